From an optimization exercise on the open Yosys and OpenROAD flow, aimed at small area; shortcuts taken in it are not production practice.
RTL that was checked went through simulation tests only; none was proved equivalent to the original.
The runs stand in the order in which they began. Some may have run side by side, so a run need not build on the results above it, and the first need not be the original design.
Some runs may be left out. An edit can pass the tests and still lose a function that they never use.
Function not checked in runs 6, 7 and 15: the RTL went through the layout flow alone.
The clock cells of runs 24 to 34 come from the design's own scripts or RTL, not from TritonCTS.
No driver is modelled on the clock port, so clock power and skew are understated where the tree is cut down; a real chip needs a root buffer or a tree.

==> config.mk <==
export PLATFORM = sky130hd
export DESIGN_NAME = mvm_uart_system
export DESIGN_NICKNAME = mvm_uart_system
export VERILOG_FILES = /design/flow/design.v
export SDC_FILE = /design/flow/constraint.sdc
export NUM_CORES = 4
export LEC_CHECK = 0
export CAP_MARGIN = 20
export CORE_MARGIN = 2
export CORE_UTILIZATION = 40
export SLEW_MARGIN = 20
==> run.sh <==
#!/bin/bash
# synth_recipe.tcl (not shown) runs the flow's synth.tcl, then flattens the netlist and writes it again
# the make line also repeats each setting of config.mk as NAME=value (left out here)
make -C /OpenROAD-flow-scripts/flow DESIGN_CONFIG=/design/flow/config.mk WORK_HOME=/design/flow/orfs CLKGATE_MAP_FILE= SYNTH_SCRIPT=/design/flow/synth_recipe.tcl finish
==> constraint.sdc <==
create_clock -name core_clock -period 10.0 [get_ports {clk}]
set_input_delay 2.0000 -clock core_clock [delete_from_list [all_inputs] [get_ports {clk}]]
set_output_delay 2.0000 -clock core_clock [all_outputs]
set_load 0.01 [all_outputs]
==> design.v <==
module uart_tx #(
    parameter CLOCKS_PER_PULSE = 4,
             BITS_PER_WORD    = 8,
             W_OUT            = 256,
             STOP_BITS        = 1,
    localparam NUM_WORDS   = (W_OUT + BITS_PER_WORD - 1) / BITS_PER_WORD,
    localparam TOTAL_BITS  = BITS_PER_WORD + 1 + STOP_BITS
)(
    input  logic clk,    
    input  logic rstn,   
    input  logic s_valid,
    input  logic [W_OUT-1:0] s_data,
    output logic s_ready,
    output logic tx
);
    typedef enum logic [2:0] {
        IDLE,
        LOAD,
        START,
        DATA,
        STOP,
        WAIT
    } state_t;
    state_t state;
    logic [$clog2(CLOCKS_PER_PULSE)-1:0] clock_counter;
    logic [$clog2(BITS_PER_WORD)-1:0] bit_counter;
    logic [$clog2(NUM_WORDS)-1:0] word_counter;
    logic [W_OUT-1:0] tx_data;
    logic [BITS_PER_WORD-1:0] current_byte;
    logic [31:0] total_bytes_sent;
    always_ff @(posedge clk or negedge rstn) begin
        if (!rstn) begin
            state <= IDLE;
            clock_counter <= '0;
            bit_counter <= '0;
            word_counter <= '0;
            tx_data <= '0;
            current_byte <= '0;
            tx <= 1'b1;
            s_ready <= 1'b1;
            total_bytes_sent <= '0;
        end else begin
            case (state)
                IDLE: begin
                    tx <= 1'b1;
                    s_ready <= 1'b1;
                    if (s_valid) begin
                        state <= LOAD;
                        tx_data <= s_data;
                        word_counter <= '0;
                        s_ready <= 1'b0;
                    end
                end
                LOAD: begin
                    current_byte <= tx_data[word_counter*BITS_PER_WORD +: BITS_PER_WORD];
                    state <= START;
                    clock_counter <= '0;
                end
                START: begin
                    tx <= 1'b0;
                    if (clock_counter == CLOCKS_PER_PULSE - 1) begin
                        state <= DATA;
                        clock_counter <= '0;
                        bit_counter <= '0;
                    end else begin
                        clock_counter <= clock_counter + 1;
                    end
                end
                DATA: begin
                    tx <= current_byte[bit_counter];
                    if (clock_counter == CLOCKS_PER_PULSE - 1) begin
                        clock_counter <= '0;
                        if (bit_counter == BITS_PER_WORD - 1) begin
                            state <= STOP;
                        end else begin
                            bit_counter <= bit_counter + 1;
                        end
                    end else begin
                        clock_counter <= clock_counter + 1;
                    end
                end
                STOP: begin
                    tx <= 1'b1;
                    if (clock_counter == CLOCKS_PER_PULSE - 1) begin
                        clock_counter <= '0;
                        total_bytes_sent <= total_bytes_sent + 1;
                        if (word_counter == NUM_WORDS - 1) begin
                            state <= WAIT;
                        end else begin
                            word_counter <= word_counter + 1;
                            state <= LOAD;
                        end
                    end else begin
                        clock_counter <= clock_counter + 1;
                    end
                end
                WAIT: begin
                    tx <= 1'b1;
                    if (clock_counter == CLOCKS_PER_PULSE - 1) begin
                        state <= IDLE;
                        s_ready <= 1'b1;
                    end else begin
                        clock_counter <= clock_counter + 1;
                    end
                end
            endcase
        end
    end
endmodule
module uart_rx #(
    parameter CLOCKS_PER_PULSE = 4,
             BITS_PER_WORD    = 8,
             W_OUT            = 24,
    localparam NUM_WORDS      = (W_OUT + BITS_PER_WORD - 1) / BITS_PER_WORD,
    localparam SAMPLE_POINT   = CLOCKS_PER_PULSE/2
)(
    input  logic clk,
    input  logic rstn,
    input  logic rx,
    output logic m_valid,
    output logic [W_OUT-1:0] m_data
);
    typedef enum logic [2:0] {
        IDLE,
        START,
        DATA,
        STOP,
        ACCUMULATE
    } state_t;
    state_t state;
    logic [$clog2(CLOCKS_PER_PULSE)-1:0] clock_counter;
    logic [$clog2(BITS_PER_WORD)-1:0] bit_counter;
    logic [$clog2(NUM_WORDS)-1:0] word_counter;
    logic [BITS_PER_WORD-1:0] shift_reg;
    logic [W_OUT-1:0] data_accumulator;
    logic rx_meta, rx_sync;
    always_ff @(posedge clk) begin
        {rx_sync, rx_meta} <= {rx_meta, rx};
    end
    always_ff @(posedge clk or negedge rstn) begin
        if (!rstn) begin
            state <= IDLE;
            clock_counter <= '0;
            bit_counter <= '0;
            word_counter <= '0;
            shift_reg <= '0;
            data_accumulator <= '0;
            m_valid <= 1'b0;
            m_data <= '0;
        end else begin
            m_valid <= 1'b0;
            case (state)
                IDLE: begin
                    if (!rx_sync) begin
                        state <= START;
                        clock_counter <= '0;
                        if (word_counter == '0)
                            data_accumulator <= '0;
                    end
                end
                START: begin
                    if (clock_counter == SAMPLE_POINT) begin
                        if (!rx_sync) begin
                            state <= DATA;
                            clock_counter <= '0;
                            bit_counter <= '0;
                        end else
                            state <= IDLE;
                    end else
                        clock_counter <= clock_counter + 1;
                end
                DATA: begin
                    if (clock_counter == SAMPLE_POINT) begin
                        shift_reg <= {rx_sync, shift_reg[BITS_PER_WORD-1:1]};
                        bit_counter <= bit_counter + 1;
                        if (bit_counter == BITS_PER_WORD-1)
                            state <= STOP;
                    end
                    if (clock_counter == CLOCKS_PER_PULSE-1)
                        clock_counter <= '0;
                    else
                        clock_counter <= clock_counter + 1;
                end
                STOP: begin
                    if (clock_counter == SAMPLE_POINT) begin
                        if (rx_sync) begin
                            state <= ACCUMULATE;
                            clock_counter <= '0;
                        end else
                            state <= IDLE;   
                    end else
                        clock_counter <= clock_counter + 1;
                end
                ACCUMULATE: begin
                    data_accumulator[(word_counter*BITS_PER_WORD) +: BITS_PER_WORD] <= shift_reg;
                    word_counter <= word_counter + 1;
                    if (word_counter == NUM_WORDS-1) begin
                        state <= IDLE;
                        word_counter <= '0;
                        m_valid <= 1'b1;
                        m_data <= {shift_reg, data_accumulator[W_OUT-BITS_PER_WORD-1:0]};
                    end else
                        state <= IDLE;
                end
            endcase
        end
    end
endmodule
module skid_buffer #(
    parameter int WIDTH = 8
) (
    input  logic              clk,
    input  logic              rst_n,
    input  logic              s_valid,
    output logic              s_ready,
    input  logic [WIDTH-1:0]  s_data,
    output logic              m_valid,
    input  logic              m_ready,
    output logic [WIDTH-1:0]  m_data
);
    logic [WIDTH-1:0] pipe_data;
    logic             pipe_valid;
    logic [WIDTH-1:0] skid_data;
    logic             skid_valid;
    wire pipe_stall = m_valid && !m_ready;
    wire pipe_transfer = m_valid && m_ready;
    wire input_transfer = s_valid && s_ready;
    assign s_ready = !skid_valid;
    always_ff @(posedge clk or negedge rst_n) begin
        if (!rst_n) begin
            pipe_data <= '0;
            skid_data <= '0;
        end else begin
            if (input_transfer) begin
                pipe_data <= s_data;
            end
            if (input_transfer && pipe_stall) begin
                skid_data <= s_data;
            end
        end
    end
    always_ff @(posedge clk or negedge rst_n) begin
        if (!rst_n) begin
            pipe_valid <= 1'b0;
            skid_valid <= 1'b0;
        end else begin
            if (pipe_transfer) begin
                pipe_valid <= skid_valid ? 1'b1 : input_transfer;
            end else if (!pipe_stall) begin
                pipe_valid <= input_transfer;
            end
            if (pipe_transfer) begin
                skid_valid <= 1'b0;
            end else if (input_transfer && pipe_stall) begin
                skid_valid <= 1'b1;
            end
        end
    end
    assign m_valid = pipe_valid;
    assign m_data = pipe_data;
endmodule
module matvec_mul #(
    parameter R=8, C=8, W_X=8, W_K=8,
    localparam DEPTH = $clog2(C),
               W_M = W_X + W_K,
               W_Y = W_M + DEPTH
  )(  
    input  logic clk, cen,
    input  logic signed [R-1:0][C-1:0][W_K-1:0] k,
    input  logic signed        [C-1:0][W_X-1:0] x, 
    output logic signed        [R-1:0][W_Y-1:0] y
  );
  localparam C_PAD = 2**$clog2(C);
  logic signed [W_Y-1:0] tree [R][DEPTH+1][C_PAD];  
  logic signed [C_PAD-1:0][W_X-1:0] x_pad;
  logic signed [R-1:0][C_PAD-1:0][W_K-1:0] k_pad;      
  always_comb begin
    x_pad = '0;
    k_pad = '0;
    for (int i = 0; i < C; i++) begin
      x_pad[i] = x[i];
    end
    for (int i = 0; i < R; i++) begin
      for (int j = 0; j < C; j++) begin
        k_pad[i][j] = k[i][j];
      end
    end
  end
  genvar r, c, d, a;
  for (r=0; r<R; r=r+1) begin
    for (c=0; c<C_PAD; c=c+1)
      always_ff @(posedge clk)   
        if (cen) tree[r][0][c] <= $signed(k_pad[r][c]) * $signed(x_pad[c]);
    for (d=0; d<DEPTH; d=d+1)
      for (a=0; a<C_PAD/2**(d+1); a=a+1)
        always_ff @(posedge clk)   
          if (cen) tree[r][d+1][a] <= tree[r][d][2*a] + tree[r][d][2*a+1];
    assign y[r] = tree[r][DEPTH][0];
  end
endmodule
module axis_matvec_mul #(
    parameter R=8, C=8, W_X=8, W_K=8,
    localparam W_Y = W_X + W_K + $clog2(C)
)(
    input  logic clk, rstn,
    output logic s_axis_kx_tready,
    input  logic s_axis_kx_tvalid,
    input  logic [R*C*W_K + C*W_X -1:0] s_axis_kx_tdata,
    input  logic m_axis_y_tready,
    output logic m_axis_y_tvalid,
    output logic [R*W_Y-1:0] m_axis_y_tdata
);
    typedef enum logic [2:0] {
        IDLE,
        LOAD_DATA,
        COMPUTING,
        RESULT_READY
    } state_t;
    state_t state, next_state;
    logic [R-1:0][C-1:0][W_K-1:0] k_reg;
    logic [C-1:0][W_X-1:0] x_reg;
    logic [R*W_Y-1:0] y_reg;
    logic computing;
    logic [$clog2(C+2)-1:0] compute_counter;
    always_ff @(posedge clk or negedge rstn) begin
        if (!rstn) begin
            state <= IDLE;
        end else begin
            state <= next_state;
        end
    end
    matvec_mul #(
        .R(R), .C(C), .W_X(W_X), .W_K(W_K)
    ) MATVEC (
        .clk(clk),
        .cen(computing),
        .k(k_reg),
        .x(x_reg),
        .y(y_reg)
    );
    always_comb begin
        next_state = state;
        case (state)
            IDLE: 
                if (s_axis_kx_tvalid && s_axis_kx_tready)
                    next_state = LOAD_DATA;
            LOAD_DATA:
                next_state = COMPUTING;
            COMPUTING: 
                if (compute_counter == C+1)
                    next_state = RESULT_READY;
            RESULT_READY:
                if (m_axis_y_tready)
                    next_state = IDLE;
        endcase
    end
    always_ff @(posedge clk or negedge rstn) begin
        if (!rstn) begin
            k_reg <= '0;
            x_reg <= '0;
            computing <= 1'b0;
            compute_counter <= '0;
            m_axis_y_tvalid <= 1'b0;
            m_axis_y_tdata <= '0;
        end else begin
            case (state)
                IDLE: begin
                    compute_counter <= '0;
                    computing <= 1'b0;
                    if (s_axis_kx_tvalid && s_axis_kx_tready) begin
                        for (int r = 0; r < R; r++) begin
                            for (int c = 0; c < C; c++) begin
                                k_reg[r][c] <= s_axis_kx_tdata[(r*C + c)*W_K +: W_K];
                            end
                        end
                        for (int c = 0; c < C; c++) begin
                            x_reg[c] <= s_axis_kx_tdata[R*C*W_K + c*W_X +: W_X];
                        end
                    end
                end
                LOAD_DATA: begin
                    computing <= 1'b1;
                end
                COMPUTING: begin
                    compute_counter <= compute_counter + 1;
                    if (compute_counter == C+1) begin
                        m_axis_y_tdata <= y_reg;
                        m_axis_y_tvalid <= 1'b1;
                        computing <= 1'b0;
                    end
                end
                RESULT_READY: begin
                    if (m_axis_y_tready) begin
                        m_axis_y_tvalid <= 1'b0;
                    end
                end
            endcase
        end
    end
    assign s_axis_kx_tready = (state == IDLE);
endmodule
module mvm_uart_system #(
    parameter int CLOCKS_PER_PULSE = 16,
    parameter int BITS_PER_WORD    = 8,
    parameter int R       = 8,
    parameter int C       = 8,
    parameter int W_X     = 4,
    parameter int W_K     = 3,
    parameter int W_Y_OUT = 32,
    localparam int W_Y      = W_X + W_K + $clog2(C),
    localparam int W_BUS_KX = R*C*W_K + C*W_X,
    localparam int W_BUS_Y  = R*W_Y_OUT
)(
    input  logic clk,
    input  logic rstn,
    input  logic rx,
    output logic tx
);
    logic                  rx_valid, rx_ready;
    logic [W_BUS_KX-1:0]  rx_data;
    logic                  skid_valid, skid_ready;
    logic [W_BUS_KX-1:0]  skid_data;
    logic                  mvm_valid, mvm_ready;
    logic [R*W_Y-1:0]     mvm_data;
    logic                  tx_valid;
    logic                  tx_ready;
    logic [R*W_Y_OUT-1:0] tx_data;
    enum logic [2:0] {
        IDLE,
        RECEIVING,
        PROCESSING,
        TRANSMITTING,
        COMPLETE
    } state;
    always_ff @(posedge clk or negedge rstn) begin
        if (!rstn) begin
            state <= IDLE;
        end else begin
            case (state)
                IDLE: if (rx_valid) state <= RECEIVING;
                RECEIVING: if (skid_valid) state <= PROCESSING;
                PROCESSING: if (mvm_valid) state <= TRANSMITTING;
                TRANSMITTING: if (tx_ready && !tx_valid) state <= COMPLETE;
                COMPLETE: state <= IDLE;
            endcase
        end
    end
    uart_rx #(
        .CLOCKS_PER_PULSE (CLOCKS_PER_PULSE),
        .BITS_PER_WORD    (BITS_PER_WORD),
        .W_OUT            (W_BUS_KX)
    ) UART_RX (
        .clk     (clk),
        .rstn    (rstn),
        .rx      (rx),
        .m_valid (rx_valid),
        .m_data  (rx_data)
    );
    skid_buffer #(
        .WIDTH (W_BUS_KX)
    ) UART_TO_MVM_SKID (
        .clk     (clk),
        .rst_n    (rstn),
        .s_valid (rx_valid),
        .s_ready (rx_ready),
        .s_data  (rx_data),
        .m_valid (skid_valid),
        .m_ready (skid_ready),
        .m_data  (skid_data)
    );
    axis_matvec_mul #(
        .R   (R),
        .C   (C),
        .W_X (W_X),
        .W_K (W_K)
    ) AXIS_MVM (
        .clk                (clk),
        .rstn               (rstn),
        .s_axis_kx_tready   (skid_ready),
        .s_axis_kx_tvalid   (skid_valid),
        .s_axis_kx_tdata    (skid_data),
        .m_axis_y_tready    (tx_ready),
        .m_axis_y_tvalid    (mvm_valid),
        .m_axis_y_tdata     (mvm_data)
    );
    genvar r;
    generate
        for (r = 0; r < R; r++) begin : g_output_conversion
            logic [W_Y-1:0] y_up;
            assign y_up = mvm_data[W_Y*(r+1)-1 : W_Y*r];
            assign tx_data[W_Y_OUT*(r+1)-1 : W_Y_OUT*r] = $signed(y_up);
        end
    endgenerate
    uart_tx #(
        .CLOCKS_PER_PULSE (CLOCKS_PER_PULSE),
        .BITS_PER_WORD    (BITS_PER_WORD),
        .W_OUT            (W_BUS_Y)
    ) UART_TX (
        .clk     (clk),
        .rstn    (rstn),
        .s_ready (tx_ready),
        .s_valid (mvm_valid),
        .s_data  (tx_data),
        .tx      (tx)
    );
endmodule
==> results.txt, run 1 <==
status: complete, no violations
CP max stage delay: 540 ps
share of layout cells above drive strength 1: 12.0%
fin util: 44.4%
final period utilization: 43.6%
worst hold path stage count: 0
Die Y: 539 um
HP Class: flop to flop
ys flop type: dfrtp_1
initial antenna violation count: 20
mapped cell area: 114,000 sq um
die width: 539 um
gr ovfl total: 0
min Tclk post-route: 4360 ps
Root Buffer: clkbuf_16
most used cell, CP: ha_1
Inserted Clock Buffers: 231
Vias: 69,700
Total GRT Usage: 18.4%
vias in the first global route: 69,900
CP max-delay cell: buf_4
CTS tree: done
global placement routability congestion: 0.863
clock sinks: 2,117
Max H-tree Level: 4
Critical Path RT: 10,750 ps
Worst-path clk slew: 60 ps
Mapped Cells: 9,560
final setup violation count: 0
Max Cap Violations: 0
Syn-to-layout area delta: 10.6%
Worst setup EP type: flop
final hold violations: 0
hold buffer count at CTS: 0
Ports: 4
critical path arrival: 5110 ps
max reg flops: 1,008
Routed Wire Length: 269,000 um
Post-CTS Setup Inserts: 0
Final Non-Filler Cells: 13,600
Biggest register: AXIS_MVM.MATVEC.tree
Die ar.: 290,000 sq um
RSZ-0062 raised after global routing: false
worst r2r path cells: 10
largest net degree at the start of global routing: 198
top fanout value on the critical path: 62
normalized max-slew margin: 21.6%
dpl hpwl: 196,000 um
Reg-to-Reg Start: UART_RX.word_counter[0]
commonest non-fill, non-tap cells in the layout: 1,309 x nand2_1, 1,096 x dfrtp_1, 1,008 x edfxtp_1
Filler cells: 25,700
critical path class: flop to flop
Placed Cells: 13,100
worst skew pair latency: 890 ps
Max clock buf depth: 4
detailed-router iteration count before antenna repair: 6
commonest non-fill, non-tap cell in the layout: nand2_1
fmax: 0.230 GHz
Resized cells post-CTS: 0
Netlist cell types: 87
syn_area_per_cell: 12.0 sq um
sequential area share after synthesis: 50.7%
critical hold path startpoint: UART_RX.rx_meta
critical path startpoint: UART_RX.word_counter[0]
Slew @ Worst Pin: 1180 ps
worst clock skew: 83.5 ps
core area: 285,000 sq um
first-pass GRT wire length: 415,000 um
EDFF count, synth: 1,008
post-route ant nets: 0
synthesis-stage register bit count: 2,117
Final TNS setup: 0 ps
port buffer count: 3
CP startpoint kind: flop
number of DRC markers in iteration 0: 5,121
syn nets: 10,900
Nets: 10,900
YS warnings: 7
DRC: 0
Initial Utilization: 40.2%
multi-input logic area: 52,300 sq um
Avg WL per Cell: 19.8 um
register area: 58,000 sq um
top flop regs: AXIS_MVM.MATVEC.tree: 1008 flops, UART_RX.m_data: 224 flops, UART_TO_MVM_SKID.pipe_data: 224 flops
Final Slew Violations: 0
via/cell ratio: 5.14
worst path cell trace: inv_1 > ha_1 > nor3b_1 > ha_1 > nor2b_1 > o21a_1 > nand2_4 > buf_4 > o31a_1 > a22o_1
async set or reset register ratio after synthesis: 52.3%
row count: 196
-- layout make-up --
| class | count | share of cell area [%] |
|---|---|---|
| Sequential cell | 2117 | 45.9 |
| Multi-Input combinational cell | 6354 | 41.3 |
| Clock buffer | 309 | 5.14 |
| Tap cell | 3762 | 3.72 |
| Inverter | 812 | 2.41 |
| Clock inverter | 112 | 0.931 |
| Timing Repair Buffer | 78 | 0.586 |
| Antenna cell | 14 | 0.0277 |
-- worst max-delay path, delay by kind of cell (launching register included) --
family                   cells  cell delay [ps]
adder cells (fa/ha/maj)      2              610
flip-flops                   1              490
buffers and inverters        2              820
AND/OR/NAND/NOR              3             1080
AO/OA/AOI/OAI                3             1160
-- layer usage --
metal / track usage, % / routed length [um]
met1: 26.6 / 127000
met2: 29.2 / 122000
met3: 1.98 / 11200
met4: 5.69 / 8020
met5: 0 / 13
-- cells in the mapped netlist, types with 102 or more instances --
master	instances	area share [%]
ha_1	972	11
nand2b_1	186	1.0
dfrtp_1	1105	24
o21ai_1	117	0.51
edfxtp_1	1008	26
a21oi_1	372	1.6
xor2_1	114	0.87
nor2b_1	117	0.64
and2_1	254	1.4
xnor2_1	410	3.1
inv_1	811	2.7
mux2_2	637	6.3
a21o_1	102	0.67
fa_1	376	6.6
a22o_1	107	0.82
nand2_1	1312	4.3
clkbuf_1	220	0.72
o21ai_0	315	1.4
nor2_1	246	0.81
-- per-stage QoR --
stage | hold slack, ps | setup slack (ps) | cell area [sq um]
2_1_floorplan | 310 | 2170 | 114000
4_1_cts | 346 | 5600 | 126000
5_1_grt | 356 | 5400 | 126000
6_report | 347 | 5640 | 126000
3_3_place_gp | 311 | 5770 | 119000
3_5_place_dp | 332 | 5650 | 119000
-- cell families (layout without fill, tap and decap cells) --
| family | after synthesis | count (layout) | share of synthesized area [%] |
|---|---|---|---|
| simple gates | 2417 | 2417 | 9.91 |
| flops | 2117 | 2117 | 50.7 |
| compound gates | 1406 | 1406 | 7.97 |
| fa+ha+maj | 1348 | 1348 | 17.2 |
| buf+inv | 1089 | 1311 | 3.64 |
| mux | 657 | 657 | 6.50 |
| xor+xnor | 526 | 526 | 4.04 |
| other cells | 0 | 14 | 0 |
-- path summary, 6_finish.rpt --
path	endpoint	slack, ps
worst max-delay path	UART_RX.data_accumulator[125]	5640
worst min-delay path	UART_RX.rx_sync	350
worst max register to register	UART_RX.data_accumulator[125]	5640
worst min register to register	UART_RX.rx_sync	350
max in group asynchronous	UART_RX.m_data[10]	6650
min in group asynchronous	UART_TX.bit_counter[0]	1040
Power of run 1 is not shown: the default activity estimate is doubtful for this run.
==> run 2, diff against run 1 <==
==> design.v (replaced) <==
module mvm_uart_system (
    input  logic clk,
    input  logic rstn,
    input  logic rx,
    output logic tx
);
    localparam logic [1:0] M_RX = 2'd0, M_CMP = 2'd1, M_TX = 2'd2;
    logic [1:0] mode;
    logic [3:0] ph;      
    logic [7:0] cnt;     
    logic [1:0] bj;      
    logic [2:0] c;       
    logic [2:0] r;       
    logic       xp;      
    wire rx_mode  = (mode == M_RX);
    wire cmp_mode = (mode == M_CMP);
    wire tx_mode  = (mode == M_TX);
    wire cnt_zero = (cnt == 8'd0);
    wire [3:0] bitn = cnt[7:4];
    wire go = rx_mode  ? ~rx :
              cmp_mode ? (ph == {r[0], 3'b000}) :
                         (ph == 4'd0);
    wire last = rx_mode  ? (cnt == 8'd143) :
                cmp_mode ? (cnt == 8'd39) :
                           (cnt == 8'd159);
    wire rx_data = rx_mode & (bitn != 4'd0);
    wire rx_adv  = rx_data & (cnt[3:0] == 4'd15);
    wire wbase   = rx_data & (ph[2:0] == c);
    always_ff @(posedge clk or negedge rstn) begin
        if (!rstn) begin
            ph <= '0;
        end else begin
            ph <= ph + 4'd1;
        end
    end
    always_ff @(posedge clk or negedge rstn) begin
        if (!rstn) begin
            mode <= M_RX;
            cnt  <= '0;
            bj   <= '0;
            c    <= '0;
            r    <= '0;
            xp   <= 1'b0;
        end else begin
            if ((cnt_zero & ~go) | last)
                cnt <= '0;
            else
                cnt <= cnt + 8'd1;
            if (rx_adv) begin
                if (!xp) begin
                    if (bj == 2'd2) begin
                        bj <= '0;
                        c  <= c + 3'd1;
                        if (c == 3'd7) begin
                            r <= r + 3'd1;
                            if (r == 3'd7) xp <= 1'b1;
                        end
                    end else begin
                        bj <= bj + 2'd1;
                    end
                end else begin
                    bj <= bj + 2'd1;
                    if (bj == 2'd3) begin
                        c <= c + 3'd1;
                        if (c == 3'd7) begin
                            xp   <= 1'b0;
                            mode <= M_CMP;
                        end
                    end
                end
            end
            if (cmp_mode & last)
                mode <= M_TX;
            if (tx_mode & last) begin
                bj <= bj + 2'd1;
                if (bj == 2'd3) begin
                    r    <= r + 3'd1;
                    mode <= (r == 3'd7) ? M_RX : M_CMP;
                end
            end
        end
    end
    logic [15:0] kl [12];
    logic [7:0]  xl [4];
    logic [11:0] ktail;
    logic [3:0]  xc;
    genvar g;
    for (g = 0; g < 12; g++) begin : g_kloop
        wire we = wbase & ~xp & (ph[3] == r[0]) &
                  (r[2:1] == 2'(g / 3)) & (bj == 2'(g % 3));
        always_ff @(posedge clk)
            kl[g] <= {kl[g][14:0], we ? rx : kl[g][15]};
        assign ktail[g] = kl[g][15];
    end
    for (g = 0; g < 4; g++) begin : g_xloop
        wire we = wbase & xp & (bj == 2'(g));
        always_ff @(posedge clk)
            xl[g] <= {xl[g][6:0], we ? rx : xl[g][7]};
        assign xc[g] = xl[g][7];
    end
    logic [9:0] R;
    wire k      = ktail[{r[2:1], 2'b00} - {2'b00, r[2:1]} + {2'b00, cnt[5:4]}];
    wire acc    = cmp_mode & ~cnt[3] & k;
    wire neg    = cnt[5];
    wire [3:0] op  = acc ? (xc ^ {4{neg}}) : 4'd0;
    wire       cin = acc & neg;
    wire [7:0] cin_v = cmp_mode & cnt_zero ? 8'd0 : R[9:2];
    wire [7:0] sum   = cin_v + {{4{op[3]}}, op} + {7'd0, cin};
    wire shift = (cmp_mode & ((cnt == 8'd8) | (cnt == 8'd24))) |
                 (tx_mode & (cnt[3:0] == 4'd15) & (bitn != 4'd0) & (bitn != 4'd9));
    always_ff @(posedge clk) begin
        if (shift)
            R <= {R[9], R[9:1]};
        else
            R <= {sum, R[1:0]};
    end
    always_comb begin
        if (!tx_mode)
            tx = 1'b1;
        else if (bitn == 4'd0)
            tx = cnt_zero & ~go;
        else if (bitn == 4'd9)
            tx = 1'b1;
        else
            tx = R[0];
    end
endmodule
==> run 2 against run 1 <==
Maximum frequency decreased by 11%. Non-clock buffer count decreased by 75. Die area decreased by 93%. Flip-flop and latch count decreased by 1860. Clock-buffer cell count decreased by 276. Largest cell class unchanged.
==> results.txt, run 2 <==
Worst-path clk slew: 60 ps (about the same)
die width: 138 um (-74%)
Final TNS setup: 0 ps (unchanged)
CP startpoint kind: flop
Ports: 4 (unchanged)
Post-CTS Setup Inserts: 0 (unchanged)
Compound-Gate Fraction of Synth Area: 3.57% (-4.4 points)
largest net degree at the start of global routing: 24 (-88%)
critical path class: flop to output pin
critical path arrival: 2880 ps (-2230 ps)
clock sinks: 257 (-88%)
Filler cells: 1,517 (-94%)
Post-Synth Adder-Cell Area: 4.51% (-13 points)
Synth area leaders: dfxtp_1 65%, dfrtp_1 8.0%, mux2_2 4.7%
setup slack, reg-to-reg: 5550 ps (-90 ps)
first-pass GRT wire length: 17,100 um (-96%)
worst skew pair latency: 500 ps (-390 ps)
final cell area excluding filler cells: 8230 sq um (-93%)
Avg WL per Cell: 13.3 um (-33%)
final setup violation count: 0 (unchanged)
Biggest register: kl
async set or reset register ratio after synthesis: 8.95% (-43 points)
Critical Path RT: 8000 ps (-2750 ps)
Root Buffer: clkbuf_16
dpl hpwl: 6590 um (-97%)
vias in the first global route: 3,530 (-95%)
HP Class: flop to flop
number of DRC markers in iteration 0: 227 (-96%)
leading area contributor after synthesis: dfxtp_1
Placed Area: 7410 sq um (-94%)
detailed-router iteration count before antenna repair: 4 (-2)
Max H-tree Level: 1 (-3)
sequential area share after synthesis: 73.9% (+23 points)
synthesis-stage register bit count: 257 (-88%)
Worst setup EP type: output pin
initial antenna violation count: 0 (-100%)
status: complete, no violations
Synth top area share: 64.6% (+38 points)
hold buffer count at CTS: 0 (unchanged)
multi-input logic area: 1750 sq um (-97%)
post-route ant nets: 0 (unchanged)
Hold WS: 317 ps (-30.9 ps)
Max clock buf depth: 3 (-1)
Die Y: 138 um (-74%)
gr ovfl total: 0 (unchanged)
core area: 17,400 sq um (-94%)
mapped cell area: 7160 sq um (-94%)
commonest non-fill, non-tap cells in the layout: 231 x dfxtp_1, 30 x mux2_2, 28 x nor2_1
Total GRT Usage: 11.6% (-6.9 points)
synth cell count leaders: 231 x dfxtp_1, 30 x mux2_2, 28 x nor2_1
Ant. Diodes: 0 (-14)
Inserted Clock Buffers: 25 (-89%)
Initial Utilization: 41.1% (+0.92 points)
Placed Cells: 717 (-95%)
top flop regs: kl: 192 flops, xl: 32 flops, R: 10 flops
Max Cap Violations: 0 (unchanged)
min Tclk post-route: 4880 ps (+521 ps)
Syn-to-layout area delta: 15.0%
Resized cells post-CTS: 0 (unchanged)
largest family of logic cells by synthesized area: simple AND/OR/NAND/NOR gates
syn_area_per_cell: 14.3 sq um (+20%)
worst clock skew: 9.33 ps (-74.1 ps)
XOR/XNOR share of the synthesized area: 3.29% (-0.75 points)
share of layout cells above drive strength 1: 15.4% (+3.4 points)
row count: 48 (-76%)
final period utilization: 48.8% (+5.2 points)
EDFF count, synth: 3 (-99.7%)
CTS tree: done
Slew @ Worst Pin: 625 ps (-550 ps)
RSZ-0062 raised after global routing: false
Vias: 3,406 (-95%)
final hold violations: 0 (unchanged)
Final Slew Violations: 0 (unchanged)
port buffer count: 3 (unchanged)
count leader, synth: dfxtp_1
Die ar.: 19,000 sq um (-93%)
commonest non-fill, non-tap cell in the layout: dfxtp_1
Netlist cell types: 51 (-41%)
normalized max-slew margin: 58.3% (+37 points)
top fanout value on the critical path: 14 (-77%)
max reg flops: 192 (-81%)
global placement routability congestion: 0.798 (-7.6%)
via/cell ratio: 4.46 (-13%)
YS warnings: 3 (-4)
Routed Wire Length: 10,100 um (-96%)
register area: 5290 sq um (-91%)
syn nets: 527 (-95%)
fmax: 0.205 GHz (-11%)
simple-gate portion of the synthesized area: 7.13% (-2.8 points)
mux share of post-synthesis cell area: 5.94% (-0.56 points)
Final Non-Filler Cells: 763 (-94%)
DRC: 0 (unchanged)
Nets: 546 (-95%)
Mapped Cells: 500 (-95%)
ys flop type: dfxtp_1
run 2: final cells by class:
cell class	instances	share of cell area, %
Clock inverter	13	1.60
Clock buffer	33	8.45
Multi-Input combinational cell	216	21.2
Timing Repair Buffer	3	0.304
Sequential cell	257	64.3
Tap cell	225	3.42
Inverter	16	0.729
run 2: through the flow:
| step | setup WS, ps | util, % |
|---|---|---|
| floorplan | 5830 | - |
| global placement | 5690 | 42.6 |
| detailed placement | 5570 | 42.6 |
| CTS | 5100 | 47.3 |
| global route | 4960 | 47.3 |
| finish | 5120 | 47.3 |
run 2: cells by family (layout without fill, tap and decap cells):
logic type                 after synthesis  after routing
DFF                                    257            257
and+or+nand+nor                         95             95
xor gates and xnor gates                26             26
AOI/OAI and AO/OA                       36             36
buffers and inverters                   27             65
muxes                                   35             35
adders and majority gates               24             24
run 2: routing by layer:
| metal | part of all wire (%) | GRT usage [%] |
|---|---|---|
| met5 | 0 | 0 |
| met4 | 2.7 | 3.97 |
| met3 | 3.5 | 2.72 |
| met2 | 42 | 18.1 |
| met1 | 52 | 15.8 |
run 2: critical path, cell delays in order (launching register included):
cell,delay [ps]
dfrtp_1,580
or4_4,640
or3_1,390
o211ai_1,200
clkdlybuf4s50_1,560
run 2: final timing paths:
path | from | to | cells after the start
worst max-delay path | cnt[5] | tx | 4
worst min-delay path | kl[8][13] | kl[8][14] | 0
worst max register to register | r[2] | R[8] | 14
worst min register to register | kl[8][13] | kl[8][14] | 0
max in group asynchronous | rstn | r[2] | 1
min in group asynchronous | rstn | cnt[1] | 1
Power of run 2 is not shown: the default activity estimate is doubtful for this run.
==> run 3, diff against run 2 <==
--- a/config.mk
+++ b/config.mk
@@ -9,3 +9,6 @@
 export CORE_MARGIN = 2
 export CORE_UTILIZATION = 40
+export CTS_BUF_LIST = sky130_fd_sc_hd__clkbuf_8
+export CTS_CLUSTER_DIAMETER = 60
+export CTS_CLUSTER_SIZE = 20
 export SLEW_MARGIN = 20
==> run 3 against run 2 <==
Clock-buffer cell count is 16 lower. Still clean. Critical path depth stayed put. Synthesized cell count did not move. First-iteration DRC count fell by 3.1%. Sequential share of layout area up 4.6 points. Routed wire length fell by 2.7%. Maximum frequency is 0.58% lower. Clock skew increased by 14 ps. Critical path type unchanged. Via count fell by 2.4%. Register-to-register slack worse by 20 ps. Non-clock buffer count is the same. Highest routed layer unchanged. Global-route usage is 0.30 points lower.
==> results.txt, run 3 <==
Buf/Inv on CP: 1 (unchanged)
fmax: 0.204 GHz (-0.58%)
Biggest register: kl
largest net degree at the start of global routing: 24 (unchanged)
first-pass GRT wire length: 16,600 um (-2.7%)
Resized cells post-CTS: 0 (unchanged)
DRC: 0 (unchanged)
Final Slew Violations: 0 (unchanged)
mux share of post-synthesis cell area: 5.94% (unchanged)
syn nets: 527 (unchanged)
Max clock buf depth: 3 (unchanged)
hold buffer count at CTS: 0 (unchanged)
clock sinks: 257 (unchanged)
min Tclk post-route: 4910 ps (+28.7 ps)
Final TNS setup: 0 ps (unchanged)
mapped cell area: 7160 sq um (unchanged)
status: complete, no violations
Post-CTS Setup Inserts: 0 (unchanged)
share of layout cells above drive strength 1: 12.0% (-3.4 points)
commonest non-fill, non-tap cell in the layout: dfxtp_1
Worst-path clk slew: 120 ps (+60 ps)
count leader, synth: dfxtp_1
worst skew pair latency: 510 ps (about the same)
Netlist cell types: 51 (unchanged)
Compound-Gate Fraction of Synth Area: 3.57% (unchanged)
post-route ant nets: 0 (unchanged)
max reg flops: 192 (unchanged)
vias in the first global route: 3,417 (-3.2%)
XOR/XNOR share of the synthesized area: 3.29% (unchanged)
initial antenna violation count: 0 (unchanged)
detailed-router iteration count before antenna repair: 4 (unchanged)
critical path arrival: 2910 ps (+30 ps)
final cell area excluding filler cells: 7680 sq um (-6.7%)
final period utilization: 49.1% (+0.29 points)
Placed Cells: 717 (unchanged)
via/cell ratio: 4.49 (+0.52%)
largest family of logic cells by synthesized area: simple AND/OR/NAND/NOR gates
Final Non-Filler Cells: 741 (-2.9%)
Inserted Clock Buffers: 17 (-32%)
number of DRC markers in iteration 0: 220 (-3.1%)
Avg WL per Cell: 13.3 um (+0.15%)
Initial Utilization: 41.1% (unchanged)
Max Cap Violations: 0 (unchanged)
Placed Area: 7410 sq um (unchanged)
Ports: 4 (unchanged)
critical path class: flop to output pin
final hold violations: 0 (unchanged)
ys flop type: dfxtp_1
worst clock skew: 23.6 ps (+14.3 ps)
row count: 48 (unchanged)
Nets: 538 (-1.5%)
Die Y: 138 um (unchanged)
Max H-tree Level: 1 (unchanged)
EDFF count, synth: 3 (unchanged)
synth cell count leaders: 231 x dfxtp_1, 30 x mux2_2, 28 x nor2_1
Syn-to-layout area delta: 7.38%
CP startpoint kind: flop
Mapped Cells: 500 (unchanged)
final setup violation count: 0 (unchanged)
Routed Wire Length: 9850 um (-2.7%)
async set or reset register ratio after synthesis: 8.95% (unchanged)
CTS tree: done
worst path cell trace: or4_4 > or3_1 > o211ai_1 > clkdlybuf4s50_1
global placement routability congestion: 0.798 (unchanged)
commonest non-fill, non-tap cells in the layout: 231 x dfxtp_1, 30 x mux2_2, 28 x nor2_1
YS warnings: 3 (unchanged)
dpl hpwl: 6590 um (unchanged)
Synth top area share: 64.6% (unchanged)
Critical Path RT: 8000 ps (about the same)
fin util: 44.1% (-3.1 points)
CP max stage delay: 640 ps (about the same)
Post-Synth Adder-Cell Area: 4.51% (unchanged)
Die ar.: 19,000 sq um (unchanged)
RSZ-0062 raised after global routing: false
Filler cells: 1,564 (+3.1%)
Worst setup EP type: output pin
die width: 138 um (unchanged)
Vias: 3,325 (-2.4%)
Ant. Diodes: 0 (unchanged)
CP delay by family, top: simple AND/OR/NAND/NOR gates
synthesis-stage register bit count: 257 (unchanged)
Synth area leaders: dfxtp_1 65%, dfrtp_1 8.0%, mux2_2 4.7%
HP Class: flop to flop
simple-gate portion of the synthesized area: 7.13% (unchanged)
sequential area share after synthesis: 73.9% (unchanged)
top fanout value on the critical path: 14 (unchanged)
normalized max-slew margin: 58.9% (+0.57 points)
Total GRT Usage: 11.3% (-0.30 points)
Slew @ Worst Pin: 617 ps (-8.61 ps)
port buffer count: 3 (unchanged)
leading area contributor after synthesis: dfxtp_1
syn_area_per_cell: 14.3 sq um (unchanged)
top flop regs: kl: 192 flops, xl: 32 flops, R: 10 flops
Root Buffer: clkbuf_8
gr ovfl total: 0 (unchanged)
CP max-delay cell: or4_4
core area: 17,400 sq um (unchanged)
-- run 3: cell counts after synthesis --
No cell type changed its count.
-- run 3: through the flow --
stage	hold slack [ps]	worst slack, ps
CTS	311	5050
detailed placement	312	5570
global placement	310	5690
floorplan	310	5830
finish	312	5090
global route	313	4920
-- run 3: area by class of cell --
class,instances,area [sq um],area share (%)
clock inverter,7,45.0,0.586
tap,225,282,3.66
timing repair buffer,3,25.0,0.326
inverter,16,60.1,0.782
multi-input combinational,216,1750,22.8
sequential,257,5290,68.8
clock buffer,17,234,3.04
-- run 3: worst register-to-register path: cells and delay by family (launching register included) --
family                   cells  cell delay (ps)
adder cells (fa/ha/maj)      3             1560
multiplexers                 3              960
AO/OA/AOI/OAI                4              640
flip-flops                   1              630
AND/OR/NAND/NOR              3              420
buffers and inverters        1              150
-- run 3: metal layers --
metal  track usage, %  vias up  share of wire, %
met5                0        -                 0
met4             3.68        0               2.4
met3             2.35       18               3.2
met1             15.9     1601                52
met2             17.4       35                42
li1                 -     1671                 -
-- run 3: kinds of logic (layout without fill, tap and decap cells) --
kind of cell / count (synthesis) / in the layout
XOR/XNOR: 26 / 26
flip-flops: 257 / 257
adder cells (fa/ha/maj): 24 / 24
AND/OR/NAND/NOR: 95 / 95
AO/OA/AOI/OAI: 36 / 36
multiplexers: 35 / 35
buffers and inverters: 27 / 43
-- run 3: path summary, 6_finish.rpt --
kind / start / endpoint / slack (ps) / cells past startpoint
max in group asynchronous: rstn / bj[0] / 8190 / 1
min in group asynchronous: rstn / cnt[5] / 1450 / 1
worst min register to register: xl[1][2] / xl[1][3] / 310 / 0
worst max register to register: r[2] / R[8] / 5530 / 14
worst max-delay path: cnt[5] / tx / 5090 / 4
worst min-delay path: xl[1][2] / xl[1][3] / 310 / 0
Power of run 3 is not shown: the default activity estimate is doubtful for this run.
==> run 4, diff against run 3 <==
--- a/config.mk
+++ b/config.mk
@@ -9,6 +9,6 @@
 export CORE_MARGIN = 2
 export CORE_UTILIZATION = 40
-export CTS_BUF_LIST = sky130_fd_sc_hd__clkbuf_8
-export CTS_CLUSTER_DIAMETER = 60
-export CTS_CLUSTER_SIZE = 20
+export CTS_BUF_LIST = sky130_fd_sc_hd__clkbuf_16
+export CTS_CLUSTER_DIAMETER = 80
+export CTS_CLUSTER_SIZE = 30
 export SLEW_MARGIN = 20
==> run 4 against run 3 <==
Critical path depth did not move. Routed wire length decreased by 1.9%. Still clean on timing, DRC and antenna. Synthesized cell count unchanged. Critical path type unchanged.
==> results.txt, run 4 <==
critical path arrival: 2840 ps (-70 ps)
simple-gate portion of the synthesized area: 7.13% (unchanged)
fmax: 0.207 GHz (+1.4%)
DRC: 0 (unchanged)
sequential area share after synthesis: 73.9% (unchanged)
YS warnings: 3 (unchanged)
Post-CTS Setup Inserts: 0 (unchanged)
largest net degree at the start of global routing: 31 (+29%)
Reg-to-Reg Start: r[2]
Max clock buf depth: 3 (unchanged)
Placed Cells: 717 (unchanged)
post-route ant nets: 0 (unchanged)
syn nets: 527 (unchanged)
via/cell ratio: 4.50 (+0.24%)
vias in the first global route: 3,351 (-1.9%)
Die Y: 138 um (unchanged)
share of layout cells above drive strength 1: 11.2% (-0.84 points)
port buffer count: 3 (unchanged)
status: complete, no violations
Syn-to-layout area delta: 8.85%
normalized max-slew margin: 58.8% (about the same)
hold buffer count at CTS: 0 (unchanged)
Netlist cell types: 51 (unchanged)
Initial Utilization: 41.1% (unchanged)
gr ovfl total: 0 (unchanged)
async set or reset register ratio after synthesis: 8.95% (unchanged)
final setup violation count: 0 (unchanged)
Total GRT Usage: 11.1% (-0.21 points)
worst path cell trace: or4_4 > or3_1 > o211ai_1 > clkdlybuf4s50_1
Die ar.: 19,000 sq um (unchanged)
final period utilization: 48.4% (-0.68 points)
worst skew pair latency: 470 ps (-40 ps)
Worst setup EP type: output pin
RSZ-0062 raised after global routing: false
critical hold path startpoint: kl[10][11]
HP Class: flop to flop
Max H-tree Level: 1 (unchanged)
synth cell count leaders: 231 x dfxtp_1, 30 x mux2_2, 28 x nor2_1
top flop regs: kl: 192 flops, xl: 32 flops, R: 10 flops
syn_area_per_cell: 14.3 sq um (unchanged)
critical path class: flop to output pin
largest family of logic cells by synthesized area: simple AND/OR/NAND/NOR gates
Final TNS setup: 0 ps (unchanged)
Ports: 4 (unchanged)
Nets: 534 (-0.74%)
Vias: 3,306 (-0.57%)
Biggest register: kl
min Tclk post-route: 4840 ps (-67.7 ps)
XOR/XNOR share of the synthesized area: 3.29% (unchanged)
global placement routability congestion: 0.798 (unchanged)
CP max-delay cell: or4_4
count leader, synth: dfxtp_1
CP startpoint kind: flop
first-pass GRT wire length: 16,300 um (-1.7%)
initial antenna violation count: 0 (unchanged)
Synth area leaders: dfxtp_1 65%, dfrtp_1 8.0%, mux2_2 4.7%
final hold violations: 0 (unchanged)
Synth top area share: 64.6% (unchanged)
detailed-router iteration count before antenna repair: 6 (+2)
EDFF count, synth: 3 (unchanged)
Mapped Cells: 500 (unchanged)
commonest non-fill, non-tap cell in the layout: dfxtp_1
worst clock skew: 13.2 ps (-10.4 ps)
Inserted Clock Buffers: 13 (-4)
CTS tree: done
Ant. Diodes: 0 (unchanged)
Final Non-Filler Cells: 735 (-0.81%)
Resized cells post-CTS: 0 (unchanged)
clock sinks: 257 (unchanged)
Worst-path clk slew: 100 ps (-20 ps)
Final Slew Violations: 0 (unchanged)
number of DRC markers in iteration 0: 338 (+54%)
ys flop type: dfxtp_1
top fanout value on the critical path: 14 (unchanged)
dpl hpwl: 6590 um (unchanged)
core area: 17,400 sq um (unchanged)
max reg flops: 192 (unchanged)
CP max stage delay: 640 ps (about the same)
Root Buffer: clkbuf_16
synthesis-stage register bit count: 257 (unchanged)
row count: 48 (unchanged)
mapped cell area: 7160 sq um (unchanged)
critical path startpoint: cnt[5]
mux share of post-synthesis cell area: 5.94% (unchanged)
Max Cap Violations: 0 (unchanged)
Slew @ Worst Pin: 617 ps (+0.692 ps)
Routed Wire Length: 9660 um (-1.9%)
Critical Path RT: 8000 ps (about the same)
Compound-Gate Fraction of Synth Area: 3.57% (unchanged)
die width: 138 um (unchanged)
commonest non-fill, non-tap cells in the layout: 231 x dfxtp_1, 30 x mux2_2, 28 x nor2_1
Post-Synth Adder-Cell Area: 4.51% (unchanged)
Avg WL per Cell: 13.1 um (-1.1%)
leading area contributor after synthesis: dfxtp_1
==> run 4: cell families after synthesis <==
group,after synthesis
AOI/OAI and AO/OA,36
xor gates and xnor gates,26
adders and majority gates,24
buffers and inverters,27
DFF,257
muxes,35
and+or+nand+nor,95
==> run 4: worst max-delay path: cells and delay by family, from the launching register on <==
kind                   cells  cell delay [ps]
and+or+nand+nor            2             1030
DFF                        1              590
buffers and inverters      1              560
AOI/OAI and AO/OA          1              200
==> run 4: layer usage <==
metal,vias up,share of wire [%],global-route usage (%)
li1,1663,-,-
met1,1593,51,15.5
met2,33,43,17.5
met3,17,3.1,2.24
met4,0,2.4,3.06
met5,-,0,0
==> run 4: worst paths after layout <==
check / to / slack [ps] / depth (start not counted)
max: tx / 5160 / 4
min: kl[10][12] / 330 / 0
max reg2reg: R[8] / 5550 / 14
min reg2reg: kl[10][12] / 330 / 0
max in group asynchronous: mode[0] / 8120 / 1
min in group asynchronous: cnt[0] / 1510 / 1
==> run 4: through the flow <==
| stage | util (%) | instance area (sq um) | setup slack [ps] | hold WS, ps |
|---|---|---|---|---|
| CTS | 44.8 | 7790 | 5140 | 330 |
| floorplan | - | 7160 | 5830 | 310 |
| global placement | 42.6 | 7410 | 5690 | 310 |
| finish | 44.7 | 7790 | 5160 | 326 |
| detailed placement | 42.6 | 7410 | 5570 | 312 |
| global route | 44.7 | 7790 | 5000 | 335 |
==> run 4: layout make-up <==
cell class,instances,area (sq um)
Clock buffer,13,325
Clock inverter,5,58.8
Fill cell,1549,9630
Inverter,16,60.1
Multi-Input combinational cell,216,1750
Sequential cell,257,5290
Tap cell,225,282
Timing Repair Buffer,3,25.0
Power of run 4 is not shown: the default activity estimate is doubtful for this run.
==> run 5, diff against run 4 <==
--- a/config.mk
+++ b/config.mk
@@ -8,7 +8,7 @@
 export CAP_MARGIN = 20
 export CORE_MARGIN = 2
-export CORE_UTILIZATION = 40
-export CTS_BUF_LIST = sky130_fd_sc_hd__clkbuf_16
-export CTS_CLUSTER_DIAMETER = 80
-export CTS_CLUSTER_SIZE = 30
+export CORE_UTILIZATION = 65
+export CTS_BUF_LIST = sky130_fd_sc_hd__clkbuf_4
+export CTS_CLUSTER_DIAMETER = 40
+export CTS_CLUSTER_SIZE = 10
 export SLEW_MARGIN = 20
==> run 5 against run 4 <==
First-iteration DRC count fell by 66%. Critical path depth did not move. Via count rose by 3.4%. Register-to-register slack improved by 30 ps. Die area fell by 37%. Utilization rose by 26 points. Final area fell by 1.7%. Clock skew rose by 4.1 ps. Clock-buffer cell count rose by 26. Flip-flop and latch count did not move. Critical path type unchanged.
==> results.txt, run 5 <==
YS warnings: 3 (unchanged)
synth cell count leaders: 231 x dfxtp_1, 30 x mux2_2, 28 x nor2_1
critical path arrival: 2980 ps (+140 ps)
Max clock buf depth: 3 (unchanged)
Worst-path clk slew: 90 ps (about the same)
core area: 10,800 sq um (-38%)
Total GRT Usage: 18.3% (+7.2 points)
via/cell ratio: 5.04 (+12%)
Nets: 555 (+3.9%)
async set or reset register ratio after synthesis: 8.95% (unchanged)
Max H-tree Level: 2 (+1)
Synth top area share: 64.6% (unchanged)
ys flop type: dfxtp_1
number of DRC markers in iteration 0: 115 (-66%)
normalized max-slew margin: 60.3% (+1.5 points)
clock sinks: 257 (unchanged)
initial antenna violation count: 0 (unchanged)
worst path cell trace: or4_4 > or3_1 > o211ai_1 > clkdlybuf4s50_1
max reg flops: 192 (unchanged)
syn nets: 527 (unchanged)
CP max stage delay: 640 ps (about the same)
fmax: 0.201 GHz (-2.8%)
dpl hpwl: 6540 um (-0.80%)
Netlist cell types: 51 (unchanged)
Resized cells post-CTS: 0 (unchanged)
largest net degree at the start of global routing: 24 (-23%)
vias in the first global route: 3,551 (+6.0%)
Critical Path RT: 8000 ps (about the same)
gr ovfl total: 0 (unchanged)
RSZ-0062 raised after global routing: false
Routed Wire Length: 10,100 um (+4.4%)
CTS tree: done
mapped cell area: 7160 sq um (unchanged)
EDFF count, synth: 3 (unchanged)
row count: 38 (-21%)
synthesis-stage register bit count: 257 (unchanged)
die width: 109 um (-21%)
Placed Cells: 632 (-12%)
Biggest register: kl
global placement routability congestion: 0.752 (-5.7%)
top sig layer: met4
Slew @ Worst Pin: 593 ps (-24.3 ps)
sequential area share after synthesis: 73.9% (unchanged)
worst clock skew: 17.3 ps (+4.08 ps)
critical path class: flop to output pin
count leader, synth: dfxtp_1
routed wl met2: 4600 um (+11%)
setup slack, reg-to-reg: 5580 ps (+30 ps)
min Tclk post-route: 4980 ps (+142 ps)
top flop regs: kl: 192 flops, xl: 32 flops, R: 10 flops
first-pass GRT wire length: 16,700 um (+2.3%)
port buffer count: 3 (unchanged)
M1 WL: 4940 um (-0.64%)
Syn-to-layout area delta: 6.96%
Post-CTS Setup Inserts: 0 (unchanged)
Worst setup EP type: output pin
commonest non-fill, non-tap cell in the layout: dfxtp_1
final hold violations: 0 (unchanged)
hold buffer count at CTS: 0 (unchanged)
Mapped Cells: 500 (unchanged)
final setup violation count: 0 (unchanged)
Inserted Clock Buffers: 34 (+21)
Avg WL per Cell: 14.8 um (+13%)
HP Class: flop to flop
CP startpoint kind: flop
Die Y: 109 um (-21%)
CP delay by family, top: simple AND/OR/NAND/NOR gates
Max Cap Violations: 0 (unchanged)
Initial Utilization: 66.3% (+25 points)
final period utilization: 49.8% (+1.4 points)
Ports: 4 (unchanged)
status: complete, no violations
Final TNS setup: 0 ps (unchanged)
top fanout value on the critical path: 14 (unchanged)
share of layout cells above drive strength 1: 15.8% (+4.6 points)
Final Non-Filler Cells: 679 (-7.6%)
CP max-delay cell: or4_4
leading area contributor after synthesis: dfxtp_1
Ant. Diodes: 0 (unchanged)
met3 wire length: 362 um (+20%)
Root Buffer: clkbuf_4
post-route ant nets: 0 (unchanged)
Synth area leaders: dfxtp_1 65%, dfrtp_1 8.0%, mux2_2 4.7%
detailed-router iteration count before antenna repair: 4 (-2)
commonest non-fill, non-tap cells in the layout: 231 x dfxtp_1, 39 x clkbuf_4, 30 x mux2_2
worst skew pair latency: 570 ps (+100 ps)
DRC: 0 (unchanged)
Final Slew Violations: 0 (unchanged)
Die ar.: 11,900 sq um (-37%)
Buf/Inv on CP: 1 (unchanged)
syn_area_per_cell: 14.3 sq um (unchanged)
Vias: 3,420 (+3.4%)
[run 5: worst paths after layout]
| path | to | from | depth (start not counted) |
|---|---|---|---|
| setup / recovery | tx | cnt[5] | 4 |
| hold / removal | kl[10][15] | kl[10][14] | 0 |
| setup reg to reg | R[8] | r[2] | 14 |
| hold reg to reg | kl[10][15] | kl[10][14] | 0 |
| max in group asynchronous | ph[1] | rstn | 1 |
| min in group asynchronous | cnt[2] | rstn | 1 |
[run 5: worst register-to-register path, stage by stage (launching register included)]
cell and delay [ps]:
dfrtp_1 590, inv_1 150, fa_1 660, mux4_2 520, mux2i_1 150, o32ai_1 130
nand2_1 140, nor2_1 80, fa_1 480, fa_1 440, a21o_1 180, a21oi_1 260
or4b_2 180, o2111ai_1 100, mux2_2 270
[run 5: cell families after synthesis]
kind of cell	after synthesis	synth area share [%]
AO/OA/AOI/OAI	36	3.57
XOR/XNOR	26	3.29
adder cells (fa/ha/maj)	24	4.51
buffers and inverters	27	1.64
flip-flops	257	73.9
multiplexers	35	5.94
AND/OR/NAND/NOR	95	7.13
[run 5: area by class of cell]
type / instances / area (sq um)
flip-flops and latches: 257 / 5290
fillers: 734 / 3140
multi-input cells: 216 / 1750
clock buffers: 39 / 293
well taps: 140 / 175
clock inverters: 8 / 62.6
inverters: 16 / 60.1
repair buffers: 3 / 25.0
[run 5: through the flow]
| stage | area, sq um | util (%) | worst slack [ps] | hold WS, ps |
|---|---|---|---|---|
| floorplan | 7160 | - | 5830 | 310 |
| global placement | 7300 | 67.7 | 5660 | 310 |
| detailed placement | 7300 | 67.7 | 5580 | 312 |
| CTS | 7660 | 71.0 | 4990 | 318 |
| global route | 7650 | 70.9 | 4900 | 325 |
| finish | 7650 | 70.9 | 5020 | 326 |
[run 5: routing by layer]
| layer | GRT usage [%] | up-vias |
|---|---|---|
| li1 | - | 1724 |
| met1 | 24.7 | 1640 |
| met2 | 28.2 | 43 |
| met3 | 4.54 | 13 |
| met4 | 7.88 | 0 |
| met5 | 0 | - |
Power of run 5 is not shown: the default activity estimate is doubtful for this run.
==> run 6, diff against run 5 <==
--- a/design.v
+++ b/design.v
@@ -19,9 +19,8 @@
     wire [3:0] bitn = cnt[7:4];
     wire go = rx_mode  ? ~rx :
-              cmp_mode ? (ph == {r[0], 3'b000}) :
-                         (ph == 4'd0);
-    wire last = rx_mode  ? (cnt == 8'd143) :
-                cmp_mode ? (cnt == 8'd39) :
-                           (cnt == 8'd159);
+              cmp_mode ? ((ph[2:0] == 3'd0) & (ph[3] == r[0])) :
+                         1'b1;
+    wire last = (cnt[3:0] == 4'd15) &
+                (bitn == (rx_mode ? 4'd8 : cmp_mode ? 4'd2 : 4'd9));
     wire rx_data = rx_mode & (bitn != 4'd0);
     wire rx_adv  = rx_data & (cnt[3:0] == 4'd15);
@@ -100,5 +99,13 @@
     end
     logic [9:0] R;
-    wire k      = ktail[{r[2:1], 2'b00} - {2'b00, r[2:1]} + {2'b00, cnt[5:4]}];
+    logic [2:0] krow;
+    always_comb
+        case (r[2:1])
+            2'd0: krow = ktail[2:0];
+            2'd1: krow = ktail[5:3];
+            2'd2: krow = ktail[8:6];
+            default: krow = ktail[11:9];
+        endcase
+    wire k      = cnt[5] ? krow[2] : cnt[4] ? krow[1] : krow[0];
     wire acc    = cmp_mode & ~cnt[3] & k;
     wire neg    = cnt[5];
@@ -107,5 +114,5 @@
     wire [7:0] cin_v = cmp_mode & cnt_zero ? 8'd0 : R[9:2];
     wire [7:0] sum   = cin_v + {{4{op[3]}}, op} + {7'd0, cin};
-    wire shift = (cmp_mode & ((cnt == 8'd8) | (cnt == 8'd24))) |
+    wire shift = (cmp_mode & (cnt[3:0] == 4'd8) & ~cnt[5]) |
                  (tx_mode & (cnt[3:0] == 4'd15) & (bitn != 4'd0) & (bitn != 4'd9));
     always_ff @(posedge clk) begin
@@ -115,13 +122,4 @@
             R <= {sum, R[1:0]};
     end
-    always_comb begin
-        if (!tx_mode)
-            tx = 1'b1;
-        else if (bitn == 4'd0)
-            tx = cnt_zero & ~go;
-        else if (bitn == 4'd9)
-            tx = 1'b1;
-        else
-            tx = R[0];
-    end
+    assign tx = ~tx_mode | (bitn == 4'd9) | ((bitn != 4'd0) & R[0]);
 endmodule
--- a/config.mk
+++ b/config.mk
@@ -8,7 +8,7 @@
 export CAP_MARGIN = 20
 export CORE_MARGIN = 2
-export CORE_UTILIZATION = 65
-export CTS_BUF_LIST = sky130_fd_sc_hd__clkbuf_4
-export CTS_CLUSTER_DIAMETER = 40
-export CTS_CLUSTER_SIZE = 10
+export CORE_UTILIZATION = 40
+export CTS_BUF_LIST = sky130_fd_sc_hd__clkbuf_8
+export CTS_CLUSTER_DIAMETER = 60
+export CTS_CLUSTER_SIZE = 20
 export SLEW_MARGIN = 20
==> run 6 against run 5 <==
First-iteration DRC count is 60% higher. Largest cell class unchanged. Final area is 0.77% higher. Highest routed layer unchanged. Clock-buffer cell count is 20 lower.
==> results.txt, run 6 <==
status: complete, no violations
critical path class: flop to output pin
post-route ant nets: 0 (unchanged)
YS warnings: 3 (unchanged)
commonest non-fill, non-tap cells in the layout: 231 x dfxtp_1, 23 x dfrtp_1, 22 x nor2_1
ys flop type: dfxtp_1
clock sinks: 257 (unchanged)
Mapped Cells: 504 (+0.80%)
count leader, synth: dfxtp_1
HP Class: flop to flop
Post-CTS Setup Inserts: 0 (unchanged)
Final Slew Violations: 0 (unchanged)
critical path startpoint: cnt[5]
Max Cap Violations: 0 (unchanged)
Synth area leaders: dfxtp_1 65%, dfrtp_1 8.1%, ha_1 3.3%
syn_area_per_cell: 14.2 sq um (-1.0%)
Synth top area share: 64.8% (+0.16 points)
setup slack, reg-to-reg: 6420 ps (+840 ps)
row count: 48 (+26%)
RSZ-0062 raised after global routing: false
synthesis-stage register bit count: 257 (unchanged)
worst clock skew: 18.2 ps (+0.908 ps)
Final TNS setup: 0 ps (unchanged)
Total GRT Usage: 11.2% (-7.1 points)
Reg-to-Reg Start: cnt[5]
dpl hpwl: 6520 um (-0.23%)
R2R Path End: R[8]
Resized cells post-CTS: 0 (unchanged)
final period utilization: 43.1% (-6.7 points)
min Tclk post-route: 4310 ps (-669 ps)
worst path cell trace: or3_1 > a21oi_1 > o21bai_1 > clkdlybuf4s50_1
syn nets: 528 (+0.19%)
Initial Utilization: 41.1% (-25 points)
max reg flops: 192 (unchanged)
final setup violation count: 0 (unchanged)
number of DRC markers in iteration 0: 184 (+60%)
EDFF count, synth: 3 (unchanged)
Worst setup EP type: output pin
DRC: 0 (unchanged)
fmax: 0.232 GHz (+16%)
CTS tree: done
global placement routability congestion: 0.819 (+8.8%)
critical path arrival: 2310 ps (-670 ps)
Vias: 3,407 (-0.38%)
vias in the first global route: 3,372 (-5.0%)
Critical Path RT: 8000 ps (about the same)
Die ar.: 18,900 sq um (+60%)
top flop regs: kl: 192 flops, xl: 32 flops, R: 10 flops
top fanout value on the critical path: 17 (+3)
Routed Wire Length: 9880 um (-2.0%)
CP max stage delay: 620 ps (-20 ps)
gr ovfl total: 0 (unchanged)
mapped cell area: 7140 sq um (-0.24%)
CP startpoint kind: flop
Worst-path clk slew: 110 ps (+20 ps)
WHS Endpoint: kl[7][15]
normalized max-slew margin: 58.9% (-1.4 points)
sequential area share after synthesis: 74.1% (+0.18 points)
commonest non-fill, non-tap cell in the layout: dfxtp_1
async set or reset register ratio after synthesis: 8.95% (unchanged)
leading area contributor after synthesis: dfxtp_1
Slew @ Worst Pin: 617 ps (+23.5 ps)
Nets: 538 (-3.1%)
Syn-to-layout area delta: 8.04%
core area: 17,400 sq um (+61%)
Avg WL per Cell: 13.3 um (-11%)
final hold violations: 0 (unchanged)
worst hold path stage count: 0 (unchanged)
critical hold path startpoint: kl[7][14]
Ports: 4 (unchanged)
Ant. Diodes: 0 (unchanged)
hold buffer count at CTS: 0 (unchanged)
Biggest register: kl
Die Y: 138 um (+26%)
via/cell ratio: 4.57 (-9.2%)
Root Buffer: clkbuf_8
initial antenna violation count: 0 (unchanged)
share of layout cells above drive strength 1: 11.2% (-4.6 points)
largest net degree at the start of global routing: 24 (unchanged)
die width: 138 um (+26%)
Max clock buf depth: 3 (unchanged)
Netlist cell types: 58 (+14%)
Max H-tree Level: 1 (-1)
port buffer count: 3 (unchanged)
CP max-delay cell: dfrtp_1
Inserted Clock Buffers: 18 (-47%)
first-pass GRT wire length: 16,500 um (-1.5%)
worst skew pair latency: 510 ps (-60 ps)
worst r2r path cells: 12 (-2)
detailed-router iteration count before antenna repair: 4 (unchanged)
synth cell count leaders: 231 x dfxtp_1, 23 x dfrtp_1, 22 x nor2_1
## run 6: cell count changes in the layout (fill, tap and decap cells not counted), moves of 5 or more
cell / change
clkbuf_4: -39
clkbuf_8: +19
mux2_2: -10
o21ai_0: +7
and3_1: -6
nand4_1: +6
nor2_1: -6
nor2b_1: +6
nand3_1: +5
## run 6: critical path, delay by kind of cell (launching register included)
family,cells,cell delay [ps]
compound gates,2,260
simple gates,1,450
buf+inv,1,480
flops,1,620
## run 6: cell families (layout without fill, tap and decap cells)
logic type | after synthesis | after routing | synth area share [%]
compound gates | 47 | 47 | 4.36
xor+xnor | 26 | 26 | 3.29
fa+ha+maj | 21 | 21 | 3.89
buf+inv | 24 | 40 | 1.73
flops | 257 | 257 | 74.1
mux | 26 | 26 | 4.15
simple gates | 103 | 103 | 8.46
## run 6: layout make-up
class	instances	area (sq um)
Sequential cell	257	5290
Multi-Input combinational cell	223	1730
Timing Repair Buffer	3	25.0
Fill cell	1554	9640
Tap cell	225	282
Clock buffer	19	262
Clock inverter	7	88.8
Inverter	11	41.3
## run 6: stage by stage
step	area (sq um)	setup slack [ps]	util (%)	hold WS (ps)	std cells
after global routing	7710	5580	44.4	317	745
final	7710	5690	44.4	319	745
after CTS	7720	5660	44.5	320	745
after detailed placement	7370	6170	42.5	312	719
after floorplan	7140	6680	-	310	504
after global placement	7370	6250	42.5	309	719
## run 6: routing by layer
| layer | GRT usage [%] | vias up | wire length (um) |
|---|---|---|---|
| met5 | 0 | - | 0 |
| met4 | 4.81 | 0 | 259 |
| met2 | 16.8 | 74 | 4210 |
| met3 | 2.98 | 26 | 488 |
| met1 | 15.2 | 1612 | 4920 |
| li1 | - | 1695 | - |
## run 6: worst max path at each step
stage,to,cells after the start
2_1_floorplan,tx,5
3_3_place_gp,cnt[5],5
3_5_place_dp,cnt[7],5
4_1_cts,tx,4
5_1_grt,tx,4
6_report,tx,4
Power of run 6 is not shown: the default activity estimate is doubtful for this run.
==> run 7, diff against run 6 <==
==> flow/run.sh (new file) <==
#!/bin/bash
# Own layout flow: the standard ORFS flow (standard.sh) with two changes:
#  - Yosys's technology mapping uses an area-oriented ABC script (flow/abc_area.script)
#    in place of ORFS's speed script; registers and names are untouched.
#  - clock tree synthesis uses mid-size clock buffers and no dummy loads.
# Each tool's full output goes to logs in this folder (standard.log, and ORFS's own
# per-step logs under orfs/logs/).
set -euo pipefail
W=$PWD
S=$W/scripts_area
rm -rf "$S"
cp -r "$FLOW_HOME/scripts" "$S"
cp "$W/flow/abc_area.script" "$S/abc_speed.script"
CTS="-sink_clustering_enable -repair_clock_nets -dont_use_dummy_load -buf_list sky130_fd_sc_hd__clkbuf_8 -sink_clustering_size 20 -sink_clustering_max_diameter 60"
bash "$W/standard.sh" "SCRIPTS_DIR=$S" "CTS_ARGS=$CTS" finish > "$W/standard.log" 2>&1
==> flow/abc_area.script (new file) <==
&get -n
&st
&dch
&nf -R 1000
&put
topo
dnsize -c
==> standard.sh (new file) <==
#!/bin/bash
# synth_recipe.tcl (not shown) runs the flow's synth.tcl, then flattens the netlist and writes it again
# the make line also repeats each setting of config.mk as NAME=value (left out here)
make -C /OpenROAD-flow-scripts/flow DESIGN_CONFIG=/design/flow/config.mk WORK_HOME=/design/flow/orfs CLKGATE_MAP_FILE= SYNTH_SCRIPT=/design/flow/synth_recipe.tcl "${@:-finish}"
--- a/config.mk
+++ b/config.mk
@@ -9,6 +9,3 @@
 export CORE_MARGIN = 2
 export CORE_UTILIZATION = 40
-export CTS_BUF_LIST = sky130_fd_sc_hd__clkbuf_8
-export CTS_CLUSTER_DIAMETER = 60
-export CTS_CLUSTER_SIZE = 20
 export SLEW_MARGIN = 20
removed: run.sh
==> run 7 against run 6 <==
Via count is 7.3% lower. Routed wire length fell by 9.7%. Largest cell class unchanged. Setup slack got worse by 75 ps.
==> results.txt, run 7 <==
Max H-tree Level: 1 (unchanged)
Buf/Inv on CP: 1 (unchanged)
Ports: 4 (unchanged)
final setup violation count: 0 (unchanged)
Final Non-Filler Cells: 705 (-5.4%)
final period utilization: 43.9% (+0.75 points)
Synth area leaders: dfxtp_1 68%, dfrtp_1 8.5%, mux2_1 4.0%
Max clock buf depth: 3 (unchanged)
CP startpoint kind: flop
EDFF count, synth: 3 (unchanged)
Slew @ Worst Pin: 1020 ps (+403 ps)
leading area contributor after synthesis: dfxtp_1
Syn-to-layout area delta: 8.20%
YS warnings: 3 (unchanged)
normalized max-slew margin: 32.0% (-27 points)
mapped cell area: 6770 sq um (-5.2%)
Worst setup EP type: output pin
worst skew pair latency: 510 ps (about the same)
CP max-delay cell: or4_1
Critical Path RT: 8000 ps (about the same)
Reg-to-Reg Start: cnt[5]
core area: 16,600 sq um (-4.5%)
Vias: 3,157 (-7.3%)
worst clock skew: 36.1 ps (+17.8 ps)
global placement routability congestion: 0.762 (-6.9%)
RSZ-0062 raised after global routing: false
hold buffer count at CTS: 0 (unchanged)
Netlist cell types: 39 (-33%)
Initial Utilization: 40.8% (-0.30 points)
clock sinks: 257 (unchanged)
Worst-path clk slew: 100 ps (about the same)
Die Y: 134 um (-2.5%)
die width: 134 um (-2.5%)
top fanout value on the critical path: 14 (-3)
Total GRT Usage: 10.5% (-0.68 points)
critical path startpoint: cnt[5]
share of layout cells above drive strength 1: 4.12% (-7.0 points)
gr ovfl total: 0 (unchanged)
count leader, synth: dfxtp_1
worst r2r path cells: 11 (-1)
commonest non-fill, non-tap cells in the layout: 231 x dfxtp_1, 24 x mux2_1, 23 x nor2_1, 23 x dfrtp_1, 22 x nand2_1
number of DRC markers in iteration 0: 93 (-49%)
critical path arrival: 2390 ps (+80 ps)
sequential area share after synthesis: 78.1% (+4.0 points)
Avg WL per Cell: 12.7 um (-4.6%)
Final TNS setup: 0 ps (unchanged)
top flop regs: kl: 192 flops, xl: 32 flops, R: 10 flops
initial antenna violation count: 0 (unchanged)
synthesis-stage register bit count: 257 (unchanged)
Synth top area share: 68.3% (+3.5 points)
Mapped Cells: 464 (-7.9%)
synth cell count leaders: 231 x dfxtp_1, 24 x mux2_1, 23 x dfrtp_1, 23 x nor2_1, 22 x nand2_1
min Tclk post-route: 4390 ps (+74.5 ps)
setup slack, reg-to-reg: 6090 ps (-330 ps)
syn nets: 488 (-7.6%)
worst path cell trace: or4_1 > a21o_1 > clkdlybuf4s50_1
Placed Cells: 687 (-4.5%)
async set or reset register ratio after synthesis: 8.95% (unchanged)
critical path class: flop to output pin
post-route ant nets: 0 (unchanged)
via/cell ratio: 4.48 (-2.1%)
status: complete, no violations
row count: 47 (-2.1%)
CP delay by family, top: simple AND/OR/NAND/NOR gates
CTS tree: done
final hold violations: 0 (unchanged)
number of cells on the critical path: 3 (-1)
Root Buffer: clkbuf_8
CP max stage delay: 670 ps (+50 ps)
DRC: 0 (unchanged)
HP Class: flop to flop
largest net degree at the start of global routing: 24 (unchanged)
syn_area_per_cell: 14.6 sq um (+3.0%)
port buffer count: 3 (unchanged)
Routed Wire Length: 8920 um (-9.7%)
Post-CTS Setup Inserts: 0 (unchanged)
Ant. Diodes: 0 (unchanged)
dpl hpwl: 5890 um (-9.7%)
Max Cap Violations: 0 (unchanged)
detailed-router iteration count before antenna repair: 4 (unchanged)
R2R Path End: R[8]
ys flop type: dfxtp_1
Die ar.: 18,000 sq um (-5.0%)
max reg flops: 192 (unchanged)
Nets: 511 (-5.0%)
first-pass GRT wire length: 15,000 um (-8.9%)
Inserted Clock Buffers: 18 (unchanged)
Final Slew Violations: 0 (unchanged)
vias in the first global route: 3,094 (-8.2%)
crit path capture: tx
commonest non-fill, non-tap cell in the layout: dfxtp_1
Resized cells post-CTS: 0 (unchanged)
Biggest register: kl
fmax: 0.228 GHz (-1.7%)
==> run 7: worst min-delay path by stage <==
stage               startpoint          to  slack, ps  cells after the start
finish                xl[3][2]    xl[3][3]        330                      0
global route         kl[8][10]   kl[8][11]        340                      0
CTS                   xl[3][2]    xl[3][3]        330                      0
detailed placement    kl[2][5]    kl[2][6]        310                      0
global placement    kl[10][12]  kl[10][13]        310                      0
floorplan             kl[0][9]   kl[0][10]        310                      0
==> run 7: worst register-to-register path: stages (launching register included) <==
cell and delay [ps]:
dfrtp_1 550, or4_1 670, or4_1 660, and2_0 250, fa_1 430, fa_1 420, nand3_1 90, nand2_1 80
a21o_1 190, a21oi_1 170, xor2_1 160, a21oi_1 80
==> run 7: routing by layer <==
layer	GRT usage, %	vias up	wire length, um
li1	-	1577	-
met1	14.5	1519	4430
met2	16.0	41	3830
met3	2.72	20	400
met4	4.09	0	249
met5	0	-	0
==> run 7: cell type report <==
class	count	area (sq um)
fill	1529	9260
sequential	257	5290
multi-input combinational	196	1450
tap	220	275
clock buffer	18	248
inverter	11	41.3
timing repair buffer	3	25.0
==> run 7: cell families after synthesis <==
family          Yosys count  synth area share (%)
flops                   257                  78.1
simple gates             90                  6.41
compound gates           38                  3.79
mux                      24                  3.99
xor+xnor                 23                  2.97
fa+ha+maj                21                  4.10
buf+inv                  11                 0.610
==> run 7: metrics by stage <==
stage	setup slack [ps]	hold slack (ps)	cell area (sq um)	util, %
global placement	5900	310	7080	42.7
CTS	5610	325	7320	44.2
detailed placement	5780	312	7080	42.7
finish	5610	328	7330	44.2
global route	5500	337	7330	44.2
floorplan	6460	310	6770	-
Power of run 7 is not shown: the default activity estimate is doubtful for this run.
==> run 8, diff against run 7 <==
--- a/design.v
+++ b/design.v
@@ -5,5 +5,5 @@
     output logic tx
 );
-    localparam logic [1:0] M_RX = 2'd0, M_CMP = 2'd1, M_TX = 2'd2;
+    localparam logic [1:0] M_RXK = 2'd0, M_RXX = 2'd1, M_CMP = 2'd2, M_TX = 2'd3;
     logic [1:0] mode;
     logic [3:0] ph;      
@@ -12,6 +12,6 @@
     logic [2:0] c;       
     logic [2:0] r;       
-    logic       xp;      
-    wire rx_mode  = (mode == M_RX);
+    wire rx_mode  = ~mode[1];
+    wire xp       = (mode == M_RXX);
     wire cmp_mode = (mode == M_CMP);
     wire tx_mode  = (mode == M_TX);
@@ -35,10 +35,9 @@
     always_ff @(posedge clk or negedge rstn) begin
         if (!rstn) begin
-            mode <= M_RX;
+            mode <= M_RXK;
             cnt  <= '0;
             bj   <= '0;
             c    <= '0;
             r    <= '0;
-            xp   <= 1'b0;
         end else begin
             if ((cnt_zero & ~go) | last)
@@ -53,5 +52,5 @@
                         if (c == 3'd7) begin
                             r <= r + 3'd1;
-                            if (r == 3'd7) xp <= 1'b1;
+                            if (r == 3'd7) mode <= M_RXX;
                         end
                     end else begin
@@ -62,8 +61,5 @@
                     if (bj == 2'd3) begin
                         c <= c + 3'd1;
-                        if (c == 3'd7) begin
-                            xp   <= 1'b0;
-                            mode <= M_CMP;
-                        end
+                        if (c == 3'd7) mode <= M_CMP;
                     end
                 end
@@ -75,5 +71,5 @@
                 if (bj == 2'd3) begin
                     r    <= r + 3'd1;
-                    mode <= (r == 3'd7) ? M_RX : M_CMP;
+                    mode <= (r == 3'd7) ? M_RXK : M_CMP;
                 end
             end
@@ -113,5 +109,12 @@
     wire       cin = acc & neg;
     wire [7:0] cin_v = cmp_mode & cnt_zero ? 8'd0 : R[9:2];
-    wire [7:0] sum   = cin_v + {{4{op[3]}}, op} + {7'd0, cin};
+    wire [7:0] opx = {{4{op[3]}}, op};
+    logic [8:0] cy;
+    logic [7:0] sum;
+    assign cy[0] = cin;
+    for (genvar i = 0; i < 8; i++) begin : g_fa
+        assign sum[i]  = cin_v[i] ^ opx[i] ^ cy[i];
+        assign cy[i+1] = (cin_v[i] & opx[i]) | (cin_v[i] & cy[i]) | (opx[i] & cy[i]);
+    end
     wire shift = (cmp_mode & (cnt[3:0] == 4'd8) & ~cnt[5]) |
                  (tx_mode & (cnt[3:0] == 4'd15) & (bitn != 4'd0) & (bitn != 4'd9));
--- a/flow/run.sh
+++ b/flow/run.sh
@@ -12,4 +12,4 @@
 cp -r "$FLOW_HOME/scripts" "$S"
 cp "$W/flow/abc_area.script" "$S/abc_speed.script"
-CTS="-sink_clustering_enable -repair_clock_nets -dont_use_dummy_load -buf_list sky130_fd_sc_hd__clkbuf_8 -sink_clustering_size 20 -sink_clustering_max_diameter 60"
+CTS=$(cat "$W/flow/cts_args")
 bash "$W/standard.sh" "SCRIPTS_DIR=$S" "CTS_ARGS=$CTS" finish > "$W/standard.log" 2>&1
==> flow/cts_args (new file) <==
-sink_clustering_enable -repair_clock_nets -dont_use_dummy_load -buf_list sky130_fd_sc_hd__clkbuf_4 sky130_fd_sc_hd__clkbuf_8 -sink_clustering_size 22 -sink_clustering_max_diameter 50
==> run 8 against run 7 <==
The run now fails in 4_1_cts. Synthesized cell count shrank 3.2%. Area after synthesis shrank 1.4%.
==> results.txt, run 8 <==
synthesis-stage register bit count: 256 (-0.39%)
syn_area_per_cell: 14.9 sq um (+1.9%)
mapped cell area: 6680 sq um (-1.4%)
Ports: 4 (unchanged)
async set or reset register ratio after synthesis: 8.59% (-0.36 points)
error msg: [ERROR STA-0564] clock_tree_synthesis positional arguments not supported.
dpl hpwl: 5720 um (-2.8%)
count leader, synth: dfxtp_1
ys flop type: dfxtp_1
Die Y: 133 um (-0.69%)
row count: 47 (unchanged)
port buffer count: 3 (unchanged)
YS warnings: 3 (unchanged)
sequential area share after synthesis: 78.9% (+0.75 points)
Mapped Cells: 449 (-3.2%)
syn nets: 472 (-3.3%)
Initial Utilization: 40.5% (-0.29 points)
synth cell count leaders: 231 x dfxtp_1, 30 x nand2_1, 26 x mux2_1
global placement routability congestion: 0.822 (+7.8%)
status: did not finish
Synth top area share: 69.3% (+0.99 points)
die width: 133 um (-0.69%)
stopping stage: 4_1_cts
leading area contributor after synthesis: dfxtp_1
Placed Area: 6980 sq um (-1.4%)
Synth area leaders: dfxtp_1 69%, dfrtp_1 8.2%, mux2_1 4.4%
EDFF count, synth: 3 (unchanged)
Netlist cell types: 38 (-2.6%)
-- run 8: cell types whose count changed after synthesis, moves of 3 or more --
cell | previous run | this run
a21o_1 | 5 | 1
ha_1 | 19 | 13
nand2_1 | 22 | 30
and2_0 | 9 | 6
a21oi_1 | 13 | 9
nand3_1 | 17 | 7
o21ai_0 | 3 | 8
xor2_1 | 9 | 6
fa_1 | 2 | 7
-- run 8: cells by family after synthesis --
logic type,share of synthesized area [%]
adder cells (fa/ha/maj),4.54
AND/OR/NAND/NOR,6.02
AO/OA/AOI/OAI,3.00
XOR/XNOR,2.36
multiplexers,4.54
flip-flops,78.9
buffers and inverters,0.675
-- run 8: through the flow --
step / utilization [%] / setup WS [ps] / instances
floorplan: - / 5370 / 449
global placement: 42.4 / 5110 / 672
detailed placement: 42.4 / 4950 / 672
-- run 8: worst min-delay path by stage --
stage	startpoint	cells after the start	to
after detailed placement	kl[0][11]	0	kl[0][12]
after global placement	kl[9][14]	0	kl[9][15]
after floorplan	kl[0][9]	0	kl[0][10]
==> run 9, diff against run 8 <==
==> flow/cts_args (replaced) <==
-sink_clustering_enable -repair_clock_nets -dont_use_dummy_load -buf_list sky130_fd_sc_hd__clkbuf_8 -sink_clustering_size 20 -sink_clustering_max_diameter 60
==> run 9 against run 8 <==
The run now finishes clean. Synthesized cell count stayed put. Area after synthesis stayed put.
==> results.txt, run 9 <==
status: complete, no violations
Worst setup EP type: flop
fmax: 0.199 GHz
top fanout value on the critical path: 10
share of layout cells above drive strength 1: 4.04%
CP max stage delay: 510 ps
via/cell ratio: 4.38
CTS tree: done
most used cell, CP: fa_1
RSZ-0062 raised after global routing: false
Filler cells: 1,488
Biggest register: kl
R2R Path End: R[9]
async set or reset register ratio after synthesis: 8.59% (unchanged)
largest net degree at the start of global routing: 23
Die Y: 133 um (unchanged)
number of DRC markers in iteration 0: 145
vias in the first global route: 2,950
row count: 47 (unchanged)
dpl hpwl: 5720 um (unchanged)
mapped cell area: 6680 sq um (unchanged)
max reg flops: 192
initial antenna violation count: 0
Reg-to-Reg Start: r[2]
Inserted Clock Buffers: 18
min Tclk post-route: 5040 ps
Initial Utilization: 40.5% (unchanged)
Mapped Cells: 449 (unchanged)
Total GRT Usage: 10.1%
CP startpoint kind: flop
synth cell count leaders: 231 x dfxtp_1, 30 x nand2_1, 26 x mux2_1
Synth top area share: 69.3% (unchanged)
CP max-delay cell: dfrtp_1
Die ar.: 17,700 sq um
clock sinks: 256
final hold violations: 0
commonest non-fill, non-tap cells in the layout: 231 x dfxtp_1, 30 x nand2_1, 26 x mux2_1
setup slack, reg-to-reg: 4960 ps
first-pass GRT wire length: 14,300 um
Max H-tree Level: 1
normalized max-slew margin: 34.2%
Critical Path RT: 10,230 ps
Slew @ Worst Pin: 974 ps
worst path cell trace: nor2_1 > a222oi_1 > a21oi_1 > nor2_1 > a21oi_1 > o21ai_0 > clkinv_1 > nand2_1 > fa_1 > clkinv_1 > fa_1 > fa_1 > fa_1 > fa_1 > fa_1 > fa_1 > xor2_1 > xnor2_1
Post-CTS Setup Inserts: 0
critical path arrival: 5270 ps
hold buffer count at CTS: 0
Routed Wire Length: 8670 um
crit path capture: R[9]
post-route ant nets: 0
top flop regs: kl: 192 flops, xl: 32 flops, R: 10 flops
Resized cells post-CTS: 0
HP Class: flop to flop
Root Buffer: clkbuf_8
worst r2r path cells: 18
global placement routability congestion: 0.822 (unchanged)
port buffer count: 3 (unchanged)
Max clock buf depth: 3
worst skew pair latency: 500 ps
Max Cap Violations: 0
Synth area leaders: dfxtp_1 69%, dfrtp_1 8.2%, mux2_1 4.4%
synthesis-stage register bit count: 256 (unchanged)
Final TNS setup: 0 ps
Nets: 495
commonest non-fill, non-tap cell in the layout: dfxtp_1
Placed Cells: 672 (unchanged)
Avg WL per Cell: 12.6 um
sequential area share after synthesis: 78.9% (unchanged)
gr ovfl total: 0
Worst-path clk slew: 110 ps
Ant. Diodes: 0
syn_area_per_cell: 14.9 sq um (unchanged)
critical path startpoint: r[2]
final period utilization: 50.4%
syn nets: 472 (unchanged)
Syn-to-layout area delta: 8.21%
EDFF count, synth: 3 (unchanged)
Netlist cell types: 38 (unchanged)
YS warnings: 3 (unchanged)
core area: 16,500 sq um
Final Slew Violations: 0
Ports: 4 (unchanged)
DRC: 0
Final Non-Filler Cells: 690
final setup violation count: 0
detailed-router iteration count before antenna repair: 5
count leader, synth: dfxtp_1
ys flop type: dfxtp_1
worst clock skew: 52.7 ps
critical path class: flop to flop
Vias: 3,020
die width: 133 um (unchanged)
leading area contributor after synthesis: dfxtp_1
-- run 9: cells by family after synthesis --
family | count (synthesis) | synth area share, %
fa+ha+maj | 20 | 4.54
simple gates | 86 | 6.02
buf+inv | 12 | 0.675
mux | 27 | 4.54
flops | 256 | 78.9
compound gates | 30 | 3.00
xor+xnor | 18 | 2.36
-- run 9: through the flow --
stage	setup slack (ps)	area [sq um]	hold WS (ps)	utilization, %
floorplan	5370	6680	310	-
global placement	5110	6980	310	42.4
detailed placement	4950	6980	312	42.4
CTS	4920	7230	304	43.9
global route	4600	7220	309	43.9
finish	4960	7220	300	43.9
-- run 9: critical path: cells and delay by family (launching register included) --
family / cells / cell delay, ps
AOI/OAI and AO/OA: 4 / 930
xor gates and xnor gates: 2 / 300
adders and majority gates: 7 / 2460
buffers and inverters: 2 / 220
DFF: 1 / 510
and+or+nand+nor: 3 / 330
-- run 9: cell type report --
cell class | count | area, sq um | area share [%]
Clock buffer | 18 | 248 | 3.43
Inverter | 12 | 45.0 | 0.624
Multi-Input combinational cell | 181 | 1370 | 18.9
Sequential cell | 256 | 5270 | 72.9
Tap cell | 220 | 275 | 3.81
Timing Repair Buffer | 3 | 25.0 | 0.346
-- run 9: worst min path at each step --
stage,startpoint,depth (start not counted),endpoint,slack [ps]
5_1_grt,xl[0][3],0,xl[0][4],310
2_1_floorplan,kl[0][9],0,kl[0][10],310
6_report,kl[10][4],0,kl[10][5],300
3_3_place_gp,kl[9][14],0,kl[9][15],310
4_1_cts,xl[2][0],0,xl[2][1],300
3_5_place_dp,kl[0][11],0,kl[0][12],310
-- run 9: routing by layer --
layer | vias to the layer above | track usage [%] | wire length [um]
met2 | 46 | 14.6 | 3580
met4 | 0 | 4.02 | 234
met1 | 1449 | 14.4 | 4510
met5 | - | 0 | 0
li1 | 1506 | - | -
met3 | 19 | 2.63 | 346
Power of run 9 is not shown: the default activity estimate is doubtful for this run.
==> run 10, diff against run 9 <==
==> flow/cts_args (replaced) <==
-sink_clustering_enable -repair_clock_nets -dont_use_dummy_load -buf_list sky130_fd_sc_hd__clkbuf_8 -sink_clustering_size 23 -sink_clustering_max_diameter 50
==> run 10 against run 9 <==
Routed wire length down 0.83%. Worst hold slack lost 25 ps. First-iteration DRC count up 12%. Via count is 0.26% lower. Register-to-register slack better by 20 ps. Non-clock buffer count unchanged. Maximum frequency is 0.47% higher. Area after synthesis stayed put. Clock skew rose by 18 ps. Global-route usage about the same. Highest routed layer unchanged. Largest cell class unchanged. Utilization is 0.17 points higher.
==> results.txt, run 10 <==
synthesis-stage register bit count: 256 (unchanged)
sequential area share after synthesis: 78.9% (unchanged)
via/cell ratio: 4.35 (-0.55%)
Die Y: 133 um (unchanged)
Synth top area share: 69.3% (unchanged)
Reg-to-Reg Start: r[2]
Nets: 497 (+0.40%)
critical path startpoint: r[2]
dpl hpwl: 5720 um (unchanged)
Post-CTS Setup Inserts: 0 (unchanged)
hold buffer count at CTS: 0 (unchanged)
CP startpoint kind: flop
Total GRT Usage: 10.0% (-0.033 points)
clock sinks: 256 (unchanged)
ys flop type: dfxtp_1
commonest non-fill, non-tap cell in the layout: dfxtp_1
largest family of logic cells by synthesized area: simple AND/OR/NAND/NOR gates
number of DRC markers in iteration 0: 163 (+12%)
top flop regs: kl: 192 flops, xl: 32 flops, R: 10 flops
Avg WL per Cell: 12.4 um (-1.1%)
syn nets: 472 (unchanged)
Biggest register: kl
register area: 5270 sq um (unchanged)
Synth area leaders: dfxtp_1 69%, dfrtp_1 8.2%, mux2_1 4.4%
Final TNS setup: 0 ps (unchanged)
Vias: 3,012 (-0.26%)
Critical Path RT: 10,200 ps (-30 ps)
critical path class: flop to flop
CTS tree: done
detailed-router iteration count before antenna repair: 4 (-1)
row count: 47 (unchanged)
Hold WS: 275 ps (-24.8 ps)
die width: 133 um (unchanged)
DRC: 0 (unchanged)
first-pass GRT wire length: 14,300 um (-0.15%)
worst r2r path cells: 18 (unchanged)
RSZ-0062 raised after global routing: false
max reg flops: 192 (unchanged)
leading area contributor after synthesis: dfxtp_1
Resized cells post-CTS: 0 (unchanged)
share of layout cells above drive strength 1: 4.45% (+0.41 points)
fmax: 0.199 GHz (+0.47%)
Initial Utilization: 40.5% (unchanged)
EDFF count, synth: 3 (unchanged)
count leader, synth: dfxtp_1
largest net degree at the start of global routing: 24 (+4.3%)
status: complete, no violations
min Tclk post-route: 5010 ps (-23.5 ps)
YS warnings: 3 (unchanged)
async set or reset register ratio after synthesis: 8.59% (unchanged)
Ports: 4 (unchanged)
Die ar.: 17,700 sq um (unchanged)
final period utilization: 50.1% (-0.23 points)
simple-gate portion of the synthesized area: 6.02% (unchanged)
Root Buffer: clkbuf_8
commonest non-fill, non-tap cells in the layout: 231 x dfxtp_1, 30 x nand2_1, 26 x mux2_1
multi-input logic area: 1370 sq um (unchanged)
Slew @ Worst Pin: 978 ps (+3.99 ps)
Worst-path clk slew: 120 ps (about the same)
final cell area excluding filler cells: 7250 sq um (+0.38%)
fin util: 44.0% (+0.17 points)
Placed Area: 6980 sq um (unchanged)
port buffer count: 3 (unchanged)
Syn-to-layout area delta: 8.62%
XOR/XNOR share of the synthesized area: 2.36% (unchanged)
initial antenna violation count: 0 (unchanged)
Post-Synth Adder-Cell Area: 4.54% (unchanged)
setup slack, reg-to-reg: 4990 ps (+20 ps)
gr ovfl total: 0 (unchanged)
Filler cells: 1,482 (-0.40%)
normalized max-slew margin: 33.9% (-0.27 points)
Worst setup EP type: flop
mapped cell area: 6680 sq um (unchanged)
final hold violations: 0 (unchanged)
core area: 16,500 sq um (unchanged)
top fanout value on the critical path: 10 (unchanged)
critical path arrival: 5220 ps (-50 ps)
Compound-Gate Fraction of Synth Area: 3.00% (unchanged)
final setup violation count: 0 (unchanged)
vias in the first global route: 2,985 (+1.2%)
Max clock buf depth: 3 (unchanged)
crit path capture: R[9]
Max H-tree Level: 1 (unchanged)
HP Class: flop to flop
mux share of post-synthesis cell area: 4.54% (unchanged)
R2R Path End: R[9]
Ant. Diodes: 0 (unchanged)
synth cell count leaders: 231 x dfxtp_1, 30 x nand2_1, 26 x mux2_1
worst clock skew: 70.5 ps (+17.7 ps)
Netlist cell types: 38 (unchanged)
global placement routability congestion: 0.822 (unchanged)
Final Slew Violations: 0 (unchanged)
Max Cap Violations: 0 (unchanged)
post-route ant nets: 0 (unchanged)
Routed Wire Length: 8600 um (-0.83%)
Inserted Clock Buffers: 20 (+2)
Mapped Cells: 449 (unchanged)
syn_area_per_cell: 14.9 sq um (unchanged)
worst skew pair latency: 510 ps (about the same)
-- run 10: worst min path at each step --
stage | startpoint | to | slack (ps) | cells after the start
6_report | kl[8][4] | kl[8][5] | 280 | 0
3_3_place_gp | kl[9][14] | kl[9][15] | 310 | 0
2_1_floorplan | kl[0][9] | kl[0][10] | 310 | 0
3_5_place_dp | kl[0][11] | kl[0][12] | 310 | 0
4_1_cts | kl[8][4] | kl[8][5] | 280 | 0
5_1_grt | kl[8][4] | kl[8][5] | 280 | 0
-- run 10: through the flow --
step	instances	setup WS [ps]
5_1_grt	692	4630
3_5_place_dp	672	4950
2_1_floorplan	449	5370
3_3_place_gp	672	5110
6_report	692	4990
4_1_cts	692	4950
-- run 10: area by class of cell --
type                            instances  area share (%)
Sequential cell                       256            72.6
Multi-Input combinational cell        181            18.8
Clock buffer                           20            3.80
Tap cell                              220            3.80
Inverter                               12           0.621
Timing Repair Buffer                    3           0.345
-- run 10: cell families after synthesis --
kind of cell	after synthesis
and+or+nand+nor	86
buffers and inverters	12
DFF	256
muxes	27
adders and majority gates	20
AOI/OAI and AO/OA	30
xor gates and xnor gates	18
-- run 10: critical path, stage by stage, from the launching register on --
cell	delay [ps]
dfrtp_1	500
nor2_1	120
a222oi_1	390
a21oi_1	120
nor2_1	90
a21oi_1	50
o21ai_0	360
clkinv_1	150
nand2_1	110
fa_1	180
clkinv_1	70
fa_1	370
fa_1	390
fa_1	380
fa_1	390
fa_1	380
fa_1	380
xor2_1	180
xnor2_1	120
-- run 10: layer usage --
metal	wire, um	track usage [%]
met4	242	4.14
met3	291	2.55
met2	3610	14.7
met1	4450	14.2
met5	0	0
Power of run 10 is not shown: the default activity estimate is doubtful for this run.
==> run 11, diff against run 10 <==
--- a/config.mk
+++ b/config.mk
@@ -8,4 +8,4 @@
 export CAP_MARGIN = 20
 export CORE_MARGIN = 2
-export CORE_UTILIZATION = 40
+export CORE_UTILIZATION = 60
 export SLEW_MARGIN = 20
==> run 11 against run 10 <==
Still clean. Routed wire length rose by 0.97%. Worst hold slack better by 54 ps. Clock-buffer cell count decreased by 4. Utilization grew 21 points. Area after synthesis stayed put. Register-to-register slack got worse by 150 ps. Non-clock buffer count stayed put. Critical endpoint unchanged.
==> results.txt, run 11 <==
status: complete, no violations
post-route ant nets: 0 (unchanged)
Nets: 493 (-0.80%)
setup slack, reg-to-reg: 4840 ps (-150 ps)
Synth top area share: 69.3% (unchanged)
leading area contributor after synthesis: dfxtp_1
ys flop type: dfxtp_1
CP startpoint kind: flop
Resized cells post-CTS: 0 (unchanged)
Reg-to-Reg Start: r[2]
commonest non-fill, non-tap cell in the layout: dfxtp_1
port buffer count: 3 (unchanged)
DRC: 0 (unchanged)
Max Cap Violations: 0 (unchanged)
gr ovfl total: 0 (unchanged)
syn_area_per_cell: 14.9 sq um (unchanged)
first-pass GRT wire length: 14,400 um (+0.92%)
final setup violation count: 0 (unchanged)
sequential area share after synthesis: 78.9% (unchanged)
worst clock skew: 68.4 ps (-2.02 ps)
Ports: 4 (unchanged)
RSZ-0062 raised after global routing: false
Hold WS: 329 ps (+54.3 ps)
Max clock buf depth: 3 (unchanged)
core area: 10,800 sq um (-34%)
CP max stage delay: 530 ps (+30 ps)
Final TNS setup: 0 ps (unchanged)
syn nets: 472 (unchanged)
Critical Path RT: 10,170 ps (-30 ps)
largest net degree at the start of global routing: 24 (unchanged)
critical hold path startpoint: xl[3][6]
final period utilization: 51.6% (+1.5 points)
worst r2r path cells: 18 (unchanged)
dpl hpwl: 5810 um (+1.6%)
Max H-tree Level: 1 (unchanged)
detailed-router iteration count before antenna repair: 4 (unchanged)
HP Class: flop to flop
top flop regs: kl: 192 flops, xl: 32 flops, R: 10 flops
number of DRC markers in iteration 0: 186 (+14%)
Ant. Diodes: 0 (unchanged)
Total GRT Usage: 15.6% (+5.6 points)
YS warnings: 3 (unchanged)
critical path class: flop to flop
synthesis-stage register bit count: 256 (unchanged)
worst path cell trace: nor2_1 > a222oi_1 > nand2_1 > o21ai_0 > a21oi_1 > o21ai_0 > clkinv_1 > nand2_1 > fa_1 > clkinv_1 > fa_1 > fa_1 > fa_1 > fa_1 > fa_1 > fa_1 > xor2_1 > xnor2_1
Vias: 2,951 (-2.0%)
Die Y: 109 um (-18%)
normalized max-slew margin: 29.6% (-4.3 points)
Routed Wire Length: 8680 um (+0.97%)
global placement routability congestion: 0.880 (+7.0%)
async set or reset register ratio after synthesis: 8.59% (unchanged)
multi-input logic area: 1370 sq um (unchanged)
Initial Utilization: 61.6% (+21 points)
synth cell count leaders: 231 x dfxtp_1, 30 x nand2_1, 26 x mux2_1
CP max-delay cell: dfrtp_1
Worst setup EP type: flop
clock sinks: 256 (unchanged)
Die ar.: 12,000 sq um (-32%)
Placed Area: 6880 sq um (-1.4%)
Buf/Inv on CP: 2 (unchanged)
Netlist cell types: 38 (unchanged)
Worst-path clk slew: 120 ps (about the same)
Synth area leaders: dfxtp_1 69%, dfrtp_1 8.2%, mux2_1 4.4%
final hold violations: 0 (unchanged)
Post-CTS Setup Inserts: 0 (unchanged)
fmax: 0.194 GHz (-2.9%)
Final Slew Violations: 0 (unchanged)
register area: 5270 sq um (unchanged)
R2R Path End: R[9]
Biggest register: kl
worst hold path stage count: 0 (unchanged)
Inserted Clock Buffers: 16 (-20%)
commonest non-fill, non-tap cells in the layout: 231 x dfxtp_1, 30 x nand2_1, 26 x mux2_1
Syn-to-layout area delta: 6.30%
max reg flops: 192 (unchanged)
most used cell, CP: fa_1
CP delay by family, top: adder cells
number of cells on the critical path: 18 (unchanged)
EDFF count, synth: 3 (unchanged)
Filler cells: 804 (-46%)
top fanout value on the critical path: 10 (unchanged)
mapped cell area: 6680 sq um (unchanged)
Slew @ Worst Pin: 1040 ps (+64.0 ps)
Avg WL per Cell: 14.3 um (+15%)
row count: 38 (-19%)
fin util: 65.5% (+21 points)
Mapped Cells: 449 (unchanged)
initial antenna violation count: 0 (unchanged)
die width: 109 um (-18%)
critical path arrival: 5330 ps (+110 ps)
share of layout cells above drive strength 1: 3.63% (-0.82 points)
CTS tree: done
vias in the first global route: 2,950 (-1.2%)
worst skew pair latency: 500 ps (about the same)
hold buffer count at CTS: 0 (unchanged)
via/cell ratio: 4.85 (+12%)
final cell area excluding filler cells: 7100 sq um (-2.1%)
min Tclk post-route: 5160 ps (+149 ps)
count leader, synth: dfxtp_1
WHS Endpoint: xl[3][7]
Root Buffer: clkbuf_8
[run 11: cell counts after synthesis]
Identical to the previous run, type by type.
[run 11: logic make-up after synthesis]
logic type,after synthesis,share of synthesized area (%)
adder cells (fa/ha/maj),20,4.54
buffers and inverters,12,0.675
flip-flops,256,78.9
XOR/XNOR,18,2.36
multiplexers,27,4.54
AO/OA/AOI/OAI,30,3.00
AND/OR/NAND/NOR,86,6.02
[run 11: how the worst max path moves through the flow]
stage	start	slack, ps	endpoint
final	r[2]	4840	R[9]
after global routing	r[2]	4480	R[9]
after CTS	r[2]	4840	R[9]
after detailed placement	r[2]	4970	R[9]
after global placement	r[2]	5100	R[9]
after floorplan	r[2]	5370	R[9]
[run 11: final cells by class]
type | count | share of cell area [%]
inverter | 12 | 0.635
sequential | 256 | 74.2
multi-input combinational | 181 | 19.2
timing repair buffer | 3 | 0.353
clock buffer | 16 | 3.10
tap | 140 | 2.47
[run 11: worst register-to-register path: cells and delay by family (launching register included)]
| family | cells | cell delay, ps |
|---|---|---|
| compound gates | 4 | 900 |
| xor+xnor | 2 | 300 |
| fa+ha+maj | 7 | 2540 |
| buf+inv | 2 | 230 |
| flops | 1 | 530 |
| simple gates | 3 | 320 |
[run 11: per-layer routing]
metal  wire length [um]  GRT usage, %  up-vias
met5                  0             0        -
met4                154          4.52        0
met3                358          3.32       15
met2               3740          24.1       44
met1               4430          22.5     1385
li1                   -             -     1507
[run 11: per-stage QoR]
| step | setup slack (ps) | std cells |
|---|---|---|
| after detailed placement | 4970 | 592 |
| after global routing | 4480 | 608 |
| after global placement | 5100 | 592 |
| after floorplan | 5370 | 449 |
| final | 4840 | 608 |
| after CTS | 4840 | 608 |
Power of run 11 is not shown: the default activity estimate is doubtful for this run.
==> run 12, diff against run 11 <==
==> flow/abc_area.script (replaced) <==
&get -n
&st
&deepsyn -T 30
&dch
&nf -R 1000
&put
topo
dnsize -c
==> run 12 against run 11 <==
Synthesized cell count fell by 0.45%. Clock-buffer cell count unchanged. Cell count down 0.33%. Largest cell class unchanged. Flip-flop and latch count stayed put. Setup slack improved by 340 ps.
==> results.txt, run 12 <==
status: complete, no violations
EDFF count, synth: 3 (unchanged)
dpl hpwl: 5720 um (-1.7%)
final setup violation count: 0 (unchanged)
Slew @ Worst Pin: 673 ps (-369 ps)
Filler cells: 797 (-0.87%)
global placement routability congestion: 0.801 (-8.9%)
met3 usage: 3.53% (+0.21 points)
die width: 109 um (-0.64%)
Critical Path RT: 10,220 ps (+50 ps)
Worst setup EP type: flop
Biggest register: kl
DRC: 0 (unchanged)
commonest non-fill, non-tap cells in the layout: 231 x dfxtp_1, 27 x o21ai_0, 22 x nand2_1, 22 x dfrtp_1, 17 x nor2_1
critical path arrival: 5040 ps (-290 ps)
number of DRC markers in iteration 0: 160 (-14%)
synthesis-stage register bit count: 256 (unchanged)
Routed Wire Length: 8590 um (-0.99%)
final hold violations: 0 (unchanged)
Final TNS setup: 0 ps (unchanged)
min Tclk post-route: 4820 ps (-342 ps)
top fanout value on the critical path: 10 (unchanged)
Max Cap Violations: 0 (unchanged)
port buffer count: 3 (unchanged)
ys flop type: dfxtp_1
gr ovfl total: 0 (unchanged)
count leader, synth: dfxtp_1
worst clock skew: 71.3 ps (+2.90 ps)
YS warnings: 3 (unchanged)
Resized cells post-CTS: 0 (unchanged)
most used cell, CP: fa_1
Total GRT Usage: 15.5% (-0.11 points)
normalized max-slew margin: 54.8% (+25 points)
Syn-to-layout area delta: 6.38% (about the same)
gr busiest metal: met2
Inserted Clock Buffers: 16 (unchanged)
Final Slew Violations: 0 (unchanged)
final setup margin: 5180 ps (+342 ps)
Avg WL per Cell: 14.2 um (-0.66%)
syn_area_per_cell: 14.7 sq um (-0.89%)
CP max stage delay: 490 ps (-40 ps)
sequential area share after synthesis: 79.9% (+1.1 points)
share of layout cells above drive strength 1: 3.65% (+0.016 points)
Buf/Inv on CP: 1 (-1)
GR Layer Usage met1: 22.3% (-0.24 points)
mapped cell area: 6590 sq um (-1.3%)
CTS tree: done
synth cell count leaders: 231 x dfxtp_1, 28 x o21ai_0, 22 x dfrtp_1, 22 x nand2_1, 17 x nor2_1
first-pass GRT wire length: 14,400 um (-0.15%)
fin util: 64.9% (-0.53 points)
Placed Area: 6790 sq um (-1.3%)
initial antenna violation count: 0 (unchanged)
HP Class: flop to flop
Nets: 491 (-0.41%)
commonest non-fill, non-tap cell in the layout: dfxtp_1
Die Y: 109 um (-0.64%)
CP max-delay cell: dfrtp_1
Ant. Diodes: 0 (unchanged)
core area: 10,800 sq um (-0.44%)
worst skew pair latency: 500 ps (about the same)
post-route ant nets: 0 (unchanged)
CP delay by family, top: adder cells
worst path cell trace: and2_0 > a222oi_1 > nand3_1 > nand3b_1 > a21oi_1 > a21oi_1 > fa_1 > clkinv_1 > fa_1 > fa_1 > fa_1 > fa_1 > fa_1 > fa_1 > xor2_1 > xnor2_1
Mapped Cells: 447 (-0.45%)
Die ar.: 11,800 sq um (-1.3%)
Netlist cell types: 35 (-7.9%)
Worst-path clk slew: 120 ps (about the same)
vias in the first global route: 2,988 (+1.3%)
critical path class: flop to flop
detailed-router iteration count before antenna repair: 6 (+2)
final period utilization: 48.2% (-3.4 points)
Synth top area share: 70.2% (+0.93 points)
Post-CTS Setup Inserts: 0 (unchanged)
Max H-tree Level: 1 (unchanged)
pre-CTS WS: 5200 ps (+232 ps)
Root Buffer: clkbuf_8
leading area contributor after synthesis: dfxtp_1
top flop regs: kl: 192 flops, xl: 32 flops, R: 10 flops
CP startpoint kind: flop
hold buffer count at CTS: 0 (unchanged)
Synth area leaders: dfxtp_1 70%, dfrtp_1 8.4%, ha_1 2.5%
Initial Utilization: 61.0% (-0.55 points)
met2 Track Usage GR: 23.8% (-0.28 points)
final cell area excluding filler cells: 7010 sq um (-1.3%)
syn nets: 470 (-0.42%)
via/cell ratio: 4.92 (+1.3%)
Vias: 2,980 (+0.98%)
RSZ-0062 raised after global routing: false
async set or reset register ratio after synthesis: 8.59% (unchanged)
clock sinks: 256 (unchanged)
largest net degree at the start of global routing: 24 (unchanged)
fmax: 0.207 GHz (+7.1%)
Max clock buf depth: 3 (unchanged)
Ports: 4 (unchanged)
row count: 38 (unchanged)
max reg flops: 192 (unchanged)
-- run 12: kinds of logic after synthesis --
logic type	synth area share [%]
XOR/XNOR	1.86
multiplexers	2.39
AND/OR/NAND/NOR	6.14
flip-flops	79.9
AO/OA/AOI/OAI	4.45
adder cells (fa/ha/maj)	4.60
buffers and inverters	0.627
-- run 12: layout make-up --
class,count,area [sq um],area share (%)
well taps,140,175,2.50
clock buffers,16,220,3.14
repair buffers,3,25.0,0.357
inverters,11,41.3,0.589
flip-flops and latches,256,5270,75.1
multi-input cells,180,1280,18.3
-- run 12: worst paths after layout --
check	from	to	slack [ps]	cells after the start
setup / recovery	r[2]	R[9]	5180	16
hold / removal	kl[8][13]	kl[8][14]	310	0
setup reg to reg	r[2]	R[9]	5180	16
hold reg to reg	kl[8][13]	kl[8][14]	310	0
max in group asynchronous	rstn	cnt[3]	8120	1
min in group asynchronous	rstn	r[2]	1450	1
-- run 12: through the flow --
stage | hold WS [ps] | std cells
final | 314 | 606
after global routing | 329 | 606
after CTS | 323 | 606
after detailed placement | 312 | 590
after global placement | 310 | 590
after floorplan | 310 | 447
-- run 12: routing by layer --
metal / up-vias / part of all wire (%)
met5: - / 0
met4: 0 / 1.7
met3: 16 / 4.4
met2: 43 / 43
met1: 1411 / 51
li1: 1510 / -
-- run 12: worst register-to-register path, stage by stage (launching register included) --
cell,delay (ps)
dfrtp_1,490
and2_0,230
a222oi_1,350
nand3_1,130
nand3b_1,110
a21oi_1,80
a21oi_1,230
fa_1,210
clkinv_1,80
fa_1,390
fa_1,400
fa_1,390
fa_1,390
fa_1,390
fa_1,380
xor2_1,180
xnor2_1,120
Power of run 12 is not shown: the default activity estimate is doubtful for this run.
==> run 13, diff against run 12 <==
==> flow/cts_args (replaced) <==
-sink_clustering_enable -repair_clock_nets -dont_use_dummy_load -buf_list sky130_fd_sc_hd__clkbuf_8 -sink_clustering_size 22 -sink_clustering_max_diameter 80
==> run 13 against run 12 <==
Still clean. Worst hold slack got worse by 4.7 ps. Routed wire length is 0.80% higher. Clock skew shrank 37 ps. Die area did not move. Final area down 0.20%. Utilization down 0.13 points.
==> results.txt, run 13 <==
die width: 109 um (unchanged)
leading area contributor after synthesis: dfxtp_1
final period utilization: 48.3% (+0.12 points)
vias in the first global route: 3,013 (+0.84%)
post-route ant nets: 0 (unchanged)
critical path class: flop to flop
sequential area share after synthesis: 79.9% (unchanged)
Total GRT Usage: 15.8% (+0.30 points)
normalized max-slew margin: 55.2% (+0.40 points)
Synth top area share: 70.2% (unchanged)
worst path cell trace: and2_0 > a222oi_1 > nand3_1 > nand3b_1 > a21oi_1 > a21oi_1 > fa_1 > clkinv_1 > fa_1 > fa_1 > fa_1 > fa_1 > fa_1 > fa_1 > xor2_1 > xnor2_1
Root Buffer: clkbuf_8
Initial Utilization: 61.0% (unchanged)
most used cell, CP: fa_1
share of layout cells above drive strength 1: 3.44% (-0.21 points)
HP Class: flop to flop
simple-gate portion of the synthesized area: 6.14% (unchanged)
Critical Path RT: 10,230 ps (about the same)
Vias: 2,998 (+0.60%)
max reg flops: 192 (unchanged)
Slew @ Worst Pin: 667 ps (-5.96 ps)
Nets: 490 (-0.20%)
Max clock buf depth: 3 (unchanged)
EDFF count, synth: 3 (unchanged)
syn_area_per_cell: 14.7 sq um (unchanged)
worst clock skew: 34.6 ps (-36.8 ps)
fmax: 0.207 GHz (-0.25%)
XOR/XNOR share of the synthesized area: 1.86% (unchanged)
YS warnings: 3 (unchanged)
Resized cells post-CTS: 0 (unchanged)
Biggest register: kl
mapped cell area: 6590 sq um (unchanged)
Final Slew Violations: 0 (unchanged)
ys flop type: dfxtp_1
Worst-path clk slew: 120 ps (about the same)
synth cell count leaders: 231 x dfxtp_1, 28 x o21ai_0, 22 x dfrtp_1, 22 x nand2_1, 17 x nor2_1
commonest non-fill, non-tap cell in the layout: dfxtp_1
Ports: 4 (unchanged)
CP max-delay cell: dfrtp_1
global placement routability congestion: 0.801 (unchanged)
Worst setup EP type: flop
commonest non-fill, non-tap cells in the layout: 231 x dfxtp_1, 27 x o21ai_0, 22 x nand2_1, 22 x dfrtp_1, 17 x nor2_1
top fanout value on the critical path: 10 (unchanged)
Synth area leaders: dfxtp_1 70%, dfrtp_1 8.4%, ha_1 2.5%
async set or reset register ratio after synthesis: 8.59% (unchanged)
Final TNS setup: 0 ps (unchanged)
Filler cells: 791 (-0.75%)
Compound-Gate Fraction of Synth Area: 4.45% (unchanged)
CP max stage delay: 490 ps (about the same)
worst skew pair latency: 510 ps (about the same)
status: complete, no violations
Avg WL per Cell: 14.3 um (+0.97%)
Die ar.: 11,800 sq um (unchanged)
CTS tree: done
initial antenna violation count: 0 (unchanged)
Post-Synth Adder-Cell Area: 4.60% (unchanged)
top flop regs: kl: 192 flops, xl: 32 flops, R: 10 flops
final hold violations: 0 (unchanged)
count leader, synth: dfxtp_1
dpl hpwl: 5720 um (unchanged)
final setup violation count: 0 (unchanged)
Routed Wire Length: 8660 um (+0.80%)
hold buffer count at CTS: 0 (unchanged)
Netlist cell types: 35 (unchanged)
Syn-to-layout area delta: 6.17%
CP startpoint kind: flop
synthesis-stage register bit count: 256 (unchanged)
largest net degree at the start of global routing: 23 (-4.2%)
critical path arrival: 5060 ps (+20 ps)
port buffer count: 3 (unchanged)
Mapped Cells: 447 (unchanged)
mux share of post-synthesis cell area: 2.39% (unchanged)
detailed-router iteration count before antenna repair: 4 (-2)
Inserted Clock Buffers: 15 (-1)
DRC: 0 (unchanged)
syn nets: 470 (unchanged)
first-pass GRT wire length: 14,600 um (+1.3%)
min Tclk post-route: 4830 ps (+11.9 ps)
Die Y: 109 um (unchanged)
fin util: 64.8% (-0.13 points)
number of DRC markers in iteration 0: 164 (+2.5%)
gr ovfl total: 0 (unchanged)
Post-CTS Setup Inserts: 0 (unchanged)
Ant. Diodes: 0 (unchanged)
Max Cap Violations: 0 (unchanged)
clock sinks: 256 (unchanged)
RSZ-0062 raised after global routing: false
via/cell ratio: 4.96 (+0.77%)
largest family of logic cells by synthesized area: simple AND/OR/NAND/NOR gates
row count: 38 (unchanged)
Max H-tree Level: 1 (unchanged)
core area: 10,800 sq um (unchanged)
==> run 13: worst paths after layout <==
check | from | end | slack [ps] | cells after the start
max in group asynchronous | rstn | mode[1] | 8170 | 1
hold reg to reg | kl[7][13] | kl[7][14] | 310 | 0
min in group asynchronous | rstn | ph[1] | 1450 | 1
setup / recovery | r[2] | R[9] | 5170 | 16
hold / removal | kl[7][13] | kl[7][14] | 310 | 0
setup reg to reg | r[2] | R[9] | 5170 | 16
==> run 13: cell type report <==
class	instances	area [sq um]	area share, %
flip-flops and latches	256	5270	75.3
multi-input cells	180	1280	18.3
clock buffers	15	206	2.95
well taps	140	175	2.50
inverters	11	41.3	0.590
repair buffers	3	25.0	0.358
==> run 13: layer usage <==
metal  track usage (%)  share of wire (%)  vias up
met2              24.4                 43       38
li1                  -                  -     1505
met4              5.77                2.6        0
met1              22.4                 51     1437
met5                 0                  0        -
met3              3.11                3.6       18
==> run 13: cell families after synthesis <==
kind of cell | Yosys count
adder cells (fa/ha/maj) | 20
XOR/XNOR | 14
flip-flops | 256
multiplexers | 14
AND/OR/NAND/NOR | 83
buffers and inverters | 11
AO/OA/AOI/OAI | 49
==> run 13: critical path, delay by kind of cell (launching register included) <==
family / cells / cell delay, ps
simple gates: 3 / 460
compound gates: 3 / 670
fa+ha+maj: 7 / 2560
xor+xnor: 2 / 300
flops: 1 / 490
buf+inv: 1 / 80
==> run 13: metrics by stage <==
step | hold WS [ps] | cell area (sq um) | setup slack [ps] | instances
floorplan | 310 | 6590 | 5500 | 447
global placement | 310 | 6790 | 5350 | 590
detailed placement | 312 | 6790 | 5200 | 590
CTS | 308 | 7000 | 5160 | 605
global route | 316 | 6990 | 4840 | 605
finish | 309 | 6990 | 5170 | 605
Power of run 13 is not shown: the default activity estimate is doubtful for this run.
==> run 14, diff against run 13 <==
--- a/design.v
+++ b/design.v
@@ -22,5 +22,5 @@
                          1'b1;
     wire last = (cnt[3:0] == 4'd15) &
-                (bitn == (rx_mode ? 4'd8 : cmp_mode ? 4'd2 : 4'd9));
+                (bitn == (rx_mode ? 4'd8 : cmp_mode ? 4'd3 : 4'd9));
     wire rx_data = rx_mode & (bitn != 4'd0);
     wire rx_adv  = rx_data & (cnt[3:0] == 4'd15);
@@ -103,10 +103,11 @@
             default: krow = ktail[11:9];
         endcase
-    wire k      = cnt[5] ? krow[2] : cnt[4] ? krow[1] : krow[0];
+    wire zfill  = cmp_mode & (cnt[5:4] == 2'd0);
+    wire k      = cnt[5] ? (cnt[4] ? krow[2] : krow[1]) : krow[0];
     wire acc    = cmp_mode & ~cnt[3] & k;
-    wire neg    = cnt[5];
+    wire neg    = cnt[5] & cnt[4];
     wire [3:0] op  = acc ? (xc ^ {4{neg}}) : 4'd0;
     wire       cin = acc & neg;
-    wire [7:0] cin_v = cmp_mode & cnt_zero ? 8'd0 : R[9:2];
+    wire [7:0] cin_v = R[9:2];
     wire [7:0] opx = {{4{op[3]}}, op};
     logic [8:0] cy;
@@ -117,9 +118,11 @@
         assign cy[i+1] = (cin_v[i] & opx[i]) | (cin_v[i] & cy[i]) | (opx[i] & cy[i]);
     end
-    wire shift = (cmp_mode & (cnt[3:0] == 4'd8) & ~cnt[5]) |
-                 (tx_mode & (cnt[3:0] == 4'd15) & (bitn != 4'd0) & (bitn != 4'd9));
+    wire shift = zfill |
+                 ((cnt[3:0] == 4'd15) &
+                  ((cmp_mode & (cnt[5] ^ cnt[4])) |
+                   (tx_mode & (bitn != 4'd0) & (bitn != 4'd9))));
     always_ff @(posedge clk) begin
         if (shift)
-            R <= {R[9], R[9:1]};
+            R <= {R[9] & ~zfill, R[9:1]};
         else
             R <= {sum, R[1:0]};
==> run 14 against run 13 <==
Highest routed layer unchanged. Maximum frequency down 5.8%. Critical endpoint is now R[9]. Final area barely moved. Die area about the same. Routed wire length decreased by 1.1%. Critical path type unchanged.
==> results.txt, run 14 <==
status: complete, no violations
final hold violations: 0 (unchanged)
Die ar.: 11,800 sq um (about the same)
count leader, synth: dfxtp_1
share of layout cells above drive strength 1: 3.46% (+0.015 points)
Initial Utilization: 61.0% (about the same)
Worst-path clk slew: 120 ps (about the same)
Routed Wire Length: 8570 um (-1.1%)
top sig layer: met4
Total GRT Usage: 15.7% (-0.092 points)
Mapped Cells: 445 (-0.45%)
initial antenna violation count: 0 (unchanged)
multi-input logic area: 1280 sq um (+0.39%)
worst skew pair latency: 490 ps (-20 ps)
RSZ-0062 raised after global routing: false
Biggest register: kl
Nets: 491 (+0.20%)
top fanout value on the critical path: 12 (+2)
Max Cap Violations: 0 (unchanged)
first-pass GRT wire length: 14,300 um (-1.7%)
gr ovfl total: 0 (unchanged)
Slew @ Worst Pin: 700 ps (+32.2 ps)
syn nets: 471 (+0.21%)
Final TNS setup: 0 ps (unchanged)
Netlist cell types: 32 (-8.6%)
row count: 38 (unchanged)
Resized cells post-CTS: 0 (unchanged)
ys flop type: dfxtp_1
min Tclk post-route: 5130 ps (+295 ps)
Ports: 4 (unchanged)
detailed-router iteration count before antenna repair: 4 (unchanged)
Final Slew Violations: 0 (unchanged)
number of DRC markers in iteration 0: 118 (-28%)
final setup violation count: 0 (unchanged)
syn_area_per_cell: 14.8 sq um (+0.49%)
critical path arrival: 5560 ps (+500 ps)
CP startpoint kind: flop
Filler cells: 796 (+0.63%)
commonest non-fill, non-tap cells in the layout: 232 x dfxtp_1, 34 x a21oi_1, 22 x dfrtp_1
Worst setup EP type: flop
Post-CTS Setup Inserts: 0 (unchanged)
commonest non-fill, non-tap cell in the layout: dfxtp_1
HP Class: flop to flop
Synth top area share: 70.5% (+0.28 points)
die width: 109 um (about the same)
leading area contributor after synthesis: dfxtp_1
Hold WS: 321 ps (+11.6 ps)
CTS tree: done
Critical Path RT: 10,430 ps (+200 ps)
clock sinks: 256 (unchanged)
final period utilization: 51.3% (+3.0 points)
Max H-tree Level: 1 (unchanged)
worst hold path stage count: 0 (unchanged)
Root Buffer: clkbuf_8
largest net degree at the start of global routing: 23 (unchanged)
worst clock skew: 29.9 ps (-4.62 ps)
sequential area share after synthesis: 79.8% (-0.18 points)
vias in the first global route: 2,949 (-2.1%)
final setup margin: 4870 ps (-295 ps)
Max clock buf depth: 3 (unchanged)
via/cell ratio: 4.97 (+0.33%)
hold buffer count at CTS: 0 (unchanged)
YS warnings: 3 (unchanged)
register area: 5260 sq um (-0.19%)
Die Y: 109 um (about the same)
Syn-to-layout area delta: 6.17% (about the same)
met3 wire length: 306 um (-2.5%)
post-route ant nets: 0 (unchanged)
max reg flops: 192 (unchanged)
normalized max-slew margin: 53.4% (-1.8 points)
pre-CTS WS: 4920 ps (-277 ps)
Vias: 2,998 (unchanged)
global placement routability congestion: 0.850 (+6.2%)
Synth area leaders: dfxtp_1 70%, dfrtp_1 8.4%, ha_1 3.0%
EDFF count, synth: 2 (-1)
synth cell count leaders: 232 x dfxtp_1, 34 x a21oi_1, 22 x dfrtp_1
DRC: 0 (unchanged)
critical path class: flop to flop
async set or reset register ratio after synthesis: 8.59% (unchanged)
dpl hpwl: 5710 um (-0.16%)
M1 WL: 4360 um (-0.84%)
mapped cell area: 6590 sq um (about the same)
Avg WL per Cell: 14.2 um (-0.75%)
top flop regs: kl: 192 flops, xl: 32 flops, R: 10 flops
fmax: 0.195 GHz (-5.8%)
Inserted Clock Buffers: 15 (unchanged)
worst r2r path cells: 18 (+2)
port buffer count: 3 (unchanged)
core area: 10,800 sq um (unchanged)
routed wl met2: 3660 um (-1.7%)
synthesis-stage register bit count: 256 (unchanged)
Ant. Diodes: 0 (unchanged)
-- run 14: cell types whose count changed after synthesis, sizes merged, moves of 3 or more --
cell    previous run  this run
mux2              14        17
nand3             12         6
o21ai             28         3
a222oi             3         0
and2               8         2
ha                13        16
a21oi              8        34
nor3b              0         5
and3               2         5
a31oi              2         5
-- run 14: metal layers --
metal	up-vias	GRT usage (%)
met1	1428	22.8
met5	-	0
met3	23	3.11
met2	43	23.6
li1	1504	-
met4	0	5.95
-- run 14: cell families (layout without fill, tap and decap cells) --
group | after synthesis | in the layout | synth area share [%]
buffers and inverters | 13 | 31 | 0.741
and+or+nand+nor | 72 | 72 | 5.30
muxes | 17 | 17 | 2.91
adders and majority gates | 23 | 23 | 5.17
AOI/OAI and AO/OA | 53 | 53 | 4.67
DFF | 256 | 256 | 79.8
xor gates and xnor gates | 11 | 11 | 1.46
-- run 14: through the flow --
stage | instance area (sq um) | cells | util (%)
floorplan | 6590 | 445 | -
global placement | 6790 | 588 | 62.9
detailed placement | 6790 | 588 | 62.9
CTS | 7000 | 603 | 64.9
global route | 7000 | 603 | 64.8
finish | 7000 | 603 | 64.8
-- run 14: final cells by class --
class | instances | share of cell area (%)
multi-input cells | 176 | 18.4
flip-flops and latches | 256 | 75.1
inverters | 13 | 0.698
clock buffers | 15 | 2.95
well taps | 140 | 2.50
repair buffers | 3 | 0.358
-- run 14: critical path, cell delays in order (launching register included) --
cell and delay (ps):
dfrtp_1 510, nor2b_1 210, a22o_1 240, o21ai_0 170, a2111oi_0 140, and2_0 260, nor2_1 130, a21oi_1 70
fa_1 420, fa_1 400, fa_1 400, fa_1 400, fa_1 410, fa_1 400, fa_1 380, a21boi_0 150
o21ai_0 120, xor2_1 180, a21oi_1 110
-- run 14: worst paths after layout --
| path | start | to | slack (ps) |
|---|---|---|---|
| min reg2reg | kl[2][12] | kl[2][13] | 320 |
| max in group asynchronous | rstn | cnt[3] | 8140 |
| min | kl[2][12] | kl[2][13] | 320 |
| max reg2reg | r[1] | R[9] | 4870 |
| min in group asynchronous | rstn | cnt[7] | 1480 |
| max | r[1] | R[9] | 4870 |
Power of run 14 is not shown: the default activity estimate is doubtful for this run.
==> run 15, diff against run 14 <==
--- a/design.v
+++ b/design.v
@@ -25,4 +25,9 @@
     wire rx_data = rx_mode & (bitn != 4'd0);
     wire rx_adv  = rx_data & (cnt[3:0] == 4'd15);
+    wire tx_end  = tx_mode & last;
+    wire bj_step = rx_adv | tx_end;
+    wire bj_wrap = (bj == 2'd3) | (~xp & ~tx_mode & (bj == 2'd2));
+    wire c_step  = rx_adv & bj_wrap;
+    wire r_step  = (c_step & ~xp & (c == 3'd7)) | (tx_end & (bj == 2'd3));
     wire wbase   = rx_data & (ph[2:0] == c);
     always_ff @(posedge clk or negedge rstn) begin
@@ -41,37 +46,15 @@
             r    <= '0;
         end else begin
-            if ((cnt_zero & ~go) | last)
-                cnt <= '0;
-            else
-                cnt <= cnt + 8'd1;
-            if (rx_adv) begin
-                if (!xp) begin
-                    if (bj == 2'd2) begin
-                        bj <= '0;
-                        c  <= c + 3'd1;
-                        if (c == 3'd7) begin
-                            r <= r + 3'd1;
-                            if (r == 3'd7) mode <= M_RXX;
-                        end
-                    end else begin
-                        bj <= bj + 2'd1;
-                    end
-                end else begin
-                    bj <= bj + 2'd1;
-                    if (bj == 2'd3) begin
-                        c <= c + 3'd1;
-                        if (c == 3'd7) mode <= M_CMP;
-                    end
-                end
-            end
-            if (cmp_mode & last)
+            cnt[7:4] <= last ? 4'd0 : cnt[7:4] + {3'd0, cnt[3:0] == 4'd15};
+            cnt[3:0] <= {cnt[3:1] + {2'd0, cnt[0]}, ~cnt[0] & ~(cnt_zero & ~go)};
+            if (bj_step) bj <= bj_wrap ? 2'd0 : bj + 2'd1;
+            if (c_step)  c  <= c + 3'd1;
+            if (r_step)  r  <= r + 3'd1;
+            if (c_step & (c == 3'd7) & (xp | (r == 3'd7)))
+                mode <= xp ? M_CMP : M_RXX;
+            if (last & cmp_mode)
                 mode <= M_TX;
-            if (tx_mode & last) begin
-                bj <= bj + 2'd1;
-                if (bj == 2'd3) begin
-                    r    <= r + 3'd1;
-                    mode <= (r == 3'd7) ? M_RXK : M_CMP;
-                end
-            end
+            if (r_step & tx_mode)
+                mode <= (r == 3'd7) ? M_RXK : M_CMP;
         end
     end
==> flow/cts_args (replaced) <==
-sink_clustering_enable -repair_clock_nets -dont_use_dummy_load -buf_list sky130_fd_sc_hd__clkbuf_8 -sink_clustering_size 21 -sink_clustering_max_diameter 70
==> run 15 against run 14 <==
Utilization shrank 0.086 points. Maximum frequency shrank 0.82%. Synthesized cell count shrank 0.67%. Sequential share of layout area grew 0.43 points. Largest cell class unchanged.
==> results.txt, run 15 <==
count leader, synth: dfxtp_1
fin util: 64.7% (-0.086 points)
Initial Utilization: 60.7% (-0.30 points)
Post-CTS Setup Inserts: 0 (unchanged)
final setup violation count: 0 (unchanged)
Vias: 2,962 (-1.2%)
simple-gate portion of the synthesized area: 5.23% (-0.065 points)
synthesis-stage register bit count: 256 (unchanged)
YS warnings: 3 (unchanged)
XOR/XNOR share of the synthesized area: 1.61% (+0.15 points)
critical path class: flop to flop
Critical Path RT: 10,360 ps (-70 ps)
Syn-to-layout area delta: 6.56%
dpl hpwl: 5470 um (-4.1%)
Ports: 4 (unchanged)
worst skew pair latency: 480 ps (about the same)
mux share of post-synthesis cell area: 2.07% (-0.84 points)
Nets: 492 (+0.20%)
Max H-tree Level: 1 (unchanged)
leading area contributor after synthesis: dfxtp_1
fmax: 0.193 GHz (-0.82%)
hold buffer count at CTS: 0 (unchanged)
largest net degree at the start of global routing: 23 (unchanged)
ys flop type: dfxtp_1
Final TNS setup: 0 ps (unchanged)
port buffer count: 3 (unchanged)
max reg flops: 192 (unchanged)
Final Slew Violations: 0 (unchanged)
Worst setup EP type: flop
CP max-delay cell: dfrtp_1
Inserted Clock Buffers: 16 (+1)
Slew @ Worst Pin: 748 ps (+48.3 ps)
EDFF count, synth: 2 (unchanged)
Max clock buf depth: 3 (unchanged)
min Tclk post-route: 5170 ps (+42.6 ps)
RSZ-0062 raised after global routing: false
most used cell, CP: fa_1
Worst-path clk slew: 120 ps (about the same)
top flop regs: kl: 192 flops, xl: 32 flops, R: 10 flops
Max Cap Violations: 0 (unchanged)
clock sinks: 256 (unchanged)
final hold violations: 0 (unchanged)
Netlist cell types: 31 (-3.1%)
Routed Wire Length: 8380 um (-2.2%)
row count: 38 (unchanged)
detailed-router iteration count before antenna repair: 4 (unchanged)
CTS tree: done
Ant. Diodes: 0 (unchanged)
DRC: 0 (unchanged)
Resized cells post-CTS: 0 (unchanged)
CP delay by family, top: adder cells
core area: 10,700 sq um (-0.44%)
Die Y: 108 um (-0.45%)
Synth area leaders: dfxtp_1 71%, dfrtp_1 8.4%, ha_1 3.5%
largest family of logic cells by synthesized area: adder cells
initial antenna violation count: 0 (unchanged)
status: complete, no violations
gr ovfl total: 0 (unchanged)
Root Buffer: clkbuf_8
syn_area_per_cell: 14.8 sq um (-0.26%)
first-pass GRT wire length: 14,200 um (-1.1%)
via/cell ratio: 4.92 (-1.0%)
sequential area share after synthesis: 80.5% (+0.75 points)
mapped cell area: 6530 sq um (-0.93%)
async set or reset register ratio after synthesis: 8.59% (unchanged)
post-route ant nets: 0 (unchanged)
Buf/Inv on CP: 0 (unchanged)
vias in the first global route: 2,940 (-0.31%)
Avg WL per Cell: 13.9 um (-2.0%)
commonest non-fill, non-tap cell in the layout: dfxtp_1
Synth top area share: 71.2% (+0.66 points)
commonest non-fill, non-tap cells in the layout: 232 x dfxtp_1, 32 x nor2_1, 25 x a21oi_1
Filler cells: 799 (+0.38%)
Total GRT Usage: 15.5% (-0.21 points)
worst path cell trace: nand2b_1 > o21ai_0 > nor4_1 > o21ai_0 > a211oi_1 > and2_0 > nor2_1 > a21oi_1 > fa_1 > fa_1 > fa_1 > fa_1 > fa_1 > fa_1 > fa_1 > o21ai_0 > a21o_1 > xor2_1 > a21oi_1
normalized max-slew margin: 50.1% (-3.2 points)
die width: 108 um (-0.45%)
Compound-Gate Fraction of Synth Area: 4.29% (-0.38 points)
global placement routability congestion: 0.916 (+7.7%)
number of DRC markers in iteration 0: 123 (+4.2%)
syn nets: 470 (-0.21%)
Mapped Cells: 442 (-0.67%)
HP Class: flop to flop
worst clock skew: 23.5 ps (-6.44 ps)
share of layout cells above drive strength 1: 3.90% (+0.44 points)
CP startpoint kind: flop
synth cell count leaders: 232 x dfxtp_1, 32 x nor2_1, 25 x a21oi_1
Biggest register: kl
critical path arrival: 5530 ps (-30 ps)
CP max stage delay: 510 ps (about the same)
Post-Synth Adder-Cell Area: 5.60% (+0.43 points)
final period utilization: 51.7% (+0.43 points)
Die ar.: 11,700 sq um (-0.89%)
top fanout value on the critical path: 11 (-1)
[run 15: metrics by stage]
step / setup slack (ps) / cells / hold slack (ps) / area, sq um
2_1_floorplan: 5250 / 442 / 310 / 6530
3_3_place_gp: 5030 / 586 / 310 / 6740
3_5_place_dp: 4920 / 586 / 312 / 6740
4_1_cts: 4860 / 602 / 318 / 6960
5_1_grt: 4380 / 602 / 320 / 6960
6_report: 4830 / 602 / 311 / 6960
[run 15: path summary, 6_finish.rpt]
| check | startpoint | to | slack, ps | depth (start not counted) |
|---|---|---|---|---|
| max | r[2] | R[9] | 4830 | 19 |
| min | kl[11][8] | kl[11][9] | 310 | 0 |
| max reg2reg | r[2] | R[9] | 4830 | 19 |
| min reg2reg | kl[11][8] | kl[11][9] | 310 | 0 |
| max in group asynchronous | rstn | cnt[4] | 8170 | 1 |
| min in group asynchronous | rstn | c[2] | 1470 | 1 |
[run 15: area by class of cell]
type	instances	area, sq um	share of cell area [%]
Clock buffer	16	220	3.17
Inverter	12	45.0	0.648
Sequential cell	256	5260	75.6
Multi-Input combinational cell	174	1230	17.6
Tap cell	140	175	2.52
Timing Repair Buffer	4	32.5	0.468
[run 15: cells by family after synthesis]
kind of cell               after synthesis
DFF                                    256
and+or+nand+nor                         76
AOI/OAI and AO/OA                       49
adders and majority gates               25
xor gates and xnor gates                12
buffers and inverters                   12
muxes                                   12
[run 15: metal layers]
metal / GRT usage, % / wire [um] / vias to the layer above
li1: - / - / 1483
met1: 22.6 / 4260 / 1407
met2: 22.6 / 3480 / 48
met3: 3.25 / 324 / 24
met4: 6.59 / 327 / 0
met5: 0 / 0 / -
[run 15: worst register-to-register path, delay by kind of cell (launching register included)]
| kind | cells | cell delay, ps |
|---|---|---|
| and+or+nand+nor | 4 | 740 |
| xor gates and xnor gates | 1 | 140 |
| AOI/OAI and AO/OA | 7 | 880 |
| DFF | 1 | 510 |
| adders and majority gates | 7 | 2770 |
Power of run 15 is not shown: the default activity estimate is doubtful for this run.
==> run 16, diff against run 15 <==
--- a/design.v
+++ b/design.v
@@ -22,5 +22,5 @@
                          1'b1;
     wire last = (cnt[3:0] == 4'd15) &
-                (bitn == (rx_mode ? 4'd8 : cmp_mode ? 4'd3 : 4'd9));
+                (bitn == (rx_mode ? 4'd8 : cmp_mode ? 4'd4 : 4'd9));
     wire rx_data = rx_mode & (bitn != 4'd0);
     wire rx_adv  = rx_data & (cnt[3:0] == 4'd15);
@@ -78,5 +78,5 @@
     end
     logic [9:0] R;
-    logic [2:0] krow;
+    logic [2:0] krow;    
     always_comb
         case (r[2:1])
@@ -86,22 +86,22 @@
             default: krow = ktail[11:9];
         endcase
-    wire zfill  = cmp_mode & (cnt[5:4] == 2'd0);
-    wire k      = cnt[5] ? (cnt[4] ? krow[2] : krow[1]) : krow[0];
-    wire acc    = cmp_mode & ~cnt[3] & k;
-    wire neg    = cnt[5] & cnt[4];
-    wire [3:0] op  = acc ? (xc ^ {4{neg}}) : 4'd0;
+    wire zfill  = cmp_mode & (bitn == 4'd0);
+    wire [1:0] j = {bitn[2] | (bitn[1] & bitn[0]), ~bitn[0]};
+    wire x      = xc[j];
+    wire acc    = cmp_mode & ~cnt[3] & x;
+    wire neg    = bitn[2];
+    wire [2:0] op  = acc ? (krow ^ {3{neg}}) : 3'd0;
     wire       cin = acc & neg;
-    wire [7:0] cin_v = R[9:2];
-    wire [7:0] opx = {{4{op[3]}}, op};
-    logic [8:0] cy;
-    logic [7:0] sum;
+    wire [6:0] opx = {{4{op[2]}}, op};
+    logic [7:0] cy;
+    logic [6:0] sum;
     assign cy[0] = cin;
-    for (genvar i = 0; i < 8; i++) begin : g_fa
-        assign sum[i]  = cin_v[i] ^ opx[i] ^ cy[i];
-        assign cy[i+1] = (cin_v[i] & opx[i]) | (cin_v[i] & cy[i]) | (opx[i] & cy[i]);
+    for (genvar i = 0; i < 7; i++) begin : g_fa
+        assign sum[i]  = R[i+3] ^ opx[i] ^ cy[i];
+        assign cy[i+1] = (R[i+3] & opx[i]) | (R[i+3] & cy[i]) | (opx[i] & cy[i]);
     end
     wire shift = zfill |
                  ((cnt[3:0] == 4'd15) &
-                  ((cmp_mode & (cnt[5] ^ cnt[4])) |
+                  ((cmp_mode & ~bitn[2]) |
                    (tx_mode & (bitn != 4'd0) & (bitn != 4'd9))));
     always_ff @(posedge clk) begin
@@ -109,5 +109,5 @@
             R <= {R[9] & ~zfill, R[9:1]};
         else
-            R <= {sum, R[1:0]};
+            R <= {sum, R[2:0]};
     end
     assign tx = ~tx_mode | (bitn == 4'd9) | ((bitn != 4'd0) & R[0]);
==> run 16 against run 15 <==
Clock skew is 23 ps higher. First-iteration DRC count down 8.1%. Utilization hardly changed. Synthesized cell count is 2.0% lower. Worst hold slack worse by 23 ps. Still clean.
==> results.txt, run 16 <==
Slew @ Worst Pin: 712 ps (-36.3 ps)
share of layout cells above drive strength 1: 4.20% (+0.31 points)
CP max stage delay: 510 ps (about the same)
via/cell ratio: 4.76 (-3.3%)
final hold violations: 0 (unchanged)
Max Cap Violations: 0 (unchanged)
Netlist cell types: 32 (+3.2%)
Max H-tree Level: 1 (unchanged)
most used cell, CP: fa_1
Max clock buf depth: 3 (unchanged)
CP max-delay cell: dfrtp_1
core area: 10,700 sq um (-0.44%)
die width: 108 um (-0.16%)
status: complete, no violations
post-route ant nets: 0 (unchanged)
critical path class: flop to flop
Die ar.: 11,700 sq um (-0.31%)
synthesis-stage register bit count: 256 (unchanged)
Syn-to-layout area delta: 6.46% (about the same)
final setup margin: 5790 ps (+961 ps)
synth cell count leaders: 231 x dfxtp_1, 34 x nor2_1, 22 x dfrtp_1
first-pass GRT wire length: 13,800 um (-2.2%)
worst path cell trace: nor2_1 > a211oi_1 > or3_1 > clkinv_1 > nand2_1 > mux2i_1 > fa_1 > fa_1 > fa_1 > fa_1 > fa_1 > fa_1 > xnor2_1 > nor2_1 > xnor2_1 > nor2_1
critical hold path startpoint: kl[1][5]
met3 wire length: 342 um (+5.6%)
detailed-router iteration count before antenna repair: 6 (+2)
Filler cells: 789 (-1.3%)
commonest non-fill, non-tap cell in the layout: dfxtp_1
critical path startpoint: cnt[6]
ys flop type: dfxtp_1
leading area contributor after synthesis: dfxtp_1
Routed Wire Length: 8160 um (-2.7%)
Vias: 2,816 (-4.9%)
pre-CTS WS: 5800 ps (+880 ps)
HP Class: flop to flop
Final TNS setup: 0 ps (unchanged)
M1 WL: 4090 um (-3.9%)
Biggest register: kl
Synth area leaders: dfxtp_1 71%, dfrtp_1 8.5%, ha_1 2.9%
initial antenna violation count: 0 (unchanged)
Total GRT Usage: 15.2% (-0.29 points)
Initial Utilization: 60.8% (+0.071 points)
Final Slew Violations: 0 (unchanged)
count leader, synth: dfxtp_1
Root Buffer: clkbuf_8
syn_area_per_cell: 15.0 sq um (+1.7%)
port buffer count: 3 (unchanged)
Hold WS: 288 ps (-23.3 ps)
commonest non-fill, non-tap cells in the layout: 231 x dfxtp_1, 34 x nor2_1, 22 x dfrtp_1
Die Y: 108 um (-0.16%)
Nets: 478 (-2.8%)
gr ovfl total: 0 (unchanged)
mapped cell area: 6510 sq um (-0.33%)
top fanout value on the critical path: 9 (-2)
syn nets: 457 (-2.8%)
Mapped Cells: 433 (-2.0%)
hold buffer count at CTS: 0 (unchanged)
CP delay by family, top: adder cells
worst clock skew: 46.2 ps (+22.7 ps)
global placement routability congestion: 0.815 (-11%)
RSZ-0062 raised after global routing: false
sequential area share after synthesis: 80.9% (+0.42 points)
min Tclk post-route: 4210 ps (-961 ps)
Critical Path RT: 10,400 ps (+40 ps)
Ant. Diodes: 0 (unchanged)
number of DRC markers in iteration 0: 113 (-8.1%)
top sig layer: met4
clock sinks: 256 (unchanged)
largest net degree at the start of global routing: 23 (unchanged)
Avg WL per Cell: 13.8 um (-1.1%)
CTS tree: done
Post-CTS Setup Inserts: 0 (unchanged)
Ports: 4 (unchanged)
Buf/Inv on CP: 1 (+1)
Inserted Clock Buffers: 16 (unchanged)
row count: 38 (unchanged)
CP startpoint kind: flop
YS warnings: 3 (unchanged)
Worst setup EP type: flop
Synth top area share: 71.1% (-0.075 points)
normalized max-slew margin: 51.2% (+1.1 points)
top flop regs: kl: 192 flops, xl: 32 flops, R: 10 flops
vias in the first global route: 2,907 (-1.1%)
EDFF count, synth: 3 (+1)
max reg flops: 192 (unchanged)
routed wl met2: 3480 um (+0.20%)
dpl hpwl: 5340 um (-2.5%)
async set or reset register ratio after synthesis: 8.59% (unchanged)
worst skew pair latency: 500 ps (+20 ps)
fmax: 0.238 GHz (+23%)
Resized cells post-CTS: 0 (unchanged)
final period utilization: 42.1% (-9.6 points)
DRC: 0 (unchanged)
final setup violation count: 0 (unchanged)
Worst-path clk slew: 110 ps (about the same)
critical path arrival: 4610 ps (-920 ps)
Reg-to-Reg Start: cnt[6]
run 16: cell types whose count changed after synthesis, moves of 2 or more:
| cell | change |
|---|---|
| mux2i_1 | +3 |
| mux4_2 | +2 |
| nor2_1 | +2 |
| nand4_1 | -3 |
| nor3b_1 | +4 |
| o21ai_0 | -7 |
| a21oi_1 | -5 |
| nand2_1 | -2 |
| ha_1 | -3 |
| xnor2_1 | +3 |
run 16: worst reg2reg max path: stages, from the launching register on:
cell and delay, ps:
dfrtp_1 510, nor2_1 140, a211oi_1 200, or3_1 160
clkinv_1 60, nand2_1 120, mux2i_1 120, fa_1 420
fa_1 390, fa_1 390, fa_1 390, fa_1 380
fa_1 380, xnor2_1 140, nor2_1 130, xnor2_1 130
nor2_1 50
run 16: metal layers:
metal  vias up  track usage (%)
li1       1437                -
met1      1320             21.4
met2        39             23.0
met3        20             3.56
met4         0             6.32
met5         -                0
run 16: per-stage QoR:
| step | util [%] | cell area (sq um) | std cells |
|---|---|---|---|
| floorplan | - | 6510 | 433 |
| global placement | 62.7 | 6710 | 576 |
| detailed placement | 62.7 | 6710 | 576 |
| CTS | 64.8 | 6930 | 592 |
| global route | 64.7 | 6930 | 592 |
| finish | 64.7 | 6930 | 592 |
run 16: path summary, 6_finish.rpt:
check / depth (start not counted) / slack, ps / to
setup / recovery: 16 / 5790 / R[9]
hold / removal: 0 / 290 / kl[1][6]
setup reg to reg: 16 / 5790 / R[9]
hold reg to reg: 0 / 290 / kl[1][6]
max in group asynchronous: 1 / 8180 / bj[1]
min in group asynchronous: 1 / 1440 / cnt[0]
run 16: area by class of cell:
class                   instances  area (sq um)  share of cell area, %
multi-input cells             164          1190                   17.2
clock buffers                  16           220                   3.18
inverters                      13          48.8                  0.704
well taps                     140           175                   2.53
flip-flops and latches        256          5270                   76.0
repair buffers                  3          25.0                  0.361
run 16: logic make-up (layout without fill, tap and decap cells):
| family | count (synthesis) | in the layout | share of synthesized area (%) |
|---|---|---|---|
| buffers and inverters | 13 | 32 | 0.750 |
| multiplexers | 16 | 16 | 3.06 |
| AO/OA/AOI/OAI | 34 | 34 | 2.98 |
| flip-flops | 256 | 256 | 80.9 |
| adder cells (fa/ha/maj) | 21 | 21 | 4.73 |
| XOR/XNOR | 14 | 14 | 1.88 |
| AND/OR/NAND/NOR | 79 | 79 | 5.67 |
Power of run 16 is not shown: the default activity estimate is doubtful for this run.
==> run 17, diff against run 16 <==
==> flow/cts_args (replaced) <==
-sink_clustering_enable -repair_clock_nets -dont_use_dummy_load -buf_list sky130_fd_sc_hd__clkbuf_8 -sink_clustering_size 20 -sink_clustering_max_diameter 60
==> run 17 against run 16 <==
Clock skew is 13 ps lower. First-iteration DRC count grew 12%. Sequential share of layout area shrank 0.15 points. Cell count is 0.17% higher. Critical path depth fell by 4. Flip-flop and latch count is the same. Routed wire length shrank 1.8%. Die area is the same. Non-clock buffer count unchanged. Worst hold slack gained 24 ps. Via count up 0.64%. Critical endpoint unchanged.
==> results.txt, run 17 <==
status: complete, no violations
core area: 10,700 sq um (unchanged)
number of DRC markers in iteration 0: 126 (+12%)
Avg WL per Cell: 13.5 um (-1.9%)
number of cells on the critical path: 12 (-4)
XOR/XNOR share of the synthesized area: 1.88% (unchanged)
Critical Path RT: 10,380 ps (-20 ps)
async set or reset register ratio after synthesis: 8.59% (unchanged)
Compound-Gate Fraction of Synth Area: 2.98% (unchanged)
syn_area_per_cell: 15.0 sq um (unchanged)
Mapped Cells: 433 (unchanged)
initial antenna violation count: 0 (unchanged)
leading area contributor after synthesis: dfxtp_1
Placed Area: 6710 sq um (unchanged)
Total GRT Usage: 15.1% (-0.12 points)
final cell area excluding filler cells: 6940 sq um (+0.20%)
register area: 5270 sq um (unchanged)
Buf/Inv on CP: 0 (-1)
ys flop type: dfxtp_1
top flop regs: kl: 192 flops, xl: 32 flops, R: 10 flops
clock sinks: 256 (unchanged)
critical path class: flop to flop
via/cell ratio: 4.78 (+0.47%)
Synth top area share: 71.1% (unchanged)
Max clock buf depth: 3 (unchanged)
Syn-to-layout area delta: 6.67%
synthesis-stage register bit count: 256 (unchanged)
Die Y: 108 um (unchanged)
mux share of post-synthesis cell area: 3.06% (unchanged)
mapped cell area: 6510 sq um (unchanged)
dpl hpwl: 5340 um (unchanged)
worst skew pair latency: 490 ps (about the same)
Worst-path clk slew: 110 ps (about the same)
final hold violations: 0 (unchanged)
simple-gate portion of the synthesized area: 5.67% (unchanged)
die width: 108 um (unchanged)
Synth area leaders: dfxtp_1 71%, dfrtp_1 8.5%, ha_1 2.9%
YS warnings: 3 (unchanged)
DRC: 0 (unchanged)
setup slack, reg-to-reg: 5760 ps (-30 ps)
vias in the first global route: 2,939 (+1.1%)
Post-CTS Setup Inserts: 0 (unchanged)
sequential area share after synthesis: 80.9% (unchanged)
Ant. Diodes: 0 (unchanged)
EDFF count, synth: 3 (unchanged)
normalized max-slew margin: 51.3% (+0.052 points)
critical path arrival: 4620 ps (about the same)
first-pass GRT wire length: 13,800 um (-0.30%)
WHS Endpoint: kl[1][6]
CP startpoint kind: flop
Post-Synth Adder-Cell Area: 4.73% (unchanged)
synth cell count leaders: 231 x dfxtp_1, 34 x nor2_1, 22 x dfrtp_1
Final Slew Violations: 0 (unchanged)
largest family of logic cells by synthesized area: simple AND/OR/NAND/NOR gates
count leader, synth: dfxtp_1
Ports: 4 (unchanged)
max reg flops: 192 (unchanged)
multi-input logic area: 1190 sq um (unchanged)
worst hold path stage count: 0 (unchanged)
global placement routability congestion: 0.815 (unchanged)
Max H-tree Level: 1 (unchanged)
post-route ant nets: 0 (unchanged)
Filler cells: 781 (-1.0%)
HP Class: flop to flop
Biggest register: kl
CTS tree: done
Die ar.: 11,700 sq um (unchanged)
fmax: 0.236 GHz (-0.71%)
RSZ-0062 raised after global routing: false
Resized cells post-CTS: 0 (unchanged)
top fanout value on the critical path: 11 (+2)
share of layout cells above drive strength 1: 4.42% (+0.21 points)
Vias: 2,834 (+0.64%)
Reg-to-Reg Start: r[1]
Netlist cell types: 32 (unchanged)
row count: 38 (unchanged)
gr ovfl total: 0 (unchanged)
port buffer count: 3 (unchanged)
detailed-router iteration count before antenna repair: 4 (-2)
Nets: 479 (+0.21%)
Max Cap Violations: 0 (unchanged)
worst path cell trace: mux4_2 > mux2i_1 > fa_1 > fa_1 > fa_1 > fa_1 > fa_1 > fa_1 > xnor2_1 > nor2_1 > xnor2_1 > nor2_1
final period utilization: 42.4% (+0.30 points)
Final TNS setup: 0 ps (unchanged)
final setup violation count: 0 (unchanged)
syn nets: 457 (unchanged)
worst r2r path cells: 12 (-4)
Initial Utilization: 60.8% (unchanged)
commonest non-fill, non-tap cells in the layout: 231 x dfxtp_1, 34 x nor2_1, 22 x dfrtp_1
Root Buffer: clkbuf_8
CP max-delay cell: dfrtp_1
Worst setup EP type: flop
critical hold path startpoint: kl[1][5]
worst clock skew: 33.4 ps (-12.8 ps)
Slew @ Worst Pin: 711 ps (-0.764 ps)
Inserted Clock Buffers: 17 (+1)
hold buffer count at CTS: 0 (unchanged)
Routed Wire Length: 8010 um (-1.8%)
R2R Path End: R[9]
commonest non-fill, non-tap cell in the layout: dfxtp_1
CP max stage delay: 580 ps (+70 ps)
largest net degree at the start of global routing: 23 (unchanged)
most used cell, CP: fa_1
CP delay by family, top: adder cells
min Tclk post-route: 4240 ps (+30.1 ps)
[run 17: cell counts after synthesis]
Identical to the previous run, type by type.
[run 17: area by class of cell]
cell class / count / share of cell area [%]
Clock buffer: 17 / 3.37
Sequential cell: 256 / 75.9
Timing Repair Buffer: 3 / 0.361
Multi-Input combinational cell: 164 / 17.2
Inverter: 13 / 0.703
Tap cell: 140 / 2.52
[run 17: logic make-up after synthesis]
group | Yosys count
AO/OA/AOI/OAI | 34
XOR/XNOR | 14
adder cells (fa/ha/maj) | 21
buffers and inverters | 13
flip-flops | 256
multiplexers | 16
AND/OR/NAND/NOR | 79
[run 17: stage by stage]
| stage | cells | hold WS [ps] | worst slack [ps] | utilization, % |
|---|---|---|---|---|
| 3_5_place_dp | 576 | 312 | 5800 | 62.7 |
| 5_1_grt | 593 | 313 | 5460 | 64.9 |
| 3_3_place_gp | 576 | 311 | 5870 | 62.7 |
| 4_1_cts | 593 | 313 | 5780 | 64.9 |
| 6_report | 593 | 311 | 5760 | 64.9 |
| 2_1_floorplan | 433 | 310 | 5980 | - |
[run 17: worst max-delay path by stage]
stage          slack (ps)   start  endpoint
3_3_place_gp         5870    r[1]      R[9]
6_report             5760    r[1]      R[9]
2_1_floorplan        5980    r[1]      R[9]
4_1_cts              5780    r[1]      R[9]
5_1_grt              5460  cnt[6]      R[9]
3_5_place_dp         5800    r[1]      R[9]
[run 17: layer usage]
| metal | track usage [%] | vias to the layer above | part of all wire [%] |
|---|---|---|---|
| met3 | 3.74 | 22 | 4.5 |
| met1 | 21.0 | 1330 | 50 |
| li1 | - | 1436 | - |
| met2 | 23.0 | 46 | 43 |
| met4 | 6.14 | 0 | 3.0 |
| met5 | 0 | - | 0 |
Power of run 17 is not shown: the default activity estimate is doubtful for this run.
==> run 18, diff against run 17 <==
==> flow/abc_area.script (replaced) <==
&get -n
&st
&dch
&nf -R 1000
&put
topo
dnsize -c
==> flow/cts_args (replaced) <==
-sink_clustering_enable -repair_clock_nets -dont_use_dummy_load -buf_list sky130_fd_sc_hd__clkbuf_8 -sink_clustering_size 21 -sink_clustering_max_diameter 70
==> run 18 against run 17 <==
Non-clock buffer count is 2 higher. Sequential share of layout area is 0.14 points higher. Via count is 0.11% higher. Maximum frequency is 3.2% lower. Utilization is 1.6 points higher. Critical path type unchanged. Highest routed layer unchanged.
==> results.txt, run 18 <==
status: complete, no violations
Filler cells: 738 (-5.5%)
Final Slew Violations: 0 (unchanged)
Mapped Cells: 433 (unchanged)
global placement routability congestion: 0.765 (-6.2%)
Worst setup EP type: flop
ys flop type: dfxtp_1
syn nets: 457 (unchanged)
Worst-path clk slew: 110 ps (about the same)
port buffer count: 3 (unchanged)
Die ar.: 11,700 sq um (-0.22%)
dpl hpwl: 5280 um (-1.1%)
row count: 37 (-2.6%)
sequential area share after synthesis: 81.1% (+0.19 points)
final hold violations: 0 (unchanged)
setup slack, reg-to-reg: 5620 ps (-140 ps)
Critical Path RT: 10,290 ps (-90 ps)
Ports: 4 (unchanged)
synth cell count leaders: 231 x dfxtp_1, 29 x nand2_1, 22 x dfrtp_1
largest net degree at the start of global routing: 23 (unchanged)
commonest non-fill, non-tap cell in the layout: dfxtp_1
Avg WL per Cell: 13.9 um (+2.7%)
Synth top area share: 71.2% (+0.16 points)
R2R Path End: R[9]
Max Cap Violations: 0 (unchanged)
post-route ant nets: 0 (unchanged)
gr ovfl total: 0 (unchanged)
worst skew pair latency: 500 ps (about the same)
Die Y: 108 um (-0.11%)
die width: 108 um (-0.11%)
EDFF count, synth: 3 (unchanged)
count leader, synth: dfxtp_1
Final TNS setup: 0 ps (unchanged)
Syn-to-layout area delta: 6.73% (about the same)
final period utilization: 43.8% (+1.4 points)
RSZ-0062 raised after global routing: false
Total GRT Usage: 15.5% (+0.34 points)
crit path capture: R[9]
via/cell ratio: 4.81 (+0.61%)
initial antenna violation count: 0 (unchanged)
max reg flops: 192 (unchanged)
synthesis-stage register bit count: 256 (unchanged)
clock sinks: 256 (unchanged)
critical path class: flop to flop
Biggest register: kl
Root Buffer: clkbuf_8
Inserted Clock Buffers: 16 (-1)
detailed-router iteration count before antenna repair: 4 (unchanged)
critical path arrival: 4670 ps (+50 ps)
Reg-to-Reg Start: r[1]
min Tclk post-route: 4380 ps (+141 ps)
Nets: 480 (+0.21%)
Slew @ Worst Pin: 980 ps (+270 ps)
vias in the first global route: 2,824 (-3.9%)
worst clock skew: 58.4 ps (+25.1 ps)
core area: 10,400 sq um (-2.6%)
critical path startpoint: r[1]
Netlist cell types: 32 (unchanged)
DRC: 0 (unchanged)
Vias: 2,837 (+0.11%)
Post-CTS Setup Inserts: 0 (unchanged)
number of DRC markers in iteration 0: 152 (+21%)
worst r2r path cells: 13 (+1)
async set or reset register ratio after synthesis: 8.59% (unchanged)
Max H-tree Level: 1 (unchanged)
first-pass GRT wire length: 14,000 um (+1.4%)
final setup violation count: 0 (unchanged)
normalized max-slew margin: 34.6% (-17 points)
Synth area leaders: dfxtp_1 71%, dfrtp_1 8.5%, ha_1 2.9%
Resized cells post-CTS: 0 (unchanged)
commonest non-fill, non-tap cells in the layout: 231 x dfxtp_1, 29 x nand2_1, 22 x dfrtp_1
Initial Utilization: 62.3% (+1.5 points)
fmax: 0.228 GHz (-3.2%)
CTS tree: done
YS warnings: 3 (unchanged)
HP Class: flop to flop
register area: 5270 sq um (unchanged)
mapped cell area: 6490 sq um (-0.23%)
top flop regs: kl: 192 flops, xl: 32 flops, R: 10 flops
CP startpoint kind: flop
leading area contributor after synthesis: dfxtp_1
Max clock buf depth: 3 (unchanged)
hold buffer count at CTS: 0 (unchanged)
Ant. Diodes: 0 (unchanged)
syn_area_per_cell: 15.0 sq um (-0.23%)
Routed Wire Length: 8190 um (+2.2%)
share of layout cells above drive strength 1: 4.63% (+0.21 points)
top fanout value on the critical path: 6 (-5)
multi-input logic area: 1190 sq um (-0.10%)
run 18: layout make-up:
| cell class | instances | share of cell area [%] |
|---|---|---|
| sequential | 256 | 76.0 |
| multi-input combinational | 166 | 17.2 |
| clock buffer | 16 | 3.18 |
| tap | 136 | 2.46 |
| inverter | 11 | 0.596 |
| timing repair buffer | 5 | 0.578 |
run 18: through the flow:
stage          cells  utilization (%)  setup slack [ps]  hold slack, ps  cell area [sq um]
6_report         590             66.5              5620             286               6930
2_1_floorplan    433                -              6150             310               6490
4_1_cts          590             66.6              5610             287               6930
3_5_place_dp     574             64.4              5690             312               6710
5_1_grt          590             66.5              5400             291               6930
3_3_place_gp     574             64.4              5870             310               6710
run 18: metal layers:
layer	up-vias	routed length [um]	GRT usage (%)
met5	-	0	0
met2	34	3250	22.0
li1	1469	-	-
met4	0	243	5.31
met3	20	296	2.95
met1	1314	4400	23.9
run 18: logic make-up (layout without fill, tap and decap cells):
logic type,after synthesis,in the layout,share of synthesized area (%)
flip-flops,256,256,81.1
XOR/XNOR,14,14,1.89
AND/OR/NAND/NOR,76,76,5.34
AO/OA/AOI/OAI,43,43,4.05
buffers and inverters,11,32,0.636
adder cells (fa/ha/maj),21,21,4.74
multiplexers,12,12,2.24
run 18: worst min path at each step:
stage / from / endpoint / slack [ps] / cells after the start
finish: kl[8][8] / kl[8][9] / 290 / 0
detailed placement: kl[2][9] / kl[2][10] / 310 / 0
global placement: xl[3][3] / xl[3][4] / 310 / 0
CTS: kl[8][6] / kl[8][7] / 290 / 0
floorplan: kl[0][9] / kl[0][10] / 310 / 0
global route: kl[8][8] / kl[8][9] / 290 / 0
run 18: critical path, cell delays in order (launching register included):
cell	delay, ps
dfrtp_1	440
nor2b_1	210
a222oi_1	450
nand2_1	170
nor2_1	130
a211oi_1	80
fa_1	440
fa_1	410
fa_1	390
fa_1	400
fa_1	400
fa_1	390
xnor2_1	170
o22ai_1	90
Power of run 18 is not shown: the default activity estimate is doubtful for this run.
==> run 19, diff against run 18 <==
==> flow/abc_area.script (replaced) <==
&get -n
&st
&syn2
&dch
&nf -R 1000
&put
topo
dnsize -c
==> run 19 against run 18 <==
Die area is essentially flat. Non-clock buffer count is the same. First-iteration DRC count grew 4.6%. Worst hold slack lost 22 ps. Clock skew shrank 4.2 ps. Critical path type is now flop to output pin. Clock-buffer cell count is the same. Highest routed layer unchanged. Setup slack lost 180 ps. Final area shrank 0.22%. Synthesized cell count grew 1.2%.
==> results.txt, run 19 <==
status: complete, no violations
Max Cap Violations: 0 (unchanged)
critical path class: flop to output pin
critical path arrival: 2560 ps (-2110 ps)
share of layout cells above drive strength 1: 4.36% (-0.27 points)
core area: 10,400 sq um (unchanged)
first-pass GRT wire length: 14,000 um (-0.10%)
critical path startpoint: cnt[6]
Critical Path RT: 8000 ps (-2290 ps)
number of cells on the critical path: 3 (-10)
leading area contributor after synthesis: dfxtp_1
number of DRC markers in iteration 0: 159 (+4.6%)
setup slack, reg-to-reg: 5810 ps (+190 ps)
Buf/Inv on CP: 1 (+1)
syn nets: 462 (+1.1%)
Routed Wire Length: 8100 um (-1.1%)
Worst-path clk slew: 110 ps (about the same)
normalized max-slew margin: 34.3% (-0.37 points)
Nets: 485 (+1.0%)
mapped cell area: 6490 sq um (about the same)
critical hold path startpoint: kl[3][5]
hold buffer count at CTS: 0 (unchanged)
commonest non-fill, non-tap cells in the layout: 231 x dfxtp_1, 42 x nor2_1, 22 x a21oi_1, 22 x dfrtp_1, 16 x clkbuf_8
Vias: 2,874 (+1.3%)
Ports: 4 (unchanged)
final period utilization: 45.6% (+1.8 points)
Initial Utilization: 62.3% (about the same)
top flop regs: kl: 192 flops, xl: 32 flops, R: 10 flops
Total GRT Usage: 15.4% (-0.10 points)
detailed-router iteration count before antenna repair: 4 (unchanged)
Syn-to-layout area delta: 6.56%
Die Y: 108 um (about the same)
clock sinks: 256 (unchanged)
Die ar.: 11,700 sq um (about the same)
synthesis-stage register bit count: 256 (unchanged)
global placement routability congestion: 0.823 (+7.7%)
worst skew pair latency: 490 ps (about the same)
R2R Path End: R[9]
worst clock skew: 54.2 ps (-4.23 ps)
worst path cell trace: nor4_1 > o21bai_1 > clkdlybuf4s50_1
gr ovfl total: 0 (unchanged)
final hold violations: 0 (unchanged)
RSZ-0062 raised after global routing: false
post-route ant nets: 0 (unchanged)
dpl hpwl: 5220 um (-1.1%)
CP max-delay cell: nor4_1
Ant. Diodes: 0 (unchanged)
fmax: 0.219 GHz (-4.0%)
vias in the first global route: 2,949 (+4.4%)
Final TNS setup: 0 ps (unchanged)
largest net degree at the start of global routing: 23 (unchanged)
CP delay by family, top: simple AND/OR/NAND/NOR gates
Max clock buf depth: 3 (unchanged)
CP startpoint kind: flop
Netlist cell types: 30 (-6.3%)
Post-CTS Setup Inserts: 0 (unchanged)
sequential area share after synthesis: 81.2% (about the same)
syn_area_per_cell: 14.8 sq um (-1.2%)
Root Buffer: clkbuf_8
final setup violation count: 0 (unchanged)
synth cell count leaders: 231 x dfxtp_1, 42 x nor2_1, 22 x a21oi_1, 22 x dfrtp_1, 15 x ha_1
top fanout value on the critical path: 12 (+6)
Avg WL per Cell: 13.6 um (-2.0%)
worst r2r path cells: 14 (+1)
Max H-tree Level: 1 (unchanged)
CP max stage delay: 870 ps (+420 ps)
CTS tree: done
min Tclk post-route: 4560 ps (+181 ps)
commonest non-fill, non-tap cell in the layout: dfxtp_1
async set or reset register ratio after synthesis: 8.59% (unchanged)
Final Slew Violations: 0 (unchanged)
Synth area leaders: dfxtp_1 71%, dfrtp_1 8.5%, ha_1 2.9%
crit path capture: tx
Inserted Clock Buffers: 16 (unchanged)
EDFF count, synth: 3 (unchanged)
count leader, synth: dfxtp_1
max reg flops: 192 (unchanged)
Reg-to-Reg Start: r[2]
Biggest register: kl
port buffer count: 3 (unchanged)
Mapped Cells: 438 (+1.2%)
Synth top area share: 71.3% (about the same)
HP Class: flop to flop
Resized cells post-CTS: 0 (unchanged)
row count: 37 (unchanged)
initial antenna violation count: 0 (unchanged)
DRC: 0 (unchanged)
Slew @ Worst Pin: 977 ps (-3.42 ps)
YS warnings: 3 (unchanged)
via/cell ratio: 4.83 (+0.45%)
die width: 108 um (about the same)
ys flop type: dfxtp_1
Worst setup EP type: output pin
[run 19: changes by cell type in the layout (fill, tap and decap cells not counted), sizes merged, moves of 2 or more]
cell	previous run	this run
a21oi	9	22
a222oi	3	0
a31oi	6	8
a41oi	0	2
nand2	29	13
nand2b	1	3
nand3	16	5
nor2	15	42
o21ai	15	4
o22ai	4	7
[run 19: per-stage QoR]
stage	hold slack [ps]	instances	util [%]	cell area, sq um	setup WS (ps)
2_1_floorplan	310	438	-	6490	6000
3_3_place_gp	310	577	64.2	6690	5870
3_5_place_dp	312	578	64.3	6690	5780
4_1_cts	268	594	66.4	6910	5400
5_1_grt	264	595	66.4	6910	5260
6_report	264	595	66.4	6910	5440
[run 19: final cells by class]
type / instances / area [sq um]
inverters: 12 / 45.0
flip-flops and latches: 256 / 5270
clock buffers: 16 / 220
well taps: 136 / 170
multi-input cells: 170 / 1180
repair buffers: 5 / 35.0
fillers: 752 / 3500
[run 19: worst min path at each step]
stage | endpoint | slack, ps | cells past startpoint
6_report | kl[3][6] | 260 | 0
5_1_grt | kl[3][6] | 260 | 0
4_1_cts | kl[3][6] | 270 | 0
3_5_place_dp | kl[10][2] | 310 | 0
3_3_place_gp | xl[3][1] | 310 | 0
2_1_floorplan | kl[0][10] | 310 | 0
[run 19: cells by family after synthesis]
group,Yosys count,share of synthesized area (%)
xor+xnor,13,1.76
fa+ha+maj,21,4.74
simple gates,76,5.13
compound gates,49,4.44
buf+inv,12,0.694
mux,11,2.08
flops,256,81.2
[run 19: worst register-to-register path: cells and delay by family (launching register included)]
family	cells	cell delay, ps
adder cells (fa/ha/maj)	6	2380
AND/OR/NAND/NOR	3	550
AO/OA/AOI/OAI	4	510
flip-flops	1	450
XOR/XNOR	1	180
[run 19: per-layer routing]
| layer | vias to the layer above | GRT usage (%) | part of all wire [%] | routed length, um |
|---|---|---|---|---|
| li1 | 1474 | - | - | - |
| met1 | 1342 | 22.1 | 51 | 4110 |
| met2 | 34 | 22.6 | 42 | 3380 |
| met3 | 24 | 3.19 | 3.4 | 274 |
| met4 | 0 | 6.96 | 4.1 | 336 |
| met5 | - | 0 | 0 | 0 |
Power of run 19 is not shown: the default activity estimate is doubtful for this run.
==> run 20, diff against run 19 <==
==> design.v (replaced) <==
module mvm_uart_system (
    input  logic clk,
    input  logic rstn,
    input  logic rx,
    output logic tx
);
    logic       rxk;     
    logic       rxx;     
    wire        txm = ~rxk & ~rxx;   
    logic [3:0] ph;      
    logic [7:0] cnt;     
    logic [1:0] bj;      
    logic [2:0] c;       
    logic [2:0] r;       
    wire rx_mode  = rxk | rxx;
    wire cnt_zero = (cnt == 8'd0);
    wire [3:0] bitn = cnt[7:4];
    wire e15 = (cnt[3:0] == 4'd15);
    wire go   = rx_mode ? ~rx : (ph == 4'd0);
    wire last = e15 & (bitn == (rx_mode ? 4'd8 : 4'd9));
    wire wait_go = cnt_zero & ~go;    
    wire rx_data = rx_mode & (bitn != 4'd0);
    wire rx_adv  = rx_data & e15;
    wire tx_end  = txm & last;
    wire bj_step = rx_adv | tx_end;
    wire bj_wrap = (bj == 2'd3) | (rxk & (bj == 2'd2));
    wire c_step  = rx_adv & bj_wrap;
    wire r_step  = (c_step & rxk & (c == 3'd7)) | (tx_end & (bj == 2'd3));
    wire wbase   = rx_data & (ph[2:0] == c);
    always_ff @(posedge clk or negedge rstn) begin
        if (!rstn) begin
            ph <= '0;
        end else begin
            ph <= ph + 4'd1;
        end
    end
    always_ff @(posedge clk or negedge rstn) begin
        if (!rstn) begin
            rxk <= 1'b1;
            rxx <= 1'b0;
            cnt <= '0;
            bj  <= '0;
            c   <= '0;
            r   <= '0;
        end else begin
            cnt[7:4] <= last ? 4'd0 : cnt[7:4] + {3'd0, e15};
            cnt[3:0] <= {cnt[3:1] + {2'd0, cnt[0]}, ~cnt[0] & ~wait_go};
            if (bj_step) bj <= bj_wrap ? 2'd0 : bj + 2'd1;
            if (c_step)  c  <= c + 3'd1;
            if (r_step)  r  <= r + 3'd1;
            if (c_step & (c == 3'd7) & (rxx | (r == 3'd7))) begin
                rxk <= 1'b0;
                rxx <= rxk;
            end
            if (r_step & txm & (r == 3'd7))
                rxk <= 1'b1;
        end
    end
    logic [15:0] kl [12];
    logic [7:0]  xl [4];
    logic [11:0] ktail;
    logic [3:0]  xc;
    genvar g;
    for (g = 0; g < 12; g++) begin : g_kloop
        wire we = wbase & rxk & (ph[3] == r[0]) &
                  (r[2:1] == 2'(g / 3)) & (bj == 2'(g % 3));
        always_ff @(posedge clk)
            kl[g] <= {kl[g][14:0], we ? rx : kl[g][15]};
        assign ktail[g] = kl[g][15];
    end
    for (g = 0; g < 4; g++) begin : g_xloop
        wire we = wbase & rxx & (bj == 2'(g));
        always_ff @(posedge clk)
            xl[g] <= {xl[g][6:0], we ? rx : xl[g][7]};
        assign xc[g] = xl[g][7];
    end
    logic [6:0] A;       
    logic       q;       
    logic [2:0] krow;    
    always_comb
        case (r[2:1])
            2'd0: krow = ktail[2:0];
            2'd1: krow = ktail[5:3];
            2'd2: krow = ktail[8:6];
            default: krow = ktail[11:9];
        endcase
    wire x   = xc[bitn[1:0]];
    wire acc = txm & ~wait_go & (bj == 2'd0) & (bitn[3:2] == 2'd0) & (cnt[3] == r[0]) & x;
    wire neg = (bitn[1:0] == 2'd3);
    wire [2:0] op  = acc ? (krow ^ {3{neg}}) : 3'd0;
    wire       cin = acc & neg;
    wire [6:0] opx = {{4{op[2]}}, op};
    logic [7:0] cy;
    logic [6:0] sum;
    assign cy[0] = cin;
    for (genvar i = 0; i < 7; i++) begin : g_fa
        assign sum[i]  = A[i] ^ opx[i] ^ cy[i];
        assign cy[i+1] = (A[i] & opx[i]) | (A[i] & cy[i]) | (opx[i] & cy[i]);
    end
    wire take  = txm & e15 & (bitn[3:0] <= 4'd7);
    wire clear = rx_mode | (txm & (bitn == 4'd9) & (bj == 2'd3));
    always_ff @(posedge clk) begin
        if (take | clear)
            A <= {sum[6] & ~clear, sum[6:1]};
        else
            A <= sum;
        if (take)
            q <= sum[0];
    end
    assign tx = ~txm | wait_go | (bitn == 4'd9) | ((bitn != 4'd0) & q);
endmodule
==> run 20 against run 19 <==
Critical endpoint is now A[5]. First-iteration DRC count is 29% lower. Setup slack got worse by 1200 ps. Synthesized cell count shrank 5.3%. Via count fell by 5.1%. Maximum frequency decreased by 21%. Clock skew is 7.6 ps lower. Sequential share of layout area decreased by 0.34 points. Utilization shrank 0.15 points. Still clean on timing, DRC and antenna. Critical path depth rose by 10.
==> results.txt, run 20 <==
status: complete, no violations
critical path class: input port to flop
Ports: 4 (unchanged)
Max H-tree Level: 1 (unchanged)
Initial Utilization: 62.2% (-0.072 points)
EDFF count, synth: 1 (-2)
syn_area_per_cell: 15.5 sq um (+5.0%)
Root Buffer: clkbuf_8
synth cell count leaders: 231 x dfxtp_1, 27 x mux2_1, 26 x nor2_1
Slew @ Worst Pin: 645 ps (-332 ps)
XOR/XNOR share of the synthesized area: 2.44% (+0.69 points)
top flop regs: kl: 192 flops, xl: 32 flops, cnt: 8 flops
detailed-router iteration count before antenna repair: 4 (unchanged)
Die Y: 108 um (-0.27%)
Worst-path clk slew: 110 ps (about the same)
Biggest register: kl
worst clock skew: 46.6 ps (-7.60 ps)
worst skew pair latency: 490 ps (about the same)
Final TNS setup: 0 ps (unchanged)
CP startpoint kind: input port
simple-gate portion of the synthesized area: 5.28% (+0.15 points)
syn nets: 439 (-5.0%)
dpl hpwl: 5230 um (+0.20%)
CTS tree: done
Synth area leaders: dfxtp_1 72%, dfrtp_1 8.1%, mux2_1 4.7%
top fanout value on the critical path: 17 (+5)
core area: 10,400 sq um (-0.44%)
global placement routability congestion: 0.798 (-3.1%)
synthesis-stage register bit count: 254 (-0.78%)
Post-CTS Setup Inserts: 0 (unchanged)
register area: 5210 sq um (-1.1%)
largest family of logic cells by synthesized area: simple AND/OR/NAND/NOR gates
post-route ant nets: 0 (unchanged)
Total GRT Usage: 14.6% (-0.72 points)
max reg flops: 192 (unchanged)
Max clock buf depth: 3 (unchanged)
via/cell ratio: 4.79 (-0.92%)
Ant. Diodes: 0 (unchanged)
commonest non-fill, non-tap cells in the layout: 231 x dfxtp_1, 27 x mux2_1, 26 x nor2_1
Compound-Gate Fraction of Synth Area: 1.28% (-3.2 points)
Post-Synth Adder-Cell Area: 4.77% (+0.027 points)
number of DRC markers in iteration 0: 113 (-29%)
largest net degree at the start of global routing: 23 (unchanged)
vias in the first global route: 2,695 (-8.6%)
Avg WL per Cell: 14.0 um (+3.0%)
row count: 37 (unchanged)
HP Class: flop to flop
final period utilization: 57.7% (+12 points)
initial antenna violation count: 0 (unchanged)
ys flop type: dfxtp_1
Max Cap Violations: 0 (unchanged)
Netlist cell types: 29 (-3.3%)
leading area contributor after synthesis: dfxtp_1
final cell area excluding filler cells: 6870 sq um (-0.67%)
sequential area share after synthesis: 80.7% (-0.46 points)
hold buffer count at CTS: 0 (unchanged)
Routed Wire Length: 7990 um (-1.3%)
count leader, synth: dfxtp_1
Nets: 460 (-5.2%)
DRC: 0 (unchanged)
port buffer count: 3 (unchanged)
Mapped Cells: 415 (-5.3%)
Syn-to-layout area delta: 6.44%
Final Slew Violations: 0 (unchanged)
Inserted Clock Buffers: 16 (unchanged)
Vias: 2,728 (-5.1%)
share of layout cells above drive strength 1: 4.38% (+0.021 points)
commonest non-fill, non-tap cell in the layout: dfxtp_1
multi-input logic area: 1210 sq um (+3.2%)
RSZ-0062 raised after global routing: false
Synth top area share: 71.7% (+0.40 points)
first-pass GRT wire length: 13,100 um (-6.2%)
gr ovfl total: 0 (unchanged)
critical path arrival: 6140 ps (+3580 ps)
Die ar.: 11,600 sq um (-0.54%)
fmax: 0.173 GHz (-21%)
final hold violations: 0 (unchanged)
Resized cells post-CTS: 0 (unchanged)
Placed Area: 6650 sq um (-0.62%)
Filler cells: 779 (+3.6%)
die width: 108 um (-0.27%)
mapped cell area: 6450 sq um (-0.56%)
Critical Path RT: 10,370 ps (+2370 ps)
fin util: 66.2% (-0.15 points)
Worst setup EP type: flop
async set or reset register ratio after synthesis: 8.66% (+0.068 points)
mux share of post-synthesis cell area: 5.06% (+3.0 points)
clock sinks: 254 (-0.78%)
YS warnings: 3 (unchanged)
normalized max-slew margin: 56.7% (+22 points)
final setup violation count: 0 (unchanged)
Hold WS: 289 ps (+24.7 ps)
min Tclk post-route: 5770 ps (+1210 ps)
## run 20: changes by cell type after synthesis, sizes merged, moves of 4 or more
cell	change
a31oi	-8
clkinv	-4
nor2	-16
a21oi	-19
and2	+5
o22ai	-4
mux2	+17
nor3	+6
## run 20: final timing paths
path | from | end | slack [ps] | cells past startpoint
min in group asynchronous | rstn | cnt[6] | 1460 | 1
worst max register to register | cnt[5] | A[5] | 5590 | 15
worst max-delay path | rx | A[5] | 4230 | 13
max in group asynchronous | rstn | cnt[2] | 8160 | 1
worst min register to register | kl[6][5] | kl[6][6] | 290 | 0
worst min-delay path | kl[6][5] | kl[6][6] | 290 | 0
## run 20: logic make-up (layout without fill, tap and decap cells)
| group | count (synthesis) | after routing |
|---|---|---|
| compound gates | 14 | 14 |
| xor+xnor | 18 | 18 |
| fa+ha+maj | 21 | 21 |
| flops | 254 | 254 |
| buf+inv | 8 | 27 |
| mux | 28 | 28 |
| simple gates | 72 | 72 |
## run 20: stage by stage
stage	instances	worst slack (ps)
6_report	570	4230
5_1_grt	570	4000
4_1_cts	570	4230
3_5_place_dp	554	3680
3_3_place_gp	554	3800
2_1_floorplan	415	4850
## run 20: worst max-delay path: stages
cell and delay, ps:
clkdlybuf4s50_1 840, o211ai_1 230, nand4_1 190, nor2_1 100, fa_1 400, fa_1 390, fa_1 390, fa_1 390
fa_1 390, fa_1 380, xor2_1 160, xnor2_1 180, a21oi_1 90
## run 20: routing by layer
metal  GRT usage, %  wire length [um]  share of wire (%)
met5              0                 0                  0
met4           5.31               193                2.4
met3           2.91               264                3.3
met2           22.0              3360                 42
met1           21.2              4170                 52
## run 20: layout make-up
| cell class | instances | area share (%) |
|---|---|---|
| repair buffers | 3 | 0.364 |
| well taps | 136 | 2.48 |
| inverters | 8 | 0.437 |
| flip-flops and latches | 254 | 75.8 |
| clock buffers | 16 | 3.21 |
| multi-input cells | 153 | 17.7 |
Power of run 20 is not shown: the default activity estimate is doubtful for this run.
==> run 21, diff against run 20 <==
==> flow/abc_area.script (replaced) <==
&get -n
&st
&dch
&nf -R 1000
&put
topo
dnsize -c
==> run 21 against run 20 <==
Clock skew grew 18 ps. Via count is 0.62% higher. Routed wire length shrank 0.10%. Area after synthesis grew 0.12%. Maximum frequency increased by 11%.
==> results.txt, run 21 <==
status: complete, no violations
Biggest register: kl
CTS tree: done
Total GRT Usage: 14.9% (+0.24 points)
core area: 10,400 sq um (unchanged)
Root Buffer: clkbuf_8
dpl hpwl: 5290 um (+1.1%)
ys flop type: dfxtp_1
EDFF count, synth: 1 (unchanged)
count leader, synth: dfxtp_1
share of layout cells above drive strength 1: 4.91% (+0.53 points)
row count: 37 (unchanged)
Hold WS: 252 ps (-36.8 ps)
top fanout value on the critical path: 7 (-10)
CP max stage delay: 630 ps (-210 ps)
worst skew pair latency: 500 ps (about the same)
Post-CTS Setup Inserts: 0 (unchanged)
Nets: 454 (-1.3%)
Worst setup EP type: flop
synthesis-stage register bit count: 254 (unchanged)
number of DRC markers in iteration 0: 118 (+4.4%)
Max Cap Violations: 0 (unchanged)
Ant. Diodes: 0 (unchanged)
Max H-tree Level: 1 (unchanged)
sequential area share after synthesis: 80.6% (-0.094 points)
Max clock buf depth: 3 (unchanged)
Netlist cell types: 32 (+10%)
Slew @ Worst Pin: 773 ps (+128 ps)
YS warnings: 3 (unchanged)
detailed-router iteration count before antenna repair: 4 (unchanged)
initial antenna violation count: 0 (unchanged)
Die Y: 108 um (about the same)
vias in the first global route: 2,694 (-0.037%)
Ports: 4 (unchanged)
critical path class: flop to flop
Mapped Cells: 409 (-1.4%)
syn_area_per_cell: 15.8 sq um (+1.6%)
first-pass GRT wire length: 13,400 um (+2.2%)
final period utilization: 52.1% (-5.6 points)
Final Non-Filler Cells: 564 (-1.1%)
fmax: 0.192 GHz (+11%)
worst path cell trace: or4_1 > or4b_1 > a31oi_1 > nor2_1 > nand2_1 > nor3_1 > nand3_1 > nor2_1 > fa_1 > fa_1 > fa_1 > fa_1 > fa_1 > fa_1 > xor2_1 > xnor2_1 > a21oi_1
Die ar.: 11,600 sq um (+0.11%)
Resized cells post-CTS: 0 (unchanged)
commonest non-fill, non-tap cells in the layout: 231 x dfxtp_1, 26 x mux2_1, 25 x nand2_1
hold buffer count at CTS: 0 (unchanged)
top flop regs: kl: 192 flops, xl: 32 flops, cnt: 8 flops
HP Class: flop to flop
port buffer count: 3 (unchanged)
async set or reset register ratio after synthesis: 8.66% (unchanged)
min Tclk post-route: 5210 ps (-560 ps)
largest net degree at the start of global routing: 23 (unchanged)
max reg flops: 192 (unchanged)
via/cell ratio: 4.87 (+1.7%)
DRC: 0 (unchanged)
clock sinks: 254 (unchanged)
Placed Cells: 548 (-1.1%)
normalized max-slew margin: 48.3% (-8.3 points)
mapped cell area: 6460 sq um (+0.12%)
RSZ-0062 raised after global routing: false
gr ovfl total: 0 (unchanged)
Routed Wire Length: 7980 um (-0.10%)
critical path arrival: 5600 ps (-540 ps)
CP max-delay cell: or4_1
die width: 108 um (about the same)
Avg WL per Cell: 14.2 um (+0.96%)
Vias: 2,745 (+0.62%)
commonest non-fill, non-tap cell in the layout: dfxtp_1
synth cell count leaders: 231 x dfxtp_1, 26 x mux2_1, 25 x nand2_1
final setup violation count: 0 (unchanged)
final hold violations: 0 (unchanged)
post-route ant nets: 0 (unchanged)
Initial Utilization: 62.3% (+0.072 points)
CP startpoint kind: flop
most used cell, CP: fa_1
global placement routability congestion: 0.844 (+5.8%)
Inserted Clock Buffers: 16 (unchanged)
syn nets: 433 (-1.4%)
Worst-path clk slew: 120 ps (about the same)
worst clock skew: 64.3 ps (+17.7 ps)
Syn-to-layout area delta: 6.43% (about the same)
Critical Path RT: 10,390 ps (+20 ps)
leading area contributor after synthesis: dfxtp_1
Synth top area share: 71.6% (-0.083 points)
Synth area leaders: dfxtp_1 72%, dfrtp_1 8.1%, mux2_1 4.5%
Final Slew Violations: 0 (unchanged)
Final TNS setup: 0 ps (unchanged)
==> run 21: cell families after synthesis <==
logic type	after synthesis	share of synthesized area, %
XOR/XNOR	17	2.31
flip-flops	254	80.6
AO/OA/AOI/OAI	15	1.51
adder cells (fa/ha/maj)	21	4.77
buffers and inverters	6	0.349
AND/OR/NAND/NOR	67	4.88
multiplexers	29	5.58
==> run 21: layout make-up <==
type / instances / area (sq um)
sequential: 254 / 5210
multi-input combinational: 149 / 1230
tap: 136 / 170
fill: 758 / 3500
clock buffer: 16 / 220
timing repair buffer: 3 / 25.0
inverter: 6 / 22.5
==> run 21: final timing paths <==
kind | startpoint | to | slack [ps] | depth (start not counted)
worst min-delay path | kl[5][8] | kl[5][9] | 250 | 0
worst max-delay path | cnt[4] | A[5] | 4790 | 17
worst min register to register | kl[5][8] | kl[5][9] | 250 | 0
min in group asynchronous | rstn | cnt[2] | 1430 | 1
worst max register to register | cnt[4] | A[5] | 4790 | 17
max in group asynchronous | rstn | cnt[7] | 8170 | 1
==> run 21: layer usage <==
| metal | vias up | track usage, % | share of wire [%] |
|---|---|---|---|
| li1 | 1367 | - | - |
| met1 | 1320 | 22.6 | 53 |
| met2 | 37 | 21.2 | 42 |
| met3 | 21 | 2.97 | 3.0 |
| met4 | 0 | 5.40 | 2.8 |
| met5 | - | 0 | 0 |
==> run 21: worst max-delay path, delay by kind of cell (launching register included) <==
kind | cells | cell delay, ps
adders and majority gates | 6 | 2370
and+or+nand+nor | 7 | 1600
DFF | 1 | 470
xor gates and xnor gates | 2 | 340
AOI/OAI and AO/OA | 2 | 300
==> run 21: metrics by stage <==
stage | setup WS [ps] | utilization [%] | instance area [sq um]
floorplan | 5120 | - | 6460
finish | 4790 | 66.3 | 6870
detailed placement | 4810 | 64.2 | 6660
global placement | 4950 | 64.2 | 6660
global route | 4540 | 66.3 | 6870
CTS | 4790 | 66.3 | 6880
Power of run 21 is not shown: the default activity estimate is doubtful for this run.
==> run 22, diff against run 21 <==
==> flow/cts_args (replaced) <==
-sink_clustering_enable -repair_clock_nets -dont_use_dummy_load -buf_list sky130_fd_sc_hd__clkbuf_8 -sink_clustering_size 20 -sink_clustering_max_diameter 60
==> run 22 against run 21 <==
Still clean on timing, DRC and antenna. Global-route usage up 0.062 points. Register-to-register slack improved by 20 ps. Final area is 0.20% higher. Clock-buffer cell count is 1 higher. Routed wire length grew 1.4%.
==> results.txt, run 22 <==
hold buffer count at CTS: 0 (unchanged)
most used cell, CP: fa_1
Ant. Diodes: 0 (unchanged)
Nets: 455 (+0.22%)
CTS tree: done
commonest non-fill, non-tap cell in the layout: dfxtp_1
RSZ-0062 raised after global routing: false
largest net degree at the start of global routing: 23 (unchanged)
status: complete, no violations
count leader, synth: dfxtp_1
ys flop type: dfxtp_1
Worst setup EP type: flop
Mapped Cells: 409 (unchanged)
Slew @ Worst Pin: 775 ps (+1.62 ps)
min Tclk post-route: 5190 ps (-22.6 ps)
number of DRC markers in iteration 0: 101 (-14%)
Inserted Clock Buffers: 17 (+1)
share of layout cells above drive strength 1: 5.13% (+0.22 points)
global placement routability congestion: 0.844 (unchanged)
worst path cell trace: or4_1 > or4b_1 > a31oi_1 > nor2_1 > nand2_1 > nor3_1 > nand3_1 > nor2_1 > fa_1 > fa_1 > fa_1 > fa_1 > fa_1 > fa_1 > xor2_1 > xnor2_1 > a21oi_1
row count: 37 (unchanged)
DRC: 0 (unchanged)
critical path startpoint: cnt[4]
Biggest register: kl
CP max-delay cell: or4_1
sequential area share after synthesis: 80.6% (unchanged)
syn nets: 433 (unchanged)
first-pass GRT wire length: 13,500 um (+0.62%)
Resized cells post-CTS: 0 (unchanged)
Root Buffer: clkbuf_8
EDFF count, synth: 1 (unchanged)
port buffer count: 3 (unchanged)
final setup violation count: 0 (unchanged)
Critical Path RT: 10,320 ps (-70 ps)
Total GRT Usage: 14.9% (+0.062 points)
YS warnings: 3 (unchanged)
HP Class: flop to flop
Max clock buf depth: 3 (unchanged)
normalized max-slew margin: 48.2% (-0.11 points)
Final TNS setup: 0 ps (unchanged)
fmax: 0.193 GHz (+0.44%)
Routed Wire Length: 8090 um (+1.4%)
Buf/Inv on CP: 0 (unchanged)
top flop regs: kl: 192 flops, xl: 32 flops, cnt: 8 flops
Die ar.: 11,600 sq um (unchanged)
Worst-path clk slew: 100 ps (-20 ps)
Max Cap Violations: 0 (unchanged)
critical path arrival: 5500 ps (-100 ps)
max reg flops: 192 (unchanged)
die width: 108 um (unchanged)
Filler cells: 759 (+0.13%)
synthesis-stage register bit count: 254 (unchanged)
Synth area leaders: dfxtp_1 72%, dfrtp_1 8.1%, mux2_1 4.5%
dpl hpwl: 5290 um (unchanged)
Synth top area share: 71.6% (unchanged)
synth cell count leaders: 231 x dfxtp_1, 26 x mux2_1, 25 x nand2_1
worst clock skew: 75.2 ps (+10.9 ps)
clock sinks: 254 (unchanged)
vias in the first global route: 2,697 (+0.11%)
Syn-to-layout area delta: 6.64%
detailed-router iteration count before antenna repair: 4 (unchanged)
critical path class: flop to flop
critical hold path startpoint: kl[11][8]
leading area contributor after synthesis: dfxtp_1
Avg WL per Cell: 14.3 um (+1.2%)
gr ovfl total: 0 (unchanged)
Post-CTS Setup Inserts: 0 (unchanged)
core area: 10,400 sq um (unchanged)
Reg-to-Reg Start: cnt[4]
CP startpoint kind: flop
worst skew pair latency: 500 ps (about the same)
final hold violations: 0 (unchanged)
final period utilization: 51.9% (-0.23 points)
async set or reset register ratio after synthesis: 8.66% (unchanged)
CP delay by family, top: adder cells
Die Y: 108 um (unchanged)
commonest non-fill, non-tap cells in the layout: 231 x dfxtp_1, 26 x mux2_1, 25 x nand2_1
Max H-tree Level: 1 (unchanged)
Initial Utilization: 62.3% (unchanged)
Netlist cell types: 32 (unchanged)
Vias: 2,726 (-0.69%)
syn_area_per_cell: 15.8 sq um (unchanged)
post-route ant nets: 0 (unchanged)
top fanout value on the critical path: 7 (unchanged)
Ports: 4 (unchanged)
mapped cell area: 6460 sq um (unchanged)
initial antenna violation count: 0 (unchanged)
CP max stage delay: 630 ps (about the same)
Final Slew Violations: 0 (unchanged)
via/cell ratio: 4.82 (-0.87%)
==> run 22: kinds of logic (layout without fill, tap and decap cells) <==
logic type                 count (synthesis)  after routing  share of synthesized area, %
AOI/OAI and AO/OA                         15             15                          1.51
xor gates and xnor gates                  17             17                          2.31
adders and majority gates                 21             21                          4.77
buffers and inverters                      6             26                         0.349
DFF                                      254            254                          80.6
muxes                                     29             29                          5.58
and+or+nand+nor                           67             67                          4.88
==> run 22: per-layer routing <==
| layer | track usage (%) | wire (um) | share of wire, % | up-vias |
|---|---|---|---|---|
| li1 | - | - | - | 1362 |
| met1 | 23.2 | 4250 | 52 | 1318 |
| met2 | 20.9 | 3360 | 41 | 34 |
| met3 | 3.69 | 377 | 4.7 | 12 |
| met4 | 3.94 | 110 | 1.4 | 0 |
| met5 | 0 | 0 | 0 | - |
==> run 22: through the flow <==
stage	util [%]	hold WS (ps)	instance area, sq um	worst slack [ps]	instances
2_1_floorplan	-	310	6460	5120	409
3_3_place_gp	64.2	311	6660	4950	548
3_5_place_dp	64.2	312	6660	4810	548
4_1_cts	66.5	286	6890	4810	565
5_1_grt	66.4	291	6890	4560	565
6_report	66.4	286	6890	4810	565
==> run 22: final cells by class <==
type                       instances  area, sq um  area share (%)
sequential                       254         5210            75.6
clock buffer                      17          234            3.40
multi-input combinational        149         1230            17.9
timing repair buffer               3         25.0           0.363
inverter                           6         22.5           0.327
tap                              136          170            2.47
==> run 22: worst paths after layout <==
path	cells past startpoint	slack, ps	endpoint
min reg2reg	0	290	kl[11][9]
min	0	290	kl[11][9]
max in group asynchronous	1	8110	rxk
max reg2reg	17	4810	A[5]
max	17	4810	A[5]
min in group asynchronous	1	1490	ph[2]
Power of run 22 is not shown: the default activity estimate is doubtful for this run.
==> run 23, diff against run 22 <==
==> flow/abc_area.script (replaced) <==
&get -n
&st
&syn2
&dch
&nf -R 1000
&put
topo
dnsize -c
==> run 23 against run 22 <==
Synthesized cell count is 1.5% higher. Via count decreased by 0.15%. Routed wire length fell by 0.41%. Still clean on timing, DRC and antenna. Critical endpoint unchanged. Utilization fell by 0.072 points. Critical path type is now input port to flop. Sequential share of layout area up 0.083 points. Worst hold slack improved by 41 ps. Area after synthesis down 0.12%. Flip-flop and latch count is the same.
==> results.txt, run 23 <==
status: complete, no violations
initial antenna violation count: 0 (unchanged)
synth cell count leaders: 231 x dfxtp_1, 27 x mux2_1, 26 x nor2_1
gr ovfl total: 0 (unchanged)
Total GRT Usage: 14.8% (-0.18 points)
count leader, synth: dfxtp_1
worst skew pair latency: 500 ps (about the same)
dpl hpwl: 5230 um (-1.1%)
Max clock buf depth: 3 (unchanged)
normalized max-slew margin: 57.4% (+9.1 points)
syn_area_per_cell: 15.5 sq um (-1.6%)
simple-gate portion of the synthesized area: 5.28% (+0.39 points)
largest family of logic cells by synthesized area: simple AND/OR/NAND/NOR gates
Critical Path RT: 10,350 ps (+30 ps)
hold buffer count at CTS: 0 (unchanged)
top flop regs: kl: 192 flops, xl: 32 flops, cnt: 8 flops
commonest non-fill, non-tap cell in the layout: dfxtp_1
Avg WL per Cell: 14.1 um (-1.5%)
Slew @ Worst Pin: 635 ps (-140 ps)
Synth top area share: 71.7% (+0.083 points)
Post-Synth Adder-Cell Area: 4.77% (+0.0055 points)
number of DRC markers in iteration 0: 118 (+17%)
die width: 108 um (about the same)
sequential area share after synthesis: 80.7% (+0.094 points)
Inserted Clock Buffers: 17 (unchanged)
share of layout cells above drive strength 1: 4.60% (-0.53 points)
Worst-path clk slew: 110 ps (about the same)
syn nets: 439 (+1.4%)
met3 wire length: 311 um (-18%)
YS warnings: 3 (unchanged)
HP Class: flop to flop
CP startpoint kind: input port
Resized cells post-CTS: 0 (unchanged)
RSZ-0062 raised after global routing: false
detailed-router iteration count before antenna repair: 4 (unchanged)
leading area contributor after synthesis: dfxtp_1
Nets: 461 (+1.3%)
worst clock skew: 61.2 ps (-14.1 ps)
commonest non-fill, non-tap cells in the layout: 231 x dfxtp_1, 27 x mux2_1, 26 x nor2_1
row count: 37 (unchanged)
ys flop type: dfxtp_1
Vias: 2,722 (-0.15%)
top sig layer: met4
XOR/XNOR share of the synthesized area: 2.44% (+0.14 points)
Post-CTS Setup Inserts: 0 (unchanged)
mapped cell area: 6450 sq um (-0.12%)
vias in the first global route: 2,700 (+0.11%)
Compound-Gate Fraction of Synth Area: 1.28% (-0.23 points)
core area: 10,400 sq um (unchanged)
post-route ant nets: 0 (unchanged)
Die Y: 108 um (about the same)
Mapped Cells: 415 (+1.5%)
Final Slew Violations: 0 (unchanged)
clock sinks: 254 (unchanged)
Synth area leaders: dfxtp_1 72%, dfrtp_1 8.1%, mux2_1 4.7%
first-pass GRT wire length: 13,300 um (-1.7%)
final period utilization: 57.9% (+6.0 points)
largest net degree at the start of global routing: 23 (unchanged)
min Tclk post-route: 5790 ps (+603 ps)
Syn-to-layout area delta: 6.65% (about the same)
EDFF count, synth: 1 (unchanged)
Root Buffer: clkbuf_8
fmax: 0.173 GHz (-10%)
Ant. Diodes: 0 (unchanged)
global placement routability congestion: 0.798 (-5.5%)
Die ar.: 11,600 sq um (-0.11%)
final hold violations: 0 (unchanged)
Netlist cell types: 29 (-9.4%)
Final TNS setup: 0 ps (unchanged)
via/cell ratio: 4.77 (-1.2%)
M1 WL: 4210 um (-0.97%)
critical path arrival: 6140 ps (+640 ps)
Initial Utilization: 62.2% (-0.072 points)
Biggest register: kl
Worst setup EP type: flop
top fanout value on the critical path: 17 (+10)
port buffer count: 3 (unchanged)
max reg flops: 192 (unchanged)
critical path class: input port to flop
synthesis-stage register bit count: 254 (unchanged)
Routed Wire Length: 8060 um (-0.41%)
Ports: 4 (unchanged)
routed wl met2: 3390 um (+1.0%)
mux share of post-synthesis cell area: 5.06% (-0.52 points)
Max Cap Violations: 0 (unchanged)
CTS tree: done
Max H-tree Level: 1 (unchanged)
async set or reset register ratio after synthesis: 8.66% (unchanged)
final setup violation count: 0 (unchanged)
DRC: 0 (unchanged)
run 23: cell count changes in the layout (fill, tap and decap cells not counted), moves of 3 or more:
cell / delta
xnor2_1: +4
xor2_1: -3
nor2_1: +10
a31oi_1: -3
o22ai_1: +3
nand2_1: -11
nand3_1: -3
nor3_1: +7
run 23: worst max-delay path, stage by stage:
cell,delay [ps]
clkdlybuf4s50_1,840
o211ai_1,230
nand4_1,190
nor2_1,100
fa_1,400
fa_1,390
fa_1,390
fa_1,390
fa_1,390
fa_1,390
xor2_1,160
xnor2_1,180
a21oi_1,90
run 23: per-stage QoR:
| stage | utilization, % | setup WS, ps | instances | area (sq um) | hold WS [ps] |
|---|---|---|---|---|---|
| 6_report | 66.3 | 4210 | 571 | 6880 | 327 |
| 5_1_grt | 66.3 | 3980 | 571 | 6880 | 329 |
| 4_1_cts | 66.4 | 4210 | 571 | 6890 | 327 |
| 3_5_place_dp | 64.1 | 3680 | 554 | 6650 | 312 |
| 3_3_place_gp | 64.1 | 3800 | 554 | 6650 | 310 |
| 2_1_floorplan | - | 4850 | 415 | 6450 | 310 |
run 23: logic make-up (layout without fill, tap and decap cells):
logic type                 Yosys count  after routing
adders and majority gates           21             21
xor gates and xnor gates            18             18
and+or+nand+nor                     72             72
DFF                                254            254
buffers and inverters                8             28
AOI/OAI and AO/OA                   14             14
muxes                               28             28
run 23: worst paths after layout:
kind                           start        end  slack [ps]  depth (start not counted)
min reg2reg                kl[5][12]  kl[5][13]         330                          0
min                        kl[5][12]  kl[5][13]         330                          0
max in group asynchronous       rstn     cnt[2]        8150                          1
max reg2reg                   cnt[5]       A[5]        5600                         15
max                               rx       A[5]        4210                         13
min in group asynchronous       rstn       r[0]        1450                          1
run 23: final cells by class:
class	instances	area, sq um
Multi-Input combinational cell	153	1210
Fill cell	789	3490
Inverter	8	30.0
Tap cell	136	170
Clock buffer	17	234
Sequential cell	254	5210
Timing Repair Buffer	3	25.0
run 23: layer usage:
metal	track usage [%]	vias up
met5	0	-
met4	4.67	0
met3	3.45	15
met2	22.1	37
met1	21.4	1290
li1	-	1380
Power of run 23 is not shown: the default activity estimate is doubtful for this run.
==> run 24, diff against run 23 <==
==> flow/run.sh (replaced) <==
#!/bin/bash
# Own layout flow: the standard ORFS flow (standard.sh) with two changes:
#  - Yosys's technology mapping uses an area-oriented ABC script (flow/abc_area.script)
#    in place of ORFS's speed script; registers and names are untouched.
#  - the clock tree step builds a two-level tree (flow/my_cts.tcl): one root
#    buffer fed by the clock port drives leaf buffers, each driving a compact
#    group of at most MY_CTS_MAX_SINKS flip-flops.
# Each tool's full output goes to logs in this folder (standard.log, and ORFS's own
# per-step logs under orfs/logs/).
set -euo pipefail
W=$PWD
S=$W/scripts_area
rm -rf "$S"
cp -r "$FLOW_HOME/scripts" "$S"
cp "$W/flow/abc_area.script" "$S/abc_speed.script"
cp "$W/flow/my_cts.tcl" "$S/my_cts.tcl"
python3 - "$S/cts.tcl" <<'PY'
import sys
p = sys.argv[1]
s = open(p).read()
old = "log_cmd clock_tree_synthesis {*}$cts_args"
assert old in s
s = s.replace(old, "source $::env(SCRIPTS_DIR)/my_cts.tcl")
open(p, "w").write(s)
PY
source "$W/flow/cts_params"
export MY_CTS_MAX_SINKS MY_CTS_LEAF MY_CTS_ROOT
bash "$W/standard.sh" "SCRIPTS_DIR=$S" finish > "$W/standard.log" 2>&1
==> flow/cts_params (new file) <==
MY_CTS_MAX_SINKS=21
MY_CTS_LEAF=sky130_fd_sc_hd__clkbuf_8
MY_CTS_ROOT=sky130_fd_sc_hd__clkbuf_8
==> flow/my_cts.tcl (new file) <==
# Two-level clock tree built directly (replaces clock_tree_synthesis):
# the flip-flops are split by recursive bisection of their placement into
# groups of at most CTS_MAX_SINKS; each group gets a leaf clock buffer at its
# centre, and one root buffer, fed by the clock port, drives every leaf buffer.
set max_sinks $::env(MY_CTS_MAX_SINKS)
set leaf_cell $::env(MY_CTS_LEAF)
set root_cell $::env(MY_CTS_ROOT)

set block [ord::get_db_block]
set db [ord::get_db]
set clk_net [$block findNet clk]

set sinks {}
foreach it [$clk_net getITerms] {
  set inst [$it getInst]
  set bb [$inst getBBox]
  set x [expr {([$bb xMin] + [$bb xMax]) / 2}]
  set y [expr {([$bb yMin] + [$bb yMax]) / 2}]
  lappend sinks [list $x $y $it]
}
puts "my_cts: [llength $sinks] sinks on clk"

proc split_groups {pts k} {
  # split pts into k groups of near-equal size by recursive bisection
  if {$k <= 1} { return [list $pts] }
  set xs [lmap p $pts {lindex $p 0}]
  set ys [lmap p $pts {lindex $p 1}]
  set dx [expr {[tcl::mathfunc::max {*}$xs] - [tcl::mathfunc::min {*}$xs]}]
  set dy [expr {[tcl::mathfunc::max {*}$ys] - [tcl::mathfunc::min {*}$ys]}]
  set axis [expr {$dx >= $dy ? 0 : 1}]
  set sorted [lsort -integer -index $axis $pts]
  set k1 [expr {$k / 2}]
  set k2 [expr {$k - $k1}]
  set n [llength $sorted]
  set n1 [expr {int(round(double($n) * $k1 / $k))}]
  set a [lrange $sorted 0 [expr {$n1 - 1}]]
  set b [lrange $sorted $n1 end]
  return [concat [split_groups $a $k1] [split_groups $b $k2]]
}

set n [llength $sinks]
set k [expr {($n + $max_sinks - 1) / $max_sinks}]
set groups [split_groups $sinks $k]

set leaf_master [$db findMaster $leaf_cell]
set root_master [$db findMaster $root_cell]
set root_net [odb::dbNet_create $block "clknet_root"]
$root_net setSigType CLOCK

set i 0
set sx 0
set sy 0
foreach g $groups {
  set gx 0
  set gy 0
  foreach p $g {
    set gx [expr {$gx + [lindex $p 0]}]
    set gy [expr {$gy + [lindex $p 1]}]
  }
  set gx [expr {$gx / [llength $g]}]
  set gy [expr {$gy / [llength $g]}]
  set buf [odb::dbInst_create $block $leaf_master "clkbuf_leaf_$i"]
  $buf setLocation $gx $gy
  $buf setPlacementStatus PLACED
  set net [odb::dbNet_create $block "clknet_leaf_$i"]
  $net setSigType CLOCK
  foreach p $g {
    set it [lindex $p 2]
    $it disconnect
    $it connect $net
  }
  [$buf findITerm X] connect $net
  [$buf findITerm A] connect $root_net
  puts "my_cts: leaf $i drives [llength $g] sinks at ($gx, $gy)"
  set sx [expr {$sx + $gx}]
  set sy [expr {$sy + $gy}]
  incr i
}
set rx [expr {$sx / $i}]
set ry [expr {$sy / $i}]
set root [odb::dbInst_create $block $root_master "clkbuf_root"]
$root setLocation $rx $ry
$root setPlacementStatus PLACED
[$root findITerm A] connect $clk_net
[$root findITerm X] connect $root_net
puts "my_cts: root at ($rx, $ry) drives $i leaf buffers"

set_propagated_clock [all_clocks]
removed: flow/cts_args
==> run 24 against run 23 <==
Critical path type unchanged. Area after synthesis did not move. Routed wire length fell by 0.71%. Worst hold slack got worse by 13 ps. Flip-flop and latch count did not move. Cell count fell by 0.53%. Largest cell class unchanged. Utilization fell by 0.40 points. First-iteration DRC count fell by 28%. Still clean.
==> results.txt, run 24 <==
status: complete, no violations
commonest non-fill, non-tap cells in the layout: 231 x dfxtp_1, 27 x mux2_1, 26 x nor2_1
gr ovfl total: 0 (unchanged)
Worst setup EP type: flop
number of DRC markers in iteration 0: 85 (-28%)
synthesis-stage register bit count: 254 (unchanged)
Ant. Diodes: 0 (unchanged)
DRC: 0 (unchanged)
max reg flops: 192 (unchanged)
final hold violations: 0 (unchanged)
dpl hpwl: 5230 um (unchanged)
normalized max-slew margin: 57.3% (-0.087 points)
final setup violation count: 0 (unchanged)
worst path cell trace: clkdlybuf4s50_1 > o211ai_1 > nand4_1 > nor2_1 > fa_1 > fa_1 > fa_1 > fa_1 > fa_1 > fa_1 > xor2_1 > xnor2_1 > a21oi_1
critical hold path startpoint: xl[3][6]
mapped cell area: 6450 sq um (unchanged)
post-route ant nets: 0 (unchanged)
CP startpoint kind: input port
synth cell count leaders: 231 x dfxtp_1, 27 x mux2_1, 26 x nor2_1
die width: 108 um (unchanged)
global placement routability congestion: 0.798 (unchanged)
Critical Path RT: 10,330 ps (-20 ps)
Nets: 458 (-0.65%)
R2R Path End: A[5]
Die ar.: 11,600 sq um (unchanged)
count leader, synth: dfxtp_1
syn_area_per_cell: 15.5 sq um (unchanged)
YS warnings: 3 (unchanged)
sequential area share after synthesis: 80.7% (unchanged)
detailed-router iteration count before antenna repair: 4 (unchanged)
setup slack, reg-to-reg: 5590 ps (about the same)
Ports: 4 (unchanged)
via/cell ratio: 4.75 (-0.36%)
min Tclk post-route: 5830 ps (+37.3 ps)
final period utilization: 58.3% (+0.37 points)
Biggest register: kl
Syn-to-layout area delta: 6.01%
Netlist cell types: 29 (unchanged)
row count: 37 (unchanged)
Mapped Cells: 415 (unchanged)
ys flop type: dfxtp_1
critical path class: input port to flop
Reg-to-Reg Start: cnt[5]
share of layout cells above drive strength 1: 3.94% (-0.66 points)
Synth top area share: 71.7% (unchanged)
Post-CTS Setup Inserts: 0 (unchanged)
Slew @ Worst Pin: 636 ps (+1.29 ps)
Die Y: 108 um (unchanged)
vias in the first global route: 2,663 (-1.4%)
RSZ-0062 raised after global routing: false
WHS Endpoint: xl[3][7]
Max Cap Violations: 0 (unchanged)
worst skew pair latency: 460 ps (-40 ps)
worst clock skew: 21.8 ps (-39.4 ps)
fmax: 0.172 GHz (-0.64%)
largest net degree at the start of global routing: 23 (unchanged)
commonest non-fill, non-tap cell in the layout: dfxtp_1
Initial Utilization: 62.2% (unchanged)
worst r2r path cells: 15 (unchanged)
Synth area leaders: dfxtp_1 72%, dfrtp_1 8.1%, mux2_1 4.7%
worst hold path stage count: 0 (unchanged)
Routed Wire Length: 8000 um (-0.71%)
hold buffer count at CTS: 0 (unchanged)
critical path arrival: 6150 ps (about the same)
CP max-delay cell: clkdlybuf4s50_1
Final TNS setup: 0 ps (unchanged)
async set or reset register ratio after synthesis: 8.66% (unchanged)
CP max stage delay: 850 ps (about the same)
core area: 10,400 sq um (unchanged)
Total GRT Usage: 14.2% (-0.59 points)
Resized cells post-CTS: 0 (unchanged)
Final Slew Violations: 0 (unchanged)
Filler cells: 790 (+0.13%)
port buffer count: 3 (unchanged)
first-pass GRT wire length: 13,100 um (-0.94%)
HP Class: flop to flop
EDFF count, synth: 1 (unchanged)
syn nets: 439 (unchanged)
Worst-path clk slew: 120 ps (about the same)
top flop regs: kl: 192 flops, xl: 32 flops, cnt: 8 flops
most used cell, CP: fa_1
initial antenna violation count: 0 (unchanged)
leading area contributor after synthesis: dfxtp_1
top fanout value on the critical path: 17 (unchanged)
Vias: 2,698 (-0.88%)
Avg WL per Cell: 14.1 um (-0.18%)
run 24: changes by cell type in the layout (fill, tap and decap cells not counted):
cell	before	now
clkbuf_8	17	14
run 24: worst max-delay path: cells and delay by family:
kind / cells / cell delay [ps]
buf+inv: 1 / 850
simple gates: 2 / 290
fa+ha+maj: 6 / 2350
compound gates: 2 / 320
xor+xnor: 2 / 340
run 24: how the worst max path moves through the flow:
stage	from	to	slack, ps	depth (start not counted)
2_1_floorplan	rx	A[5]	4850	12
3_3_place_gp	rx	A[5]	3800	13
3_5_place_dp	rx	A[5]	3680	13
4_1_cts	rx	A[5]	4180	13
5_1_grt	rx	A[5]	3950	13
6_report	rx	A[5]	4170	13
run 24: layer usage:
layer | up-vias | wire length [um] | part of all wire [%] | global-route usage, %
met4 | 0 | 216 | 2.7 | 3.11
met5 | - | 0 | 0 | 0
met2 | 26 | 3410 | 43 | 23.0
li1 | 1375 | - | - | -
met3 | 15 | 249 | 3.1 | 1.51
met1 | 1282 | 4130 | 52 | 20.8
run 24: cell type report:
cell class / instances / area [sq um] / area share, %
sequential: 254 / 5210 / 76.1
inverter: 8 / 30.0 / 0.439
tap: 136 / 170 / 2.49
buffer: 14 / 193 / 2.82
timing repair buffer: 3 / 25.0 / 0.366
multi-input combinational: 153 / 1210 / 17.8
run 24: logic make-up after synthesis:
family | count (synthesis) | share of synthesized area, %
and+or+nand+nor | 72 | 5.28
AOI/OAI and AO/OA | 14 | 1.28
DFF | 254 | 80.7
muxes | 28 | 5.06
buffers and inverters | 8 | 0.465
xor gates and xnor gates | 18 | 2.44
adders and majority gates | 21 | 4.77
run 24: per-stage QoR:
| step | std cells | hold slack [ps] | instance area [sq um] | setup WS (ps) | utilization (%) |
|---|---|---|---|---|---|
| 4_1_cts | 568 | 317 | 6840 | 4180 | 66.0 |
| 2_1_floorplan | 415 | 310 | 6450 | 4850 | - |
| 6_report | 568 | 314 | 6840 | 4170 | 66.0 |
| 3_3_place_gp | 554 | 310 | 6650 | 3800 | 64.1 |
| 3_5_place_dp | 554 | 312 | 6650 | 3680 | 64.1 |
| 5_1_grt | 568 | 323 | 6840 | 3950 | 66.0 |
Power of run 24 is not shown: the default activity estimate is doubtful for this run.
==> run 25, diff against run 24 <==
==> flow/cts_params (replaced) <==
MY_CTS_MAX_SINKS=18
MY_CTS_LEAF=sky130_fd_sc_hd__clkbuf_8
MY_CTS_ROOT=sky130_fd_sc_hd__clkbuf_8
==> run 25 against run 24 <==
Largest cell class unchanged. Still clean on timing, DRC and antenna. Cell count rose by 0.35%. Global-route usage down 0.12 points. Critical path type unchanged. First-iteration DRC count up 8.2%. Sequential share of layout area down 0.31 points. Via count did not move. Critical path depth unchanged. Routed wire length decreased by 1.5%. Flip-flop and latch count stayed put. Highest routed layer unchanged. Clock skew decreased by 9.6 ps. Area after synthesis unchanged. Setup slack lost 2.4 ps.
==> results.txt, run 25 <==
Reg-to-Reg Start: cnt[5]
Final Slew Violations: 0 (unchanged)
worst r2r path cells: 15 (unchanged)
Placed Area: 6650 sq um (unchanged)
Die Y: 108 um (unchanged)
Biggest register: kl
Netlist cell types: 29 (unchanged)
max reg flops: 192 (unchanged)
Filler cells: 776 (-1.8%)
WHS Endpoint: xl[1][3]
vias in the first global route: 2,695 (+1.2%)
Total GRT Usage: 14.0% (-0.12 points)
pre-CTS WS: 3680 ps (unchanged)
mux share of post-synthesis cell area: 5.06% (unchanged)
Post-Synth Adder-Cell Area: 4.77% (unchanged)
synth cell count leaders: 231 x dfxtp_1, 27 x mux2_1, 26 x nor2_1
setup slack, reg-to-reg: 5590 ps (about the same)
top fanout value on the critical path: 17 (unchanged)
EDFF count, synth: 1 (unchanged)
largest net degree at the start of global routing: 23 (unchanged)
share of layout cells above drive strength 1: 4.38% (+0.44 points)
row count: 37 (unchanged)
worst skew pair latency: 460 ps (about the same)
core area: 10,400 sq um (unchanged)
RSZ-0062 raised after global routing: false
Critical Path RT: 10,330 ps (about the same)
normalized max-slew margin: 56.5% (-0.76 points)
final hold violations: 0 (unchanged)
final period utilization: 58.3% (about the same)
Avg WL per Cell: 13.8 um (-1.9%)
commonest non-fill, non-tap cell in the layout: dfxtp_1
first-pass GRT wire length: 13,100 um (-0.53%)
Final TNS setup: 0 ps (unchanged)
async set or reset register ratio after synthesis: 8.66% (unchanged)
mapped cell area: 6450 sq um (unchanged)
final setup violation count: 0 (unchanged)
Ant. Diodes: 0 (unchanged)
critical path class: input port to flop
simple-gate portion of the synthesized area: 5.28% (unchanged)
largest family of logic cells by synthesized area: simple AND/OR/NAND/NOR gates
syn_area_per_cell: 15.5 sq um (unchanged)
DRC: 0 (unchanged)
final setup margin: 4170 ps (-2.36 ps)
R2R Path End: A[5]
dpl hpwl: 5230 um (unchanged)
Ports: 4 (unchanged)
Syn-to-layout area delta: 6.44%
Vias: 2,698 (unchanged)
Slew @ Worst Pin: 647 ps (+11.3 ps)
Synth area leaders: dfxtp_1 72%, dfrtp_1 8.1%, mux2_1 4.7%
top flop regs: kl: 192 flops, xl: 32 flops, cnt: 8 flops
Post-CTS Setup Inserts: 0 (unchanged)
via/cell ratio: 4.73 (-0.35%)
detailed-router iteration count before antenna repair: 6 (+2)
initial antenna violation count: 0 (unchanged)
Placed Cells: 554 (unchanged)
critical path arrival: 6160 ps (about the same)
Initial Utilization: 62.2% (unchanged)
Max Cap Violations: 0 (unchanged)
Synth top area share: 71.7% (unchanged)
syn nets: 439 (unchanged)
HP Class: flop to flop
gr ovfl total: 0 (unchanged)
count leader, synth: dfxtp_1
hold buffer count at CTS: 0 (unchanged)
synthesis-stage register bit count: 254 (unchanged)
global placement routability congestion: 0.798 (unchanged)
die width: 108 um (unchanged)
Final Non-Filler Cells: 570 (+0.35%)
Mapped Cells: 415 (unchanged)
status: complete, no violations
CP startpoint kind: input port
Routed Wire Length: 7880 um (-1.5%)
ys flop type: dfxtp_1
Compound-Gate Fraction of Synth Area: 1.28% (unchanged)
sequential area share after synthesis: 80.7% (unchanged)
worst hold path stage count: 0 (unchanged)
commonest non-fill, non-tap cells in the layout: 231 x dfxtp_1, 27 x mux2_1, 26 x nor2_1
min Tclk post-route: 5830 ps (+2.36 ps)
worst clock skew: 12.2 ps (-9.56 ps)
XOR/XNOR share of the synthesized area: 2.44% (unchanged)
fmax: 0.172 GHz (about the same)
leading area contributor after synthesis: dfxtp_1
Nets: 460 (+0.44%)
post-route ant nets: 0 (unchanged)
critical hold path startpoint: xl[1][2]
Worst-path clk slew: 100 ps (-20 ps)
final cell area excluding filler cells: 6870 sq um (+0.40%)
YS warnings: 3 (unchanged)
Die ar.: 11,600 sq um (unchanged)
Worst setup EP type: flop
Resized cells post-CTS: 0 (unchanged)
number of DRC markers in iteration 0: 92 (+8.2%)
port buffer count: 3 (unchanged)
## run 25: cell counts after synthesis
Identical to the previous run, type by type.
## run 25: logic make-up after synthesis
kind of cell | count (synthesis)
flip-flops | 254
AND/OR/NAND/NOR | 72
multiplexers | 28
adder cells (fa/ha/maj) | 21
XOR/XNOR | 18
AO/OA/AOI/OAI | 14
buffers and inverters | 8
## run 25: worst max path at each step
| stage | start | to | slack [ps] | cells after the start |
|---|---|---|---|---|
| after global routing | rx | A[5] | 3950 | 13 |
| final | rx | A[5] | 4170 | 13 |
| after floorplan | rx | A[5] | 4850 | 12 |
| after global placement | rx | A[5] | 3800 | 13 |
| after CTS | rx | A[5] | 4190 | 13 |
| after detailed placement | rx | A[5] | 3680 | 13 |
## run 25: routing by layer
layer	wire length, um	up-vias	global-route usage, %
li1	-	1374	-
met1	4100	1272	20.8
met2	3340	35	22.2
met3	237	17	1.69
met4	206	0	3.48
met5	0	-	0
## run 25: per-stage QoR
step / util, % / hold WS, ps
3_5_place_dp: 64.1 / 312
6_report: 66.2 / 326
2_1_floorplan: - / 310
4_1_cts: 66.3 / 326
5_1_grt: 66.2 / 337
3_3_place_gp: 64.1 / 310
## run 25: area by class of cell
| cell class | count | area, sq um | share of cell area (%) |
|---|---|---|---|
| Tap cell | 136 | 170 | 2.48 |
| Timing Repair Buffer | 3 | 25.0 | 0.364 |
| Sequential cell | 254 | 5210 | 75.8 |
| Buffer | 16 | 220 | 3.21 |
| Inverter | 8 | 30.0 | 0.437 |
| Multi-Input combinational cell | 153 | 1210 | 17.7 |
## run 25: critical path: stages
cell and delay, ps:
clkdlybuf4s50_1 850, o211ai_1 240, nand4_1 190, nor2_1 100
fa_1 400, fa_1 390, fa_1 390, fa_1 390
fa_1 390, fa_1 390, xor2_1 160, xnor2_1 180
a21oi_1 90
Power of run 25 is not shown: the default activity estimate is doubtful for this run.
==> run 26, diff against run 25 <==
==> flow/cts_params (replaced) <==
MY_CTS_MAX_SINKS=19
MY_CTS_LEAF=sky130_fd_sc_hd__clkbuf_8
MY_CTS_ROOT=sky130_fd_sc_hd__clkbuf_8
==> run 26 against run 25 <==
Via count increased by 0.63%. Register-to-register slack about the same. Global-route usage increased by 0.12 points. Critical path depth unchanged. Die area unchanged. Flip-flop and latch count unchanged. First-iteration DRC count increased by 3.3%.
==> results.txt, run 26 <==
Initial Utilization: 62.2% (unchanged)
DRC: 0 (unchanged)
worst clock skew: 17.4 ps (+5.17 ps)
first-pass GRT wire length: 13,200 um (+1.0%)
Max Cap Violations: 0 (unchanged)
core area: 10,400 sq um (unchanged)
Slew @ Worst Pin: 649 ps (+1.36 ps)
number of DRC markers in iteration 0: 95 (+3.3%)
top fanout value on the critical path: 17 (unchanged)
status: complete, no violations
syn nets: 439 (unchanged)
most used cell, CP: fa_1
Netlist cell types: 29 (unchanged)
mapped cell area: 6450 sq um (unchanged)
Die Y: 108 um (unchanged)
Resized cells post-CTS: 0 (unchanged)
Worst-path clk slew: 110 ps (about the same)
Total GRT Usage: 14.2% (+0.12 points)
hold buffer count at CTS: 0 (unchanged)
HP Class: flop to flop
syn_area_per_cell: 15.5 sq um (unchanged)
final setup violation count: 0 (unchanged)
Filler cells: 790 (+1.8%)
die width: 108 um (unchanged)
async set or reset register ratio after synthesis: 8.66% (unchanged)
min Tclk post-route: 5810 ps (-21.8 ps)
Worst setup EP type: flop
critical path class: input port to flop
CP max stage delay: 840 ps (about the same)
final hold violations: 0 (unchanged)
Ant. Diodes: 0 (unchanged)
Synth area leaders: dfxtp_1 72%, dfrtp_1 8.1%, mux2_1 4.7%
initial antenna violation count: 0 (unchanged)
leading area contributor after synthesis: dfxtp_1
CP startpoint kind: input port
Syn-to-layout area delta: 6.23%
dpl hpwl: 5230 um (unchanged)
worst skew pair latency: 460 ps (about the same)
Avg WL per Cell: 13.9 um (+0.32%)
post-route ant nets: 0 (unchanged)
Critical Path RT: 10,340 ps (about the same)
Vias: 2,715 (+0.63%)
Final TNS setup: 0 ps (unchanged)
synth cell count leaders: 231 x dfxtp_1, 27 x mux2_1, 26 x nor2_1
Final Slew Violations: 0 (unchanged)
final period utilization: 58.1% (-0.22 points)
EDFF count, synth: 1 (unchanged)
global placement routability congestion: 0.798 (unchanged)
YS warnings: 3 (unchanged)
commonest non-fill, non-tap cells in the layout: 231 x dfxtp_1, 27 x mux2_1, 26 x nor2_1
Post-CTS Setup Inserts: 0 (unchanged)
fmax: 0.172 GHz (+0.38%)
row count: 37 (unchanged)
share of layout cells above drive strength 1: 4.16% (-0.22 points)
ys flop type: dfxtp_1
detailed-router iteration count before antenna repair: 4 (-2)
gr ovfl total: 0 (unchanged)
max reg flops: 192 (unchanged)
synthesis-stage register bit count: 254 (unchanged)
Biggest register: kl
register area: 5210 sq um (unchanged)
Synth top area share: 71.7% (unchanged)
port buffer count: 3 (unchanged)
RSZ-0062 raised after global routing: false
vias in the first global route: 2,675 (-0.74%)
via/cell ratio: 4.77 (+0.81%)
Die ar.: 11,600 sq um (unchanged)
normalized max-slew margin: 56.4% (-0.091 points)
count leader, synth: dfxtp_1
CP max-delay cell: clkdlybuf4s50_1
Nets: 459 (-0.22%)
largest net degree at the start of global routing: 23 (unchanged)
top flop regs: kl: 192 flops, xl: 32 flops, cnt: 8 flops
Mapped Cells: 415 (unchanged)
Ports: 4 (unchanged)
multi-input logic area: 1210 sq um (unchanged)
worst path cell trace: clkdlybuf4s50_1 > o211ai_1 > nand4_1 > nor2_1 > fa_1 > fa_1 > fa_1 > fa_1 > fa_1 > fa_1 > xor2_1 > xnor2_1 > a21oi_1
Routed Wire Length: 7890 um (+0.14%)
critical path arrival: 6140 ps (-20 ps)
commonest non-fill, non-tap cell in the layout: dfxtp_1
sequential area share after synthesis: 80.7% (unchanged)
-- run 26: final timing paths --
check,from,to,slack [ps],cells past startpoint
hold / removal,xl[3][6],xl[3][7],320,0
setup reg to reg,cnt[5],A[5],5590,15
hold reg to reg,xl[3][6],xl[3][7],320,0
setup / recovery,rx,A[5],4190,13
max in group asynchronous,rstn,rxk,8150,1
min in group asynchronous,rstn,c[0],1490,1
-- run 26: critical path, delay by kind of cell --
family                   cells  cell delay [ps]
adder cells (fa/ha/maj)      6             2350
buffers and inverters        1              840
XOR/XNOR                     2              340
AO/OA/AOI/OAI                2              320
AND/OR/NAND/NOR              2              290
-- run 26: cell type report --
class                   count  share of cell area (%)
inverters                   8                   0.438
repair buffers              3                   0.365
well taps                 136                    2.48
multi-input cells         153                    17.7
plain buffers              15                    3.01
flip-flops and latches    254                    76.0
-- run 26: cell families (layout without fill, tap and decap cells) --
logic type,count (synthesis),after routing,share of synthesized area (%)
AOI/OAI and AO/OA,14,14,1.28
xor gates and xnor gates,18,18,2.44
adders and majority gates,21,21,4.77
buffers and inverters,8,26,0.465
DFF,254,254,80.7
muxes,28,28,5.06
and+or+nand+nor,72,72,5.28
-- run 26: stage by stage --
stage | hold WS, ps | utilization (%) | setup slack [ps] | area [sq um] | instances
2_1_floorplan | 310 | - | 4850 | 6450 | 415
3_3_place_gp | 310 | 64.1 | 3800 | 6650 | 554
3_5_place_dp | 312 | 64.1 | 3680 | 6650 | 554
4_1_cts | 325 | 66.1 | 4190 | 6860 | 569
5_1_grt | 328 | 66.1 | 3960 | 6850 | 569
6_report | 321 | 66.1 | 4190 | 6850 | 569
-- run 26: per-layer routing --
| metal | up-vias | wire (um) | global-route usage (%) |
|---|---|---|---|
| met1 | 1287 | 4050 | 21.3 |
| met4 | 0 | 251 | 3.94 |
| met2 | 31 | 3330 | 22.2 |
| met5 | - | 0 | 0 |
| met3 | 21 | 264 | 1.27 |
| li1 | 1376 | - | - |
Power of run 26 is not shown: the default activity estimate is doubtful for this run.
==> run 27, diff against run 26 <==
==> flow/run.sh (replaced) <==
#!/bin/bash
# Own layout flow: the standard ORFS flow (standard.sh) with two changes:
#  - Yosys's technology mapping is run with several area-oriented ABC scripts
#    (flow/abc_*.script, in place of ORFS's speed script) and the smallest
#    netlist by Yosys's cell area is kept; registers and names are untouched.
#  - the clock tree step builds a two-level tree (flow/my_cts.tcl): one root
#    buffer fed by the clock port drives leaf buffers, each driving a compact
#    group of at most MY_CTS_MAX_SINKS flip-flops.
# Each tool's full output goes to logs in this folder (synth_*.log, standard.log,
# and ORFS's own per-step logs under orfs/logs/).
set -euo pipefail
W=$PWD
source "$W/flow/cts_params"
export MY_CTS_MAX_SINKS MY_CTS_LEAF MY_CTS_ROOT
best=""
best_area=""
for f in "$W"/flow/abc_*.script; do
  n=$(basename "$f" .script)
  S=$W/scripts_$n
  rm -rf "$S"
  cp -r "$FLOW_HOME/scripts" "$S"
  cp "$f" "$S/abc_speed.script"
  cp "$W/flow/my_cts.tcl" "$S/my_cts.tcl"
  python3 - "$S/cts.tcl" <<'PY'
import sys
p = sys.argv[1]
s = open(p).read()
old = "log_cmd clock_tree_synthesis {*}$cts_args"
assert old in s
s = s.replace(old, "source $::env(SCRIPTS_DIR)/my_cts.tcl")
open(p, "w").write(s)
PY
  rm -rf "$W/orfs"
  if bash "$W/standard.sh" "SCRIPTS_DIR=$S" synth > "$W/synth_$n.log" 2>&1; then
    a=$(grep "Chip area" "$W"/orfs/reports/*/mvm_uart_system/base/synth_stat.txt | awk '{print $NF}')
    echo "$n: $a" >> "$W/synth_choice.log"
    if [[ -z "$best" ]] || python3 -c "import sys; sys.exit(0 if float('$a') < float('$best_area') else 1)"; then
      rm -rf "$W/orfs_best"
      mv "$W/orfs" "$W/orfs_best"
      best=$n
      best_area=$a
    fi
  fi
done
echo "chosen: $best ($best_area)" >> "$W/synth_choice.log"
rm -rf "$W/orfs"
mv "$W/orfs_best" "$W/orfs"
bash "$W/standard.sh" "SCRIPTS_DIR=$W/scripts_$best" finish > "$W/standard.log" 2>&1
==> flow/abc_s11.script (new file) <==
&get -n
&st
&deepsyn -T 30
&dch
&nf -R 1000
&put
topo
dnsize -c
==> flow/abc_s15.script (new file) <==
&get -n
&st
&dch -f
&nf -R 1000
&put
topo
dnsize -c
==> flow/abc_s16.script (new file) <==
&get -n
&st
&syn2
&dch
&nf -R 1000
&put
topo
dnsize -c
==> flow/abc_s5.script (new file) <==
&get -n
&st
&dch
&nf -R 1000
&put
topo
dnsize -c
removed: flow/abc_area.script
==> run 27 against run 26 <==
Still clean on timing, DRC and antenna. Setup slack gained 1000 ps. Register-to-register slack lost 380 ps. Routed wire length is essentially flat. Die area is essentially flat. Flip-flop and latch count is the same. Critical endpoint unchanged. Highest routed layer unchanged.
==> results.txt, run 27 <==
dpl hpwl: 5280 um (+1.0%)
Critical Path RT: 10,310 ps (-30 ps)
critical path arrival: 5100 ps (-1040 ps)
post-route ant nets: 0 (unchanged)
detailed-router iteration count before antenna repair: 4 (unchanged)
mapped cell area: 6440 sq um (about the same)
Hold WS: 328 ps (+7.03 ps)
hold buffer count at CTS: 0 (unchanged)
critical path class: flop to flop
leading area contributor after synthesis: dfxtp_1
syn_area_per_cell: 15.6 sq um (+0.63%)
CP max-delay cell: or4_1
Final TNS setup: 0 ps (unchanged)
final period utilization: 47.9% (-10 points)
HP Class: flop to flop
fmax: 0.209 GHz (+21%)
Max Cap Violations: 0 (unchanged)
normalized max-slew margin: 51.8% (-4.7 points)
final hold violations: 0 (unchanged)
Resized cells post-CTS: 0 (unchanged)
commonest non-fill, non-tap cell in the layout: dfxtp_1
most used cell, CP: fa_1
status: complete, no violations
worst hold path stage count: 0 (unchanged)
async set or reset register ratio after synthesis: 8.66% (unchanged)
Mapped Cells: 412 (-0.72%)
number of DRC markers in iteration 0: 75 (-21%)
row count: 37 (unchanged)
Synth area leaders: dfxtp_1 72%, dfrtp_1 8.2%, mux2_1 4.5%
DRC: 0 (unchanged)
Final Slew Violations: 0 (unchanged)
Ports: 4 (unchanged)
Biggest register: kl
Syn-to-layout area delta: 6.23% (about the same)
Netlist cell types: 31 (+6.9%)
port buffer count: 3 (unchanged)
setup slack, reg-to-reg: 5210 ps (-380 ps)
Vias: 2,712 (-0.11%)
syn nets: 436 (-0.68%)
Nets: 456 (-0.65%)
EDFF count, synth: 1 (unchanged)
Die Y: 108 um (about the same)
Placed Area: 6650 sq um (about the same)
vias in the first global route: 2,732 (+2.1%)
CP startpoint kind: flop
via/cell ratio: 4.79 (+0.42%)
Worst setup EP type: flop
CP max stage delay: 590 ps (-250 ps)
gr ovfl total: 0 (unchanged)
final setup violation count: 0 (unchanged)
core area: 10,400 sq um (unchanged)
first-pass GRT wire length: 13,300 um (+0.79%)
synth cell count leaders: 231 x dfxtp_1, 26 x mux2_1, 21 x dfrtp_1, 21 x nand2_1, 16 x nor2_1
Routed Wire Length: 7890 um (about the same)
Avg WL per Cell: 13.9 um (+0.54%)
ys flop type: dfxtp_1
min Tclk post-route: 4790 ps (-1020 ps)
synthesis-stage register bit count: 254 (unchanged)
commonest non-fill, non-tap cells in the layout: 231 x dfxtp_1, 26 x mux2_1, 21 x nand2_1, 21 x dfrtp_1, 16 x nor2_1
sequential area share after synthesis: 80.8% (about the same)
worst path cell trace: or4_1 > a311oi_1 > nor3_1 > nand2_1 > nor3_1 > nand3_1 > nor2_1 > fa_1 > fa_1 > fa_1 > fa_1 > fa_1 > fa_1 > xor2_1 > xnor2_1 > a21oi_1
die width: 108 um (about the same)
largest net degree at the start of global routing: 23 (unchanged)
YS warnings: 3 (unchanged)
top flop regs: kl: 192 flops, xl: 32 flops, cnt: 8 flops
Total GRT Usage: 14.4% (+0.19 points)
top fanout value on the critical path: 7 (-10)
Synth top area share: 71.8% (about the same)
Post-CTS Setup Inserts: 0 (unchanged)
share of layout cells above drive strength 1: 4.19% (+0.029 points)
Die ar.: 11,600 sq um (about the same)
count leader, synth: dfxtp_1
RSZ-0062 raised after global routing: false
Worst-path clk slew: 110 ps (about the same)
initial antenna violation count: 0 (unchanged)
Slew @ Worst Pin: 718 ps (+69.3 ps)
Initial Utilization: 62.2% (about the same)
Ant. Diodes: 0 (unchanged)
worst r2r path cells: 16 (+1)
fin util: 66.0% (about the same)
Filler cells: 767 (-2.9%)
global placement routability congestion: 0.807 (+1.2%)
final cell area excluding filler cells: 6850 sq um (about the same)
worst skew pair latency: 450 ps (about the same)
max reg flops: 192 (unchanged)
worst clock skew: 15.2 ps (-2.24 ps)
-- run 27: changes by cell type after synthesis, moves of 3 or more --
cell	previous run	this run
nor2_1	26	16
a21oi_1	3	8
nand3_1	5	12
nor3_1	8	3
xnor2_1	9	5
a222oi_1	0	3
nand2_1	14	21
o21ai_0	5	2
-- run 27: metrics by stage --
stage	worst slack, ps	std cells
floorplan	5490	412
global placement	5350	551
detailed placement	5210	551
CTS	5170	566
global route	4880	566
finish	5210	566
-- run 27: cell families (layout without fill, tap and decap cells) --
group                      Yosys count  after routing  synth area share [%]
DFF                                254            254                  80.8
and+or+nand+nor                     67             67                  4.83
muxes                               27             27                  4.89
adders and majority gates           21             21                  4.78
AOI/OAI and AO/OA                   20             20                  2.14
xor gates and xnor gates            16             16                  2.17
buffers and inverters                7             25                 0.408
-- run 27: routing by layer --
layer  vias up  global-route usage, %  routed length [um]
li1       1381                      -                   -
met1      1288                   22.0                4120
met2        24                   22.0                3360
met3        19                   1.33                 166
met4         0                   4.12                 250
met5         -                      0                   0
-- run 27: worst paths after layout --
| kind | start | endpoint |
|---|---|---|
| worst max-delay path | cnt[4] | A[5] |
| worst min-delay path | xl[0][5] | xl[0][6] |
| worst max register to register | cnt[4] | A[5] |
| worst min register to register | xl[0][5] | xl[0][6] |
| max in group asynchronous | rstn | rxk |
| min in group asynchronous | rstn | c[2] |
-- run 27: layout make-up --
class                   instances  area (sq um)  share of cell area (%)
repair buffers                  3          25.0                   0.365
plain buffers                  15           206                    3.02
flip-flops and latches        254          5210                    76.0
inverters                       7          26.3                   0.384
multi-input cells             151          1210                    17.7
well taps                     136           170                    2.49
-- run 27: worst max-delay path, delay by kind of cell (launching register included) --
family | cells | cell delay [ps]
xor gates and xnor gates | 2 | 360
DFF | 1 | 460
adders and majority gates | 6 | 2320
AOI/OAI and AO/OA | 2 | 460
and+or+nand+nor | 6 | 1060
Power of run 27 is not shown: the default activity estimate is doubtful for this run.
==> run 28, diff against run 27 <==
==> flow/abc_s10.script (new file) <==
&get -n
&st
&dc2
&dch
&nf -R 1000
&put
&get -n
&st
&dch
&nf -R 1000
&put
topo
dnsize -c
==> flow/abc_s14.script (new file) <==
&get -n
&st
&deepsyn -T 60
&put
&get -n
&st
&dch
&nf -R 1000
&put
topo
dnsize -c
==> flow/abc_s17.script (new file) <==
&get -n
&st
&dch
&nf -R 1000
&dch
&nf -R 1000
&put
topo
dnsize -c
==> flow/abc_s3.script (new file) <==
strash
balance
rewrite
refactor
balance
rewrite
rewrite -z
balance
refactor -z
rewrite -z
balance
dch
map -a
topo
dnsize -c
==> flow/abc_s7.script (new file) <==
&get -n
&st
&synch2
&if -g -K 6
&synch2
&dch
&nf -R 1000
&put
topo
dnsize -c
==> flow/abc_s9.script (new file) <==
strash
dc2
dch -f
amap
topo
==> run 28 against run 27 <==
Still clean. Final area is the same. Routed wire length increased by 3.1%. Cell count increased by 10%. Area after synthesis about the same. Via count rose by 9.1%. First-iteration DRC count fell by 11%. Maximum frequency is 23% lower. Critical endpoint unchanged.
==> results.txt, run 28 <==
largest net degree at the start of global routing: 23 (unchanged)
count leader, synth: dfxtp_1
number of DRC markers in iteration 0: 67 (-11%)
EDFF count, synth: 1 (unchanged)
critical hold path startpoint: kl[7][14]
Biggest register: kl
setup slack, reg-to-reg: 5320 ps (+110 ps)
worst hold path stage count: 0 (unchanged)
worst clock skew: 17.9 ps (+2.74 ps)
Initial Utilization: 62.1% (about the same)
share of layout cells above drive strength 1: 3.90% (-0.28 points)
Placed Cells: 608 (+10%)
via/cell ratio: 4.74 (-1.0%)
Final Non-Filler Cells: 624 (+10%)
ys flop type: dfxtp_1
most used cell, CP: fa_1
HP Class: flop to flop
Synth top area share: 71.8% (about the same)
global placement routability congestion: 0.793 (-1.7%)
row count: 37 (unchanged)
critical path class: input port to flop
hold buffer count at CTS: 0 (unchanged)
DRC: 0 (unchanged)
normalized max-slew margin: 55.2% (+3.4 points)
final setup violation count: 0 (unchanged)
commonest non-fill, non-tap cell in the layout: dfxtp_1
YS warnings: 3 (unchanged)
status: complete, no violations
final hold violations: 0 (unchanged)
worst skew pair latency: 450 ps (about the same)
first-pass GRT wire length: 13,800 um (+3.5%)
detailed-router iteration count before antenna repair: 4 (unchanged)
top flop regs: kl: 192 flops, xl: 32 flops, cnt: 8 flops
commonest non-fill, non-tap cells in the layout: 231 x dfxtp_1, 50 x nor2_1, 31 x clkinv_1
Max Cap Violations: 0 (unchanged)
Mapped Cells: 469 (+14%)
Die Y: 108 um (about the same)
Netlist cell types: 24 (-23%)
met2 Track Usage GR: 21.9% (-0.090 points)
Reg-to-Reg Start: rxx
min Tclk post-route: 6200 ps (+1410 ps)
WHS Endpoint: kl[7][15]
worst r2r path cells: 17 (+1)
syn nets: 493 (+13%)
CP max-delay cell: clkdlybuf4s50_1
Ports: 4 (unchanged)
fmax: 0.161 GHz (-23%)
max reg flops: 192 (unchanged)
Die ar.: 11,600 sq um (about the same)
critical path arrival: 6530 ps (+1430 ps)
synthesis-stage register bit count: 254 (unchanged)
syn_area_per_cell: 13.7 sq um (-12%)
met3 usage: 2.42% (+1.1 points)
Final Slew Violations: 0 (unchanged)
core area: 10,400 sq um (unchanged)
worst path cell trace: clkdlybuf4s50_1 > clkinv_1 > a211oi_1 > nand4_1 > clkinv_1 > nor2_1 > nand4_1 > nor2_1 > fa_1 > fa_1 > fa_1 > fa_1 > fa_1 > fa_1 > xnor2_1 > xor2_1 > a21oi_1
top fanout value on the critical path: 14 (+7)
mapped cell area: 6440 sq um (about the same)
gr ovfl total: 0 (unchanged)
leading area contributor after synthesis: dfxtp_1
dpl hpwl: 5490 um (+4.0%)
final cell area excluding filler cells: 6850 sq um (unchanged)
async set or reset register ratio after synthesis: 8.66% (unchanged)
RSZ-0062 raised after global routing: false
Post-CTS Setup Inserts: 0 (unchanged)
Resized cells post-CTS: 0 (unchanged)
Final TNS setup: 0 ps (unchanged)
Placed Area: 6640 sq um (about the same)
sequential area share after synthesis: 80.8% (about the same)
initial antenna violation count: 1 (+1)
final period utilization: 62.0% (+14 points)
post-route ant nets: 0 (unchanged)
GR Layer Usage met1: 22.7% (+0.74 points)
CP max stage delay: 520 ps (-70 ps)
Worst setup EP type: flop
R2R Path End: A[5]
Vias: 2,959 (+9.1%)
port buffer count: 3 (unchanged)
Avg WL per Cell: 13.0 um (-6.5%)
CP startpoint kind: input port
synth cell count leaders: 231 x dfxtp_1, 50 x nor2_1, 31 x clkinv_1
Worst-path clk slew: 120 ps (about the same)
vias in the first global route: 2,905 (+6.3%)
gr busiest metal: met1
Nets: 513 (+13%)
Synth area leaders: dfxtp_1 72%, dfrtp_1 8.2%, ha_1 2.9%
die width: 108 um (about the same)
Syn-to-layout area delta: 6.27% (about the same)
Critical Path RT: 10,330 ps (+20 ps)
Total GRT Usage: 14.8% (+0.42 points)
Routed Wire Length: 8130 um (+3.1%)
Slew @ Worst Pin: 668 ps (-49.9 ps)
run 28: changes by cell type in the layout (fill, tap and decap cells not counted), sizes merged, moves of 9 or more:
cell,delta
mux2,-25
nor2,+34
o21ai,+13
nand2,+9
clkinv,+24
a21oi,+16
run 28: worst max-delay path, delay by kind of cell:
family | cells | cell delay (ps)
buffers and inverters | 3 | 960
AO/OA/AOI/OAI | 2 | 410
XOR/XNOR | 2 | 380
adder cells (fa/ha/maj) | 6 | 2370
AND/OR/NAND/NOR | 4 | 390
run 28: worst max path at each step:
stage,startpoint,endpoint,cells after the start
2_1_floorplan,rx,A[5],16
3_3_place_gp,rx,A[5],17
3_5_place_dp,rx,A[5],17
4_1_cts,rx,A[5],17
5_1_grt,rx,A[5],17
6_report,rx,A[5],17
run 28: cells by family after synthesis:
group,Yosys count,share of synthesized area [%]
mux,1,0.175
xor+xnor,14,1.90
compound gates,51,4.41
simple gates,97,6.12
fa+ha+maj,21,4.78
buf+inv,31,1.81
flops,254,80.8
run 28: per-layer routing:
| metal | up-vias | wire length, um |
|---|---|---|
| met5 | - | 0 |
| met1 | 1374 | 4120 |
| met4 | 0 | 182 |
| met3 | 15 | 292 |
| met2 | 37 | 3540 |
| li1 | 1533 | - |
run 28: stage by stage:
stage	utilization, %	hold WS [ps]	setup slack, ps
floorplan	-	310	4270
global placement	64.1	310	3460
detailed placement	64.1	312	3320
CTS	66.0	318	3820
global route	66.0	327	3520
finish	66.0	314	3800
run 28: layout make-up:
class / count / area (sq um)
diodes: 1 / 2.50
plain buffers: 15 / 206
fillers: 774 / 3520
inverters: 31 / 116
multi-input cells: 184 / 1120
flip-flops and latches: 254 / 5210
well taps: 136 / 170
repair buffers: 3 / 25.0
Power of run 28 is not shown: the default activity estimate is doubtful for this run.
==> run 29, diff against run 28 <==
==> flow/cts_params (replaced) <==
MY_CTS_MAX_SINKS=20
MY_CTS_LEAF=sky130_fd_sc_hd__clkbuf_8
MY_CTS_ROOT=sky130_fd_sc_hd__clkbuf_8
--- a/flow/my_cts.tcl
+++ b/flow/my_cts.tcl
@@ -1,5 +1,6 @@
 # Two-level clock tree built directly (replaces clock_tree_synthesis):
 # the flip-flops are split by recursive bisection of their placement into
-# groups of at most CTS_MAX_SINKS; each group gets a leaf clock buffer at its
+# groups of at most MY_CTS_MAX_SINKS (refined by capacitated nearest-centre
+# assignment); each group gets a leaf clock buffer at its
 # centre, and one root buffer, fed by the clock port, drives every leaf buffer.
 set max_sinks $::env(MY_CTS_MAX_SINKS)
@@ -42,4 +43,43 @@
 set k [expr {($n + $max_sinks - 1) / $max_sinks}]
 set groups [split_groups $sinks $k]
+
+# refine: capacitated nearest-centre assignment, a few rounds
+for {set iter 0} {$iter < 8} {incr iter} {
+  set centres {}
+  foreach g $groups {
+    set gx 0
+    set gy 0
+    foreach p $g {
+      set gx [expr {$gx + [lindex $p 0]}]
+      set gy [expr {$gy + [lindex $p 1]}]
+    }
+    lappend centres [list [expr {$gx / [llength $g]}] [expr {$gy / [llength $g]}]]
+  }
+  set pairs {}
+  set si 0
+  foreach p $sinks {
+    set ci 0
+    foreach cc $centres {
+      set d [expr {abs([lindex $p 0] - [lindex $cc 0]) + abs([lindex $p 1] - [lindex $cc 1])}]
+      lappend pairs [list $d $si $ci]
+      incr ci
+    }
+    incr si
+  }
+  set pairs [lsort -integer -index 0 $pairs]
+  set taken [lrepeat [llength $sinks] 0]
+  set fill [lrepeat $k 0]
+  set newg [lrepeat $k {}]
+  foreach pr $pairs {
+    lassign $pr d si ci
+    if {[lindex $taken $si] || [lindex $fill $ci] >= $max_sinks} { continue }
+    lset taken $si 1
+    lset fill $ci [expr {[lindex $fill $ci] + 1}]
+    lset newg $ci [concat [lindex $newg $ci] [list [lindex $sinks $si]]]
+  }
+  set groups {}
+  foreach g $newg { if {[llength $g] > 0} { lappend groups $g } }
+  set k [llength $groups]
+}
 
 set leaf_master [$db findMaster $leaf_cell]
==> run 29 against run 28 <==
Clock skew is 2.5 ps lower. Sequential share of layout area grew 0.15 points. Routed wire length up 1.1%. Still clean. Worst hold slack better by 13 ps. Critical endpoint unchanged. Final area decreased by 0.20%. Maximum frequency is essentially flat. Register-to-register slack better by 20 ps.
==> results.txt, run 29 <==
status: complete, no violations
top flop regs: kl: 192 flops, xl: 32 flops, cnt: 8 flops
min Tclk post-route: 6200 ps (-5.73 ps)
row count: 37 (unchanged)
async set or reset register ratio after synthesis: 8.66% (unchanged)
synthesis-stage register bit count: 254 (unchanged)
Die Y: 108 um (unchanged)
worst skew pair latency: 450 ps (about the same)
critical path class: input port to flop
post-route ant nets: 0 (unchanged)
final hold violations: 0 (unchanged)
core area: 10,400 sq um (unchanged)
detailed-router iteration count before antenna repair: 4 (unchanged)
Initial Utilization: 62.1% (unchanged)
mapped cell area: 6440 sq um (unchanged)
largest net degree at the start of global routing: 23 (unchanged)
via/cell ratio: 4.72 (-0.38%)
DRC: 0 (unchanged)
Mapped Cells: 469 (unchanged)
register area: 5210 sq um (unchanged)
Total GRT Usage: 15.0% (+0.18 points)
gr ovfl total: 0 (unchanged)
leading area contributor after synthesis: dfxtp_1
Syn-to-layout area delta: 6.06%
max reg flops: 192 (unchanged)
hold buffer count at CTS: 0 (unchanged)
Synth top area share: 71.8% (unchanged)
vias in the first global route: 2,858 (-1.6%)
CP startpoint kind: input port
first-pass GRT wire length: 13,900 um (+0.81%)
share of layout cells above drive strength 1: 3.70% (-0.20 points)
global placement routability congestion: 0.793 (unchanged)
worst path cell trace: clkdlybuf4s50_1 > clkinv_1 > a211oi_1 > nand4_1 > clkinv_1 > nor2_1 > nand4_1 > nor2_1 > fa_1 > fa_1 > fa_1 > fa_1 > fa_1 > fa_1 > xnor2_1 > xor2_1 > a21oi_1
EDFF count, synth: 1 (unchanged)
synth cell count leaders: 231 x dfxtp_1, 50 x nor2_1, 31 x clkinv_1
Final TNS setup: 0 ps (unchanged)
Filler cells: 780 (+0.78%)
Die ar.: 11,600 sq um (unchanged)
Netlist cell types: 24 (unchanged)
Slew @ Worst Pin: 669 ps (+0.743 ps)
Nets: 512 (-0.19%)
Worst setup EP type: flop
Routed Wire Length: 8230 um (+1.1%)
HP Class: flop to flop
Avg WL per Cell: 13.2 um (+1.3%)
Vias: 2,943 (-0.54%)
commonest non-fill, non-tap cells in the layout: 231 x dfxtp_1, 50 x nor2_1, 31 x clkinv_1
YS warnings: 3 (unchanged)
count leader, synth: dfxtp_1
top fanout value on the critical path: 14 (unchanged)
sequential area share after synthesis: 80.8% (unchanged)
final setup violation count: 0 (unchanged)
fmax: 0.161 GHz (about the same)
commonest non-fill, non-tap cell in the layout: dfxtp_1
number of DRC markers in iteration 0: 81 (+21%)
port buffer count: 3 (unchanged)
CP max-delay cell: clkdlybuf4s50_1
RSZ-0062 raised after global routing: false
syn nets: 493 (unchanged)
Synth area leaders: dfxtp_1 72%, dfrtp_1 8.2%, ha_1 2.9%
dpl hpwl: 5490 um (unchanged)
Ports: 4 (unchanged)
Resized cells post-CTS: 0 (unchanged)
initial antenna violation count: 1 (unchanged)
normalized max-slew margin: 55.2% (about the same)
Max Cap Violations: 0 (unchanged)
critical path arrival: 6540 ps (about the same)
Post-CTS Setup Inserts: 0 (unchanged)
syn_area_per_cell: 13.7 sq um (unchanged)
worst clock skew: 15.4 ps (-2.46 ps)
Final Slew Violations: 0 (unchanged)
Biggest register: kl
Critical Path RT: 10,340 ps (about the same)
die width: 108 um (unchanged)
Worst-path clk slew: 120 ps (about the same)
ys flop type: dfxtp_1
multi-input logic area: 1120 sq um (unchanged)
CP max stage delay: 520 ps (about the same)
final period utilization: 62.0% (about the same)
most used cell, CP: fa_1
## run 29: cell counts after synthesis
No cell type changed its count.
## run 29: metrics by stage
| step | worst slack, ps | hold WS (ps) | cells | utilization (%) | cell area, sq um |
|---|---|---|---|---|---|
| after floorplan | 4270 | 310 | 469 | - | 6440 |
| after global placement | 3460 | 310 | 608 | 64.1 | 6640 |
| after detailed placement | 3320 | 312 | 608 | 64.1 | 6640 |
| after CTS | 3820 | 330 | 622 | 65.9 | 6840 |
| after global routing | 3520 | 331 | 622 | 65.9 | 6830 |
| final | 3800 | 327 | 623 | 65.9 | 6830 |
## run 29: worst paths after layout
check	start	to	slack (ps)	depth (start not counted)
worst min register to register	kl[7][12]	kl[7][13]	330	0
min in group asynchronous	rstn	r[2]	1500	1
worst max register to register	rxx	A[5]	5340	17
worst min-delay path	kl[7][12]	kl[7][13]	330	0
worst max-delay path	rx	A[5]	3800	17
max in group asynchronous	rstn	rxk	8140	1
## run 29: cell families after synthesis
kind of cell / synth area share [%]
fa+ha+maj: 4.78
mux: 0.175
buf+inv: 1.81
flops: 80.8
compound gates: 4.41
xor+xnor: 1.90
simple gates: 6.12
## run 29: critical path: cells and delay by family
family / cells / cell delay, ps
AOI/OAI and AO/OA: 2 / 420
adders and majority gates: 6 / 2370
xor gates and xnor gates: 2 / 380
buffers and inverters: 3 / 960
and+or+nand+nor: 4 / 390
## run 29: cell type report
class / instances / share of cell area (%)
antenna: 1 / 0.0366
multi-input combinational: 184 / 16.4
sequential: 254 / 76.2
inverter: 31 / 1.70
tap: 136 / 2.49
buffer: 14 / 2.82
timing repair buffer: 3 / 0.366
## run 29: per-layer routing
metal  routed length, um  vias up  track usage [%]  part of all wire [%]
met5                   0        -                0                     0
met4                 165        0             3.57                   2.0
met3                 330       15             2.48                   4.0
met2                3510       34             22.1                    43
met1                4220     1362             23.2                    51
li1                    -     1532                -                     -
Power of run 29 is not shown: the default activity estimate is doubtful for this run.
==> run 30, diff against run 29 <==
==> flow/cts_params (replaced) <==
MY_CTS_MAX_SINKS=21
MY_CTS_LEAF=sky130_fd_sc_hd__clkbuf_8
MY_CTS_ROOT=sky130_fd_sc_hd__clkbuf_8
==> run 30 against run 29 <==
Die area unchanged. Still clean on timing, DRC and antenna. Flip-flop and latch count unchanged. Synthesized cell count unchanged. Cell count is 0.16% lower.
==> results.txt, run 30 <==
vias in the first global route: 2,880 (+0.77%)
Post-Synth Adder-Cell Area: 4.78% (unchanged)
ys flop type: dfxtp_1
fmax: 0.161 GHz (about the same)
Placed Cells: 608 (unchanged)
Final Non-Filler Cells: 622 (-0.16%)
async set or reset register ratio after synthesis: 8.66% (unchanged)
HP Class: flop to flop
count leader, synth: dfxtp_1
largest family of logic cells by synthesized area: simple AND/OR/NAND/NOR gates
Synth top area share: 71.8% (unchanged)
synthesis-stage register bit count: 254 (unchanged)
Routed Wire Length: 8190 um (-0.46%)
post-route ant nets: 0 (unchanged)
hold buffer count at CTS: 0 (unchanged)
critical path class: input port to flop
Die Y: 108 um (unchanged)
max reg flops: 192 (unchanged)
final cell area excluding filler cells: 6830 sq um (about the same)
Syn-to-layout area delta: 6.02% (about the same)
largest net degree at the start of global routing: 23 (unchanged)
Ant. Diodes: 0 (-1)
initial antenna violation count: 0 (-1)
YS warnings: 3 (unchanged)
Vias: 2,961 (+0.61%)
die width: 108 um (unchanged)
EDFF count, synth: 1 (unchanged)
Avg WL per Cell: 13.2 um (-0.30%)
Max Cap Violations: 0 (unchanged)
Post-CTS Setup Inserts: 0 (unchanged)
normalized max-slew margin: 55.6% (+0.42 points)
mux share of post-synthesis cell area: 0.175% (unchanged)
Slew @ Worst Pin: 662 ps (-6.31 ps)
Synth area leaders: dfxtp_1 72%, dfrtp_1 8.2%, ha_1 2.9%
simple-gate portion of the synthesized area: 6.12% (unchanged)
Biggest register: kl
Final TNS setup: 0 ps (unchanged)
mapped cell area: 6440 sq um (unchanged)
commonest non-fill, non-tap cells in the layout: 231 x dfxtp_1, 50 x nor2_1, 31 x clkinv_1
Initial Utilization: 62.1% (unchanged)
Nets: 512 (unchanged)
status: complete, no violations
XOR/XNOR share of the synthesized area: 1.90% (unchanged)
Die ar.: 11,600 sq um (unchanged)
synth cell count leaders: 231 x dfxtp_1, 50 x nor2_1, 31 x clkinv_1
min Tclk post-route: 6200 ps (-0.500 ps)
syn_area_per_cell: 13.7 sq um (unchanged)
top flop regs: kl: 192 flops, xl: 32 flops, cnt: 8 flops
Worst-path clk slew: 120 ps (about the same)
Netlist cell types: 24 (unchanged)
Resized cells post-CTS: 0 (unchanged)
RSZ-0062 raised after global routing: false
first-pass GRT wire length: 13,800 um (-0.20%)
critical path arrival: 6540 ps (about the same)
worst clock skew: 25.2 ps (+9.72 ps)
top fanout value on the critical path: 14 (unchanged)
syn nets: 493 (unchanged)
final period utilization: 62.0% (about the same)
Total GRT Usage: 14.9% (-0.065 points)
global placement routability congestion: 0.793 (unchanged)
commonest non-fill, non-tap cell in the layout: dfxtp_1
fin util: 65.9% (about the same)
detailed-router iteration count before antenna repair: 4 (unchanged)
Final Slew Violations: 0 (unchanged)
leading area contributor after synthesis: dfxtp_1
port buffer count: 3 (unchanged)
row count: 37 (unchanged)
Critical Path RT: 10,340 ps (about the same)
worst skew pair latency: 460 ps (about the same)
via/cell ratio: 4.76 (+0.77%)
Compound-Gate Fraction of Synth Area: 4.41% (unchanged)
share of layout cells above drive strength 1: 3.70% (unchanged)
dpl hpwl: 5490 um (unchanged)
Placed Area: 6640 sq um (unchanged)
Mapped Cells: 469 (unchanged)
Worst setup EP type: flop
Ports: 4 (unchanged)
CP startpoint kind: input port
DRC: 0 (unchanged)
number of DRC markers in iteration 0: 95 (+17%)
gr ovfl total: 0 (unchanged)
sequential area share after synthesis: 80.8% (unchanged)
core area: 10,400 sq um (unchanged)
final hold violations: 0 (unchanged)
final setup violation count: 0 (unchanged)
-- run 30: per-layer routing --
metal  wire length, um  vias to the layer above  track usage, %
met2              3520                       42            22.0
met3               350                       16            2.00
met5                 0                        -               0
met4               211                        0            4.03
li1                  -                     1529               -
met1              4100                     1374            23.2
-- run 30: kinds of logic (layout without fill, tap and decap cells) --
group	Yosys count	in the layout
flops	254	254
simple gates	97	97
compound gates	51	51
buf+inv	31	48
fa+ha+maj	21	21
xor+xnor	14	14
mux	1	1
-- run 30: final timing paths --
path                                start   endpoint  slack [ps]  depth (start not counted)
worst max-delay path                   rx       A[5]        3800                         17
worst min-delay path            kl[0][13]  kl[0][14]         330                          0
min in group asynchronous            rstn      bj[1]        1500                          1
worst min register to register  kl[0][13]  kl[0][14]         330                          0
worst max register to register        rxx       A[5]        5340                         17
max in group asynchronous            rstn        rxk        8120                          1
-- run 30: stage by stage --
step | hold WS [ps] | setup slack [ps]
finish | 326 | 3800
global route | 325 | 3520
CTS | 326 | 3820
detailed placement | 312 | 3320
global placement | 310 | 3460
floorplan | 310 | 4270
-- run 30: cell type report --
type | count | area [sq um]
Sequential cell | 254 | 5210
Inverter | 31 | 116
Tap cell | 136 | 170
Buffer | 14 | 193
Timing Repair Buffer | 3 | 25.0
Multi-Input combinational cell | 184 | 1120
Fill cell | 780 | 3540
-- run 30: worst max-delay path, stage by stage --
cell             delay (ps)
clkdlybuf4s50_1         520
clkinv_1                360
a211oi_1                330
nand4_1                 110
clkinv_1                 80
nor2_1                   50
nand4_1                 140
nor2_1                   90
fa_1                    410
fa_1                    390
fa_1                    390
fa_1                    390
fa_1                    400
fa_1                    390
xnor2_1                 180
xor2_1                  200
a21oi_1                  90
Power of run 30 is not shown: the default activity estimate is doubtful for this run.
==> run 31, diff against run 30 <==
==> flow/cts_params (replaced) <==
MY_CTS_MAX_SINKS=22
MY_CTS_LEAF=sky130_fd_sc_hd__clkbuf_8
MY_CTS_ROOT=sky130_fd_sc_hd__clkbuf_8
==> run 31 against run 30 <==
Setup slack lost 8.1 ps. Cell count shrank 0.16%. Routed wire length grew 0.15%. Synthesized cell count is the same. Worst hold slack gained 6.0 ps. Final area shrank 0.20%. Critical path type unchanged. Critical endpoint unchanged. Largest cell class unchanged.
==> results.txt, run 31 <==
RSZ-0062 raised after global routing: false
Slew @ Worst Pin: 660 ps (-2.02 ps)
Max Cap Violations: 0 (unchanged)
min Tclk post-route: 6200 ps (+8.06 ps)
Ports: 4 (unchanged)
hold buffer count at CTS: 0 (unchanged)
syn_area_per_cell: 13.7 sq um (unchanged)
WHS Endpoint: kl[0][13]
Die ar.: 11,600 sq um (unchanged)
Hold WS: 332 ps (+5.95 ps)
Ant. Diodes: 0 (unchanged)
status: complete, no violations
first-pass GRT wire length: 13,800 um (-0.25%)
max reg flops: 192 (unchanged)
number of DRC markers in iteration 0: 90 (-5.3%)
Initial Utilization: 62.1% (unchanged)
async set or reset register ratio after synthesis: 8.66% (unchanged)
Netlist cell types: 24 (unchanged)
port buffer count: 3 (unchanged)
Critical Path RT: 10,330 ps (about the same)
Post-CTS Setup Inserts: 0 (unchanged)
synthesis-stage register bit count: 254 (unchanged)
final hold violations: 0 (unchanged)
pre-CTS WS: 3320 ps (unchanged)
critical path class: input port to flop
worst skew pair latency: 440 ps (-20 ps)
Biggest register: kl
largest net degree at the start of global routing: 23 (unchanged)
global placement routability congestion: 0.793 (unchanged)
core area: 10,400 sq um (unchanged)
Routed Wire Length: 8200 um (+0.15%)
initial antenna violation count: 0 (unchanged)
mapped cell area: 6440 sq um (unchanged)
worst hold path stage count: 0 (unchanged)
top fanout value on the critical path: 14 (unchanged)
share of layout cells above drive strength 1: 3.51% (-0.20 points)
final setup violation count: 0 (unchanged)
Synth area leaders: dfxtp_1 72%, dfrtp_1 8.2%, ha_1 2.9%
Final TNS setup: 0 ps (unchanged)
row count: 37 (unchanged)
Resized cells post-CTS: 0 (unchanged)
ys flop type: dfxtp_1
Nets: 511 (-0.20%)
final setup margin: 3800 ps (-8.06 ps)
Filler cells: 782 (+0.26%)
final period utilization: 62.0% (+0.081 points)
Worst setup EP type: flop
Vias: 2,935 (-0.88%)
vias in the first global route: 2,868 (-0.42%)
critical hold path startpoint: kl[0][12]
commonest non-fill, non-tap cell in the layout: dfxtp_1
R2R Path End: A[5]
Total GRT Usage: 14.9% (about the same)
commonest non-fill, non-tap cells in the layout: 231 x dfxtp_1, 50 x nor2_1, 31 x clkinv_1
fmax: 0.161 GHz (-0.13%)
Reg-to-Reg Start: rxx
syn nets: 493 (unchanged)
Syn-to-layout area delta: 5.81%
critical path arrival: 6530 ps (about the same)
via/cell ratio: 4.73 (-0.72%)
detailed-router iteration count before antenna repair: 4 (unchanged)
Die Y: 108 um (unchanged)
Worst-path clk slew: 120 ps (about the same)
EDFF count, synth: 1 (unchanged)
worst clock skew: 19.1 ps (-6.08 ps)
die width: 108 um (unchanged)
Synth top area share: 71.8% (unchanged)
dpl hpwl: 5490 um (unchanged)
Mapped Cells: 469 (unchanged)
CP startpoint kind: input port
setup slack, reg-to-reg: 5310 ps (-30 ps)
DRC: 0 (unchanged)
count leader, synth: dfxtp_1
normalized max-slew margin: 55.7% (+0.14 points)
synth cell count leaders: 231 x dfxtp_1, 50 x nor2_1, 31 x clkinv_1
leading area contributor after synthesis: dfxtp_1
top flop regs: kl: 192 flops, xl: 32 flops, cnt: 8 flops
sequential area share after synthesis: 80.8% (unchanged)
post-route ant nets: 0 (unchanged)
HP Class: flop to flop
Avg WL per Cell: 13.2 um (+0.31%)
Final Slew Violations: 0 (unchanged)
fin util: 65.7% (-0.13 points)
worst r2r path cells: 17 (unchanged)
YS warnings: 3 (unchanged)
gr ovfl total: 0 (unchanged)
[run 31: cell counts after synthesis]
No cell type changed its count.
[run 31: worst max path at each step]
stage                     startpoint    to  slack (ps)  depth (start not counted)
final                             rx  A[5]        3800                         17
after global routing              rx  A[5]        3510                         17
after CTS                         rx  A[5]        3810                         17
after detailed placement          rx  A[5]        3320                         17
after global placement            rx  A[5]        3460                         17
after floorplan                   rx  A[5]        4270                         16
[run 31: cells by family after synthesis]
kind of cell	count (synthesis)	share of synthesized area, %
xor gates and xnor gates	14	1.90
buffers and inverters	31	1.81
muxes	1	0.175
adders and majority gates	21	4.78
and+or+nand+nor	97	6.12
DFF	254	80.8
AOI/OAI and AO/OA	51	4.41
[run 31: worst max-delay path: stages]
cell	delay, ps
clkdlybuf4s50_1	520
clkinv_1	360
a211oi_1	330
nand4_1	110
clkinv_1	80
nor2_1	50
nand4_1	140
nor2_1	90
fa_1	410
fa_1	390
fa_1	390
fa_1	390
fa_1	400
fa_1	390
xnor2_1	180
xor2_1	200
a21oi_1	90
[run 31: per-stage QoR]
stage / std cells / instance area (sq um)
2_1_floorplan: 469 / 6440
3_3_place_gp: 608 / 6640
3_5_place_dp: 608 / 6640
4_1_cts: 621 / 6820
5_1_grt: 621 / 6820
6_report: 621 / 6820
[run 31: layout make-up]
| cell class | instances | area (sq um) | area share (%) |
|---|---|---|---|
| Timing Repair Buffer | 3 | 25.0 | 0.367 |
| Buffer | 13 | 179 | 2.62 |
| Tap cell | 136 | 170 | 2.50 |
| Inverter | 31 | 116 | 1.71 |
| Multi-Input combinational cell | 184 | 1120 | 16.4 |
| Sequential cell | 254 | 5210 | 76.4 |
[run 31: routing by layer]
metal | track usage (%) | wire [um]
met4 | 3.75 | 180
met3 | 2.00 | 279
met5 | 0 | 0
met2 | 21.9 | 3460
met1 | 23.4 | 4280
Power of run 31 is not shown: the default activity estimate is doubtful for this run.
==> run 32, diff against run 31 <==
==> flow/cts_params (replaced) <==
MY_CTS_MAX_SINKS=22
MY_CTS_LEAF=sky130_fd_sc_hd__clkbuf_8
MY_CTS_ROOT=sky130_fd_sc_hd__clkbuf_2
==> run 32 against run 31 <==
Still clean on timing, DRC and antenna. Die area did not move. Sequential share of layout area up 0.098 points. Register-to-register slack about the same. Worst hold slack better by 0.93 ps. Via count is 0.10% higher. First-iteration DRC count did not move. Global-route usage barely moved. Area after synthesis unchanged. Critical path type is now input port to output pin. Critical endpoint is now tx. Highest routed layer unchanged.
==> results.txt, run 32 <==
core area: 10,400 sq um (unchanged)
row count: 37 (unchanged)
Biggest register: kl
Mapped Cells: 469 (unchanged)
final setup margin: 3900 ps (+106 ps)
worst clock skew: 19.6 ps (+0.514 ps)
multi-input logic area: 1120 sq um (unchanged)
Synth area leaders: dfxtp_1 72%, dfrtp_1 8.2%, ha_1 2.9%
setup slack, reg-to-reg: 5310 ps (about the same)
Syn-to-layout area delta: 5.67%
syn_area_per_cell: 13.7 sq um (unchanged)
worst path cell trace: clkdlybuf4s50_1 > clkinv_1 > a211oi_1 > nand4_1 > clkinv_1 > nor2_1 > o211ai_1 > clkdlybuf4s50_1
ys flop type: dfxtp_1
Hold WS: 333 ps (+0.930 ps)
initial antenna violation count: 0 (unchanged)
Final TNS setup: 0 ps (unchanged)
critical path class: input port to output pin
share of layout cells above drive strength 1: 3.51% (unchanged)
pre-CTS WS: 3320 ps (unchanged)
first-pass GRT wire length: 13,800 um (about the same)
Total GRT Usage: 14.9% (-0.026 points)
vias in the first global route: 2,863 (-0.17%)
via/cell ratio: 4.73 (+0.10%)
Slew @ Worst Pin: 659 ps (-1.03 ps)
post-route ant nets: 0 (unchanged)
global placement routability congestion: 0.793 (unchanged)
YS warnings: 3 (unchanged)
Critical Path RT: 8000 ps (-2330 ps)
Synth top area share: 71.8% (unchanged)
R2R Path End: A[5]
worst skew pair latency: 720 ps (+280 ps)
Nets: 511 (unchanged)
Max Cap Violations: 0 (unchanged)
die width: 108 um (unchanged)
Reg-to-Reg Start: rxx
top fanout value on the critical path: 14 (unchanged)
port buffer count: 3 (unchanged)
min Tclk post-route: 6100 ps (-106 ps)
CP max-delay cell: clkdlybuf4s50_1
Routed Wire Length: 8200 um (about the same)
critical path arrival: 4100 ps (-2430 ps)
met2 Track Usage GR: 21.9% (unchanged)
CP max stage delay: 560 ps (+40 ps)
Filler cells: 782 (unchanged)
synth cell count leaders: 231 x dfxtp_1, 50 x nor2_1, 31 x clkinv_1
status: complete, no violations
leading area contributor after synthesis: dfxtp_1
Vias: 2,938 (+0.10%)
max reg flops: 192 (unchanged)
async set or reset register ratio after synthesis: 8.66% (unchanged)
commonest non-fill, non-tap cells in the layout: 231 x dfxtp_1, 50 x nor2_1, 31 x clkinv_1
final setup violation count: 0 (unchanged)
register area: 5210 sq um (unchanged)
Ports: 4 (unchanged)
gr ovfl total: 0 (unchanged)
final period utilization: 61.0% (-1.1 points)
count leader, synth: dfxtp_1
EDFF count, synth: 1 (unchanged)
normalized max-slew margin: 55.8% (+0.069 points)
final hold violations: 0 (unchanged)
crit path capture: tx
Initial Utilization: 62.1% (unchanged)
top flop regs: kl: 192 flops, xl: 32 flops, cnt: 8 flops
Netlist cell types: 24 (unchanged)
Post-CTS Setup Inserts: 0 (unchanged)
dpl hpwl: 5490 um (unchanged)
gr busiest metal: met1
DRC: 0 (unchanged)
largest net degree at the start of global routing: 23 (unchanged)
Resized cells post-CTS: 0 (unchanged)
Final Slew Violations: 0 (unchanged)
Avg WL per Cell: 13.2 um (about the same)
commonest non-fill, non-tap cell in the layout: dfxtp_1
hold buffer count at CTS: 0 (unchanged)
RSZ-0062 raised after global routing: false
number of DRC markers in iteration 0: 90 (unchanged)
mapped cell area: 6440 sq um (unchanged)
sequential area share after synthesis: 80.8% (unchanged)
Die Y: 108 um (unchanged)
CP startpoint kind: input port
Ant. Diodes: 0 (unchanged)
met3 usage: 1.94% (-0.061 points)
Final Non-Filler Cells: 621 (unchanged)
syn nets: 493 (unchanged)
synthesis-stage register bit count: 254 (unchanged)
Placed Cells: 608 (unchanged)
Die ar.: 11,600 sq um (unchanged)
critical path startpoint: rx
HP Class: flop to flop
fmax: 0.164 GHz (+1.7%)
detailed-router iteration count before antenna repair: 4 (unchanged)
Worst setup EP type: output pin
worst r2r path cells: 17 (unchanged)
Worst-path clk slew: 120 ps (about the same)
GR Layer Usage met1: 23.4% (unchanged)
-- run 32: kinds of logic (layout without fill, tap and decap cells) --
group                      Yosys count  after routing  share of synthesized area [%]
AOI/OAI and AO/OA                   51             51                           4.41
xor gates and xnor gates            14             14                           1.90
adders and majority gates           21             21                           4.78
buffers and inverters               31             47                           1.81
DFF                                254            254                           80.8
muxes                                1              1                          0.175
and+or+nand+nor                     97             97                           6.12
-- run 32: per-stage QoR --
step / utilization (%) / instance area [sq um]
2_1_floorplan: - / 6440
3_3_place_gp: 64.1 / 6640
3_5_place_dp: 64.1 / 6640
4_1_cts: 65.7 / 6810
5_1_grt: 65.6 / 6810
6_report: 65.6 / 6810
-- run 32: worst max-delay path, delay by kind of cell --
family,cells,cell delay (ps)
simple gates,2,160
buf+inv,4,1520
compound gates,2,400
-- run 32: area by class of cell --
type / instances / share of cell area (%)
Sequential cell: 254 / 76.5
Multi-Input combinational cell: 184 / 16.4
Timing Repair Buffer: 3 / 0.368
Buffer: 13 / 2.50
Tap cell: 136 / 2.50
Inverter: 31 / 1.71
-- run 32: worst min path at each step --
stage | from | endpoint | slack [ps] | cells past startpoint
2_1_floorplan | kl[0][9] | kl[0][10] | 310 | 0
3_3_place_gp | xl[1][6] | xl[1][7] | 310 | 0
3_5_place_dp | kl[0][13] | kl[0][14] | 310 | 0
4_1_cts | kl[2][10] | kl[2][11] | 330 | 0
5_1_grt | kl[2][10] | kl[2][11] | 330 | 0
6_report | kl[0][12] | kl[0][13] | 330 | 0
-- run 32: layer usage --
metal	share of wire (%)	routed length [um]
met5	0	0
met4	2.3	191
met3	3.4	280
met2	42	3450
met1	52	4280
Power of run 32 is not shown: the default activity estimate is doubtful for this run.
==> run 33, diff against run 32 <==
==> flow/cts_params (replaced) <==
MY_CTS_MAX_SINKS=22
MY_CTS_LEAF=sky130_fd_sc_hd__clkbuf_8
MY_CTS_ROOT=sky130_fd_sc_hd__clkbuf_4
==> run 33 against run 32 <==
Maximum frequency did not move. Register-to-register slack hardly changed. Routed wire length is the same. Die area is the same. Area after synthesis stayed put. Still clean on timing, DRC and antenna. Critical endpoint unchanged. Global-route usage unchanged. Synthesized cell count did not move. Utilization about the same.
==> results.txt, run 33 <==
synth cell count leaders: 231 x dfxtp_1, 50 x nor2_1, 31 x clkinv_1
Die Y: 108 um (unchanged)
Filler cells: 781 (-0.13%)
Avg WL per Cell: 13.2 um (unchanged)
number of DRC markers in iteration 0: 90 (unchanged)
final hold violations: 0 (unchanged)
via/cell ratio: 4.73 (about the same)
Hold WS: 332 ps (-0.907 ps)
hold buffer count at CTS: 0 (unchanged)
CP max-delay cell: clkdlybuf4s50_1
port buffer count: 3 (unchanged)
Vias: 2,940 (+0.068%)
Syn-to-layout area delta: 5.71% (about the same)
final period utilization: 61.0% (unchanged)
sequential area share after synthesis: 80.8% (unchanged)
commonest non-fill, non-tap cell in the layout: dfxtp_1
syn_area_per_cell: 13.7 sq um (unchanged)
critical path class: input port to output pin
commonest non-fill, non-tap cells in the layout: 231 x dfxtp_1, 50 x nor2_1, 31 x clkinv_1
RSZ-0062 raised after global routing: false
worst path cell trace: clkdlybuf4s50_1 > clkinv_1 > a211oi_1 > nand4_1 > clkinv_1 > nor2_1 > o211ai_1 > clkdlybuf4s50_1
worst clock skew: 19.2 ps (-0.370 ps)
core area: 10,400 sq um (unchanged)
EDFF count, synth: 1 (unchanged)
Netlist cell types: 24 (unchanged)
Synth area leaders: dfxtp_1 72%, dfrtp_1 8.2%, ha_1 2.9%
dpl hpwl: 5490 um (unchanged)
Initial Utilization: 62.1% (unchanged)
top flop regs: kl: 192 flops, xl: 32 flops, cnt: 8 flops
Slew @ Worst Pin: 659 ps (unchanged)
Mapped Cells: 469 (unchanged)
die width: 108 um (unchanged)
detailed-router iteration count before antenna repair: 4 (unchanged)
Synth top area share: 71.8% (unchanged)
Biggest register: kl
syn nets: 493 (unchanged)
fmax: 0.164 GHz (unchanged)
Final TNS setup: 0 ps (unchanged)
critical path arrival: 4100 ps (about the same)
DRC: 0 (unchanged)
mapped cell area: 6440 sq um (unchanged)
max reg flops: 192 (unchanged)
YS warnings: 3 (unchanged)
HP Class: flop to flop
Nets: 511 (unchanged)
Final Slew Violations: 0 (unchanged)
normalized max-slew margin: 55.8% (unchanged)
min Tclk post-route: 6100 ps (unchanged)
Ports: 4 (unchanged)
Routed Wire Length: 8200 um (unchanged)
CP max stage delay: 560 ps (about the same)
Critical Path RT: 8000 ps (about the same)
global placement routability congestion: 0.793 (unchanged)
vias in the first global route: 2,863 (unchanged)
CP startpoint kind: input port
Post-CTS Setup Inserts: 0 (unchanged)
synthesis-stage register bit count: 254 (unchanged)
row count: 37 (unchanged)
Worst-path clk slew: 120 ps (about the same)
ys flop type: dfxtp_1
async set or reset register ratio after synthesis: 8.66% (unchanged)
Worst setup EP type: output pin
worst skew pair latency: 560 ps (-160 ps)
largest net degree at the start of global routing: 23 (unchanged)
gr ovfl total: 0 (unchanged)
Resized cells post-CTS: 0 (unchanged)
count leader, synth: dfxtp_1
leading area contributor after synthesis: dfxtp_1
first-pass GRT wire length: 13,800 um (unchanged)
top fanout value on the critical path: 14 (unchanged)
initial antenna violation count: 0 (unchanged)
Ant. Diodes: 0 (unchanged)
Die ar.: 11,600 sq um (unchanged)
Total GRT Usage: 14.9% (unchanged)
final setup violation count: 0 (unchanged)
post-route ant nets: 0 (unchanged)
Max Cap Violations: 0 (unchanged)
share of layout cells above drive strength 1: 3.51% (unchanged)
status: complete, no violations
-- run 33: per-layer routing --
layer / part of all wire [%] / vias to the layer above / global-route usage [%]
li1: - / 1527 / -
met1: 52 / 1351 / 23.4
met2: 42 / 44 / 21.9
met3: 3.4 / 18 / 1.94
met4: 2.4 / 0 / 3.66
met5: 0 / - / 0
-- run 33: kinds of logic (layout without fill, tap and decap cells) --
logic type	count (synthesis)	in the layout	synth area share, %
compound gates	51	51	4.41
xor+xnor	14	14	1.90
fa+ha+maj	21	21	4.78
buf+inv	31	47	1.81
flops	254	254	80.8
mux	1	1	0.175
simple gates	97	97	6.12
-- run 33: worst paths after layout --
kind / start / to / slack [ps] / depth (start not counted)
max in group asynchronous: rstn / rxk / 8240 / 1
max: rx / tx / 3900 / 8
min in group asynchronous: rstn / c[1] / 1400 / 1
max reg2reg: rxx / A[5] / 5310 / 17
min reg2reg: kl[0][12] / kl[0][13] / 330 / 0
min: kl[0][12] / kl[0][13] / 330 / 0
-- run 33: stage by stage --
stage          setup slack [ps]  instance area (sq um)  instances  utilization [%]
2_1_floorplan              4270                   6440        469                -
3_3_place_gp               3460                   6640        608             64.1
3_5_place_dp               3320                   6640        608             64.1
4_1_cts                    3890                   6820        621             65.7
5_1_grt                    3650                   6810        621             65.7
6_report                   3900                   6810        621             65.7
-- run 33: cell type report --
cell class	count	area, sq um	area share [%]
repair buffers	3	25.0	0.367
well taps	136	170	2.50
flip-flops and latches	254	5210	76.4
plain buffers	13	173	2.54
inverters	31	116	1.71
multi-input cells	184	1120	16.4
-- run 33: critical path, delay by kind of cell --
family / cells / cell delay [ps]
compound gates: 2 / 400
simple gates: 2 / 160
buf+inv: 4 / 1520
Power of run 33 is not shown: the default activity estimate is doubtful for this run.
==> run 34, diff against run 33 <==
--- a/config.mk
+++ b/config.mk
@@ -9,3 +9,4 @@
 export CORE_MARGIN = 2
 export CORE_UTILIZATION = 60
+export PLACE_DENSITY = 0.9
 export SLEW_MARGIN = 20
==> run 34 against run 33 <==
Register-to-register slack lost 220 ps. Utilization is essentially flat. Via count grew 7.8%.
==> results.txt, run 34 <==
CP startpoint kind: input port
worst clock skew: 33.2 ps (+13.9 ps)
min Tclk post-route: 6240 ps (+141 ps)
Vias: 3,168 (+7.8%)
final period utilization: 62.4% (+1.4 points)
Worst-path clk slew: 110 ps (about the same)
YS warnings: 3 (unchanged)
Biggest register: kl
EDFF count, synth: 1 (unchanged)
fin util: 65.7% (about the same)
Nets: 511 (unchanged)
Initial Utilization: 62.1% (unchanged)
Worst setup EP type: flop
status: complete, no violations
via/cell ratio: 5.09 (+7.6%)
commonest non-fill, non-tap cell in the layout: dfxtp_1
synthesis-stage register bit count: 254 (unchanged)
Slew @ Worst Pin: 809 ps (+149 ps)
Die ar.: 11,600 sq um (unchanged)
port buffer count: 3 (unchanged)
detailed-router iteration count before antenna repair: 4 (unchanged)
number of DRC markers in iteration 0: 182 (+100%)
Max Cap Violations: 0 (unchanged)
critical path class: input port to flop
async set or reset register ratio after synthesis: 8.66% (unchanged)
count leader, synth: dfxtp_1
top flop regs: kl: 192 flops, xl: 32 flops, cnt: 8 flops
Final TNS setup: 0 ps (unchanged)
most used cell, CP: fa_1
final hold violations: 0 (unchanged)
gr ovfl total: 0 (unchanged)
HP Class: flop to flop
normalized max-slew margin: 45.8% (-10 points)
CP delay by family, top: adder cells
Critical Path RT: 10,440 ps (+2440 ps)
worst skew pair latency: 560 ps (about the same)
RSZ-0062 raised after global routing: false
leading area contributor after synthesis: dfxtp_1
mapped cell area: 6440 sq um (unchanged)
global placement routability congestion: 0.903 (+14%)
syn nets: 493 (unchanged)
pre-CTS WS: 3270 ps (-54.1 ps)
Total GRT Usage: 16.6% (+1.8 points)
CP max-delay cell: clkdlybuf4s50_1
Synth top area share: 71.8% (unchanged)
dpl hpwl: 6420 um (+17%)
Mapped Cells: 469 (unchanged)
Resized cells post-CTS: 0 (unchanged)
Synth area leaders: dfxtp_1 72%, dfrtp_1 8.2%, ha_1 2.9%
hold buffer count at CTS: 0 (unchanged)
largest net degree at the start of global routing: 23 (unchanged)
Die Y: 108 um (unchanged)
final setup violation count: 0 (unchanged)
share of layout cells above drive strength 1: 3.51% (unchanged)
Ports: 4 (unchanged)
first-pass GRT wire length: 15,300 um (+11%)
Avg WL per Cell: 15.1 um (+14%)
sequential area share after synthesis: 80.8% (unchanged)
Syn-to-layout area delta: 5.75% (about the same)
Filler cells: 704 (-9.9%)
synth cell count leaders: 231 x dfxtp_1, 50 x nor2_1, 31 x clkinv_1
critical path arrival: 6680 ps (+2580 ps)
fmax: 0.160 GHz (-2.3%)
die width: 108 um (unchanged)
Post-CTS Setup Inserts: 0 (unchanged)
vias in the first global route: 3,166 (+11%)
worst path cell trace: clkdlybuf4s50_1 > clkinv_1 > a211oi_1 > nand4_1 > clkinv_1 > nor2_1 > nand4_1 > nor2_1 > fa_1 > fa_1 > fa_1 > fa_1 > fa_1 > fa_1 > xnor2_1 > xor2_1 > a21oi_1
Hold WS: 319 ps (-12.6 ps)
post-route ant nets: 0 (unchanged)
ys flop type: dfxtp_1
DRC: 0 (unchanged)
Netlist cell types: 24 (unchanged)
top fanout value on the critical path: 14 (unchanged)
Buf/Inv on CP: 3 (-1)
initial antenna violation count: 1 (+1)
max reg flops: 192 (unchanged)
commonest non-fill, non-tap cells in the layout: 231 x dfxtp_1, 50 x nor2_1, 31 x clkinv_1
syn_area_per_cell: 13.7 sq um (unchanged)
Final Slew Violations: 0 (unchanged)
final setup margin: 3760 ps (-141 ps)
row count: 37 (unchanged)
core area: 10,400 sq um (unchanged)
CP max stage delay: 550 ps (about the same)
Routed Wire Length: 9370 um (+14%)
[run 34: logic make-up after synthesis]
kind of cell | synth area share [%]
AO/OA/AOI/OAI | 4.41
XOR/XNOR | 1.90
adder cells (fa/ha/maj) | 4.78
buffers and inverters | 1.81
flip-flops | 80.8
multiplexers | 0.175
AND/OR/NAND/NOR | 6.12
[run 34: final timing paths]
path                           start   endpoint  slack [ps]  cells after the start
setup / recovery                  rx       A[5]        3760                     17
hold / removal             kl[11][7]  kl[11][8]         320                      0
setup reg to reg                 rxx       A[5]        5090                     17
hold reg to reg            kl[11][7]  kl[11][8]         320                      0
max in group asynchronous       rstn        rxk        8210                      1
min in group asynchronous       rstn     cnt[6]        1390                      1
[run 34: final cells by class]
type,count,area (sq um),area share (%)
flip-flops and latches,254,5210,76.4
multi-input cells,184,1120,16.4
plain buffers,13,173,2.53
well taps,136,170,2.50
inverters,31,116,1.71
repair buffers,3,25.0,0.367
diodes,1,2.50,0.0367
[run 34: through the flow]
stage | area, sq um | cells
after floorplan | 6440 | 469
after global placement | 6640 | 608
after detailed placement | 6640 | 608
after CTS | 6820 | 621
after global routing | 6810 | 621
final | 6810 | 622
[run 34: metal layers]
| layer | share of wire [%] | vias up | global-route usage, % | wire (um) |
|---|---|---|---|---|
| met5 | 0 | - | 0 | 0 |
| met1 | 45 | 1485 | 22.4 | 4190 |
| li1 | - | 1521 | - | - |
| met2 | 46 | 116 | 27.9 | 4330 |
| met4 | 4.7 | 0 | 6.14 | 437 |
| met3 | 4.4 | 46 | 1.88 | 409 |
[run 34: worst reg2reg max path, cell delays in order, from the launching register on]
cell and delay (ps):
dfrtp_1 440, nor2_1 430, clkinv_1 240, a211oi_1 240, nand4_1 120, clkinv_1 90
nor2_1 50, nand4_1 140, nor2_1 100, fa_1 430, fa_1 400, fa_1 390
fa_1 400, fa_1 410, fa_1 410, xnor2_1 190, xor2_1 210, a21oi_1 100
Power of run 34 is not shown: the default activity estimate is doubtful for this run.

## separate check: timing with driven ports
Ports are ideal in the flow. The routed layouts listed here were re-timed in OpenROAD.
Step 1: set_driving_cell puts a clkbuf_16 on clk and a buf_2 on each other input, an assumption about the parent block.
Step 2, shift: input delay + t, output delay - t, t = (earliest + latest rising clock arrival at the registers) / 2. This alone moves slack from input paths to output paths.
Slacks: ideal ports / drivers / drivers and shift; pairs: ideal ports / drivers.
run	shift t [ns]	setup slack, ns	worst data-port slew with drivers (ns)
run 1	0.956	5.644 / 5.644 / 5.644	0.11
run 2	0.540	5.123 / 5.083 / 5.549	0.03
run 3	0.539	5.094 / 5.058 / 5.531	0.03
run 4	0.497	5.162 / 5.123 / 5.554	0.03
run 5	0.591	5.020 / 4.987 / 5.578	0.03
run 6	0.538	5.689 / 5.653 / 6.192	0.03
run 7	0.524	5.614 / 5.579 / 6.088	0.03
run 9	0.512	4.964 / 4.964 / 4.964	0.04
run 10	0.514	4.987 / 4.987 / 4.987	0.04
run 11	0.495	4.838 / 4.838 / 4.838	0.03
run 12	0.502	5.180 / 5.180 / 5.180	0.03
run 13	0.522	5.168 / 5.168 / 5.168	0.03
run 14	0.505	4.873 / 4.873 / 4.873	0.03
run 15	0.503	4.831 / 4.831 / 4.831	0.03
run 16	0.504	5.791 / 5.791 / 5.791	0.03
run 17	0.506	5.761 / 5.761 / 5.761	0.03
run 18	0.506	5.620 / 5.620 / 5.620	0.03
run 19	0.499	5.440 / 5.405 / 5.811	0.03
run 20	0.503	4.232 / 4.229 / 3.737	0.03
run 21	0.510	4.792 / 4.792 / 4.792	0.03
run 22	0.502	4.814 / 4.814 / 4.814	0.03
run 23	0.501	4.211 / 4.219 / 3.718	0.03
run 24	0.478	4.174 / 4.180 / 3.702	0.03
run 25	0.486	4.171 / 4.176 / 3.689	0.03
run 26	0.484	4.193 / 4.199 / 3.715	0.03
run 27	0.471	5.209 / 5.209 / 5.209	0.03
run 28	0.468	3.797 / 3.791 / 3.323	0.04
run 29	0.472	3.803 / 3.796 / 3.324	0.04
run 30	0.473	3.803 / 3.797 / 3.324	0.04
run 31	0.460	3.795 / 3.790 / 3.331	0.04
run 32	0.734	3.901 / 3.867 / 3.330	0.04
run 33	0.573	3.901 / 3.867 / 3.329	0.04
run 34	0.576	3.760 / 3.743 / 3.168	0.05
After both steps setup and hold are still met in every run listed. The setup slack of run 34, which loses most, moves by -0.017 ns with the drivers and by -0.592 ns with both steps.
